This design comes from an exercise in tuning for small area and a short achievable clock period on the open sky130 flow, not from production work.
At most, simulation tests tie the RTL to the original design; equivalence was not proved.
Order is by start time. A run may have started before the one above it ended, and the first run may already hold edits.
The series may have gaps, and a smaller design here may also do less where the tests do not look.
For runs 14 to 16, only the layout was checked, not whether the RTL still works.

[flow/design.v]
module Top(
	input clk,
	input reset,
	input signed [31:0] n,
	output reg signed [31:0] c
);
	reg signed [31:0] x;
	wire [31:0] absn;
	wire signed [31:0] n1;
	wire signed [31:0] n2;
	wire dir;
	wire signed [31:0] dirval;
	wire zerox;
	wire signed [31:0] zeroval;
	wire signed [31:0] moveval;
	wire signed [31:0] xnext;
	wire gth;
	wire ltz;
	wire crossed;
	wire signed [31:0] xmod;
	absval a0(n, absn);
	assign n1 = absn / 100;
	assign n2 = absn % 100;
	assign dir = ~n[31];
	assign dirval = dir ? 32'sd1 : -32'sd1;
	iszero z0(x, zerox);
	assign zeroval = dir ? n2 : (32'sd100 - n2);
	assign moveval = x + dirval * n2;
	mux2 m0(moveval, zeroval, zerox, xnext);
	gthundred g0(xnext, gth);
	ltzero l0(xnext, ltz);
	assign crossed = (~zerox) & (gth | ltz);
	assign xmod = (xnext % 100 + 100) % 100;
	always @(posedge clk) begin
		if (reset) begin
			x <= 32'sd50;
			c <= 32'sd0;
		end else begin
			x <= xmod;
			c <= c + n1 + crossed + (xmod == 0);
		end
	end
endmodule
module mux2(
	input [31:0] a,
	input [31:0] b,
	input sel,
	output [31:0] y
);
	assign y = sel ? b : a;
endmodule
module absval(
	input signed [31:0] a,
	output [31:0] y
);
	assign y = a[31] ? -a : a;
endmodule
module iszero(
	input signed [31:0] a,
	output z
);
	assign z = (a == 0);
endmodule
module gthundred(
	input signed [31:0] a,
	output y
);
	assign y = (a > 100);
endmodule
module ltzero(
	input signed [31:0] a,
	output y
);
	assign y = (a < 0);
endmodule
[flow/run.sh]
#!/bin/bash
# synth_recipe.tcl (not shown) runs the flow's synth.tcl, then flattens the netlist and writes it again
# the make line also repeats each setting of config.mk as NAME=value (left out here)
make -C /OpenROAD-flow-scripts/flow DESIGN_CONFIG=/design/flow/config.mk WORK_HOME=/design/flow/orfs CLKGATE_MAP_FILE= SYNTH_SCRIPT=/design/flow/synth_recipe.tcl finish
[flow/config.mk]
export PLATFORM = sky130hd
export DESIGN_NAME = Top
export DESIGN_NICKNAME = Top
export VERILOG_FILES = /design/flow/design.v
export SDC_FILE = /design/flow/constraint.sdc
export NUM_CORES = 4
export LEC_CHECK = 0
export CAP_MARGIN = 20
export CORE_MARGIN = 2
export CORE_UTILIZATION = 40
export SLEW_MARGIN = 20
[flow/constraint.sdc]
create_clock -name core_clock -period 76.0 [get_ports {clk}]
set_input_delay 15.2000 -clock core_clock [delete_from_list [all_inputs] [get_ports {clk}]]
set_output_delay 15.2000 -clock core_clock [all_outputs]
set_load 0.01 [all_outputs]
==> summary.txt, run 1 <==
The number of DRC markers in iteration 0 came out at 2,107. The number of antenna violations at the first check in global routing came out at 1. In this design, the critical path's most frequently occurring cell is sky130_fd_sc_hd__a21oi_1. The count of flip-flops with a built-in enable after synthesis came out at 0. The share of the core filled with cells in the final layout came out at 0.4310. The reported max-cap violation count came out at 0. The number of CTS-inserted buffers came out at 9. The area taken by multi-input logic gates came out at 0.03031 mm2. The path class of the tightest hold or removal check is reg -> reg.

The fraction of layout cells with a size suffix above 1 is 0.2000. The sequential element share of the synthesized area came out at 0.03739. The die footprint is 0.08802 mm2.

The signed area change from the synthesized netlist to the final layout is 6.942%. The final critical-path required period is 72,360 ps. The mean number of vias per cell is 6.019.

Yosys mapped the design onto 210 distinct sky130hd cell types. The number of placed instances, taps included, is 5,156. The clock transition at the registers of the reported paths came out at 60 ps. The CTS sink count came out at 64.

For this run, design rule violations remaining after detail routing come to 0. The deepest level of the CTS H-tree came out at 3. The synthesized instance count came out at 4,058.

Pin placement for this block handled 66 I/O pins. The number of buffers on the longest clock path is 2. The area inside the core boundary came out at 0.08501 mm2.

The fraction of registers with async set/reset is 0. The via count of the first global-routing pass came out at 29,793. The critical path data required time is 76,240 ps. The number of placement rows is 107. The via count is 31,435. For this run, the number of standard cells in the final layout without fillers is 5,223. The fill cell total of the finished layout came out at 8,488. The first detailed-routing pass took 7 iterations. The count of hold buffers inserted by post-cts repair came out at 0. TritonCTS built the clock tree. The cell at the slowest stage of the critical path is sky130_fd_sc_hd__fa_2. In the finished design, the share of the clock period the worst path needs comes to 0.9521. The number of diodes added for antenna fixing is 0. After legalization and detailed placement, the total HPWL measured 79,980 um. The post-route clock skew came out at 15.90 ps. The post-synthesis instance area is 0.03427 mm2. In the synthesized netlist the dominant register cell turns out to be sky130_fd_sc_hd__dfxtp_1. The average routed wire per standard cell is 18.93 um. The delay contributed by the slowest stage of the critical path came out at 690 ps. The area of all placed cells without fillers came out at 0.03664 mm2. The synthesized area divided by synthesized cell count came out at 8.444 um2. The number of antenna-violating nets in the routed design is 0. STA classifies the critical path endpoint as a flip-flop. For the worst setup path, the data arrival time is 72,600 ps. The clock latency on the worst-skew pair is 390 ps. The first-pass GRT wire length is 158,500 um. Before CTS, the worst setup slack after placement is 95.85 ps.

For the pin with the worst max-slew slack, the measured transition is 1077 ps. The post-route worst setup slack is 3641 ps. The largest driver fanout on the critical path came out at 18. Counting flops and latches in the post-synthesis netlist gives 64. The number of slew-limit violations in the final report is 0. In this run the clock root is driven by a sky130_fd_sc_hd__clkbuf_16. The vertical die dimension is 296.7 um. The count of endpoints failing hold in the final timing report is 0. In the final layout, flip-flops and latches occupy 0.001281 mm2. Derived from the worst setup path, the maximum achievable clock frequency is 13.82 MHz. The number of buffers added on ports came out at 65. Setup violations remaining at the end of the flow were counted as 0. The total length of routed wires came out at 98,850 um. The weighted congestion at the end of routability-driven global placement is 0.9198. The total routing usage reported by global routing is 0.2193. The total cell area at the placement stage came out at 0.03515 mm2.

The class of the most critical setup path is in -> reg. The maximum number of pins on one net before global-route repair came out at 57. The flow ran to the end and the layout has no timing, DRC or antenna violations.

The relative slew slack is 0.2632. The x dimension of the die came out at 296.7 um. For this run the aggregate overflow at the end of global routing stands at 0.

The total nets after synthesis came out at 4,557. The net count of the finished layout is 4,573. The count of yosys warnings during synthesis is 1. STA classifies the critical path startpoint as an input pin. For this configuration, the core starts out at a cell density of 0.4031.
-- synthesized netlist by cell type (all sizes together), types with 52 or more instances --
cell type,count,area share
o21ai,183,0.030
nand4,53,0.011
nor3,120,0.022
ha,215,0.079
nand2,278,0.033
a21o,52,0.013
nor4,59,0.015
clkbuf,63,0.018
o211ai,66,0.016
a21oi,235,0.040
fa,250,0.15
and2,59,0.012
nor2,296,0.034
xor2,80,0.023
inv,469,0.052
dfxtp,64,0.037
buf,99,0.028
a31oi,65,0.017
xnor2,224,0.064
nand3,95,0.015
a211oi,58,0.014
and3,53,0.011
-- cells in the final DEF (no fill, tap or decap), types with 24 or more instances in the layout --
master                            instances
sky130_fd_sc_hd__a211oi_1                42
sky130_fd_sc_hd__nor3_1                  95
sky130_fd_sc_hd__and3_1                  28
sky130_fd_sc_hd__o211ai_1                56
sky130_fd_sc_hd__a21o_1                  33
sky130_fd_sc_hd__nor2_1                 274
sky130_fd_sc_hd__inv_1                  457
sky130_fd_sc_hd__nand3_1                 89
sky130_fd_sc_hd__a311oi_1                24
sky130_fd_sc_hd__or3_1                   29
sky130_fd_sc_hd__xnor2_1                193
sky130_fd_sc_hd__buf_4                  103
sky130_fd_sc_hd__o31ai_1                 33
sky130_fd_sc_hd__nand2_1                259
sky130_fd_sc_hd__nor4_1                  40
sky130_fd_sc_hd__a31oi_1                 46
sky130_fd_sc_hd__clkdlybuf4s50_1         61
sky130_fd_sc_hd__dfxtp_1                 64
sky130_fd_sc_hd__ha_1                   214
sky130_fd_sc_hd__fa_1                   249
sky130_fd_sc_hd__xor2_1                  70
sky130_fd_sc_hd__o21ai_0                120
sky130_fd_sc_hd__nand4_1                 49
sky130_fd_sc_hd__o21ai_1                 37
sky130_fd_sc_hd__a21oi_1                197
sky130_fd_sc_hd__o2111ai_1               25
sky130_fd_sc_hd__a21oi_2                 25
sky130_fd_sc_hd__o21bai_1                45
sky130_fd_sc_hd__xnor2_2                 24
-- kinds of logic (layout without fill, tap and decap cells) --
kind of cell | count (synthesis) | count (layout) | share of synthesized area
multiplexers | 69 | 69 | 0.02410
XOR/XNOR | 307 | 307 | 0.08935
AO/OA/AOI/OAI | 1288 | 1290 | 0.3186
flip-flops | 64 | 64 | 0.03739
adder cells (fa/ha/maj) | 483 | 483 | 0.2301
AND/OR/NAND/NOR | 1207 | 1207 | 0.1997
buffers and inverters | 640 | 659 | 0.1008
-- critical path: cells and delay by family --
| family | cells | cell delay (ps) |
|---|---|---|
| xor gates and xnor gates | 9 | 1950 |
| and+or+nand+nor | 54 | 12610 |
| muxes | 6 | 1900 |
| AOI/OAI and AO/OA | 124 | 29230 |
| adders and majority gates | 18 | 6960 |
| buffers and inverters | 27 | 4560 |
-- metal layers --
layer / up-vias / wire length (um) / GRT usage
met4: 2 / 2926 / 0.06516
met3: 172 / 4833 / 0.02428
met5: - / 10 / 0
met2: 1009 / 47280 / 0.3684
li1: 15035 / - / -
met1: 15217 / 43800 / 0.2952
-- path summary, 6_finish.rpt --
| check | slack (ps) | to | depth (start not counted) | startpoint |
|---|---|---|---|---|
| max | 3640 | c[31] | 238 | n[1] |
| min | 530 | c[31] | 2 | c[31] |
| max reg2reg | 38140 | c[31] | 162 | x[10] |
| min reg2reg | 530 | c[31] | 2 | c[31] |
-- area by class of cell --
class	count	area share
timing repair buffer	171	0.04036
sequential	64	0.03496
clock buffer	9	0.006146
multi-input combinational	3356	0.8271
tap	1144	0.03906
inverter	472	0.04954
clock inverter	7	0.002834
-- metrics by stage --
step,hold slack (ps),TNS [ps]
finish,529.4,0
detailed placement,512.5,0
CTS,546.6,0
global route,602.7,-205.0
floorplan,544.4,0
global placement,532.5,0
-- sequential cells by signal, indices dropped and copies added (netlist names) --
signal  cells
c          32
x          32
-- what timing repair did --
action | 4_1_cts | 5_1_grt
gates resized for setup | 0 | 130
endpoints found under the setup margin | 0 | 28
setup buffers | 0 | 49
Power of run 1 is not shown: default switching activity piles up to over one toggle a cycle in this logic, so the estimate is an artifact.
==> run 2, diff against run 1 <==
==> flow/design.v (replaced) <==
module Top(
	input clk,
	input reset,
	input signed [31:0] n,
	output reg signed [31:0] c
);
	reg [6:0] x;
	wire s = n[31];
	wire [30:0] np = n[30:0] ^ {31{s}};    
	wire [4:0] rem [0:29];
	wire [28:0] q;
	assign rem[0] = 5'd0;
	genvar i;
	generate
		for (i = 0; i < 29; i = i + 1) begin : div
			wire [5:0] v = {rem[i], np[30-i]};
			wire ge = (v >= 6'd25);
			assign q[28-i] = ge;
			assign rem[i+1] = ge ? (v - 6'd25) : v[4:0];
		end
	endgenerate
	wire [6:0] r = {rem[29], np[1:0]};    
	wire xz = (x == 7'd0);
	wire [6:0] m = s ? (xz ? 7'd1 : 7'd101 - x) : x;
	wire [7:0] t = r + m;
	wire w = (t >= 8'd100);
	wire [6:0] rr = w ? (t - 8'd100) : t[6:0];
	wire rz = (rr == 7'd0);
	wire quirk = xz & rz;
	wire [6:0] xn = (s & ~rz) ? (7'd100 - rr) : rr;
	always @(posedge clk) begin
		if (reset) begin
			x <= 7'd50;
			c <= 32'sd0;
		end else begin
			x <= xn;
			c <= c + q + w + quirk;
		end
	end
endmodule
--- a/flow/config.mk
+++ b/flow/config.mk
@@ -5,6 +5,7 @@
 export SDC_FILE = /design/flow/constraint.sdc
 export NUM_CORES = 4
 export LEC_CHECK = 0
+export ABC_AREA = 1
 export CAP_MARGIN = 20
 export CORE_MARGIN = 2
 export CORE_UTILIZATION = 40
==> run 2 against run 1 <==
Against the previous run:
- still clean on timing, DRC and antenna
- sequential share of layout area grew 4.7 points
- non-clock buffer count shrank 105
- count of clock-buffer cells in the layout shrank 4
- first-iteration DRC count shrank 90%
- core utilization grew 2.5 points
- synthesized area shrank 75%
- final area shrank 74%
- clock skew shrank 9.0 ps
==> summary.txt, run 2 <==
The number of flip-flops and latches in the synthesized netlist came out at 39. Before CTS, the worst setup slack after placement is 32,190 ps. The tree is rooted in a sky130_fd_sc_hd__clkbuf_16. The area inside the core boundary is 0.02082 mm2.

The number of ports placed on the die boundary came out at 66. The via count came out at 7,524. The number of slew-limit violations in the final report came out at 0. The final setup violation count came out at 0.

The fraction of registers with async set/reset came out at 0. For this configuration, the core starts out at a cell density of 0.4038. The worst register-to-register path ends at c[30].

The maximum frequency from static timing analysis is 22.99 MHz. The count of unique library cells instantiated by Yosys is 48. The die footprint came out at 0.02220 mm2.

The critical path data required time came out at 76,170 ps. The number of buffers added on ports is 65. The post-route clock skew came out at 6.927 ps. The largest total area in the synthesized netlist belongs to sky130_fd_sc_hd__ha_1. The number of nets in the layout came out at 1,437. The CTS sink count is 39. The number of placement rows is 53. The startpoint kind of the worst setup timing path is an input pin. For this block, the routed nets add up to 16,840 um of wire.

In this run the worst setup path begins at n[31]. The number of CTS-inserted buffers is 5. The average routed wire per standard cell came out at 10.60 um. For the final routed database, the setup TNS stands at 0 ps. The number of hold buffers added after CTS was 0. Counting every net in the synthesized netlist gives 1,372. The post-route worst setup slack is 32,500 ps.

The minimum hold slack is 476.5 ps. The floorplan step set the die width to 149.0 um. The most common cell after layout, fill and taps aside is sky130_fd_sc_hd__nand2_1. The fraction of layout cells with a size suffix above 1 is 0.2123. The register name with the most flops is c. The multi-input combinational cells in the finished layout cover a total of 0.006790 mm2.

In the final layout, the registers with the most flip-flops are c: 32 flops, x: 7 flops. The deepest level of the CTS H-tree came out at 2. The number of antenna-violating nets in the routed design came out at 0. The area fraction of the dominant cell type after synthesis is 0.1280. The data arrival time at the worst-slack endpoint came out at 43,660 ps. TritonCTS built the clock tree. At the end of routability-driven placement, the weighted congestion stood at 0.8238.

For this run, the slowest stage of the critical path takes 530 ps. The maximum number of pins on one net before global-route repair is 42. The post-synthesis instance area came out at 0.008408 mm2.

Across the run, the number of max-cap violations was 0. The number of antenna violations at the first check in global routing was 0. The count of yosys warnings during synthesis is 1. The via count of the first global-routing pass is 6,857. The sequential element share of the synthesized area is 0.09286. Global routing finished with a remaining overflow of 0. The slew at the pin closest to its max-slew limit is 786.5 ps.

The setup slack of the most critical reg-to-reg path came out at 67,600 ps. The total half-perimeter wirelength after legalization and detailed placement came out at 14,120 um. The number of search-and-repair iterations in the first detailed-routing pass came out at 5. In the global route stage, overall resource usage came out at 0.1532. In this run the vertical extent of the chip is 149.0 um. The number of setup buffers added after CTS is 0. The fill cell total of the finished layout came out at 2,140. The final critical-path share of the clock period came out at 0.5723.

The number of DRC markers in iteration 0 came out at 204. Clock latency on the worst-skew pair, taken at its later pin, is 280 ps. The cell repeated most along the worst path is sky130_fd_sc_hd__nand2_1. The number of buffers on the longest clock path is 2.

The most critical setup path has its endpoint at c[30]. The first global-routing pass estimated 29,270 um of wire. The area taken by flip-flops and latches came out at 780.7 um2.

Along the worst path, the maximum fanout reaches 41. Setup repair after global routing left no endpoint under its margin. By startpoint and endpoint, the worst setup path is classified as in -> reg. The worst register-to-register path begins at x[1]. The largest individual stage delay along the critical path comes from the cell sky130_fd_sc_hd__buf_4. The count of cells along the worst register-to-register path is 57. Sorting the synthesized cells by area gives the leading types as sky130_fd_sc_hd__ha_1 (13%), sky130_fd_sc_hd__nand2_1 (11%), sky130_fd_sc_hd__dfxtp_1 (9.3%). Clock-pin slew was measured on the worst setup and hold paths at 60 ps.

The relative slew slack is 0.4751. The dominant cell by count in the synthesized netlist is sky130_fd_sc_hd__nand2_1. The share of the core filled with cells in the final layout is 0.4565.

The element type at the critical path end is a flip-flop. The synthesized area divided by synthesized cell count is 6.732 um2. The synthesized instance count came out at 1,249.

The most used flip-flop cell after synthesis is sky130_fd_sc_hd__dfxtp_1. The flow ran to the end and the layout has no timing, DRC or antenna violations. The count of endpoints failing hold in the final timing report is 0.

The final critical-path required period is 43,500 ps. The flip-flop count of the largest register after layout is 32. The worst hold path belongs to the class reg -> reg. The mean number of vias per cell came out at 4.735. The number of cells upsized or downsized after cts is 0. The signed area change from the synthesized netlist to the final layout came out at 13.05%. The total DRC errors in the routed layout is 0. After synthesis, the most frequently instantiated cells are sky130_fd_sc_hd__nand2_1 (238), sky130_fd_sc_hd__inv_1 (191), sky130_fd_sc_hd__nand3_1 (132), sky130_fd_sc_hd__nand2_2 (93), sky130_fd_sc_hd__ha_1 (86).

The library cells used most frequently in the layout, excluding fill and tap cells, are sky130_fd_sc_hd__nand2_1 (238), sky130_fd_sc_hd__inv_1 (191), sky130_fd_sc_hd__nand3_1 (132), sky130_fd_sc_hd__nand2_2 (93), sky130_fd_sc_hd__ha_1 (86). The count of flip-flops with a built-in enable after synthesis came out at 0. The number of diodes added for antenna fixing came out at 0.
==> run 2: changes by cell type after synthesis, moves of 83 or more <==
cell | before | now
sky130_fd_sc_hd__ha_1 | 215 | 86
sky130_fd_sc_hd__fa_1 | 250 | 3
sky130_fd_sc_hd__inv_1 | 459 | 191
sky130_fd_sc_hd__o21ai_0 | 124 | 41
sky130_fd_sc_hd__a21oi_1 | 201 | 51
sky130_fd_sc_hd__xnor2_1 | 200 | 28
sky130_fd_sc_hd__nor3_1 | 99 | 13
sky130_fd_sc_hd__nor2_1 | 279 | 60
==> run 2: cells by family (layout without fill, tap and decap cells) <==
group                    after synthesis  after routing  synth area share
flip-flops                            39             39           0.09286
XOR/XNOR                              83             83            0.1141
AND/OR/NAND/NOR                      690            690            0.4647
adder cells (fa/ha/maj)               89             89            0.1351
buffers and inverters                213            278           0.09955
AO/OA/AOI/OAI                        135            135           0.09360
==> run 2: worst min-delay path by stage <==
stage / slack [ps] / endpoint / from / cells past startpoint
2_1_floorplan: 470 / c[31] / c[31] / 1
3_3_place_gp: 450 / c[31] / c[31] / 1
3_5_place_dp: 470 / c[31] / c[31] / 1
4_1_cts: 480 / c[31] / c[31] / 1
5_1_grt: 520 / c[31] / c[31] / 1
6_report: 480 / c[31] / c[31] / 1
==> run 2: through the flow <==
| step | area (um2) | instances |
|---|---|---|
| 6_report | 9505 | 1589 |
| 4_1_cts | 9505 | 1589 |
| 2_1_floorplan | 8408 | 1249 |
| 3_3_place_gp | 9343 | 1582 |
| 5_1_grt | 9505 | 1589 |
| 3_5_place_dp | 9343 | 1582 |
==> run 2: metal layers <==
| layer | track usage | wire [um] | part of all wire | up-vias |
|---|---|---|---|---|
| li1 | - | - | - | 4140 |
| met1 | 0.2042 | 8395 | 0.50 | 3299 |
| met2 | 0.2652 | 7798 | 0.46 | 79 |
| met3 | 0.02936 | 581 | 0.035 | 6 |
| met4 | 0.01667 | 65 | 0.0039 | 0 |
| met5 | 0 | 0 | 0 | - |
==> run 2: critical path, delay by kind of cell <==
family | cells | cell delay (ps)
AND/OR/NAND/NOR | 168 | 16060
buffers and inverters | 56 | 4560
adder cells (fa/ha/maj) | 27 | 4610
AO/OA/AOI/OAI | 17 | 2890
XOR/XNOR | 1 | 210
==> run 2: final cells by class <==
cell class                 count  area share
tap                          275     0.03620
clock buffer                   5     0.01316
clock inverter                 2    0.003949
multi-input combinational    997      0.7144
timing repair buffer          66     0.06871
inverter                     205     0.08148
sequential                    39     0.08214
Power of run 2 is left out for the same reason.
==> run 3, diff against run 2 <==
==> flow/design.v (replaced) <==
module Top(
	input clk,
	input reset,
	input signed [31:0] n,
	output reg signed [31:0] c
);
	reg [6:0] x;
	wire s = n[31];
	wire [30:0] np = n[30:0] ^ {31{s}};
	wire [4:0] rem [0:29];
	wire [28:0] q;
	assign rem[0] = 5'd0;
	genvar i;
	generate
		for (i = 0; i < 29; i = i + 1) begin : div
			wire [4:0] r = rem[i];
			wire b = np[30-i];
			wire o = r[1] | r[0] | b;
			wire ge = r[4] | (r[3] & r[2] & o);    
			assign q[28-i] = ge;
			assign rem[i+1] = {r[3] ^ (ge & r[2] & o), r[2] ^ (ge & o),
			                   r[1] ^ (ge & ~r[0] & ~b), r[0] ^ (ge & ~b), b ^ ge};
		end
	endgenerate
	wire [6:0] r = {rem[29], np[1:0]};    
	wire [7:0] sm = {1'b0, x} + {1'b0, r ^ {7{s}}};
	wire ge100 = (sm >= 8'd100);
	wire le128 = (sm <= 8'd128);
	wire [6:0] xn = s ? (sm[7] ? sm[6:0] : sm[6:0] - 7'd28)
	                  : (ge100 ? sm[6:0] - 7'd100 : sm[6:0]);
	wire xz = (x == 7'd0);
	wire k0 = xz ? (~s & (r == 7'd0)) : (s ? le128 : ge100);
	wire k1 = xz & s & (r == 7'd99);
	always @(posedge clk) begin
		if (reset) begin
			x <= 7'd50;
			c <= 32'sd0;
		end else begin
			x <= xn;
			c <= c + q[24:0] + {k1, k0};
		end
	end
endmodule
==> flow/flow/run.sh (new file) <==
#!/bin/bash
# Standard ORFS layout, except that synthesis maps the logic with an
# area-oriented ABC script and without Yosys's full-adder extraction.
set -euo pipefail
W=$(pwd)
rm -rf "$W/scripts_area"
cp -r "$FLOW_HOME/scripts" "$W/scripts_area"
cp "$W/flow/abc_area.script" "$W/scripts_area/abc_area.script"
SCRIPTS_DIR="$W/scripts_area" ADDER_MAP_FILE= bash standard.sh synth > "$W/synth.log" 2>&1
bash standard.sh > "$W/layout.log" 2>&1
==> flow/flow/abc_area.script (new file) <==
strash
dc2
dch -f
map -a
topo
dnsize
stime -c
==> flow/standard.sh (new file) <==
#!/bin/bash
# synth_recipe.tcl (not shown) runs the flow's synth.tcl, then flattens the netlist and writes it again
# the make line also repeats each setting of config.mk as NAME=value (left out here)
make -C /OpenROAD-flow-scripts/flow DESIGN_CONFIG=/design/flow/config.mk WORK_HOME=/design/flow/orfs CLKGATE_MAP_FILE= SYNTH_SCRIPT=/design/flow/synth_recipe.tcl "${@:-finish}"
removed: flow/run.sh
==> run 3 against run 2 <==
Against the previous run:
- maximum frequency decreased by 4.6%
- synthesized area decreased by 39%
- sequential cell count unchanged
- largest cell class unchanged
- highest routed layer unchanged
==> summary.txt, run 3 <==
The run finished with no timing, DRC or antenna violations. The number of DRC markers in iteration 0 is 221. By area the synthesized netlist is led by sky130_fd_sc_hd__nor2_1 (20%), sky130_fd_sc_hd__dfxtp_1 (15%), sky130_fd_sc_hd__xor2_1 (12%). The multiplexer fraction of the synthesized cell area is 0.

The weighted congestion at the end of routability-driven global placement is 0.8058. Of the total synthesized cell area, the portion taken by XOR and XNOR cells is 0.1428. TritonCTS built the clock tree. The cell repeated most along the worst path is sky130_fd_sc_hd__nand2_1. Dividing the detail-routed wire length by the instance count gives 10.29 um. The signed area change from the synthesized netlist to the final layout came out at 20.51%. The floorplan step defined a core boundary enclosing 0.01262 mm2. The starting density of the core came out at 0.4084. Dividing the detail-routed via count by the number of cells gives 4.719.

The post-synthesis instance area came out at 0.005154 mm2. Of the post-synthesis cell area, the dominant cell type holds 0.2003. The fraction of layout cells with a size suffix above 1 is 0.02616.

The number of cells upsized or downsized after cts is 0. Counting every instance in the synthesized netlist gives 958. The total DRC errors in the routed layout is 0.

The minimum hold slack came out at 510.5 ps. The number of nets in the layout is 1,065. The total half-perimeter wirelength after legalization and detailed placement came out at 10,070 um. After synthesis, the share of flip-flops with an asynchronous set or reset is 0. The number of antenna violations at the first check in global routing came to 0. The pre-CTS setup slack came out at 30,200 ps. The final critical-path share of the clock period is 0.5998. The number of antenna-violating nets in the routed design came out at 0. The count of endpoints failing hold in the final timing report is 0.

The final setup violation count is 0. The sequential element share of the synthesized area is 0.1515. On the critical path, the stage with the largest delay is an instance of sky130_fd_sc_hd__buf_4. At the later pin of the worst-skew pair, clock insertion delay measures 280 ps.

The number of CTS-inserted buffers came out at 5. The post-route worst setup slack is 30,410 ps. The fill cell total of the finished layout is 1,438. The fraction of the mapped netlist area in adder cells came out at 0. The largest driver fanout on the critical path is 36. The worst register-to-register path ends at c[31]. For hold timing, the worst endpoint is c[29]. Clock tree synthesis selected as its root buffer the cell sky130_fd_sc_hd__clkbuf_16.

The number of buffers added on ports is 65. Yosys mapped the design onto 31 distinct sky130hd cell types. The count of hold buffers inserted by post-cts repair is 0. The vertical die dimension is 117.5 um. The number of flip-flops and latches in the synthesized netlist is 39.

The worst setup path is captured at a flip-flop. Of all cell types, the one taking the most synthesized area is sky130_fd_sc_hd__nor2_1. The sequential cells in the finished layout cover a total of 780.7 um2.

Setup repair after global routing left no endpoint under its margin. At the worst endpoint, the required time is 76,170 ps. The via count is 5,682. STA classifies the critical path startpoint as an input pin. The synthesized area divided by synthesized cell count came out at 5.380 um2. The most used flip-flop cell after synthesis is sky130_fd_sc_hd__dfxtp_1.

The largest single stage delay on the critical path is 470 ps. By instance count, the leading cell after synthesis is sky130_fd_sc_hd__nor2_1. The total negative slack came out at 0 ps. Sorting the synthesized cells by how often they occur yields sky130_fd_sc_hd__nor2_1 (275), sky130_fd_sc_hd__clkinv_1 (157), sky130_fd_sc_hd__nand2_1 (132), sky130_fd_sc_hd__xor2_1 (72), sky130_fd_sc_hd__o21ai_0 (71). The top cell types in the final layout, fill and taps aside, are sky130_fd_sc_hd__nor2_1 (275), sky130_fd_sc_hd__clkinv_1 (157), sky130_fd_sc_hd__nand2_1 (132), sky130_fd_sc_hd__xor2_1 (72), sky130_fd_sc_hd__o21ai_0 (71). Counting flops per register, the top entry is c. The post-route clock skew came out at 4.124 ps. The global-route congestion overflow total came out at 0. The number of placement rows came out at 41. The area fraction in compound gates after synthesis is 0.1750. The number of setup buffers added after CTS came out at 0. The die footprint is 0.01381 mm2.

The count of flip-flops with a built-in enable after synthesis came out at 0. The worst register-to-register path has a depth of 44. The number of slew-limit violations in the final report is 0.

The slew at the pin closest to its max-slew limit is 815.0 ps. The flip-flop count of the largest register after layout came out at 32. The x dimension of the die came out at 117.5 um. The first global-routing pass estimated 21,310 um of wire. The maximum frequency from static timing analysis is 21.94 MHz. The critical path in this run is classified as in -> reg. Of the total synthesized cell area, the portion taken by AND, OR, NAND and NOR gates is 0.4164. Before antenna repair, the detailed router went through 4 iterations. The largest registers in the layout are c: 32 flops, x: 7 flops. The worst hold path begins at c[29]. Synthesis produced a netlist with a net count of 992.

For this run, the total global-route usage over all layers was measured as 0.1758. Setup slack on the worst reg-to-reg path comes out at 69,380 ps. The number of diodes added for antenna fixing is 0. The CTS sink count came out at 39. The count of yosys warnings during synthesis came out at 1. In this run the worst hold path is classified as reg -> reg. Along the worst hold path, the cell count comes to 2.

The total length of routed wires is 12,390 um. The area taken by multi-input logic gates came out at 0.003784 mm2. The final critical-path required period is 45,590 ps.

The most common cell after layout, fill and taps aside is sky130_fd_sc_hd__nor2_1. The startpoint identified for the worst register-to-register timing path is x[1]. Measured against its own limit, the worst slew margin works out to 0.4549. The reported max-cap violation count is 0. After synthesis, the largest family of logic cells by area is simple AND/OR/NAND/NOR gates. The maximum number of pins on one net before global-route repair came out at 37. In this run the number of H-tree levels came out at 2.

STA puts the critical path data arrival time at 45,750 ps. The clock transition at the registers of the reported paths is 60 ps. The longest clock path from root to sink contains 2 buffers. The via count of the first global-routing pass came out at 4,960. The number of ports placed on the die boundary came out at 66. The share of the core filled with cells in the final layout is 0.4922.
run 3: changes by cell type after synthesis, sizes merged, moves of 8 or more:
cell and change:
inv -202, nand3 -99, nand3b -16, nor4 +13, xnor2 -32, and3 +8
ha -86, nand4 -8, nor2 +175, nand2 -258, xor2 +33, clkinv +154
run 3: cells by family after synthesis:
logic type,after synthesis
AO/OA/AOI/OAI,162
XOR/XNOR,84
buffers and inverters,157
flip-flops,39
AND/OR/NAND/NOR,516
run 3: critical path: cells and delay by family:
kind                   cells  cell delay (ps)
XOR/XNOR                  20             4150
buffers and inverters     48             5710
AND/OR/NAND/NOR          126            16920
AO/OA/AOI/OAI             23             3860
run 3: worst max-delay path by stage:
stage / from / to / cells past startpoint
floorplan: n[31] / c[31] / 214
global placement: n[31] / c[31] / 217
detailed placement: n[31] / c[31] / 217
CTS: n[31] / c[31] / 217
global route: n[31] / c[31] / 217
finish: n[31] / c[31] / 217
run 3: area by class of cell:
class,count,share of cell area
Inverter,157,0.09488
Tap cell,172,0.03465
Timing Repair Buffer,66,0.1052
Sequential cell,39,0.1257
Multi-Input combinational cell,762,0.6092
Clock inverter,2,0.009670
Clock buffer,6,0.02075
run 3: stage by stage:
step / instance area [um2] / instances
5_1_grt: 6211 / 1204
6_report: 6211 / 1204
2_1_floorplan: 5154 / 958
4_1_cts: 6211 / 1204
3_5_place_dp: 6022 / 1196
3_3_place_gp: 6022 / 1196
run 3: per-layer routing:
metal	vias up	routed length (um)	track usage
li1	3252	-	-
met1	2356	6888	0.2591
met2	67	5082	0.2825
met3	7	362	0.01986
met4	0	59	0.02259
met5	-	0	0
Power of run 3 is left out for the same reason.
==> run 4, diff against run 3 <==
==> flow/flow/run.sh (replaced) <==
#!/bin/bash
# Standard ORFS layout, except that synthesis maps the logic with an
# area-oriented ABC script and without Yosys's full-adder extraction, and
# the port buffers are the smallest buffer cell.
set -euo pipefail
W=$(pwd)
rm -rf "$W/scripts_area"
cp -r "$FLOW_HOME/scripts" "$W/scripts_area"
cp "$W/flow/abc_area.script" "$W/scripts_area/abc_area.script"
SCRIPTS_DIR="$W/scripts_area" ADDER_MAP_FILE= bash standard.sh synth > "$W/synth.log" 2>&1
export BUFFER_PORTS_ARGS="-buffer_cell sky130_fd_sc_hd__buf_1"
bash standard.sh > "$W/layout.log" 2>&1
--- a/flow/config.mk
+++ b/flow/config.mk
@@ -8,5 +8,6 @@
 export ABC_AREA = 1
 export CAP_MARGIN = 20
 export CORE_MARGIN = 2
-export CORE_UTILIZATION = 40
+export CORE_UTILIZATION = 70
+export CTS_BUF_LIST = sky130_fd_sc_hd__clkbuf_8
 export SLEW_MARGIN = 20
==> run 4 against run 3 <==
Against the previous run:
- clock skew hardly changed
- die area is 42% lower
- sequential share of layout area is 1.3 points higher
- via count is 3.4% higher
- register-to-register slack worse by 130 ps
- final cell count is 6.1% lower
==> summary.txt, run 4 <==
The register name with the most flops is c. After clock tree synthesis, the clock-pin slew on the worst setup and hold paths is 70 ps. The routed wire length on met3 came out at 448 um. The total negative slack came out at 0 ps.

The number of antenna violations at the first check in global routing came out at 0. The clock latency on the worst-skew pair came out at 290 ps. In this run the top signal layer used is met4. The number of flip-flops and latches in the synthesized netlist came out at 39. The path class of the lowest-slack min-delay path is reg -> reg. Clock tree synthesis found a total of 39 sinks.

Setup repair after global routing left no endpoint under its margin. The via count of the first global-routing pass was 5,225. The number of setup buffers added after CTS came out at 0. The die footprint came out at 0.008065 mm2.

The fill cell total of the finished layout came out at 652. The first detailed-routing pass ran for 6 iterations. The number of buffers on the longest clock path is 2.

The number of DRC markers in iteration 0 came out at 211. The floorplan has 31 rows. For the worst setup path, the data required time is 76,170 ps. The weighted congestion at the end of routability-driven global placement is 0.8699. The count of unique library cells instantiated by Yosys came out at 31. The cell accounting for the most synthesized area is sky130_fd_sc_hd__nor2_1. The most numerous cell type found on the critical path is sky130_fd_sc_hd__nand2_1.

Along the worst hold path, the cell count comes to 1. The signed area change from the synthesized netlist to the final layout came out at 8.861%. Entering global routing, the biggest net connects 37 pins. Once detail routing completed, the nets flagged for antenna violations numbered 0. The number of placed instances with taps included came out at 1,124. The number of slew-limit violations in the final report is 0. The fraction of registers with async set/reset came out at 0. The clock tree root buffer cell is sky130_fd_sc_hd__clkbuf_8. The global-route congestion overflow total came out at 0. The number of diodes added for antenna fixing came out at 0.

The number of ports placed on the die boundary came out at 66. The number of buffers added on ports came out at 65. The total routed wire length on the met1 layer is 5817 um. In the synthesized netlist, the cells that appear most often are sky130_fd_sc_hd__nor2_1 (275), sky130_fd_sc_hd__clkinv_1 (157), sky130_fd_sc_hd__nand2_1 (132), sky130_fd_sc_hd__xor2_1 (72), sky130_fd_sc_hd__o21ai_0 (71). For this run, the number of Yosys warnings is 1. The element type at the critical path end is a flip-flop. The count of flip-flops with a built-in enable after synthesis is 0. The total DRC errors in the routed layout is 0. After detailed routing, the average wire length per cell comes to 10.30 um. The delay contributed by the slowest stage of the critical path is 480 ps. In this run the register-to-register setup slack is 69,250 ps. The worst setup path is of the in -> reg kind. Setup violations remaining at the end of the flow were counted as 0. The final critical-path share of the clock period came out at 0.5993. The multi-input combinational cells in the finished layout cover a total of 0.003784 mm2. In the final layout, the share of cells above drive strength 1 is 0.02522. The x dimension of the die came out at 89.81 um. The data arrival time at the worst-slack endpoint came out at 45,720 ps. After floorplanning, the core was sized to cover 0.007176 mm2. In the post-synthesis netlist, the biggest area contributors are sky130_fd_sc_hd__nor2_1 (20%), sky130_fd_sc_hd__dfxtp_1 (15%), sky130_fd_sc_hd__xor2_1 (12%).

The count of cells along the worst register-to-register path is 43. The total routing usage reported by global routing came out at 0.2899. The sequential element share of the synthesized area came out at 0.1515.

Leaving out fill and tap cells, the most frequent cell in the layout is sky130_fd_sc_hd__nor2_1. In the final design database the tool counted 1,066 nets. Using the TritonRoute via totals, the vias-per-cell ratio works out to 5.200. The synthesized area divided by synthesized cell count came out at 5.380 um2. The worst pin sits at a relative slew slack of 0.5902. The tool flagged a number of max-cap violations equal to 0. Among all stages on the critical path, the largest delay is contributed by sky130_fd_sc_hd__or3b_2.

The routed length on met2 came out at 5268 um. In the post-synthesis netlist, the cell with the most instances is sky130_fd_sc_hd__nor2_1. Once layout is complete, the cells apart from fillers number 1,130.

The register with the most flip-flops in the layout has 32 of them. The number of cells upsized or downsized after cts came out at 0. Leaving out fill and tap cells, the most frequent cells in the layout are sky130_fd_sc_hd__nor2_1 (275), sky130_fd_sc_hd__clkinv_1 (157), sky130_fd_sc_hd__nand2_1 (132), sky130_fd_sc_hd__xor2_1 (72), sky130_fd_sc_hd__o21ai_0 (71). The final layout contains routed wiring with a total length of 11,640 um. The largest registers in the layout are c: 32 flops, x: 7 flops. The count of hold buffers inserted by post-cts repair is 0. The total half-perimeter wirelength after legalization and detailed placement came out at 9327 um. TritonCTS built the clock tree. The slew at the pin closest to its max-slew limit came out at 610.9 ps.

The largest driver fanout on the critical path came out at 36. For this configuration, the core starts out at a cell density of 0.7182. The worst setup path is launched from an input pin. The flow ran to the end and the layout has no timing, DRC or antenna violations. The number of CTS-inserted buffers is 5. The post-synthesis instance area came out at 0.005154 mm2. The synthesized instance count is 958.

Synthesis produced a netlist with a net count of 992. The clock arrives with 4.463 ps of skew. The area taken by flip-flops and latches came out at 780.7 um2. The final critical-path required period is 45,550 ps. Derived from the worst setup path, the maximum achievable clock frequency is 21.95 MHz.

Of the post-synthesis cell area, the dominant cell type holds 0.2003. The count of endpoints failing hold in the final timing report was 0. The deepest level of the CTS H-tree came out at 2.

The first-pass GRT wire length came out at 20,780 um. The routed layout has 5,876 vias. Among all flip-flop cells after synthesis, the most frequent one is sky130_fd_sc_hd__dfxtp_1.

From bottom edge to top edge, the die measures 89.81 um.
run 4: cell counts after synthesis:
Identical to the previous run, type by type.
run 4: path summary, 6_finish.rpt:
| kind | to | start |
|---|---|---|
| hold reg to reg | c[31] | c[31] |
| hold / removal | c[31] | c[31] |
| setup reg to reg | c[31] | x[1] |
| setup / recovery | c[31] | n[31] |
run 4: cell families (layout without fill, tap and decap cells):
group | after synthesis | after routing | share of synthesized area
buffers and inverters | 157 | 230 | 0.1143
XOR/XNOR | 84 | 84 | 0.1428
flip-flops | 39 | 39 | 0.1515
AO/OA/AOI/OAI | 162 | 162 | 0.1750
AND/OR/NAND/NOR | 516 | 516 | 0.4164
run 4: critical path: cells and delay by family:
kind	cells	cell delay [ps]
simple gates	125	16600
xor+xnor	21	4200
buf+inv	48	5690
compound gates	23	3940
run 4: final cells by class:
type	count	area share
timing repair buffer	67	0.04639
multi-input combinational	762	0.6744
tap	99	0.02208
clock inverter	1	0.0006690
sequential	39	0.1392
inverter	157	0.1050
clock buffer	5	0.01227
run 4: metal layers:
metal,GRT usage,vias up
li1,-,3243
met1,0.3867,2512
met2,0.5057,111
met3,0.03604,10
met4,0.06026,0
met5,0,-
run 4: metrics by stage:
| step | setup slack [ps] | hold slack, ps | util | area (um2) |
|---|---|---|---|---|
| CTS | 30760 | 458.7 | 0.7819 | 5610 |
| global placement | 31440 | 441.1 | 0.7718 | 5538 |
| floorplan | 35430 | 472.5 | - | 5154 |
| detailed placement | 30630 | 444.8 | 0.7718 | 5538 |
| finish | 30450 | 461.9 | 0.7819 | 5610 |
| global route | 25650 | 497.4 | 0.7819 | 5610 |
Power of run 4 is left out for the same reason.
==> run 5, diff against run 4 <==
--- a/flow/flow/run.sh
+++ b/flow/flow/run.sh
@@ -9,4 +9,4 @@
 cp "$W/flow/abc_area.script" "$W/scripts_area/abc_area.script"
 SCRIPTS_DIR="$W/scripts_area" ADDER_MAP_FILE= bash standard.sh synth > "$W/synth.log" 2>&1
 export BUFFER_PORTS_ARGS="-buffer_cell sky130_fd_sc_hd__buf_1"
-bash standard.sh > "$W/layout.log" 2>&1
+SETUP_SLACK_MARGIN=34 bash standard.sh > "$W/layout.log" 2>&1
--- a/flow/config.mk
+++ b/flow/config.mk
@@ -8,6 +8,6 @@
 export ABC_AREA = 1
 export CAP_MARGIN = 20
 export CORE_MARGIN = 2
-export CORE_UTILIZATION = 70
+export CORE_UTILIZATION = 40
 export CTS_BUF_LIST = sky130_fd_sc_hd__clkbuf_8
 export SLEW_MARGIN = 20
==> run 5 against run 4 <==
Against the previous run:
- critical endpoint unchanged
- die area increased by 71%
- first-iteration DRC count increased by 22%
- wire length increased by 23%
- sequential share of layout area decreased by 2.9 points
==> summary.txt, run 5 <==
The run finished with no timing, DRC or antenna violations. For this configuration, the core starts out at a cell density of 0.4084. The maximum number of pins on one net before global-route repair is 23. The largest driver fanout on the critical path is 5. During I/O placement, the number of pins put on the boundary was 66. The deepest level of the CTS H-tree came out at 2. The number of CTS-inserted buffers came out at 5. The average instance in the mapped netlist occupies 5.380 um2.

The first-pass GRT wire length is 22,320 um. Compared with the post-synthesis result, the final layout area differs by 37.97%. The maximum frequency from static timing analysis came out at 24.94 MHz. The data arrival time at the worst-slack endpoint is 40,300 ps. Across every metal layer, demand over resource in global routing totals 0.1856.

The die footprint came out at 0.01381 mm2. The worst setup path is launched from an input pin. The fraction of layout cells with a size suffix above 1 came out at 0.2592. The count of endpoints failing hold in the final timing report came to 0. The count of flip-flops with a built-in enable after synthesis is 0.

The post-synthesis instance area came out at 0.005154 mm2. The register name with the most flops is c. In the final timing run, aggregate negative setup slack is 0 ps. The number of antenna-violating nets in the routed design came out at 0. For this run, the slowest stage of the critical path takes 390 ps. The total half-perimeter wirelength after legalization and detailed placement is 9853 um. The vertical die dimension came out at 117.5 um. The global-route congestion overflow total is 0.

Setup repair after global routing left no endpoint under its margin. The element type at the critical path end is a flip-flop. At the pin with the least slew margin, the transition time is 616.9 ps.

The weighted congestion at the end of routability-driven global placement is 0.8241. In the final routed layout, each cell accounts on average for 11.13 um. The total cell area at the placement stage is 0.005629 mm2. The number of diodes added for antenna fixing came out at 0. For this block, the routed nets add up to 14,280 um of wire.

The number of DRC markers in iteration 0 is 257. In the post-synthesis netlist, the biggest area contributors are sky130_fd_sc_hd__nor2_1 (20%), sky130_fd_sc_hd__dfxtp_1 (15%), sky130_fd_sc_hd__xor2_1 (12%). Among all cell types in the netlist, the one instantiated most often is sky130_fd_sc_hd__nor2_1.

TritonCTS built the clock tree. Of the synthesized area, sequential elements account for 0.1515. The CTS sink count came out at 39. Across the run, the number of max-cap violations was 0. The synthesized instance count came out at 958. The most common cell after layout, fill and taps aside is sky130_fd_sc_hd__nor2_1. Among all flip-flop cells after synthesis, the most frequent one is sky130_fd_sc_hd__dfxtp_1. The path class of the lowest-slack min-delay path is reg -> reg.

Sorting the synthesized cells by how often they occur yields sky130_fd_sc_hd__nor2_1 (275), sky130_fd_sc_hd__clkinv_1 (157), sky130_fd_sc_hd__nand2_1 (132), sky130_fd_sc_hd__xor2_1 (72), sky130_fd_sc_hd__o21ai_0 (71). The final setup violation count is 0. The relative slew slack is 0.5862. The clock tree root buffer cell is sky130_fd_sc_hd__clkbuf_8. After detailed routing, the number of remaining DRC violations is 0.

The number of nets in the layout is 1,144. The area inside the core boundary is 0.01262 mm2. The number of buffers on the longest clock path is 2. The number of slew-limit violations in the final report came out at 0. The final critical-path required period is 40,100 ps. The critical path data required time is 76,190 ps. The pre-CTS setup slack came out at 30,450 ps. The clock latency on the worst-skew pair came out at 300 ps.

The post-route clock skew came out at 5.533 ps. The number of flip-flops and latches in the synthesized netlist is 39. In the final layout, the registers with the most flip-flops are c: 32 flops, x: 7 flops. In this design, the largest share of critical-path delay is due to simple AND/OR/NAND/NOR gates. The die is 117.5 um wide. The number of buffers added on ports is 65. The slowest stage of the critical path belongs to the cell sky130_fd_sc_hd__or3b_4. The final cell count without fillers is 1,283. The number of buffers and inverters on the critical path is 50.

Counting flops with an async set or reset pin after synthesis yields a share of 0. The finished cells cover 0.007111 mm2. The via count of the first global-routing pass is 5,248. The final critical-path share of the clock period came out at 0.5277.

The count of yosys warnings during synthesis is 1. For this run, the detailed router's first-pass iteration total came to 4. The class of the most critical setup path is in -> reg. The number of antenna violations at the first check in global routing is 0. The area fraction of the dominant cell type after synthesis came out at 0.2003. Leaving out fill and tap cells, the most frequent cells in the layout are sky130_fd_sc_hd__nor2_1 (224), sky130_fd_sc_hd__clkinv_1 (114), sky130_fd_sc_hd__nand2_1 (105), sky130_fd_sc_hd__buf_4 (78). The post-route worst setup slack is 35,900 ps. Summing over every cut layer, the via total after detailed routing is 6,229.

The number of placement rows came out at 41. The count of unique library cells instantiated by Yosys came out at 31. The mean number of vias per cell came out at 4.855.

After detailed placement, the design holds a cell count of 1,197. The register with the most flip-flops in the layout has 32 of them. After clock tree synthesis, the clock-pin slew on the worst setup and hold paths is 90 ps. The total nets after synthesis came out at 992. The synthesized design spends more area on one cell type than any other, namely sky130_fd_sc_hd__nor2_1.
[run 5: cell counts after synthesis]
No cell type changed its count.
[run 5: through the flow]
stage	hold WS, ps	utilization
6_report	468.9	0.5635
3_3_place_gp	434.5	0.4461
5_1_grt	525.5	0.5635
4_1_cts	474.7	0.4923
3_5_place_dp	459.3	0.4461
2_1_floorplan	472.5	-
[run 5: worst paths after layout]
kind              startpoint     to  slack [ps]  cells past startpoint
setup reg to reg        x[1]  c[31]       70380                     44
hold / removal         c[31]  c[31]         470                      1
setup / recovery       n[31]  c[31]       35900                    214
hold reg to reg        c[31]  c[31]         470                      1
[run 5: cells by family (layout without fill, tap and decap cells)]
group	count (synthesis)	count (layout)	share of synthesized area
and+or+nand+nor	516	516	0.4164
DFF	39	39	0.1515
buffers and inverters	157	310	0.1143
xor gates and xnor gates	84	84	0.1428
AOI/OAI and AO/OA	162	162	0.1750
[run 5: layout make-up]
cell class	count	area, um2
Clock buffer	5	68.82
Clock inverter	3	20.02
Fill cell	1309	5509
Inverter	157	604.3
Multi-Input combinational cell	762	4538
Sequential cell	39	780.7
Tap cell	172	215.2
Timing Repair Buffer	145	883.3
[run 5: per-layer routing]
metal	global-route usage	share of wire	wire [um]	vias up
li1	-	-	-	3385
met1	0.2551	0.49	6948	2736
met2	0.3118	0.47	6675	88
met3	0.02374	0.030	429	20
met4	0.03916	0.016	223	0
met5	0	0	0	-
[run 5: what timing repair did]
action,4_1_cts,5_1_grt
setup buffers,29,48
gates resized for setup,76,158
hold buffers,0,0
pin swaps,11,63
gates cloned,1,0
setup endpoints to repair,31,37
[run 5: worst register-to-register path: cells and delay by family, from the launching register on]
family	cells	cell delay [ps]
xor gates and xnor gates	2	340
and+or+nand+nor	22	2510
AOI/OAI and AO/OA	13	1780
buffers and inverters	7	540
DFF	1	330
Power of run 5 is left out for the same reason.
==> run 6, diff against run 5 <==
--- a/flow/flow/run.sh
+++ b/flow/flow/run.sh
@@ -9,4 +9,4 @@
 cp "$W/flow/abc_area.script" "$W/scripts_area/abc_area.script"
 SCRIPTS_DIR="$W/scripts_area" ADDER_MAP_FILE= bash standard.sh synth > "$W/synth.log" 2>&1
 export BUFFER_PORTS_ARGS="-buffer_cell sky130_fd_sc_hd__buf_1"
-SETUP_SLACK_MARGIN=34 bash standard.sh > "$W/layout.log" 2>&1
+bash standard.sh > "$W/layout.log" 2>&1
==> run 6 against run 5 <==
Against the previous run:
- maximum frequency is 11% lower
- largest cell class unchanged
- wire length is 16% lower
- still clean
- setup slack worse by 5200 ps
==> summary.txt, run 6 <==
66 I/O pins were placed. On the critical path, the stage with the largest delay is an instance of sky130_fd_sc_hd__buf_4. The global-route congestion overflow total is 0.

For the worst-skew pair, the clock arrives at the later sink with an insertion delay of 300 ps. For this run, the number of Yosys warnings is 1. The post-route clock skew came out at 6.014 ps. The count of nets left with antenna violations once routing finished came out at 0. The cell repeated most along the worst path is sky130_fd_sc_hd__nand2_1. At the pin with the least slew margin, the transition time is 607.2 ps. Of the post-synthesis cell area, the part taken by muxes is 0. The class of the most critical setup path is in -> reg.

The maximum frequency from static timing analysis is 22.07 MHz. TritonCTS built the clock tree. The final critical-path required period is 45,310 ps. The number of buffers on the longest clock path came out at 2. The number of nets in the layout is 1,066.

The fraction of registers with async set/reset is 0. The worst hold path belongs to the class reg -> reg. The count of hold buffers inserted by post-cts repair came out at 0. The via count came out at 5,686. The commonest cells after synthesis are sky130_fd_sc_hd__nor2_1 (275), sky130_fd_sc_hd__clkinv_1 (157), sky130_fd_sc_hd__nand2_1 (132), sky130_fd_sc_hd__xor2_1 (72), sky130_fd_sc_hd__o21ai_0 (71). In this run the critical register-to-register path is launched from x[1]. The startpoint kind of the worst setup timing path is an input pin.

The deepest level of the CTS H-tree came out at 2. The tool flagged a number of max-cap violations equal to 0. The total half-perimeter wirelength after legalization and detailed placement came out at 9853 um. The number of buffers added on ports is 65.

In the final layout, the share of cells above drive strength 1 is 0.02807. The die covers 0.01381 mm2. The number of CTS-inserted buffers came out at 5. The signed area change from the synthesized netlist to the final layout is 10.95%. In the final routed layout, each cell accounts on average for 9.999 um.

The clock transition at the registers of the reported paths is 90 ps. The number of antenna violations at the first check in global routing came to 0. The x dimension of the die is 117.5 um. Of the total synthesized cell area, the portion taken by XOR and XNOR cells is 0.1428.

The post-synthesis instance area came out at 0.005154 mm2. The count of endpoints failing hold in the final timing report is 0. The data arrival time at the worst-slack endpoint is 45,500 ps.

For this run, the leading register cell type out of synthesis is sky130_fd_sc_hd__dfxtp_1. More flip-flops sit in one register than any other, and that register is c. The vertical die dimension came out at 117.5 um. The minimum hold slack came out at 474.1 ps. The number of DRC markers in iteration 0 is 225.

The total negative slack came out at 0 ps. The cell count after synthesis came out at 958. The first detailed-routing pass took 4 iterations. Yosys mapped a number of flops with a built-in enable equal to 0. The most critical setup path has its startpoint at n[31]. The area fraction in compound gates after synthesis is 0.1750. The element type at the critical path end is a flip-flop. The total cell area at the placement stage is 0.005629 mm2. The delay contributed by the slowest stage of the critical path came out at 470 ps. Of the available clock period, the critical path in the final layout requires 0.5961. The relative slew slack is 0.5916. Summing all flip-flop and latch instances after layout gives 780.7 um2. The weighted congestion at the end of routability-driven global placement came out at 0.8241. The flip-flop count of the largest register after layout came out at 32. After filler insertion, the fill cell instance count of the layout stands at 1,481. Entering global routing, the biggest net connects 37 pins. After detailed routing, the number of remaining DRC violations is 0. Leaving out fill and tap cells, the most frequent cell in the layout is sky130_fd_sc_hd__nor2_1. Of the total synthesized cell area, the portion taken by full adders, half adders and majority gates is 0. The via count of the first global-routing pass was 4,924.

The cell sitting at the root of the clock tree is a sky130_fd_sc_hd__clkbuf_8. Setup violations remaining at the end of the flow were counted as 0. In the post-synthesis netlist, the biggest area contributors are sky130_fd_sc_hd__nor2_1 (20%), sky130_fd_sc_hd__dfxtp_1 (15%), sky130_fd_sc_hd__xor2_1 (12%). Row generation in the floorplan step produced 41 rows. The dominant combinational cell family by area after synthesis is simple AND/OR/NAND/NOR gates. The cell accounting for the most synthesized area is sky130_fd_sc_hd__nor2_1. The area inside the core boundary came out at 0.01262 mm2.

The total nets after synthesis is 992. The number of slew-limit violations in the final report is 0. The number of flip-flops and latches in the synthesized netlist is 39. The largest registers in the layout are c: 32 flops, x: 7 flops. Setup repair after global routing left no endpoint under its margin.

The mean number of vias per cell is 4.719. The flow ran to the end and the layout has no timing, DRC or antenna violations. The number of setup buffers added after CTS is 0. The starting density of the core came out at 0.4084. The fraction of the mapped netlist area in simple logic gates came out at 0.4164.

The number of diodes added for antenna fixing came out at 0. Along the worst path, the maximum fanout reaches 36. The share of the Yosys chip area taken by registers is 0.1515.

The number of cells upsized or downsized after cts is 0. The first global-routing pass estimated 21,060 um of wire. The total routing usage reported by global routing is 0.1738. The worst hold path begins at c[31]. Yosys instantiated no cell more often than sky130_fd_sc_hd__nor2_1.

The count of unique library cells instantiated by Yosys is 31. The area of all placed cells without fillers came out at 0.005718 mm2. Leaving out fill and tap cells, the most frequent cells in the layout are sky130_fd_sc_hd__nor2_1 (275), sky130_fd_sc_hd__clkinv_1 (157), sky130_fd_sc_hd__nand2_1 (132), sky130_fd_sc_hd__xor2_1 (72), sky130_fd_sc_hd__o21ai_0 (71).

The synthesized area divided by synthesized cell count came out at 5.380 um2. The area fraction of the dominant cell type after synthesis came out at 0.2003. For this block, the routed nets add up to 12,050 um of wire. The CTS sink count came out at 39. For the worst setup path, the data required time is 76,200 ps. Summing all multi-input logic gate instances after layout gives 0.003784 mm2.

The share of the core filled with cells in the final layout is 0.4531.
## run 6: stage by stage
step | setup WS (ps) | instances
after floorplan | 35430 | 958
after global placement | 30930 | 1197
after detailed placement | 30450 | 1197
after CTS | 30680 | 1205
after global routing | 25440 | 1205
final | 30690 | 1205
## run 6: path summary, 6_finish.rpt
path	to	slack [ps]	cells after the start
min	c[31]	470	1
max reg2reg	c[31]	69310	44
min reg2reg	c[31]	470	1
max	c[31]	30690	217
## run 6: metal layers
metal  share of wire  up-vias  track usage
met2            0.41       59       0.2833
li1                -     3251            -
met1            0.55     2372       0.2506
met4          0.0038        0      0.02410
met5               0        -            0
met3           0.027        4      0.02277
## run 6: critical path, delay by kind of cell
family,cells,cell delay (ps)
AO/OA/AOI/OAI,23,3940
AND/OR/NAND/NOR,126,16770
buffers and inverters,48,5540
XOR/XNOR,20,3960
## run 6: cell families (layout without fill, tap and decap cells)
kind of cell,Yosys count,count (layout)
DFF,39,39
xor gates and xnor gates,84,84
and+or+nand+nor,516,516
buffers and inverters,157,232
AOI/OAI and AO/OA,162,162
## run 6: final cells by class
cell class              instances  share of cell area
multi-input cells             762              0.6617
flip-flops and latches         39              0.1365
inverters                     157              0.1031
repair buffers                 67             0.04551
well taps                     172             0.03764
clock buffers                   5             0.01204
clock inverters                 3            0.003501
Power of run 6 is left out for the same reason.
==> run 7, diff against run 6 <==
==> flow/design.v (replaced) <==
module Top(
	input clk,
	input reset,
	input signed [31:0] n,
	output reg signed [31:0] c
);
	reg [6:0] x;
	wire s = n[31];
	wire [4:0] rem [0:29];
	wire [28:0] q;
	assign rem[0] = {s, s, 3'b000};    
	genvar i;
	generate
		for (i = 0; i < 29; i = i + 1) begin : div
			wire [4:0] r = rem[i];
			wire b = n[30-i];
			wire o = r[1] | r[0] | b;
			wire ge = r[4] | (r[3] & r[2] & o);    
			assign q[28-i] = ge;
			assign rem[i+1] = {r[3] ^ (ge & r[2] & o), r[2] ^ (ge & o),
			                   r[1] ^ (ge & ~r[0] & ~b), r[0] ^ (ge & ~b), b ^ ge};
		end
	endgenerate
	wire [6:0] rr = {rem[29], n[1:0]};    
	wire [7:0] sm = {1'b0, x} + {1'b0, rr};
	wire ge100 = (sm >= 8'd100);
	wire le100 = (sm <= 8'd100);
	wire [6:0] xn = ge100 ? sm[6:0] - 7'd100 : sm[6:0];
	wire xz = (x == 7'd0);
	wire rz = (rr == 7'd0);
	wire k0 = s ? (~xz & le100) : (ge100 | (xz & rz));
	wire k1 = s & xz & rz;
	always @(posedge clk) begin
		if (reset) begin
			x <= 7'd50;
			c <= 32'sd0;
		end else begin
			x <= xn;
			c <= c + (q[24:0] ^ {25{s}}) + {k1, k0};
		end
	end
endmodule
==> flow/flow/abc_area.script (replaced) <==
strash
dc2
dch -f
amap -x
topo
stime -c
==> run 7 against run 6 <==
Against the previous run:
- highest routed layer unchanged
- wire length shrank 14%
- via count shrank 9.4%
- sequential cell count is the same
- global-route usage grew 0.63 points
- count of clock-buffer cells in the layout grew 1
- core utilization grew 0.56 points
- clock skew shrank 0.82 ps
- still clean
- die area shrank 13%
- final cell count shrank 14%
==> summary.txt, run 7 <==
The flow ran to the end and the layout has no timing, DRC or antenna violations. In this run the remaining antenna-violating nets after routing total 0. The maximum number of pins on one net before global-route repair is 46. The tree is rooted in a sky130_fd_sc_hd__clkbuf_8. Pin placement for this block handled 66 I/O pins. The synthesized netlist occupies a cell area of 0.004451 mm2. The count of yosys warnings during synthesis is 1. The area inside the core boundary is 0.01084 mm2. The dominant cell by count in the synthesized netlist is sky130_fd_sc_hd__nor2_1. The detailed router finished its first iteration with 244 violations. The die footprint came out at 0.01199 mm2. The post-route clock skew came out at 5.190 ps.

The register with the most flip-flops in the final layout is c. The count of flip-flops with a built-in enable after synthesis came out at 0. After synthesis, the share of flip-flops with an asynchronous set or reset is 0.

Summed over all layers, the routed wires come to 10,370 um. Of the synthesized area, sequential elements account for 0.1754. Summed over all layers, the global routing overflow is 0. Registers take 780.7 um2.

The vertical die dimension is 109.5 um. The clock latency on the worst-skew pair came out at 290 ps. The number of flip-flops and latches in the synthesized netlist came out at 39. The final critical-path share of the clock period came out at 0.6285. Leaving out fill and tap cells, the most frequent cell in the layout is sky130_fd_sc_hd__nor2_1. STA classifies the critical path startpoint as an input pin. The count of hold buffers inserted by post-cts repair came out at 0. The first-pass GRT wire length came out at 18,310 um. The number of slew-limit violations in the final report was 0.

Ranked by total cell area, the synthesized netlist is headed by sky130_fd_sc_hd__dfxtp_1 (18%), sky130_fd_sc_hd__nor2_1 (17%), sky130_fd_sc_hd__a21oi_1 (13%). The fill cell total of the finished layout came out at 1,229. The count of cells along the worst hold path is 1.

The setup slack of the most critical reg-to-reg path came out at 68,410 ps. In this run the core area contains 38 standard-cell rows. The average routed wire per standard cell came out at 10.05 um. The total routing usage reported by global routing came out at 0.1801. The number of nets in the layout came out at 926. The cell that appears most often on the critical path is sky130_fd_sc_hd__nor2_1. Setup repair after global routing left no endpoint under its margin. The number of antenna violations at the first check in global routing is 0. The via count of the first global-routing pass came out at 4,376. The total half-perimeter wirelength after legalization and detailed placement came out at 8560 um.

The worst path in the final design needs a cycle of 47,770 ps, including I/O delays and setup. The total negative slack is 0 ps. The repair_antennas step left the layout with diodes totalling 0.

After clock tree synthesis, the clock-pin slew on the worst setup and hold paths is 70 ps. The synthesized area divided by synthesized cell count is 5.441 um2. The signed area change from the synthesized netlist to the final layout came out at 11.72%. The final setup violation count is 0. The number of clock buffers added by TritonCTS is 5.

The total nets after synthesis is 852. The CTS sink count came out at 39. The top cell types in the final layout, fill and taps aside, are sky130_fd_sc_hd__nor2_1 (196), sky130_fd_sc_hd__nand2_1 (136), sky130_fd_sc_hd__a21oi_1 (114), sky130_fd_sc_hd__o21ai_0 (87), sky130_fd_sc_hd__clkinv_1 (70). For the worst setup path, the data required time is 76,210 ps.

The area fraction of the dominant cell type after synthesis came out at 0.1754. The largest driver fanout on the critical path came out at 12. In this design, the stage delay of the slowest critical-path cell is 550 ps. TritonCTS built the clock tree.

The worst setup path is captured at a flip-flop. The count of endpoints failing hold in the final timing report was 0. Counting along the longest clock path gives a buffer depth of 2. The count of unique library cells instantiated by Yosys is 33. The synthesized instance count is 818. At the pin with the least slew margin, the transition time is 599.4 ps. The pre-antenna-repair detailed-routing pass consisted of 4 iterations. The flip-flop count of the largest register after layout is 32. The setup path with the least slack is of type in -> reg. The maximum frequency from static timing analysis came out at 20.93 MHz. The mean number of vias per cell is 4.992. The count of cells along the worst register-to-register path came out at 42. In the final layout, the share of cells above drive strength 1 is 0.01009.

The min-delay analysis places its worst path in the category reg -> reg. After clock tree synthesis, the setup repair step added 0 buffers. The number of buffers added on ports came out at 65. The cell accounting for the most synthesized area is sky130_fd_sc_hd__dfxtp_1.

The relative slew slack is 0.5953. The total DRC errors in the routed layout is 0. For the worst setup path, the data arrival time is 47,980 ps. The routed layout has 5,152 vias. The number of gates resized after CTS was 0. The x dimension of the die is 109.5 um. The largest registers in the layout are c: 32 flops, x: 7 flops. The reported max-cap violation count is 0. The most used flip-flop cell after synthesis is sky130_fd_sc_hd__dfxtp_1. The H-tree was split into 2 levels. In the final layout, the multi-input gates occupy 0.003407 mm2. The starting density of the core is 0.4105. By count the netlist is led by sky130_fd_sc_hd__nor2_1 (196), sky130_fd_sc_hd__nand2_1 (136), sky130_fd_sc_hd__a21oi_1 (114), sky130_fd_sc_hd__o21ai_0 (87), sky130_fd_sc_hd__clkinv_1 (70). The weighted congestion at the end of routability-driven global placement came out at 0.8258. The cell at the slowest stage of the critical path is sky130_fd_sc_hd__o311ai_0.
run 7: cell count changes in the layout (fill, tap and decap cells not counted), sizes merged, moves of 14 or more:
cell	previous run	this run
nand3	46	5
clkinv	158	71
nor3	18	48
nor2	275	196
nor3b	0	15
xor2	72	0
nor4	15	1
o21ai	71	87
a21oi	56	114
run 7: final cells by class:
cell class              count  share of cell area
multi-input cells         709              0.6852
repair buffers             67             0.05209
clock buffers               6             0.01661
flip-flops and latches     39              0.1570
inverters                  70             0.05284
clock inverters             1            0.001007
well taps                 140             0.03523
run 7: critical path: cells and delay by family:
family | cells | cell delay, ps
compound gates | 43 | 8860
buf+inv | 17 | 2480
simple gates | 129 | 21390
run 7: through the flow:
stage                     setup slack, ps    util  hold WS (ps)  instance area (um2)  instances
final                               28230  0.4587         462.1                 4972       1032
after global routing                22450  0.4587         512.2                 4972       1032
after CTS                           28350  0.4587         465.8                 4972       1032
after detailed placement            28220  0.4506         453.2                 4885       1025
after global placement              28530  0.4506         452.9                 4885       1025
after floorplan                     32520       -         488.1                 4451        818
run 7: per-layer routing:
layer,routed length [um],GRT usage,vias to the layer above
met3,290,0.01838,6
met1,5777,0.2641,2087
met2,4231,0.2866,48
met4,72,0.03345,0
li1,-,-,3011
met5,0,0,-
run 7: kinds of logic after synthesis:
| logic type | count (synthesis) | synth area share |
|---|---|---|
| AO/OA/AOI/OAI | 269 | 0.3435 |
| buffers and inverters | 70 | 0.05904 |
| flip-flops | 39 | 0.1754 |
| AND/OR/NAND/NOR | 440 | 0.4220 |
run 7: worst paths after layout:
check	from	end
worst max-delay path	n[31]	c[31]
worst min-delay path	c[31]	c[31]
worst max register to register	x[1]	c[31]
worst min register to register	c[31]	c[31]
Power of run 7 is left out for the same reason.
==> run 8, diff against run 7 <==
--- a/flow/design.v
+++ b/flow/design.v
@@ -6,12 +6,12 @@
 );
 	reg [6:0] x;
 	wire s = n[31];
-	wire [4:0] rem [0:29];
-	wire [28:0] q;
-	assign rem[0] = {s, s, 3'b000};    
+	wire [4:0] rem [4:29];
+	wire [24:0] q;
+	assign rem[4] = {1'b0, n[30:27]} + {1'b0, s, 2'b00, s};    
 	genvar i;
 	generate
-		for (i = 0; i < 29; i = i + 1) begin : div
+		for (i = 4; i < 29; i = i + 1) begin : div
 			wire [4:0] r = rem[i];
 			wire b = n[30-i];
 			wire o = r[1] | r[0] | b;
==> run 8 against run 7 <==
Against the previous run:
- still clean
- wire length fell by 3.7%
- final cell count did not move
- global-route usage fell by 0.45 points
- register-to-register slack improved by 860 ps
- maximum frequency rose by 2.2%
- via count fell by 0.93%
- core utilization fell by 0.27 points
- count of clock-buffer cells in the layout fell by 1
==> summary.txt, run 8 <==
The run finished with no timing, DRC or antenna violations. In the layout the commonest cells are sky130_fd_sc_hd__nor2_1 (194), sky130_fd_sc_hd__nand2_1 (141), sky130_fd_sc_hd__a21oi_1 (117), sky130_fd_sc_hd__o21ai_0 (87), sky130_fd_sc_hd__clkinv_1 (76). In the post-synthesis netlist, the biggest area contributors are sky130_fd_sc_hd__dfxtp_1 (18%), sky130_fd_sc_hd__nor2_1 (16%), sky130_fd_sc_hd__a21oi_1 (13%).

The final critical-path required period came out at 46,730 ps. The largest individual stage delay along the critical path comes from the cell sky130_fd_sc_hd__buf_1. The worst setup path is captured at a flip-flop. The signed area change from the synthesized netlist to the final layout is 11.42%. The finished layout holds 1,032 standard cells, fillers aside.

The area inside the core boundary came out at 0.01084 mm2. TritonCTS built the clock tree. The final setup violation count is 0. The flip-flop count of the largest register after layout came out at 32. The x dimension of the die is 109.3 um. The post-synthesis instance area came out at 0.004437 mm2. The post-route clock skew is 3.846 ps. Among all flip-flop cells after synthesis, the most frequent one is sky130_fd_sc_hd__dfxtp_1. The synthesized instance count came out at 819. The total negative slack is 0 ps. The number of placed instances with taps included came out at 1,026.

The sequential element share of the synthesized area is 0.1760. The worst hold path belongs to the class reg -> reg. The number of clock buffers added by TritonCTS is 5. The count of unique library cells instantiated by Yosys is 35. The setup path with the least slack is of type in -> reg. After routing the design area is 0.004943 mm2. The count of cells along the worst hold path came out at 2. The library cell used most frequently in the layout, excluding fill and tap cells, is sky130_fd_sc_hd__nor2_1. The via count is 5,104. The via count of the first global-routing pass is 4,374.

The data arrival time at the worst-slack endpoint is 46,930 ps. In the final layout, the registers with the most flip-flops are c: 32 flops, x: 7 flops. The count of yosys warnings during synthesis came out at 1. Using the TritonRoute via totals, the vias-per-cell ratio works out to 4.946. The first global-routing pass estimated 17,970 um of wire. The register name with the most flops is c.

The floorplan step defined a die boundary enclosing 0.01195 mm2. A synthesized cell averages 5.417 um2. The cell accounting for the most synthesized area is sky130_fd_sc_hd__dfxtp_1. The count of flip-flops with a built-in enable after synthesis is 0.

The dominant cell by count in the synthesized netlist is sky130_fd_sc_hd__nor2_1. The global-route congestion overflow total came out at 0. The total buffers and inverters traversed by the critical path came out at 10. The share of the core filled with cells in the final layout came out at 0.4560. The number of placement rows came out at 38. The commonest cells after synthesis are sky130_fd_sc_hd__nor2_1 (194), sky130_fd_sc_hd__nand2_1 (141), sky130_fd_sc_hd__a21oi_1 (117), sky130_fd_sc_hd__o21ai_0 (87), sky130_fd_sc_hd__clkinv_1 (76). The maximum frequency from static timing analysis is 21.40 MHz. The slew at the pin closest to its max-slew limit is 701.5 ps. The startpoint kind of the worst setup timing path is an input pin. The number of slew-limit violations in the final report is 0. The final critical-path share of the clock period came out at 0.6149.

The reported max-cap violation count is 0. The number of DRC markers in iteration 0 came out at 293. The vertical die dimension came out at 109.3 um. In this design, the critical path's most frequently occurring cell is sky130_fd_sc_hd__nor2_1.

The total DRC errors in the routed layout came out at 0. The number of diodes added for antenna fixing came out at 0. The number of ports placed on the die boundary came out at 66. The category of cells accounting for the largest share of critical-path delay is simple AND/OR/NAND/NOR gates. The number of antenna-violating nets in the routed design is 0. The weighted congestion at the end of routability-driven global placement came out at 0.8383.

The number of cells upsized or downsized after cts came out at 0. The net count of the finished layout is 927. Headroom to the max-slew limit came out at 0.5324. The CTS sink count is 39. The deepest level of the CTS H-tree is 2. The critical path data required time came out at 76,200 ps.

The number of antenna violations at the first check in global routing came out at 0. The fraction of layout cells with a size suffix above 1 is 0.007848. The total nets after synthesis is 853. The starting density of the core came out at 0.4093. The number of flip-flops and latches in the synthesized netlist is 39. The total half-perimeter wirelength after legalization and detailed placement is 8227 um.

The critical path crosses 188 cells after its start point. The count of endpoints failing hold in the final timing report came out at 0. The average routed wire per standard cell came out at 9.672 um.

Of all flip-flops after synthesis, the portion carrying an async set or reset was 0. Setup repair after global routing left no endpoint under its margin. The area fraction of the dominant cell type after synthesis came out at 0.1760. For this block, the routed nets add up to 9982 um of wire. Measured in cells, the most critical reg-to-reg path has a length of 44.

The count of hold buffers inserted by post-cts repair is 0. Of all nets on the critical path, the largest fanout is 13. The number of search-and-repair iterations in the first detailed-routing pass came out at 4.

The longest clock path from root to sink contains 2 buffers. The number of setup buffers added after CTS came out at 0. The clock latency on the worst-skew pair came out at 280 ps.

The maximum number of pins on one net before global-route repair is 47. Across every metal layer, demand over resource in global routing totals 0.1756. The cell sitting at the root of the clock tree is a sky130_fd_sc_hd__clkbuf_8. The total cell area at the placement stage is 0.004871 mm2.

The count of buffers added on input and output ports is 65. The clock transition at the registers of the reported paths came out at 70 ps. The delay contributed by the slowest stage of the critical path came out at 520 ps.
==> run 8: changes by cell type after synthesis, sizes merged, moves of 3 or more <==
cell    previous run  this run
a21oi            114       117
a31oi              9         4
clkinv            70        76
nand2            136       141
nor2b              5         2
nor3              48        51
nor3b             15        10
o21a              14        11
o221ai             2         6
==> run 8: per-stage QoR <==
step / setup WS (ps) / hold WS [ps]
after floorplan: 33190 / 473.8
after global placement: 29410 / 448.5
after detailed placement: 29130 / 447.5
after CTS: 29250 / 462.4
after global routing: 23380 / 477.8
final: 29270 / 456.2
==> run 8: logic make-up after synthesis <==
group,count (synthesis),share of synthesized area
buffers and inverters,76,0.06430
AO/OA/AOI/OAI,270,0.3480
AND/OR/NAND/NOR,434,0.4117
flip-flops,39,0.1760
==> run 8: routing by layer <==
layer / share of wire / up-vias / track usage
li1: - / 3026 / -
met1: 0.53 / 2017 / 0.2487
met2: 0.43 / 59 / 0.2906
met3: 0.034 / 2 / 0.02667
met4: 0.0019 / 0 / 0.01899
met5: 0 / - / 0
==> run 8: area by class of cell <==
class	instances	area (um2)
Timing Repair Buffer	67	259.0
Fill cell	1248	5897
Sequential cell	39	780.7
Clock inverter	1	3.754
Inverter	76	285.3
Multi-Input combinational cell	704	3371
Clock buffer	5	68.82
Tap cell	140	175.2
==> run 8: final timing paths <==
path          from     to  slack, ps
max          n[31]  c[30]      29270
min          c[31]  c[31]        460
max reg2reg   x[1]  c[30]      69270
min reg2reg  c[31]  c[31]        460
==> run 8: worst min-delay path: stages (launching register included) <==
cell and delay (ps):
sky130_fd_sc_hd__dfxtp_1 320, sky130_fd_sc_hd__clkinv_1 50, sky130_fd_sc_hd__a21oi_1 50
Power of run 8 is left out for the same reason.
==> run 9, diff against run 8 <==
--- a/flow/config.mk
+++ b/flow/config.mk
@@ -10,4 +10,5 @@
 export CORE_MARGIN = 2
 export CORE_UTILIZATION = 40
 export CTS_BUF_LIST = sky130_fd_sc_hd__clkbuf_8
+export PLACE_DENSITY = 0.9
 export SLEW_MARGIN = 20
==> run 9 against run 8 <==
Against the previous run:
- still clean on timing, DRC and antenna
- critical path depth stayed put
- final area grew 0.91%
- non-clock buffer count did not move
- setup slack got worse by 610 ps
- sequential cell count unchanged
- clock skew increased by 4.7 ps
- synthesized cell count stayed put
- wire length rose by 8.1%
- via count rose by 6.0%
- die area unchanged
- first-iteration DRC count fell by 29%
- critical endpoint unchanged
- largest cell class unchanged
==> summary.txt, run 9 <==
The worst setup path is of the in -> reg kind. Grouping stages by cell kind, the critical path spends the most delay in simple AND/OR/NAND/NOR gates. The area inside the core boundary came out at 0.01084 mm2. The count of endpoints failing hold in the final timing report came to 0. For this run, the number of Yosys warnings is 1.

The total DRC errors in the routed layout came out at 0. The number of antenna-violating nets in the routed design came out at 0. The number of placement rows is 38. Clock latency on the worst-skew pair, taken at its later pin, is 290 ps.

After clock tree synthesis, the clock-pin slew on the worst setup and hold paths is 70 ps. For the worst setup path, the data required time is 76,200 ps. The detailed router finished its first iteration with 209 violations. The die footprint is 0.01195 mm2. In the global route stage, overall resource usage came out at 0.1821.

Setup repair after global routing left no endpoint under its margin. The global-route congestion overflow total is 0. In the final layout, the registers with the most flip-flops are c: 32 flops, x: 7 flops. The flip-flop count of the largest register after layout is 32. The most numerous cell type found on the critical path is sky130_fd_sc_hd__nor2_1.

The total buffers and inverters traversed by the critical path is 10. In the finished design, the share of the clock period the worst path needs comes to 0.6229. The synthesized instance count came out at 819. The register name with the most flops is c. The worst path needs 47,340 ps of the cycle, external delays included. By area the synthesized netlist is led by sky130_fd_sc_hd__dfxtp_1 (18%), sky130_fd_sc_hd__nor2_1 (16%), sky130_fd_sc_hd__a21oi_1 (13%). For this design the top-level I/O count stands at 66.

The count of hold buffers inserted by post-cts repair came out at 0. The CTS sink count is 39. The number of cells upsized or downsized after cts came out at 0. In this run the cell area of the synthesized design comes to 0.004437 mm2. By instance count, the leading cell after synthesis is sky130_fd_sc_hd__nor2_1. The synthesized area divided by synthesized cell count is 5.417 um2. Leaving out fill and tap cells, the most frequent cells in the layout are sky130_fd_sc_hd__nor2_1 (194), sky130_fd_sc_hd__nand2_1 (141), sky130_fd_sc_hd__a21oi_1 (117), sky130_fd_sc_hd__o21ai_0 (87), sky130_fd_sc_hd__clkinv_1 (76). The total half-perimeter wirelength after legalization and detailed placement is 8849 um.

The deepest level of the CTS H-tree came out at 2. The post-route clock skew is 8.541 ps. The number of nets in the layout is 927. The cell accounting for the most synthesized area is sky130_fd_sc_hd__dfxtp_1. The clock tree root buffer cell is sky130_fd_sc_hd__clkbuf_8.

The reported max-cap violation count came out at 0. Leaving out fill and tap cells, the most frequent cell in the layout is sky130_fd_sc_hd__nor2_1. The count of unique library cells instantiated by Yosys came out at 35. The delay contributed by the slowest stage of the critical path is 520 ps. In this run the horizontal extent of the chip is 109.3 um. The startpoint of the lowest-slack register-to-register path is x[1]. The fill cell total of the finished layout came out at 1,152. The timing startpoint of the critical path is n[31]. After synthesis, the most frequently instantiated cells are sky130_fd_sc_hd__nor2_1 (194), sky130_fd_sc_hd__nand2_1 (141), sky130_fd_sc_hd__a21oi_1 (117), sky130_fd_sc_hd__o21ai_0 (87), sky130_fd_sc_hd__clkinv_1 (76). The startpoint identified for the worst hold timing path is c[31]. The worst setup path is launched from an input pin. The maximum number of pins on one net before global-route repair is 46.

The CTS tree is built. The slew at the pin closest to its max-slew limit came out at 710.0 ps. For this run, asynchronously set or reset flops after synthesis account for 0. The count of flip-flops with a built-in enable after synthesis came out at 0. The largest driver fanout on the critical path came out at 13. The element type at the critical path end is a flip-flop.

The maximum frequency from static timing analysis is 21.12 MHz. The first detailed-routing pass took 4 iterations. The total nets after synthesis came out at 853. The vertical die dimension came out at 109.3 um.

Of the cells placed in the final design, the portion with a size suffix greater than 1 is 0.01119. The first-pass GRT wire length is 18,440 um. The total length of routed wires is 10,790 um. The number of flip-flops and latches in the synthesized netlist is 39. The starting density of the core is 0.4093. The number of buffers added on ports is 65. The final setup violation count came out at 0. At the worst endpoint, the arrival time is 47,540 ps. The routed layout has 5,409 vias. The number of diodes added for antenna fixing came out at 0. The cell at the slowest stage of the critical path is sky130_fd_sc_hd__buf_1. Among all flip-flop cells after synthesis, the most frequent one is sky130_fd_sc_hd__dfxtp_1. The min-delay analysis places its worst path in the category reg -> reg.

The relative slew slack is 0.5267. Using the TritonRoute via totals, the vias-per-cell ratio works out to 5.231. The weighted congestion at the end of routability-driven global placement came out at 0.9166. The signed area change from the synthesized netlist to the final layout came out at 12.44%.

The sequential element share of the synthesized area came out at 0.1760. The number of antenna violations at the first check in global routing came out at 0. The number of slew-limit violations in the final report is 0. The number of setup buffers added after CTS is 0. The via count of the first global-routing pass is 4,658. The number of buffers on the longest clock path is 2. The number of CTS-inserted buffers came out at 5. For the final routed database, the setup TNS stands at 0 ps. The flow ran to the end and the layout has no timing, DRC or antenna violations. Dividing the detail-routed wire length by the instance count gives 10.43 um.

The share of synthesized area in the top cell type comes to 0.1760.
## run 9: cell counts after synthesis
No cell type changed its count.
## run 9: per-stage QoR
step / util / std cells / setup slack [ps] / area [um2] / hold WS, ps
after floorplan: - / 819 / 33190 / 4437 / 473.8
after global routing: 0.4602 / 1034 / 23640 / 4989 / 470.1
final: 0.4602 / 1034 / 28660 / 4989 / 451.4
after global placement: 0.4493 / 1026 / 30300 / 4871 / 445.5
after CTS: 0.4602 / 1034 / 28970 / 4989 / 454.8
after detailed placement: 0.4493 / 1026 / 28810 / 4871 / 441.8
## run 9: cells by family (layout without fill, tap and decap cells)
group,Yosys count,count (layout),synth area share
AOI/OAI and AO/OA,270,270,0.3480
DFF,39,39,0.1760
and+or+nand+nor,434,434,0.4117
buffers and inverters,76,151,0.06430
## run 9: layout make-up
cell class / count / area, um2 / area share
Tap cell: 140 / 175.2 / 0.03511
Inverter: 76 / 285.3 / 0.05719
Timing Repair Buffer: 67 / 259.0 / 0.05192
Multi-Input combinational cell: 704 / 3371 / 0.6757
Clock buffer: 6 / 82.58 / 0.01655
Sequential cell: 39 / 780.7 / 0.1565
Clock inverter: 2 / 35.03 / 0.007023
## run 9: routing by layer
layer  vias up  routed length (um)  share of wire  track usage
li1       3019                   -              -            -
met1      2323                5220           0.48       0.2333
met2        63                5063           0.47       0.3267
met3         4                 445          0.041      0.02845
met4         0                  59         0.0055      0.02893
met5         -                   0              0            0
## run 9: path summary, 6_finish.rpt
kind	depth (start not counted)	slack [ps]	endpoint
max	188	28660	c[30]
min reg2reg	2	450	c[31]
max reg2reg	44	69110	c[30]
min	2	450	c[31]
## run 9: worst min-delay path, stage by stage, from the launching register on
cell and delay, ps:
sky130_fd_sc_hd__dfxtp_1 310, sky130_fd_sc_hd__clkinv_1 50, sky130_fd_sc_hd__a21oi_1 50
Power of run 9 is left out for the same reason.
==> run 10, diff against run 9 <==
--- a/flow/config.mk
+++ b/flow/config.mk
@@ -8,7 +8,7 @@
 export ABC_AREA = 1
 export CAP_MARGIN = 20
 export CORE_MARGIN = 2
-export CORE_UTILIZATION = 40
+export CORE_UTILIZATION = 60
 export CTS_BUF_LIST = sky130_fd_sc_hd__clkbuf_8
-export PLACE_DENSITY = 0.9
+export PLACE_DENSITY = 0.85
 export SLEW_MARGIN = 20
==> run 10 against run 9 <==
Against the previous run:
- hold slack gained 4.2 ps
- core utilization up 22 points
- still clean
- wire length shrank 0.35%
==> summary.txt, run 10 <==
In the final layout, the share of cells above drive strength 1 is 0.008949. The class of the most critical setup path is in -> reg. The number of cells upsized or downsized after cts is 0. Yosys instantiated no cell more often than sky130_fd_sc_hd__nor2_1. The synthesized instance count came out at 819. The total length of routed wires is 10,750 um. The vertical die dimension came out at 89.99 um. On the final layout, the worst clock skew is 14.30 ps. The number of ports placed on the die boundary came out at 66. The number of antenna violations at the first check in global routing is 0. The number of search-and-repair iterations in the first detailed-routing pass is 6.

The number of slew-limit violations in the final report was 0. The weighted congestion at the end of routability-driven global placement came out at 0.8644. The slowest stage of the critical path belongs to the cell sky130_fd_sc_hd__buf_1. The worst setup path is launched from an input pin.

The number of buffers added on ports came out at 65. The library cells used most frequently in the layout, excluding fill and tap cells, are sky130_fd_sc_hd__nor2_1 (194), sky130_fd_sc_hd__nand2_1 (141), sky130_fd_sc_hd__a21oi_1 (117), sky130_fd_sc_hd__o21ai_0 (87), sky130_fd_sc_hd__clkinv_1 (76). Dividing the final minimum period by the clock period gives 0.6291. Yosys mapped the design onto 35 distinct sky130hd cell types. A synthesized cell averages 5.417 um2. The cell sitting at the root of the clock tree is a sky130_fd_sc_hd__clkbuf_8. The area fraction in compound gates after synthesis is 0.3480. The post-synthesis instance area is 0.004437 mm2. The starting density of the core is 0.6150.

The final critical-path required period is 47,810 ps. The number of antenna-violating nets in the routed design is 0. The area share of xor/xnor cells in the synthesized design is 0. The fraction of registers with async set/reset came out at 0. The total negative slack came out at 0 ps. The maximum number of pins on one net before global-route repair is 46. The most used flip-flop cell after synthesis is sky130_fd_sc_hd__dfxtp_1. The number of nets in the layout came out at 927. The final setup violation count came out at 0.

The fill cell total of the finished layout is 698. The count of yosys warnings during synthesis is 1. The number of buffers on the longest clock path is 2. The dominant combinational cell family by area after synthesis is simple AND/OR/NAND/NOR gates.

The path class of the tightest hold or removal check is reg -> reg. The number of diodes added for antenna fixing came out at 0. Relative to the synthesized area, the layout overhead comes to 10.46%. TritonCTS built the clock tree. The data arrival time at the worst-slack endpoint came out at 48,010 ps. The die covers 0.008098 mm2.

The area fraction of the dominant cell type after synthesis came out at 0.1760. Summed over all layers, the global routing overflow is 0. The via count is 5,558. The number of nets in the synthesized netlist is 853. The count of flip-flops with a built-in enable after synthesis is 0. The largest registers in the layout are c: 32 flops, x: 7 flops.

The clock transition at the registers of the reported paths came out at 80 ps. STA classifies the critical path endpoint as a flip-flop. The area inside the core boundary is 0.007214 mm2. The library cell used most frequently in the layout, excluding fill and tap cells, is sky130_fd_sc_hd__nor2_1. The critical path data required time came out at 76,200 ps. The share of the Yosys chip area taken by registers is 0.1760.

After synthesis, the share of cell area in mux cells is 0. Detailed placement ended at an HPWL of 8719 um. The x dimension of the die is 89.99 um. By count the netlist is led by sky130_fd_sc_hd__nor2_1 (194), sky130_fd_sc_hd__nand2_1 (141), sky130_fd_sc_hd__a21oi_1 (117), sky130_fd_sc_hd__o21ai_0 (87), sky130_fd_sc_hd__clkinv_1 (76). After floorplanning, the core was divided into 31 placement rows. Setup repair after global routing left no endpoint under its margin. Measured against its own limit, the worst slew margin works out to 0.5332. sky130_fd_sc_hd__dfxtp_1 takes more of the synthesized area than any other cell.

c holds more flip-flops than any other register. For this run, the slowest stage of the critical path takes 520 ps. The setup check on the worst reg-to-reg path leaves a slack of 69,060 ps. The critical path contains buffers and inverters numbering 10 combined. In the post-synthesis netlist, the biggest area contributors are sky130_fd_sc_hd__dfxtp_1 (18%), sky130_fd_sc_hd__nor2_1 (16%), sky130_fd_sc_hd__a21oi_1 (13%). The CTS sink count is 39. The count of endpoints failing hold in the final timing report was 0. The total DRC errors in the routed layout is 0. The fraction of the mapped netlist area in adder cells is 0.

Using the TritonRoute via totals, the vias-per-cell ratio works out to 5.597. The largest driver fanout on the critical path is 13. The flow ran to the end and the layout has no timing, DRC or antenna violations. The number of setup buffers added after CTS is 0. The post-route worst setup slack is 28,190 ps. The average routed wire per standard cell is 10.83 um. The cell that appears most often on the critical path is sky130_fd_sc_hd__nor2_1. Prior to clock tree synthesis, the placed netlist has a worst setup slack of 28,550 ps. At the later pin of the worst-skew pair, clock insertion delay measures 290 ps. The total routing usage reported by global routing is 0.2601. The number of DRC markers in iteration 0 is 284. The register with the most flip-flops in the layout has 32 of them.

The reported max-cap violation count is 0. The first global-routing pass estimated 18,860 um of wire. For the pin with the worst max-slew slack, the measured transition is 700.2 ps. The via count of the first global-routing pass was 4,875. The number of CTS-inserted buffers came out at 5. The deepest level of the CTS H-tree is 2. The maximum frequency from static timing analysis is 20.92 MHz. The share of the core filled with cells in the final layout came out at 0.6793. The category of cells accounting for the largest share of critical-path delay is simple AND/OR/NAND/NOR gates. The number of flip-flops and latches in the synthesized netlist came out at 39. Of the total synthesized cell area, the portion taken by AND, OR, NAND and NOR gates is 0.4117. The count of hold buffers inserted by post-cts repair is 0.
[run 10: area by class of cell]
| class | count | area [um2] | area share |
|---|---|---|---|
| clock buffer | 5 | 68.82 | 0.01404 |
| clock inverter | 3 | 12.51 | 0.002553 |
| inverter | 76 | 285.3 | 0.05821 |
| multi-input combinational | 704 | 3371 | 0.6878 |
| sequential | 39 | 780.7 | 0.1593 |
| tap | 99 | 123.9 | 0.02527 |
| timing repair buffer | 67 | 259.0 | 0.05285 |
[run 10: stage by stage]
| stage | instances | cell area (um2) | hold WS, ps |
|---|---|---|---|
| after floorplan | 819 | 4437 | 473.8 |
| after global placement | 985 | 4820 | 442.9 |
| after detailed placement | 985 | 4820 | 445.6 |
| after CTS | 993 | 4901 | 455.9 |
| after global routing | 993 | 4901 | 472.4 |
| final | 993 | 4901 | 455.7 |
[run 10: per-layer routing]
| layer | vias to the layer above | share of wire | track usage |
|---|---|---|---|
| li1 | 2999 | - | - |
| met1 | 2435 | 0.47 | 0.3229 |
| met2 | 108 | 0.49 | 0.4811 |
| met3 | 16 | 0.033 | 0.03101 |
| met4 | 0 | 0.0092 | 0.05897 |
| met5 | - | 0 | 0 |
[run 10: logic make-up (layout without fill, tap and decap cells)]
family / count (synthesis) / count (layout)
compound gates: 270 / 270
buf+inv: 76 / 151
simple gates: 434 / 434
flops: 39 / 39
[run 10: tightest hold or removal path, delay by kind of cell (launching register included)]
family	cells	cell delay, ps
compound gates	1	50
buf+inv	1	50
flops	1	320
[run 10: worst paths after layout]
check / from / endpoint / cells past startpoint
worst max-delay path: n[31] / c[30] / 189
worst min-delay path: c[31] / c[31] / 2
worst max register to register: x[1] / c[30] / 44
worst min register to register: c[31] / c[31] / 2
Power of run 10 is left out for the same reason.
==> run 11, diff against run 10 <==
--- a/flow/flow/run.sh
+++ b/flow/flow/run.sh
@@ -9,4 +9,4 @@
 cp "$W/flow/abc_area.script" "$W/scripts_area/abc_area.script"
 SCRIPTS_DIR="$W/scripts_area" ADDER_MAP_FILE= bash standard.sh synth > "$W/synth.log" 2>&1
 export BUFFER_PORTS_ARGS="-buffer_cell sky130_fd_sc_hd__buf_1"
-bash standard.sh > "$W/layout.log" 2>&1
+SETUP_SLACK_MARGIN=30 bash standard.sh > "$W/layout.log" 2>&1
--- a/flow/config.mk
+++ b/flow/config.mk
@@ -8,7 +8,6 @@
 export ABC_AREA = 1
 export CAP_MARGIN = 20
 export CORE_MARGIN = 2
-export CORE_UTILIZATION = 60
+export CORE_UTILIZATION = 40
 export CTS_BUF_LIST = sky130_fd_sc_hd__clkbuf_8
-export PLACE_DENSITY = 0.85
 export SLEW_MARGIN = 20
==> run 11 against run 10 <==
Against the previous run:
- first-iteration DRC count fell by 39%
- sequential share of layout area shrank 1.7 points
- register-to-register slack better by 580 ps
- synthesized cell count is the same
- largest cell class unchanged
==> summary.txt, run 11 <==
The via count of the first global-routing pass is 4,379. Once layout is complete, the utilization of the core stands at 0.5062. The number of antenna-violating nets in the routed design is 0. By count the netlist is led by sky130_fd_sc_hd__nor2_1 (194), sky130_fd_sc_hd__nand2_1 (141), sky130_fd_sc_hd__a21oi_1 (117), sky130_fd_sc_hd__o21ai_0 (87), sky130_fd_sc_hd__clkinv_1 (76).

The fraction of the mapped netlist area in adder cells came out at 0. STA classifies the critical path endpoint as a flip-flop. The area fraction of the dominant cell type after synthesis came out at 0.1760.

The x dimension of the die is 109.3 um. The reported max-cap violation count came out at 0. The final setup violation count came out at 0. The vertical die dimension came out at 109.3 um. The number of search-and-repair iterations in the first detailed-routing pass is 5. The number of antenna violations at the first check in global routing was 0.

The count of hold buffers inserted by post-cts repair came out at 0. The area inside the core boundary is 0.01084 mm2. The number of slew-limit violations in the final report came out at 0. Data on the critical path arrives at its endpoint at 42,890 ps.

The cell accounting for the most synthesized area is sky130_fd_sc_hd__dfxtp_1. The fraction of the mapped netlist area in simple logic gates came out at 0.4117. The total length of routed wires came out at 11,010 um. After synthesis, the cell types taking the most area are sky130_fd_sc_hd__dfxtp_1 (18%), sky130_fd_sc_hd__nor2_1 (16%), sky130_fd_sc_hd__a21oi_1 (13%). The fraction of registers with async set/reset is 0. The maximum number of pins on one net before global-route repair came out at 47. The starting density of the core came out at 0.4093. The total nets after synthesis is 853. The clock latency on the worst-skew pair came out at 280 ps. The tightest min-delay check is of the reg -> reg type. The area of all placed cells without fillers is 0.005488 mm2. The startpoint kind of the worst setup timing path is an input pin. CTS placed an instance of sky130_fd_sc_hd__clkbuf_8 at the clock tree root. The number of flip-flops and latches in the synthesized netlist came out at 39. The CTS sink count came out at 39. Across all hold checks on the routed design, the worst slack comes to 457.0 ps. The floorplan has 38 rows. In this run, synthesis inferred 0 flip-flops with an integrated enable.

The final critical-path share of the clock period came out at 0.5618. The mean number of vias per cell is 5.084. The cell at the slowest stage of the critical path is sky130_fd_sc_hd__a311oi_2. In the final layout, the registers with the most flip-flops are c: 32 flops, x: 7 flops. The first-pass GRT wire length is 18,000 um.

The number of CTS-inserted buffers is 5. The synthesized area divided by synthesized cell count is 5.417 um2. The flow ran to the end and the layout has no timing, DRC or antenna violations.

The dominant cell by count in the synthesized netlist is sky130_fd_sc_hd__nor2_1. The die covers 0.01195 mm2. The most used flip-flop cell after synthesis is sky130_fd_sc_hd__dfxtp_1. For this run, the number of Yosys warnings is 1. The dominant combinational cell family by area after synthesis is simple AND/OR/NAND/NOR gates. The top cell types in the final layout, fill and taps aside, are sky130_fd_sc_hd__nor2_1 (160), sky130_fd_sc_hd__nand2_1 (141), sky130_fd_sc_hd__a21oi_1 (101), sky130_fd_sc_hd__o21ai_0 (78), sky130_fd_sc_hd__clkinv_1 (70). The CTS tree is built. The post-route clock skew is 3.233 ps. The number of diodes added for antenna fixing is 0. The class of the most critical setup path is in -> reg. In the final layout, the share of cells above drive strength 1 is 0.1402. The critical path data required time came out at 76,190 ps. The number of DRC markers in iteration 0 is 173. The flip-flop count of the largest register after layout is 32. The number of buffers added on ports came out at 65.

The clock transition at the registers of the reported paths came out at 70 ps. The total half-perimeter wirelength after legalization and detailed placement is 8227 um. For this run, the post-layout net count is 934. The number of ports placed on the die boundary came out at 66. The total cell area at the placement stage is 0.004871 mm2. The cell that appears most often on the critical path is sky130_fd_sc_hd__nor2_1. After detailed routing, the average wire length per cell comes to 10.60 um.

The total DRC errors in the routed layout is 0. The relative slew slack is 0.5188. The largest driver fanout on the critical path is 13.

The count of endpoints failing hold in the final timing report came out at 0. The weighted congestion at the end of routability-driven global placement came out at 0.8383. The register name with the most flops is c. Setup repair after global routing left no endpoint under its margin. The synthesized instance count is 819. The mapped netlist covers 0.004437 mm2.

The signed area change from the synthesized netlist to the final layout is 23.69%. The total routing usage reported by global routing is 0.1758. The multiplexer fraction of the synthesized cell area is 0. Based on the critical path, the design can be clocked at up to 23.42 MHz. The H-tree was split into 2 levels. The via count came out at 5,282.

After global routing the overflow that remains totals 0. For the pin with the worst max-slew slack, the measured transition is 712.7 ps. The total negative slack is 0 ps.

The library cell used most frequently in the layout, excluding fill and tap cells, is sky130_fd_sc_hd__nor2_1. The count of unique library cells instantiated by Yosys came out at 35. The area share of xor/xnor cells in the synthesized design came out at 0. The final critical-path required period is 42,690 ps.

The number of buffers on the longest clock path is 2. The delay contributed by the slowest stage of the critical path is 450 ps. The area fraction in compound gates after synthesis came to 0.3480. The share of the Yosys chip area taken by registers is 0.1760.
[run 11: area by class of cell]
type,count,area (um2)
Clock inverter,1,3.754
Sequential cell,39,780.7
Clock buffer,5,68.82
Inverter,76,285.3
Multi-Input combinational cell,704,3859
Fill cell,1180,5353
Timing Repair Buffer,74,315.3
Tap cell,140,175.2
[run 11: final timing paths]
path	from	end	slack, ps	cells after the start
worst max-delay path	n[31]	c[25]	33310	182
worst min-delay path	c[31]	c[31]	460	2
worst max register to register	x[1]	c[25]	69640	34
worst min register to register	c[31]	c[31]	460	2
[run 11: worst max-delay path: cells and delay by family]
kind            cells  cell delay (ps)
simple gates      126            18180
buf+inv            12             1520
compound gates     44             7990
[run 11: what timing repair did]
action,CTS,global route
endpoints found under the setup margin,10,37
setup buffers,0,7
pin swaps,0,9
gates resized for setup,6,135
[run 11: cell families after synthesis]
logic type,Yosys count
AOI/OAI and AO/OA,270
and+or+nand+nor,434
buffers and inverters,76
DFF,39
[run 11: metrics by stage]
| stage | instances | setup WS [ps] |
|---|---|---|
| 2_1_floorplan | 819 | 33190 |
| 3_3_place_gp | 1026 | 29410 |
| 3_5_place_dp | 1026 | 29130 |
| 4_1_cts | 1032 | 30030 |
| 5_1_grt | 1039 | 29580 |
| 6_report | 1039 | 33310 |
[run 11: metal layers]
layer  vias up  track usage  share of wire
met5         -            0              0
met4         0      0.01899         0.0025
met3         2      0.02667          0.034
met2        54       0.2910           0.47
met1      2187       0.2491           0.50
li1       3039            -              -
Power of run 11 is left out for the same reason.
==> run 12, diff against run 11 <==
--- a/flow/flow/run.sh
+++ b/flow/flow/run.sh
@@ -9,4 +9,4 @@
 cp "$W/flow/abc_area.script" "$W/scripts_area/abc_area.script"
 SCRIPTS_DIR="$W/scripts_area" ADDER_MAP_FILE= bash standard.sh synth > "$W/synth.log" 2>&1
 export BUFFER_PORTS_ARGS="-buffer_cell sky130_fd_sc_hd__buf_1"
-SETUP_SLACK_MARGIN=30 bash standard.sh > "$W/layout.log" 2>&1
+SETUP_SLACK_MARGIN=29 bash standard.sh > "$W/layout.log" 2>&1
==> run 12 against run 11 <==
Against the previous run:
- first-iteration DRC count rose by 21%
- die area did not move
- wire length fell by 1.7%
- hold slack barely moved
- final area fell by 2.1%
==> summary.txt, run 12 <==
The number of DRC markers in iteration 0 is 210. On the final layout, the worst clock skew is 3.303 ps. Setup repair after global routing left no endpoint under its margin.

The most common cell in the synthesized netlist is sky130_fd_sc_hd__nor2_1. At the pin with the least slew margin, the transition time is 712.7 ps. Summed over all instances, the cell type with the most area after synthesis is sky130_fd_sc_hd__dfxtp_1.

The fill cell total of the finished layout is 1,201. Input and output buffers added on the ports amount to 65. The signed area change from the synthesized netlist to the final layout is 21.15%. The clock latency on the worst-skew pair is 280 ps. The congestion estimate from routability-driven global placement came to 0.8383.

The min-delay analysis places its worst path in the category reg -> reg. The synthesized area divided by synthesized cell count came out at 5.417 um2. The startpoint of the lowest-slack register-to-register path is x[1]. The largest individual stage delay along the critical path comes from the cell sky130_fd_sc_hd__a311oi_2. The critical path starts at n[31]. On the worst path, the slowest cell contributes a delay of 450 ps. The via count of the first global-routing pass is 4,374. The number of antenna violations at the first check in global routing was 0.

The floorplan step defined a die boundary enclosing 0.01195 mm2. The x dimension of the die came out at 109.3 um. Across all register-to-register paths, the minimum setup slack is 69,550 ps.

The commonest cells after synthesis are sky130_fd_sc_hd__nor2_1 (194), sky130_fd_sc_hd__nand2_1 (141), sky130_fd_sc_hd__a21oi_1 (117), sky130_fd_sc_hd__o21ai_0 (87), sky130_fd_sc_hd__clkinv_1 (76). The count of endpoints failing hold in the final timing report is 0. Entering global routing, the biggest net connects 47 pins. The number of search-and-repair iterations in the first detailed-routing pass is 4.

The fraction of registers with async set/reset came out at 0. The post-synthesis instance area is 0.004437 mm2. In this run the worst path has a maximum fanout of 13.

The routed layout has 5,229 vias. The share of synthesized area in the top cell type comes to 0.1760. The CTS sink count came out at 39. The clock passes through at most 2 buffers. The sequential element share of the synthesized area came out at 0.1760.

The largest registers in the layout are c: 32 flops, x: 7 flops. The number of ports placed on the die boundary is 66. The critical path data required time is 76,190 ps. The total nets after synthesis is 853. The flip-flop count of the largest register after layout is 32. The relative slew slack came out at 0.5188.

The area inside the core boundary is 0.01084 mm2. The library cells used most frequently in the layout, excluding fill and tap cells, are sky130_fd_sc_hd__nor2_1 (167), sky130_fd_sc_hd__nand2_1 (141), sky130_fd_sc_hd__a21oi_1 (108), sky130_fd_sc_hd__o21ai_0 (80), sky130_fd_sc_hd__clkinv_1 (73). The number of slew-limit violations in the final report came to 0. The count of yosys warnings during synthesis is 1. The cell sitting at the root of the clock tree is a sky130_fd_sc_hd__clkbuf_8. The cell that appears most often on the critical path is sky130_fd_sc_hd__nor2_1. The average routed wire per standard cell is 10.43 um. In this run the vertical extent of the chip is 109.3 um. After layout, the minimum clock period comes to 43,370 ps. In the synthesized netlist, the number of instances is 819. STA classifies the critical path startpoint as an input pin. After routing, the total negative slack on setup checks comes to 0 ps. The worst register-to-register path ends at c[25].

The number of CTS-inserted buffers came out at 5. Summed over all layers, the global routing overflow is 0. The fraction of layout cells with a size suffix above 1 came out at 0.1126. In this run the core area contains 38 standard-cell rows. The wire-length estimate of the detail-placed layout is 8227 um. For this run, design rule violations remaining after detail routing come to 0. The reported max-cap violation count came out at 0. The register with the most flip-flops in the final layout is c.

The worst setup path is of the in -> reg kind. The number of nets in the layout came out at 932. The total routing usage reported by global routing came out at 0.1756. The clock transition at the registers of the reported paths came out at 70 ps. The deepest level of the CTS H-tree came out at 2. In the synthesized netlist the dominant register cell turns out to be sky130_fd_sc_hd__dfxtp_1. The count of hold buffers inserted by post-cts repair came out at 0.

The mean number of vias per cell came out at 5.042. For this configuration, the core starts out at a cell density of 0.4093. The most common cell after layout, fill and taps aside is sky130_fd_sc_hd__nor2_1. The element type at the critical path end is a flip-flop. Counting flops and latches in the post-synthesis netlist gives 39. The total length of routed wires came out at 10,820 um. The run finished with no timing, DRC or antenna violations. The count of flip-flops with a built-in enable after synthesis came out at 0.

The data arrival time at the worst-slack endpoint is 43,560 ps. The CTS tree is built. The final setup violation count came out at 0. The number of diodes added for antenna fixing came out at 0. The first-pass GRT wire length came out at 17,970 um. The count of cells along the worst hold path came out at 2.

For this run, the top clock speed supported by timing is 23.06 MHz. After synthesis, the cell types taking the most area are sky130_fd_sc_hd__dfxtp_1 (18%), sky130_fd_sc_hd__nor2_1 (16%), sky130_fd_sc_hd__a21oi_1 (13%). Dividing the final minimum period by the clock period gives 0.5707. The path with the worst hold slack has its endpoint at c[31].

After synthesis, the netlist uses 35 different library cells. The launch instance of the worst min-delay path is c[31]. The number of antenna-violating nets in the routed design is 0. The count of cells along the worst register-to-register path came out at 36.
## run 12: how the worst max path moves through the flow
| stage | end | slack, ps | depth (start not counted) |
|---|---|---|---|
| after floorplan | c[30] | 33190 | 184 |
| after global placement | c[30] | 29410 | 189 |
| after detailed placement | c[30] | 29130 | 188 |
| after CTS | c[30] | 29250 | 189 |
| after global routing | c[25] | 28740 | 185 |
| final | c[25] | 32630 | 179 |
## run 12: critical path, delay by kind of cell
family,cells,cell delay (ps)
AOI/OAI and AO/OA,46,8380
and+or+nand+nor,121,18190
buffers and inverters,12,1700
## run 12: final cells by class
cell class / instances / area [um2] / share of cell area
clock buffers: 5 / 68.82 / 0.01280
clock inverters: 1 / 3.754 / 0.0006983
flip-flops and latches: 39 / 780.7 / 0.1453
inverters: 76 / 285.3 / 0.05307
well taps: 140 / 175.2 / 0.03259
multi-input cells: 704 / 3761 / 0.6997
repair buffers: 72 / 300.3 / 0.05587
## run 12: cell families (layout without fill, tap and decap cells)
family,Yosys count,after routing,synth area share
AND/OR/NAND/NOR,434,434,0.4117
AO/OA/AOI/OAI,270,270,0.3480
buffers and inverters,76,154,0.06430
flip-flops,39,39,0.1760
## run 12: repair_timing
action | CTS | global route
setup buffers | 0 | 5
setup endpoints to repair | 0 | 37
resized for setup | 0 | 109
## run 12: metrics by stage
step	utilization	hold WS, ps	cell area (um2)	setup slack [ps]	instances
floorplan	-	473.8	4437	33190	819
global placement	0.4493	448.5	4871	29410	1026
detailed placement	0.4493	447.5	4871	29130	1026
CTS	0.4560	462.4	4943	29250	1032
global route	0.4958	477.8	5375	28740	1037
finish	0.4958	456.8	5375	32630	1037
## run 12: per-layer routing
metal	track usage	wire length, um	vias to the layer above	share of wire
met1	0.2487	5446	2152	0.50
met2	0.2906	5054	44	0.47
met3	0.02667	320	0	0.030
met5	0	0	-	0
li1	-	-	3033	-
met4	0.01899	0	0	0
Power of run 12 is left out for the same reason.
==> run 13, diff against run 12 <==
--- a/flow/design.v
+++ b/flow/design.v
@@ -30,13 +30,33 @@
 	wire rz = (rr == 7'd0);
 	wire k0 = s ? (~xz & le100) : (ge100 | (xz & rz));
 	wire k1 = s & xz & rz;
+	wire [24:0] b = q[24:0] ^ {25{s}};
+	wire [25:0] ic;
+	wire [24:0] bk;
+	assign ic[0] = 1'b0;
+	assign ic[1] = k1;
+	assign bk[0] = b[0];
+	wire [32:0] cy;
+	wire [31:0] sum;
+	assign cy[0] = k0;
+	generate
+		for (i = 1; i < 25; i = i + 1) begin : inc
+			assign bk[i] = b[i] ^ ic[i];
+			assign ic[i+1] = b[i] & ic[i];
+		end
+		for (i = 0; i < 32; i = i + 1) begin : add
+			wire bb = (i < 25) ? bk[i] : (i == 25) ? ic[25] : 1'b0;
+			assign sum[i] = c[i] ^ bb ^ cy[i];
+			assign cy[i+1] = (c[i] & bb) | (cy[i] & (c[i] ^ bb));
+		end
+	endgenerate
 	always @(posedge clk) begin
 		if (reset) begin
 			x <= 7'd50;
 			c <= 32'sd0;
 		end else begin
 			x <= xn;
-			c <= c + (q[24:0] ^ {25{s}}) + {k1, k0};
+			c <= sum;
 		end
 	end
 endmodule
--- a/flow/flow/run.sh
+++ b/flow/flow/run.sh
@@ -9,4 +9,4 @@
 cp "$W/flow/abc_area.script" "$W/scripts_area/abc_area.script"
 SCRIPTS_DIR="$W/scripts_area" ADDER_MAP_FILE= bash standard.sh synth > "$W/synth.log" 2>&1
 export BUFFER_PORTS_ARGS="-buffer_cell sky130_fd_sc_hd__buf_1"
-SETUP_SLACK_MARGIN=29 bash standard.sh > "$W/layout.log" 2>&1
+bash standard.sh > "$W/layout.log" 2>&1
==> run 13 against run 12 <==
Against the previous run:
- setup slack worse by 6500 ps
- via count down 8.0%
- highest routed layer is now met4
- global-route usage down 0.14 points
- register-to-register slack worse by 3200 ps
- die area down 8.8%
- wire length down 12%
- still clean
- non-clock buffer count down 6
- sequential cell count unchanged
- synthesized cell count down 11%
- largest cell class unchanged
==> summary.txt, run 13 <==
The total half-perimeter wirelength after legalization and detailed placement is 7677 um. The total negative slack is 0 ps. The class of the most critical setup path is in -> reg. The H-tree was split into 2 levels. On the critical path, the stage with the largest delay is an instance of sky130_fd_sc_hd__a221oi_1.

The synthesized area divided by synthesized cell count is 5.521 um2. The filler cells instantiated in the layout total 1,078. The count of yosys warnings during synthesis is 1. Data arrives at the worst endpoint at 50,040 ps. The setup slack of the most critical reg-to-reg path is 66,370 ps. The flip-flop count of the largest register after layout came out at 32.

The number of diodes added for antenna fixing is 0. The signed area change from the synthesized netlist to the final layout came out at 13.32%. The launch instance of the worst min-delay path is c[31]. Wires add up to 9484 um.

The area fraction of the dominant cell type after synthesis is 0.1937. The path class of the lowest-slack min-delay path is reg -> reg. In this run the tool buffered the top-level ports with 65 buffer cells.

In the global route stage, overall resource usage came out at 0.1742. The relative slew slack is 0.4416. The starting density of the core is 0.4123. The largest driver fanout on the critical path is 7. The number of nets in the layout came out at 837. The clock transition at the registers of the reported paths is 80 ps.

The startpoint of the lowest-slack register-to-register path is x[1]. The critical path data required time is 76,190 ps. After synthesis the cells add up to 0.004030 mm2. The post-route clock skew came out at 3.665 ps. Derived from the worst setup path, the maximum achievable clock frequency is 20.06 MHz. The post-route worst setup slack is 26,150 ps.

Summed over all instances, the cell type with the most area after synthesis is sky130_fd_sc_hd__dfxtp_1. The weighted congestion at the end of routability-driven global placement came out at 0.8322. The number of flip-flops and latches in the synthesized netlist is 39.

In the final layout, the registers with the most flip-flops are c: 32 flops, x: 7 flops. From left edge to right edge, the die measures 104.4 um. In the post-synthesis netlist, the biggest area contributors are sky130_fd_sc_hd__dfxtp_1 (19%), sky130_fd_sc_hd__nor2_1 (16%), sky130_fd_sc_hd__a21oi_1 (15%). The fraction of layout cells with a size suffix above 1 is 0.01244. The count of unique library cells instantiated by Yosys is 25. The most common cell after layout, fill and taps aside is sky130_fd_sc_hd__nor2_1.

The flow ran to the end and the layout has no timing, DRC or antenna violations. Synthesis produced a netlist with a net count of 764. The average routed wire per standard cell is 10.12 um.

The die footprint came out at 0.01089 mm2. The first global-routing pass estimated 16,860 um of wire. The detail route stage leaves a number of antenna-violating nets equal to 0. The startpoint kind of the worst setup timing path is an input pin. The count of cells along the worst hold path is 1. After detailed routing, the number of remaining DRC violations is 0.

The number of setup buffers added after CTS came out at 0. At the pin with the least slew margin, the transition time is 837.6 ps. The element type at the critical path end is a flip-flop. The dominant cell by count in the synthesized netlist is sky130_fd_sc_hd__nor2_1. The number of antenna violations at the first check in global routing came out at 0.

Counting every instance in the synthesized netlist gives 730. By count the netlist is led by sky130_fd_sc_hd__nor2_1 (174), sky130_fd_sc_hd__a21oi_1 (124), sky130_fd_sc_hd__nand2_1 (122), sky130_fd_sc_hd__o21ai_0 (81), sky130_fd_sc_hd__nor3_1 (52). For this run, the slowest stage of the critical path takes 610 ps.

The count of cells along the worst register-to-register path is 69. At the placement stage, the worst setup path has a slack of 26,240 ps. The count of flip-flops with a built-in enable after synthesis is 0.

The library cells used most frequently in the layout, excluding fill and tap cells, are sky130_fd_sc_hd__nor2_1 (174), sky130_fd_sc_hd__a21oi_1 (124), sky130_fd_sc_hd__nand2_1 (122), sky130_fd_sc_hd__o21ai_0 (81), sky130_fd_sc_hd__buf_1 (64). The final critical-path required period is 49,850 ps. The vertical die dimension came out at 104.4 um. The via count of the first global-routing pass came out at 4,079. The clock passes through at most 2 buffers. The number of DRC markers in iteration 0 came out at 236.

Pin placement for this block handled 66 I/O pins. The number of slew-limit violations in the final report is 0. The area inside the core boundary is 0.009774 mm2. The CTS sink count came out at 39. The mean number of vias per cell came out at 5.132.

For this design, the CTS-stage hold fixing added 0 buffers. The count of endpoints failing hold in the final timing report is 0. The endpoint of the worst-slack reg-to-reg timing path is c[31]. Counting the buffers created by CTS gives 5. TritonCTS built the clock tree. The global-route congestion overflow total came out at 0. The number of search-and-repair iterations in the first detailed-routing pass came out at 4. The sequential element share of the synthesized area is 0.1937. The clock latency on the worst-skew pair came out at 280 ps.

Setup violations remaining at the end of the flow were counted as 0. In the finished design, the share of the clock period the worst path needs comes to 0.6559. The path with the worst hold slack has its endpoint at c[31]. Post-CTS repair changed the size of 0 cells. The via count is 4,809. The maximum number of pins on one net before global-route repair came out at 49. The cell repeated most along the worst path is sky130_fd_sc_hd__nor2_1. c holds more flip-flops than any other register.

Setup repair after global routing left no endpoint under its margin. The reported max-cap violation count is 0. The number of placement rows is 36.

After synthesis, the share of flip-flops with an asynchronous set or reset is 0. The cell sitting at the root of the clock tree is a sky130_fd_sc_hd__clkbuf_8. For this run, the leading register cell type out of synthesis is sky130_fd_sc_hd__dfxtp_1.
[run 13: worst max-delay path, delay by kind of cell]
kind                   cells  cell delay [ps]
AOI/OAI and AO/OA         56            10520
and+or+nand+nor          143            22910
buffers and inverters      8             1320
[run 13: kinds of logic after synthesis]
| group | after synthesis | synth area share |
|---|---|---|
| DFF | 39 | 0.1937 |
| and+or+nand+nor | 390 | 0.4083 |
| AOI/OAI and AO/OA | 261 | 0.3608 |
| buffers and inverters | 40 | 0.03725 |
[run 13: how the worst max path moves through the flow]
stage                      from  endpoint  slack [ps]
after floorplan           n[31]     c[31]       30900
after global placement    n[31]     c[31]       27200
after detailed placement  n[31]     c[31]       26240
after CTS                 n[31]     c[31]       26410
after global routing      n[31]     c[31]       20470
final                     n[31]     c[31]       26150
[run 13: layout make-up]
| cell class | count | area (um2) | share of cell area |
|---|---|---|---|
| clock inverters | 2 | 35.03 | 0.007671 |
| multi-input cells | 651 | 3099 | 0.6786 |
| repair buffers | 66 | 252.7 | 0.05534 |
| flip-flops and latches | 39 | 780.7 | 0.1710 |
| well taps | 133 | 166.4 | 0.03644 |
| clock buffers | 6 | 82.58 | 0.01808 |
| inverters | 40 | 150.1 | 0.03288 |
[run 13: routing by layer]
metal / vias up / track usage / wire length (um)
li1: 2725 / - / -
met4: 0 / 0.02027 / 50
met1: 2012 / 0.2266 / 4990
met3: 4 / 0.02632 / 293
met2: 68 / 0.3114 / 4150
met5: - / 0 / 0
[run 13: per-stage QoR]
stage / std cells / util / area [um2] / hold slack (ps)
6_report: 937 / 0.4672 / 4567 / 468.2
5_1_grt: 937 / 0.4672 / 4567 / 498.5
4_1_cts: 937 / 0.4672 / 4567 / 473.6
3_5_place_dp: 929 / 0.4552 / 4449 / 456.1
3_3_place_gp: 929 / 0.4552 / 4449 / 456.2
2_1_floorplan: 730 / - / 4030 / 501.8
Power of run 13 is left out for the same reason.
==> run 14, diff against run 13 <==
--- a/flow/design.v
+++ b/flow/design.v
@@ -36,20 +36,38 @@
 	assign ic[0] = 1'b0;
 	assign ic[1] = k1;
 	assign bk[0] = b[0];
-	wire [32:0] cy;
-	wire [31:0] sum;
-	assign cy[0] = k0;
 	generate
 		for (i = 1; i < 25; i = i + 1) begin : inc
 			assign bk[i] = b[i] ^ ic[i];
 			assign ic[i+1] = b[i] & ic[i];
 		end
+	endgenerate
+	wire [31:0] bv = {6'd0, ic[25], bk};
+	wire [31:0] pp = c ^ bv;
+	wire [31:0] gg = c & bv;
+	wire [32:0] lc, lp, cy;
+	wire bcin [6:31];
+	wire [31:0] sum;
+	assign cy[0] = k0;
+	generate
 		for (i = 0; i < 32; i = i + 1) begin : add
-			wire bb = (i < 25) ? bk[i] : (i == 25) ? ic[25] : 1'b0;
-			assign sum[i] = c[i] ^ bb ^ cy[i];
-			assign cy[i+1] = (c[i] & bb) | (cy[i] & (c[i] ^ bb));
+			localparam START = (i == 6) || (i == 13) || (i == 20) || (i == 26);
+			if (i < 6) begin : rip
+				assign cy[i+1] = gg[i] | (pp[i] & cy[i]);
+			end else begin : blk
+				wire lci = START ? 1'b0 : lc[i];
+				wire lpi = START ? 1'b1 : lp[i];
+				wire cin = START ? cy[i] : bcin[i-1];
+				assign bcin[i] = cin;
+				assign lc[i+1] = gg[i] | (pp[i] & lci);
+				assign lp[i+1] = pp[i] & lpi;
+				assign cy[i+1] = lc[i+1] | (lp[i+1] & cin);
+			end
+			assign sum[i] = pp[i] ^ cy[i];
 		end
 	endgenerate
+	assign lc[6:0] = 7'd0;
+	assign lp[6:0] = 7'd0;
 	always @(posedge clk) begin
 		if (reset) begin
 			x <= 7'd50;
==> run 14 against run 13 <==
Against the previous run:
- still clean on timing, DRC and antenna
- final area rose by 1.6%
- final cell count up 1.9%
- synthesized area rose by 1.4%
- wire length decreased by 1.2%
- maximum frequency up 0.99%
- global-route usage fell by 0.38 points
- synthesized cell count grew 2.5%
- register-to-register slack better by 290 ps
- die area up 1.3%
- sequential cell count is the same
- via count increased by 0.19%
==> summary.txt, run 14 <==
The signed area change from the synthesized netlist to the final layout is 13.59%. The post-synthesis instance area is 0.004086 mm2. The number of slew-limit violations in the final report is 0.

The number of placement rows came out at 36. The first routing iteration left 197 violations. The number of ports placed on the die boundary is 66. The weighted congestion at the end of routability-driven global placement came out at 0.8417.

The number of cells upsized or downsized after cts came out at 0. By startpoint and endpoint, the worst setup path is classified as in -> reg. After detailed routing, the number of remaining DRC violations is 0. The number of setup buffers added after CTS is 0.

Once detail routing completed, the nets flagged for antenna violations numbered 0. TritonCTS built the clock tree. Routed signal wires occupy layers up through met4. The number of buffers added on ports is 65. For this design, the CTS-stage hold fixing added 0 buffers. The largest driver fanout on the critical path came out at 17.

The most common cell after layout, fill and taps aside is sky130_fd_sc_hd__nor2_1. Detailed routing inserted a total of 4,818 vias. The total negative slack is 0 ps. Of the available clock period, the critical path in the final layout requires 0.6495. The number of flip-flops and latches in the synthesized netlist is 39.

The area taken by flip-flops and latches came out at 780.7 um2. The synthesized instance count is 748. The worst path in the final design needs a cycle of 49,360 ps, including I/O delays and setup. STA classifies the critical path endpoint as a flip-flop. The fill cell total of the finished layout came out at 1,086.

The maximum number of pins on one net before global-route repair is 41. In the final layout, the registers with the most flip-flops are c: 32 flops, x: 7 flops. The worst pin sits at a relative slew slack of 0.4795. In the final layout, the share of cells above drive strength 1 is 0.01338. The die footprint came out at 0.01104 mm2.

In the final routed layout, each cell accounts on average for 9.814 um. On the critical path, the stage with the largest delay is an instance of sky130_fd_sc_hd__a211oi_1. The tightest hold path in the finished design has a slack of 464.4 ps. The sequential element share of the synthesized area is 0.1911.

The number of search-and-repair iterations in the first detailed-routing pass is 5. The total routed wire length on the met1 layer came out at 4813 um. The dominant cell by count in the synthesized netlist is sky130_fd_sc_hd__nor2_1.

The net count of the finished layout is 855. The slew at the pin closest to its max-slew limit came out at 780.8 ps. The starting density of the core is 0.4143. The clock latency on the worst-skew pair came out at 290 ps. For this run, the number of Yosys warnings is 1. The routed wire length on met3 came out at 399 um. The area fraction of the dominant cell type after synthesis came out at 0.1911. The number of diodes added for antenna fixing came out at 0. The most used flip-flop cell after synthesis is sky130_fd_sc_hd__dfxtp_1.

The number of antenna violations at the first check in global routing came out at 0. The flow ran to the end and the layout has no timing, DRC or antenna violations. The via count of the first global-routing pass was 4,140. The clock tree synthesis step divided the H-tree into 2 levels. The commonest cells after synthesis are sky130_fd_sc_hd__nor2_1 (194), sky130_fd_sc_hd__a21oi_1 (130), sky130_fd_sc_hd__nand2_1 (112), sky130_fd_sc_hd__o21ai_0 (76), sky130_fd_sc_hd__nor3_1 (52). Data arrives at the worst endpoint at 49,550 ps.

The count of endpoints failing hold in the final timing report came out at 0. The multi-input combinational cells in the finished layout cover a total of 0.003122 mm2. Global routing finished with a remaining overflow of 0. The total routing usage reported by global routing came out at 0.1703. The delay contributed by the slowest stage of the critical path came out at 510 ps.

After synthesis, the netlist uses 25 different library cells. The synthesized area divided by synthesized cell count came out at 5.463 um2. Setup repair after global routing left no endpoint under its margin. The count of flip-flops with a built-in enable after synthesis came out at 0.

Setup violations remaining at the end of the flow were counted as 0. The clock transition at the registers of the reported paths came out at 80 ps. The area inside the core boundary came out at 0.009864 mm2.

The die is 105.1 um tall. The first-pass GRT wire length is 16,570 um. The fraction of registers with async set/reset is 0. The x dimension of the die is 105.1 um. c holds more flip-flops than any other register. In the detailed route, the total length drawn on met2 is 4122 um. The maximum frequency from static timing analysis came out at 20.26 MHz. The cell sitting at the root of the clock tree is a sky130_fd_sc_hd__clkbuf_8. The total length of routed wires is 9372 um.

The CTS sink count came out at 39. The cell accounting for the most synthesized area is sky130_fd_sc_hd__dfxtp_1. The reported max-cap violation count came out at 0. The number of buffers on the longest clock path is 2. In the layout the commonest cells are sky130_fd_sc_hd__nor2_1 (194), sky130_fd_sc_hd__a21oi_1 (130), sky130_fd_sc_hd__nand2_1 (112), sky130_fd_sc_hd__o21ai_0 (76), sky130_fd_sc_hd__buf_1 (64).

In this run, CTS created clock tree buffers numbering 5. The worst hold path belongs to the class reg -> reg. The register with the most flip-flops in the layout has 32 of them. Among the stages of the critical path, the cell type that occurs most often is sky130_fd_sc_hd__nor2_1.

In the routed layout, each cell is associated on average with a via count of 5.045. The total nets after synthesis is 782. On the final layout, the worst clock skew is 7.101 ps. By area the synthesized netlist is led by sky130_fd_sc_hd__dfxtp_1 (19%), sky130_fd_sc_hd__nor2_1 (18%), sky130_fd_sc_hd__a21oi_1 (16%). STA classifies the critical path startpoint as an input pin. The total half-perimeter wirelength after legalization and detailed placement came out at 7595 um.

The critical path data required time is 76,180 ps.
[run 14: final timing paths]
path                            startpoint     to  slack (ps)  cells after the start
worst max-delay path                 n[31]  c[31]       26640                    212
worst min-delay path                 c[31]  c[31]         460                      1
worst max register to register        x[1]  c[31]       66660                     69
worst min register to register       c[31]  c[31]         460                      1
[run 14: stage by stage]
| step | util | instances | setup WS, ps | area (um2) |
|---|---|---|---|---|
| 6_report | 0.4706 | 955 | 26640 | 4642 |
| 4_1_cts | 0.4706 | 955 | 26650 | 4642 |
| 5_1_grt | 0.4706 | 955 | 20640 | 4642 |
| 2_1_floorplan | - | 748 | 31650 | 4086 |
| 3_3_place_gp | 0.4567 | 947 | 27280 | 4506 |
| 3_5_place_dp | 0.4567 | 947 | 26510 | 4506 |
[run 14: kinds of logic (layout without fill, tap and decap cells)]
| group | count (synthesis) | count (layout) | synth area share |
|---|---|---|---|
| flip-flops | 39 | 39 | 0.1911 |
| AO/OA/AOI/OAI | 260 | 260 | 0.3515 |
| AND/OR/NAND/NOR | 401 | 401 | 0.4124 |
| buffers and inverters | 48 | 122 | 0.04501 |
[run 14: cell type report]
cell class,instances,area share
Multi-Input combinational cell,661,0.6725
Clock inverter,3,0.01456
Clock buffer,5,0.01482
Timing Repair Buffer,67,0.05606
Tap cell,133,0.03585
Sequential cell,39,0.1682
Inverter,47,0.03801
[run 14: worst max-delay path, delay by kind of cell]
family,cells,cell delay [ps]
simple gates,146,22470
buf+inv,13,1740
compound gates,53,10130
[run 14: layer usage]
metal | GRT usage | vias up
met5 | 0 | -
met4 | 0.02571 | 0
met3 | 0.03119 | 4
met2 | 0.2922 | 69
met1 | 0.2263 | 1972
li1 | - | 2773
Power of run 14 is left out for the same reason.
==> run 15, diff against run 14 <==
--- a/flow/design.v
+++ b/flow/design.v
@@ -31,15 +31,36 @@
 	wire k0 = s ? (~xz & le100) : (ge100 | (xz & rz));
 	wire k1 = s & xz & rz;
 	wire [24:0] b = q[24:0] ^ {25{s}};
+	wire [29:0] n4 = n[31:2];
 	wire [25:0] ic;
 	wire [24:0] bk;
+	wire [25:0] z;    
+	wire [25:5] u;    
+	assign z[0] = 1'b1;
+	assign u[5] = 1'b1;
 	assign ic[0] = 1'b0;
 	assign ic[1] = k1;
 	assign bk[0] = b[0];
 	generate
+		for (i = 0; i < 25; i = i + 1) begin : zp
+			assign z[i+1] = z[i] & ~n4[i];
+			if (i >= 5) begin : up
+				assign u[i+1] = u[i] & ~n4[i];
+			end
+		end
 		for (i = 1; i < 25; i = i + 1) begin : inc
 			assign bk[i] = b[i] ^ ic[i];
-			assign ic[i+1] = b[i] & ic[i];
+		end
+		for (i = 2; i < 26; i = i + 1) begin : cj
+			wire w;
+			if (i <= 3) begin : lo
+				assign w = n4[0] & (n4[i-1:1] == 0);
+			end else if (i == 4) begin : m4
+				assign w = (n4[3:0] == 4'd9);
+			end else begin : hi
+				assign w = (n4[4:0] == 5'd25) & u[i];
+			end
+			assign ic[i] = k1 & (z[i] | w);
 		end
 	endgenerate
 	wire [31:0] bv = {6'd0, ic[25], bk};
==> flow/flow/abc_area.script (replaced) <==
strash
dc2
amap -x
topo
stime -c
==> run 15 against run 14 <==
Against the previous run:
- synthesized cell count rose by 2.3%
- critical path depth rose by 14
- die area rose by 1.8%
- maximum frequency rose by 0.58%
- via count rose by 3.8%
- global-route usage rose by 1.7 points
- synthesized area rose by 1.9%
- sequential share of layout area fell by 0.17 points
- core utilization fell by 1.2 points
- clock skew rose by 2.9 ps
- non-clock buffer count fell by 2
- still clean on timing, DRC and antenna
- setup slack improved by 290 ps
==> summary.txt, run 15 <==
Clock tree synthesis found a total of 39 sinks. The signed area change from the synthesized netlist to the final layout is 12.59%. The delay contributed by the slowest stage of the critical path is 570 ps.

For this run, the detailed router's first-pass iteration total came to 5. The synthesized design contains 0 enable-type register cells. The worst setup path is captured at a flip-flop. The total length of routed wires is 10,320 um. The area taken by multi-input logic gates came out at 0.003166 mm2. The maximum frequency from static timing analysis came out at 20.38 MHz. The worst setup path is launched from an input pin. The reported max-cap violation count is 0. On the critical path, the stage with the largest delay is an instance of sky130_fd_sc_hd__a211oi_1. In the final layout, flip-flops and latches occupy 780.7 um2. The area fraction of the dominant cell type after synthesis is 0.1875. The worst hold path belongs to the class reg -> reg.

Across the routed clock network, the largest skew measured is 10.04 ps. The count of endpoints failing hold in the final timing report was 0. The class of the most critical setup path is in -> reg. The clock tree root buffer cell is sky130_fd_sc_hd__clkbuf_8.

The number of antenna diodes in the final layout is 0. After synthesis, the cell types taking the most area are sky130_fd_sc_hd__dfxtp_1 (19%), sky130_fd_sc_hd__nand2_1 (16%), sky130_fd_sc_hd__o21ai_0 (15%). The met2 routing resource usage after global routing came out at 0.3341.

In this run, synthesis produced a sequential element count of 39. The die covers 0.01124 mm2. Post-CTS repair changed the size of 0 cells. In this run the most used layer during global routing was met2. The total nets after synthesis is 799. The number of ports placed on the die boundary is 66. The critical path data required time came out at 76,230 ps. The deepest level of the CTS H-tree came out at 2. For this run, the post-layout net count is 870.

The total routing usage reported by global routing is 0.1876. The clock transition at the registers of the reported paths is 70 ps. In the layout the commonest cells are sky130_fd_sc_hd__nand2_1 (177), sky130_fd_sc_hd__nor2_1 (139), sky130_fd_sc_hd__o21ai_0 (121), sky130_fd_sc_hd__a21oi_1 (93), sky130_fd_sc_hd__buf_1 (65). Setup repair after global routing left no endpoint under its margin. Global routing finished with a remaining overflow of 0. In this run, CTS created clock tree buffers numbering 5.

The number of placement rows came out at 37. The synthesized design spends more area on one cell type than any other, namely sky130_fd_sc_hd__dfxtp_1. The area inside the core boundary is 0.01023 mm2. The maximum number of pins on one net before global-route repair came out at 29. The via count of the first global-routing pass is 4,377. The via count came out at 4,999.

More flip-flops sit in one register than any other, and that register is c. The vertical die dimension is 106.0 um. The flow ran to the end and the layout has no timing, DRC or antenna violations. The count of nets left with antenna violations once routing finished came out at 0. Once detailed placement completed, the half-perimeter wirelength came to 8393 um.

The met3 global-route usage is 0.02085. Yosys instantiated no cell more often than sky130_fd_sc_hd__nand2_1. After clock tree synthesis, the flow added hold-fix buffers numbering 0.

The relative slew slack came out at 0.4397. The flip-flop count of the largest register after layout is 32. The first routing iteration left 177 violations.

Counting along the longest clock path gives a buffer depth of 2. The slew at the pin closest to its max-slew limit came out at 835.3 ps. After routing, the total negative slack on setup checks comes to 0 ps.

For this run, the number of Yosys warnings is 1. Along the worst path, the maximum fanout reaches 11. The average routed wire per standard cell came out at 10.60 um.

The starting density of the core is 0.4070. The number of slew-limit violations in the final report came to 0. The synthesized netlist occupies a cell area of 0.004164 mm2. A synthesized cell averages 5.443 um2. In this run the horizontal extent of the chip is 106.0 um. For this run, design rule violations remaining after detail routing come to 0. The first-pass GRT wire length is 17,990 um.

By instance count, the cell type seen most on the critical path is sky130_fd_sc_hd__nand2_1. The most common cell after layout, fill and taps aside is sky130_fd_sc_hd__nand2_1. In the routed layout, each cell is associated on average with a via count of 5.138. The number of antenna violations at the first check in global routing is 0. Among all flip-flop cells after synthesis, the most frequent one is sky130_fd_sc_hd__dfxtp_1. The data arrival time at the worst-slack endpoint came out at 49,310 ps.

After filler insertion, the fill cell instance count of the layout stands at 1,141. The largest registers in the layout are c: 32 flops, x: 7 flops. The clock latency on the worst-skew pair is 300 ps. The met1 capacity usage during global routing is 0.2368. TritonCTS built the clock tree.

The fraction of registers with async set/reset came out at 0. The final critical-path required period is 49,080 ps. Dividing the final minimum period by the clock period gives 0.6458. The count of buffers added on input and output ports is 65. The final setup violation count came out at 0. The weighted congestion at the end of routability-driven global placement is 0.8177. The commonest cells after synthesis are sky130_fd_sc_hd__nand2_1 (177), sky130_fd_sc_hd__nor2_1 (139), sky130_fd_sc_hd__o21ai_0 (121), sky130_fd_sc_hd__a21oi_1 (93), sky130_fd_sc_hd__clkinv_1 (56).

Counting distinct cell types in the post-synthesis netlist gives 25. The fraction of layout cells with a size suffix above 1 is 0.009558. Buffers added to address setup during post-CTS repair amount to 0. The cell count after synthesis came out at 765.

For this run, the register share of the synthesized area comes to 0.1875.
run 15: changes by cell type after synthesis, moves of 9 or more:
cell                       change
sky130_fd_sc_hd__nor3_1       -14
sky130_fd_sc_hd__nor3b_1      +17
sky130_fd_sc_hd__nand2_1      +65
sky130_fd_sc_hd__o21ai_0      +45
sky130_fd_sc_hd__nor2b_1      +14
sky130_fd_sc_hd__a21oi_1      -37
sky130_fd_sc_hd__nor2_1       -55
sky130_fd_sc_hd__o21a_1       +18
sky130_fd_sc_hd__or2_0        -13
sky130_fd_sc_hd__clkinv_1      +9
sky130_fd_sc_hd__a211oi_1     -25
run 15: worst paths after layout:
path                             from  endpoint  slack (ps)  cells after the start
worst min-delay path            c[31]     c[31]         460                      1
worst min register to register  c[31]     c[31]         460                      1
worst max-delay path            n[31]     c[31]       26920                    226
worst max register to register   x[1]     c[31]       68030                     75
run 15: final cells by class:
cell class              count  share of cell area
clock inverters             2            0.007473
inverters                  56             0.04484
clock buffers               6             0.01761
well taps                 136             0.03630
flip-flops and latches     39              0.1665
repair buffers             65             0.05204
multi-input cells         669              0.6752
run 15: critical path: cells and delay by family:
kind,cells,cell delay (ps)
AOI/OAI and AO/OA,38,7980
and+or+nand+nor,164,22910
buffers and inverters,24,3180
run 15: cell families after synthesis:
family          after synthesis  share of synthesized area
buf+inv                      57                    0.05228
compound gates              263                     0.3453
flops                        39                     0.1875
simple gates                406                     0.4150
run 15: through the flow:
| step | worst slack (ps) | utilization | hold WS (ps) | cells | cell area, um2 |
|---|---|---|---|---|---|
| after floorplan | 32980 | - | 472.5 | 765 | 4164 |
| after global placement | 28170 | 0.4467 | 436.8 | 965 | 4571 |
| after detailed placement | 27110 | 0.4467 | 452.8 | 965 | 4571 |
| after CTS | 27230 | 0.4582 | 466.2 | 973 | 4688 |
| after global routing | 21000 | 0.4582 | 481.4 | 973 | 4688 |
| final | 26920 | 0.4582 | 455.5 | 973 | 4688 |
run 15: routing by layer:
layer / part of all wire / vias to the layer above / wire length (um)
met4: 0.011 / 0 / 115
met2: 0.46 / 68 / 4782
li1: - / 2793 / -
met1: 0.50 / 2130 / 5136
met5: 0 / - / 0
met3: 0.027 / 8 / 282
Power of run 15 is left out for the same reason.
==> run 16, diff against run 15 <==
==> flow/flow/abc_area.script (replaced) <==
strash
dc2
dch -f
amap -x
topo
stime -c
==> run 16 against run 15 <==
Against the previous run:
- still clean on timing, DRC and antenna
- count of clock-buffer cells in the layout is 1 lower
- first-iteration DRC count is 9.0% higher
- critical path depth is 6 lower
- final area is 3.1% lower
- via count is 2.4% lower
- largest cell class unchanged
==> summary.txt, run 16 <==
The element type at the critical path end is a flip-flop. The number of search-and-repair iterations in the first detailed-routing pass came out at 5. Clock skew on the completed layout was measured at 5.971 ps.

Ranked by instance count, the synthesized netlist is headed by sky130_fd_sc_hd__nor2_1 (162), sky130_fd_sc_hd__nand2_1 (115), sky130_fd_sc_hd__a21oi_1 (103), sky130_fd_sc_hd__o21ai_0 (101), sky130_fd_sc_hd__clkinv_1 (56). The post-synthesis instance area is 0.004048 mm2. The count of hold buffers inserted by post-cts repair is 0. The pre-CTS setup slack is 24,760 ps.

The deepest level of the CTS H-tree is 2. The run finished with no timing, DRC or antenna violations. In this run the worst path has a maximum fanout of 12.

The number of placement rows is 36. Synthesis handed over a netlist of 733 instances. The number of slew-limit violations in the final report came out at 0. In the post-synthesis netlist, the cell with the most instances is sky130_fd_sc_hd__nor2_1. The number of setup buffers added after CTS is 0.

The number of buffers added on ports is 65. The fraction of layout cells with a size suffix above 1 is 0.01117. The count of flip-flops with a built-in enable after synthesis came out at 0. The most used flip-flop cell after synthesis is sky130_fd_sc_hd__dfxtp_1.

The number of buffers on the longest clock path is 2. The final cell count without fillers is 939. The largest total area in the synthesized netlist belongs to sky130_fd_sc_hd__dfxtp_1. By instance count, the cell type seen most on the critical path is sky130_fd_sc_hd__nor2_1. The register with the most flip-flops in the layout has 32 of them. The final setup violation count came out at 0. Of the post-synthesis cell area, the dominant cell type holds 0.1929. In the final timing run, aggregate negative setup slack is 0 ps.

In the routed layout, each cell is associated on average with a via count of 5.196. For this block, the initial DRC count from the detailed router was 193. The reported max-cap violation count is 0. CTS saw 39 sinks. Across all layers, the routed design uses 4,879 vias. Global routing finished with a remaining overflow of 0.

The share of the core filled with cells in the final layout came out at 0.4628. The clock tree root buffer cell is sky130_fd_sc_hd__clkbuf_8. The area inside the core boundary came out at 0.009819 mm2. Leaving out fill and tap cells, the most frequent cell in the layout is sky130_fd_sc_hd__nor2_1.

The slew at the pin closest to its max-slew limit came out at 1074 ps. In the layout the commonest cells are sky130_fd_sc_hd__nor2_1 (162), sky130_fd_sc_hd__nand2_1 (115), sky130_fd_sc_hd__a21oi_1 (103), sky130_fd_sc_hd__o21ai_0 (101), sky130_fd_sc_hd__buf_1 (64). Routability-driven placement finished with a final weighted congestion of 0.8866. The path class of the tightest hold or removal check is reg -> reg.

The data arrival time at the worst-slack endpoint is 51,500 ps. The sequential element share of the synthesized area came out at 0.1929. The number of antenna-violating nets in the routed design came out at 0. The largest individual stage delay along the critical path comes from the cell sky130_fd_sc_hd__o311ai_0.

The fraction of registers with async set/reset came out at 0. The via count of the first global-routing pass is 4,168. Setup repair after global routing left no endpoint under its margin. The final critical-path share of the clock period came out at 0.6750. The number of flip-flops and latches in the synthesized netlist is 39. More flip-flops sit in one register than any other, and that register is c.

The total nets after synthesis came out at 767. The clock latency on the worst-skew pair came out at 300 ps. For the worst setup path, the data required time is 76,190 ps. The count of unique library cells instantiated by Yosys is 28. The clock transition at the registers of the reported paths is 80 ps. The vertical die dimension came out at 104.6 um. The startpoint kind of the worst setup timing path is an input pin. The total routing usage reported by global routing came out at 0.1821. The starting density of the core is 0.4122. The number of placed instances with taps included is 931. Buffers inserted during clock tree synthesis total 5. Setup slack closes at 24,700 ps. The number of antenna violations at the first check in global routing is 0. The first-pass GRT wire length is 17,330 um.

In this run the horizontal extent of the chip is 104.6 um. 0 antenna diodes ended up in the layout. Subtracting the final worst setup slack from the clock period gives 51,300 ps. The die footprint is 0.01094 mm2.

The synthesized area divided by synthesized cell count came out at 5.522 um2. The largest registers in the layout are c: 32 flops, x: 7 flops. The maximum frequency from static timing analysis is 19.49 MHz. In this run the tightest slew margin relative to its limit is 0.2749. The total DRC errors in the routed layout came out at 0.

The critical path is of the in -> reg type. TritonCTS built the clock tree. The count of yosys warnings during synthesis came out at 1. The delay contributed by the slowest stage of the critical path came out at 890 ps. The count of endpoints failing hold in the final timing report is 0.

In this run the count of I/O pins placed on the die edge is 66. The maximum number of pins on one net before global-route repair is 38. After the last flow step, the layout net total stands at 839. The signed area change from the synthesized netlist to the final layout is 12.27%. The number of cells upsized or downsized after cts came out at 0.

The routed design has 10,020 um of wire. By area the synthesized netlist is led by sky130_fd_sc_hd__dfxtp_1 (19%), sky130_fd_sc_hd__nor2_1 (15%), sky130_fd_sc_hd__a21oi_1 (13%). The total half-perimeter wirelength after legalization and detailed placement came out at 8124 um.

After detailed routing, the average wire length per cell comes to 10.67 um.
[run 16: cell types whose count changed after synthesis, sizes merged, moves of 10 or more]
| cell | delta |
|---|---|
| nand2 | -62 |
| nor3b | -12 |
| a211oi | +21 |
| a21oi | +10 |
| nor3 | +13 |
| nor2 | +23 |
| o21ai | -20 |
| o21a | -25 |
[run 16: worst max-delay path: cells and delay by family]
family	cells	cell delay (ps)
AO/OA/AOI/OAI	62	12670
buffers and inverters	16	2620
AND/OR/NAND/NOR	142	20970
[run 16: area by class of cell]
cell class                      count  area (um2)
Fill cell                        1111        5275
Timing Repair Buffer               66       252.7
Sequential cell                    39       780.7
Clock buffer                        5       68.82
Clock inverter                      3       16.27
Inverter                           56       210.2
Multi-Input combinational cell    637        3049
Tap cell                          133       166.4
[run 16: worst paths after layout]
check | start | end | slack [ps] | cells past startpoint
setup / recovery | n[31] | c[31] | 24700 | 220
setup reg to reg | x[1] | c[31] | 65740 | 67
hold reg to reg | c[31] | c[31] | 460 | 1
hold / removal | c[31] | c[31] | 460 | 1
[run 16: stage by stage]
stage	cell area, um2	hold slack [ps]
2_1_floorplan	4048	472.5
3_3_place_gp	4459	437.9
3_5_place_dp	4459	455.6
4_1_cts	4544	467.7
5_1_grt	4544	505.6
6_report	4544	457.5
[run 16: cell families after synthesis]
kind of cell           Yosys count  share of synthesized area
DFF                             39                     0.1929
and+or+nand+nor                380                     0.4037
AOI/OAI and AO/OA              257                     0.3496
buffers and inverters           57                    0.05379
[run 16: metal layers]
layer	routed length (um)	track usage	share of wire
met5	0	0	0
met4	70	0.03429	0.0070
met3	426	0.03244	0.043
met2	4466	0.3119	0.45
met1	5056	0.2413	0.50
Power of run 16 is left out for the same reason.
==> run 17, diff against run 16 <==
==> flow/design.v (replaced) <==
module Top(
	input clk,
	input reset,
	input signed [31:0] n,
	output reg signed [31:0] c
);
	reg [6:0] x;
	wire s = n[31];
	wire [4:0] rem [4:29];
	wire [24:0] q;
	assign rem[4] = {1'b0, n[30:27]} + {1'b0, s, 2'b00, s};    
	genvar i;
	generate
		for (i = 4; i < 29; i = i + 1) begin : div
			wire [4:0] r = rem[i];
			wire b = n[30-i];
			wire o = r[1] | r[0] | b;
			wire ge = r[4] | (r[3] & r[2] & o);    
			assign q[28-i] = ge;
			assign rem[i+1] = {r[3] ^ (ge & r[2] & o), r[2] ^ (ge & o),
			                   r[1] ^ (ge & ~r[0] & ~b), r[0] ^ (ge & ~b), b ^ ge};
		end
	endgenerate
	wire [6:0] rr = {rem[29], n[1:0]};    
	wire [7:0] sm = {1'b0, x} + {1'b0, rr};
	wire ge100 = (sm >= 8'd100);
	wire le100 = (sm <= 8'd100);
	wire [6:0] xn = ge100 ? sm[6:0] - 7'd100 : sm[6:0];
	wire xz = (x == 7'd0);
	wire rz = (rr == 7'd0);
	wire k0 = s ? (~xz & le100) : (ge100 | (xz & rz));
	wire k1 = s & xz & rz;
	wire [24:0] b = q[24:0] ^ {25{s}};
	wire [25:0] ic;
	wire [24:0] bk;
	assign ic[0] = 1'b0;
	assign ic[1] = k1;
	assign bk[0] = b[0];
	wire [32:0] cy;
	wire [31:0] sum;
	assign cy[0] = k0;
	generate
		for (i = 1; i < 25; i = i + 1) begin : inc
			assign bk[i] = b[i] ^ ic[i];
			assign ic[i+1] = b[i] & ic[i];
		end
		for (i = 0; i < 32; i = i + 1) begin : add
			wire bb = (i < 25) ? bk[i] : (i == 25) ? ic[25] : 1'b0;
			assign sum[i] = c[i] ^ bb ^ cy[i];
			assign cy[i+1] = (c[i] & bb) | (cy[i] & (c[i] ^ bb));
		end
	endgenerate
	always @(posedge clk) begin
		if (reset) begin
			x <= 7'd50;
			c <= 32'sd0;
		end else begin
			x <= xn;
			c <= sum;
		end
	end
endmodule
--- a/flow/config.mk
+++ b/flow/config.mk
@@ -9,5 +9,7 @@
 export CAP_MARGIN = 20
 export CORE_MARGIN = 2
 export CORE_UTILIZATION = 40
-export CTS_BUF_LIST = sky130_fd_sc_hd__clkbuf_8
+export CTS_BUF_LIST = sky130_fd_sc_hd__clkbuf_4
+export CTS_CLUSTER_DIAMETER = 30
+export CTS_CLUSTER_SIZE = 6
 export SLEW_MARGIN = 20
==> run 17 against run 16 <==
Against the previous run:
- synthesized cell count is 0.41% lower
- clock skew hardly changed
- register-to-register slack better by 630 ps
- count of clock-buffer cells in the layout stayed put
- critical endpoint unchanged
- critical path type unchanged
- highest routed layer unchanged
- setup slack better by 1600 ps
- non-clock buffer count stayed put
- synthesized area is 0.43% lower
- maximum frequency is 3.1% higher
- first-iteration DRC count is 8.8% higher
==> summary.txt, run 17 <==
The register name with the most flops is c. The x dimension of the die came out at 104.4 um. The top cell types in the final layout, fill and taps aside, are sky130_fd_sc_hd__nor2_1 (174), sky130_fd_sc_hd__a21oi_1 (124), sky130_fd_sc_hd__nand2_1 (122), sky130_fd_sc_hd__o21ai_0 (81), sky130_fd_sc_hd__buf_1 (64). The number of ports placed on the die boundary is 66. The post-route clock skew is 5.779 ps. Clock-pin slew was measured on the worst setup and hold paths at 120 ps.

The clock tree root buffer cell is sky130_fd_sc_hd__clkbuf_4. The clock reaches the later pin of the worst-skew pair after 350 ps. The number of cells upsized or downsized after cts is 0. The number of flip-flops and latches in the synthesized netlist is 39.

The cell at the slowest stage of the critical path is sky130_fd_sc_hd__a221oi_1. The average routed wire per standard cell is 10.13 um. The vertical die dimension is 104.4 um. The weighted congestion at the end of routability-driven global placement came out at 0.8322. For the worst flop-to-flop path, the logic depth is 69. The deepest level of the CTS H-tree is 2. The count of endpoints failing hold in the final timing report is 0. Counting the fill cells in the layout gives 1,080. The mean number of vias per cell is 5.139. The first-pass GRT wire length came out at 16,810 um.

The number of CTS-inserted buffers came out at 5. The routed design has 9492 um of wire. Among all flip-flop cells after synthesis, the most frequent one is sky130_fd_sc_hd__dfxtp_1.

The number of search-and-repair iterations in the first detailed-routing pass is 4. The count of yosys warnings during synthesis is 1. The cell accounting for the most synthesized area is sky130_fd_sc_hd__dfxtp_1. After synthesis, the cell types taking the most area are sky130_fd_sc_hd__dfxtp_1 (19%), sky130_fd_sc_hd__nor2_1 (16%), sky130_fd_sc_hd__a21oi_1 (15%). Of the synthesized area, sequential elements account for 0.1937. The mapped netlist covers 0.004030 mm2. The maximum number of pins on one net before global-route repair is 49.

Of the post-synthesis cell area, the dominant cell type holds 0.1937. The area inside the core boundary is 0.009774 mm2. Setup repair after global routing left no endpoint under its margin. The element type at the critical path end is a flip-flop. Static timing analysis puts the maximum clock frequency at 20.10 MHz. The count of flip-flops with a built-in enable after synthesis came out at 0. The class of the most critical setup path is in -> reg.

The count of unique library cells instantiated by Yosys came out at 25. The via count is 4,815. In the final layout, the registers with the most flip-flops are c: 32 flops, x: 7 flops. Among all cell types in the netlist, the one instantiated most often is sky130_fd_sc_hd__nor2_1. The reported max-cap violation count came out at 0.

The number of diodes added for antenna fixing came out at 0. The worst pin sits at a relative slew slack of 0.4386. Buffers inserted to repair hold after CTS numbered 0.

At the worst endpoint, the arrival time is 50,010 ps. The fraction of registers with async set/reset came out at 0. For this design, the sink count on the clock tree is 39. The global-route congestion overflow total came out at 0. The final critical-path share of the clock period came out at 0.6546. The slew at the pin closest to its max-slew limit is 842.1 ps. The starting density of the core came out at 0.4123. TritonCTS built the clock tree. The total negative slack is 0 ps. The cell that appears most often on the critical path is sky130_fd_sc_hd__nor2_1. The number of buffers added on ports came out at 65. A synthesized cell averages 5.521 um2. The die footprint came out at 0.01089 mm2. After the last flow step, the layout net total stands at 837. The number of setup buffers added after CTS is 0. After synthesis, the most frequently instantiated cells are sky130_fd_sc_hd__nor2_1 (174), sky130_fd_sc_hd__a21oi_1 (124), sky130_fd_sc_hd__nand2_1 (122), sky130_fd_sc_hd__o21ai_0 (81), sky130_fd_sc_hd__nor3_1 (52). The HPWL after detailed placement is 7677 um. The total DRC errors in the routed layout came out at 0.

The total nets after synthesis is 764. Synthesis produced 730 cells. The final critical-path required period is 49,750 ps. In this run the core area contains 36 standard-cell rows.

The clock passes through at most 2 buffers. STA puts the critical path data required time at 76,260 ps. The final setup violation count came out at 0. The count of cells along the worst hold path came out at 1.

The library cell used most frequently in the layout, excluding fill and tap cells, is sky130_fd_sc_hd__nor2_1. The path class of the lowest-slack min-delay path is reg -> reg. In this run the remaining antenna-violating nets after routing total 0. The via count of the first global-routing pass is 4,077. The number of slew-limit violations in the final report is 0. The run finished with no timing, DRC or antenna violations.

The number of DRC markers in iteration 0 came out at 210. The register with the most flip-flops in the layout has 32 of them. Along the worst path, the maximum fanout reaches 7. The signed area change from the synthesized netlist to the final layout is 12.29%. The fraction of layout cells with a size suffix above 1 came out at 0.01119. STA classifies the critical path startpoint as an input pin. The delay contributed by the slowest stage of the critical path is 610 ps. Across every metal layer, demand over resource in global routing totals 0.1745. The number of antenna violations at the first check in global routing is 0.
## run 17: cell count changes in the layout (fill, tap and decap cells not counted), sizes merged, moves of 11 or more
cell	before	now
a21oi	103	124
clkinv	57	42
nor2	162	174
nor2b	20	5
o21ai	101	81
or2	6	17
## run 17: area by class of cell
type	instances	area [um2]	share of cell area
sequential	39	780.7	0.1725
multi-input combinational	651	3099	0.6848
clock inverter	3	38.79	0.008571
clock buffer	5	37.54	0.008294
tap	133	166.4	0.03677
inverter	40	150.1	0.03318
timing repair buffer	66	252.7	0.05585
## run 17: logic make-up after synthesis
group                  synth area share
DFF                              0.1937
and+or+nand+nor                  0.4083
buffers and inverters           0.03725
AOI/OAI and AO/OA                0.3608
## run 17: final timing paths
check,from,to,slack (ps)
worst min register to register,c[31],c[31],470
worst max register to register,x[1],c[31],66370
worst min-delay path,c[31],c[31],470
worst max-delay path,n[31],c[31],26250
## run 17: worst max-delay path: cells and delay by family
kind            cells  cell delay (ps)
compound gates     56            10490
simple gates      143            22890
buf+inv             8             1310
## run 17: metrics by stage
step	worst slack (ps)	hold WS [ps]	std cells	utilization	cell area [um2]
global placement	27200	456.2	929	0.4552	4449
detailed placement	26240	456.1	929	0.4552	4449
finish	26250	474.6	937	0.4630	4526
CTS	26490	479.9	937	0.4630	4526
global route	20560	504.8	937	0.4630	4526
floorplan	30900	501.8	730	-	4030
## run 17: layer usage
layer	wire length, um	GRT usage	vias up
met2	4161	0.3105	69
met5	0	0	-
met4	67	0.03185	0
li1	-	-	2723
met1	4964	0.2250	2016
met3	299	0.02444	7
Power of run 17 is left out for the same reason.
==> run 18, diff against run 17 <==
--- a/flow/config.mk
+++ b/flow/config.mk
@@ -9,7 +9,5 @@
 export CAP_MARGIN = 20
 export CORE_MARGIN = 2
 export CORE_UTILIZATION = 40
-export CTS_BUF_LIST = sky130_fd_sc_hd__clkbuf_4
-export CTS_CLUSTER_DIAMETER = 30
-export CTS_CLUSTER_SIZE = 6
+export CTS_BUF_LIST = sky130_fd_sc_hd__clkbuf_4 sky130_fd_sc_hd__clkbuf_8
 export SLEW_MARGIN = 20
==> run 18 against run 17 <==
Against the previous run:
- clock skew is 2.1 ps lower
- final area rose by 0.91%
- count of clock-buffer cells in the layout up 1
- hold slack got worse by 6.4 ps
- core utilization rose by 0.42 points
- setup slack lost 100 ps
- maximum frequency is 0.20% lower
- critical endpoint unchanged
- global-route usage is essentially flat
- final cell count is the same
- synthesized cell count did not move
==> summary.txt, run 18 <==
The setup slack of the most critical reg-to-reg path came out at 66,370 ps. The largest driver fanout on the critical path is 7. The flow ran to the end and the layout has no timing, DRC or antenna violations. In the synthesized netlist, the cells that appear most often are sky130_fd_sc_hd__nor2_1 (174), sky130_fd_sc_hd__a21oi_1 (124), sky130_fd_sc_hd__nand2_1 (122), sky130_fd_sc_hd__o21ai_0 (81), sky130_fd_sc_hd__nor3_1 (52). The endpoint of the worst-slack reg-to-reg timing path is c[31]. The path class of the lowest-slack min-delay path is reg -> reg. The most common cell in the synthesized netlist is sky130_fd_sc_hd__nor2_1. The vertical die dimension came out at 104.4 um. The worst setup path is launched from an input pin. The data arrival time at the worst-slack endpoint is 50,040 ps. The count of flip-flops with a built-in enable after synthesis is 0. Setup violations remaining at the end of the flow were counted as 0.

The number of setup buffers added after CTS is 0. Headroom to the max-slew limit came out at 0.4416. The count of nets left with antenna violations once routing finished came out at 0. The clock tree root buffer cell is sky130_fd_sc_hd__clkbuf_8. Tracing the worst setup path back leads to its startpoint at n[31].

After detailed routing, the total wire length is 9484 um. The number of buffers on the longest clock path came out at 2. The maximum number of pins on one net before global-route repair came out at 49. The most used flip-flop cell after synthesis is sky130_fd_sc_hd__dfxtp_1. The count of unique library cells instantiated by Yosys is 25. The total DRC errors in the routed layout is 0.

The via count of the first global-routing pass is 4,079. The floorplan step defined a die boundary enclosing 0.01089 mm2. The number of ports placed on the die boundary came out at 66. sky130_fd_sc_hd__dfxtp_1 takes more of the synthesized area than any other cell.

After global routing, the most crowded layer is met2. The reported max-cap violation count is 0. The count of endpoints failing hold in the final timing report came to 0. In this design, the stage delay of the slowest critical-path cell is 610 ps. Dividing the detail-routed wire length by the instance count gives 10.12 um. The largest registers in the layout are c: 32 flops, x: 7 flops. At the end of the flow, the number of nets in the layout was 837.

The maximum frequency from static timing analysis came out at 20.06 MHz. The sequential element share of the synthesized area is 0.1937. 0 antenna diodes ended up in the layout. Following the worst setup path forward leads to its endpoint at c[31]. The signed area change from the synthesized netlist to the final layout is 13.32%. The total area inside the core boundary comes to 0.009774 mm2. Of the cells placed in the final design, the portion with a size suffix greater than 1 is 0.01244. The number of antenna violations at the first check in global routing is 0. The worst hold path begins at c[31]. The post-route clock skew is 3.665 ps.

The total routing usage reported by global routing came out at 0.1742. The library cell used most frequently in the layout, excluding fill and tap cells, is sky130_fd_sc_hd__nor2_1. The total negative slack came out at 0 ps. The mean number of vias per cell came out at 5.132.

The met1 capacity usage during global routing is 0.2266. The first routing iteration left 236 violations. The total overflow left after global routing is 0.

The first detailed-routing pass took 4 iterations. For met2 alone, demand over resource in global routing was 0.3114. The clock tree synthesis step divided the H-tree into 2 levels. The clock latency on the worst-skew pair came out at 280 ps. Dividing the final minimum period by the clock period gives 0.6559. The register name with the most flops is c. The critical path in this run is classified as in -> reg. The total nets after synthesis came out at 764.

The number of CTS-inserted buffers is 5. The count of hold buffers inserted by post-cts repair came out at 0. The number of buffers added on ports is 65. The count of cells along the worst register-to-register path came out at 69. The starting density of the core came out at 0.4123.

The library cells used most frequently in the layout, excluding fill and tap cells, are sky130_fd_sc_hd__nor2_1 (174), sky130_fd_sc_hd__a21oi_1 (124), sky130_fd_sc_hd__nand2_1 (122), sky130_fd_sc_hd__o21ai_0 (81), sky130_fd_sc_hd__buf_1 (64). The slew at the pin closest to its max-slew limit came out at 837.6 ps. The area fraction of the dominant cell type after synthesis is 0.1937. The worst path in the final design needs a cycle of 49,850 ps, including I/O delays and setup. After synthesis, the mean cell area works out to 5.521 um2. The number of placement rows came out at 36. The number of flip-flops and latches in the synthesized netlist came out at 39. The count of yosys warnings during synthesis is 1. Final hold analysis gives a worst-case slack of 468.2 ps. Clock tree synthesis found a total of 39 sinks. The post-synthesis instance area came out at 0.004030 mm2. The met3 global-route usage came out at 0.02632. Along the worst hold path, the cell count comes to 1. Of all flip-flops after synthesis, the portion carrying an async set or reset was 0.

The via count came out at 4,809. The critical path data required time is 76,190 ps. Counting stages on the worst path, the most repeated cell is sky130_fd_sc_hd__nor2_1. TritonCTS built the clock tree. After clock tree synthesis, the repair step resized 0 gates. The wire-length estimate of the detail-placed layout is 7677 um.

The flip-flop count of the largest register after layout is 32. In this run the critical register-to-register path is launched from x[1]. The die is 104.4 um wide. The cell at the slowest stage of the critical path is sky130_fd_sc_hd__a221oi_1. Counting every instance in the synthesized netlist gives 730. The weighted congestion at the end of routability-driven global placement is 0.8322. The first-pass GRT wire length came out at 16,860 um. Setup repair after global routing left no endpoint under its margin. STA classifies the critical path endpoint as a flip-flop.

The number of slew-limit violations in the final report came out at 0. The clock transition at the registers of the reported paths is 80 ps. Ranked by total cell area, the synthesized netlist is headed by sky130_fd_sc_hd__dfxtp_1 (19%), sky130_fd_sc_hd__nor2_1 (16%), sky130_fd_sc_hd__a21oi_1 (15%).
[run 18: changes by cell type in the layout (fill, tap and decap cells not counted), sizes merged]
cell and delta:
clkbuf +1, clkinv -1
[run 18: per-stage QoR]
stage / cell area, um2 / std cells / utilization / setup WS, ps
global route: 4567 / 937 / 0.4672 / 20470
floorplan: 4030 / 730 / - / 30900
finish: 4567 / 937 / 0.4672 / 26150
global placement: 4449 / 929 / 0.4552 / 27200
CTS: 4567 / 937 / 0.4672 / 26410
detailed placement: 4449 / 929 / 0.4552 / 26240
[run 18: kinds of logic (layout without fill, tap and decap cells)]
kind of cell | after synthesis | count (layout) | synth area share
buf+inv | 40 | 114 | 0.03725
simple gates | 390 | 390 | 0.4083
compound gates | 261 | 261 | 0.3608
flops | 39 | 39 | 0.1937
[run 18: area by class of cell]
type                            count  area, um2
Clock inverter                      2      35.03
Fill cell                        1078       5207
Sequential cell                    39      780.7
Multi-Input combinational cell    651       3099
Clock buffer                        6      82.58
Timing Repair Buffer               66      252.7
Inverter                           40      150.1
Tap cell                          133      166.4
[run 18: critical path: cells and delay by family]
| kind | cells | cell delay [ps] |
|---|---|---|
| AO/OA/AOI/OAI | 56 | 10520 |
| buffers and inverters | 8 | 1320 |
| AND/OR/NAND/NOR | 143 | 22910 |
[run 18: routing by layer]
metal	wire [um]	up-vias
met2	4150	68
met4	50	0
met1	4990	2012
li1	-	2725
met5	0	-
met3	293	4
[run 18: worst min path at each step]
stage	endpoint	slack [ps]
floorplan	c[31]	500
global placement	c[31]	460
detailed placement	c[31]	460
CTS	c[31]	470
global route	c[31]	500
finish	c[31]	470
Power of run 18 is left out for the same reason.
==> run 19, diff against run 18 <==
--- a/flow/config.mk
+++ b/flow/config.mk
@@ -9,5 +9,7 @@
 export CAP_MARGIN = 20
 export CORE_MARGIN = 2
 export CORE_UTILIZATION = 40
-export CTS_BUF_LIST = sky130_fd_sc_hd__clkbuf_4 sky130_fd_sc_hd__clkbuf_8
+export CTS_BUF_LIST = sky130_fd_sc_hd__clkbuf_2 sky130_fd_sc_hd__clkbuf_4
+export CTS_CLUSTER_DIAMETER = 25
+export CTS_CLUSTER_SIZE = 5
 export SLEW_MARGIN = 20
==> run 19 against run 18 <==
Against the previous run:
- synthesized cell count unchanged
- setup slack better by 100 ps
- first-iteration DRC count down 11%
- maximum frequency up 0.20%
- register-to-register slack about the same
- non-clock buffer count unchanged
- sequential share of layout area up 0.16 points
- synthesized area unchanged
- die area unchanged
- global-route usage about the same
- final area down 0.90%
- sequential cell count unchanged
- critical path type unchanged
- largest cell class unchanged
- highest routed layer unchanged
==> summary.txt, run 19 <==
The worst setup path is captured at a flip-flop. The worst hold path belongs to the class reg -> reg. The final critical-path share of the clock period is 0.6546. The total negative slack is 0 ps. The fill cell total of the finished layout came out at 1,080. The library cells used most frequently in the layout, excluding fill and tap cells, are sky130_fd_sc_hd__nor2_1 (174), sky130_fd_sc_hd__a21oi_1 (124), sky130_fd_sc_hd__nand2_1 (122), sky130_fd_sc_hd__o21ai_0 (81), sky130_fd_sc_hd__buf_1 (64). Along the worst hold path, the cell count comes to 1. The slowest stage of the critical path is the sky130_fd_sc_hd__a221oi_1 cell. For this run, the number of Yosys warnings is 1. The post-route clock skew came out at 5.779 ps. The post-synthesis instance area came out at 0.004030 mm2. For the worst setup path, the data required time is 76,260 ps. The fraction of registers with async set/reset is 0. After clock tree synthesis, the setup repair step added 0 buffers. The area fraction of the dominant cell type after synthesis is 0.1937. The largest registers in the layout are c: 32 flops, x: 7 flops. The total DRC errors in the routed layout is 0.

After detailed placement, the total cell area comes to 0.004449 mm2. After synthesis, the most frequently instantiated cells are sky130_fd_sc_hd__nor2_1 (174), sky130_fd_sc_hd__a21oi_1 (124), sky130_fd_sc_hd__nand2_1 (122), sky130_fd_sc_hd__o21ai_0 (81), sky130_fd_sc_hd__nor3_1 (52). The relative slew slack came out at 0.4386.

The number of ports placed on the die boundary came out at 66. The average routed wire per standard cell came out at 10.13 um. The via count of the first global-routing pass came out at 4,077. The maximum number of pins on one net before global-route repair came out at 49.

The number of antenna violations at the first check in global routing came to 0. The total nets after synthesis is 764. The register with the most flip-flops in the layout has 32 of them. The final critical-path required period came out at 49,750 ps. The area of all placed cells without fillers is 0.004526 mm2. The number of search-and-repair iterations in the first detailed-routing pass came out at 4. For this run, the register share of the synthesized area comes to 0.1937.

The CTS tree is built. A synthesized cell averages 5.521 um2. Derived from the worst setup path, the maximum achievable clock frequency is 20.10 MHz.

The worst setup path is of the in -> reg kind. The CTS sink count came out at 39. The reported max-cap violation count is 0.

The final setup violation count came out at 0. Of all nets on the critical path, the largest fanout is 7. During placement, the flow inserted port buffers numbering 65. The number of placement rows is 36. The clock latency on the worst-skew pair is 350 ps. The area inside the core boundary came out at 0.009774 mm2. The most common cell in the synthesized netlist is sky130_fd_sc_hd__nor2_1. STA puts the critical path data arrival time at 50,010 ps.

Counting distinct cell types in the post-synthesis netlist gives 25. The die is 104.4 um tall. The longest clock path from root to sink contains 2 buffers.

CTS placed an instance of sky130_fd_sc_hd__clkbuf_4 at the clock tree root. The fraction of layout cells with a size suffix above 1 is 0.01119. The number of CTS-inserted buffers came out at 5. The total number of cells along the worst setup path came out at 207. The weighted congestion at the end of routability-driven global placement is 0.8322.

The die footprint is 0.01089 mm2. The count of flip-flops with a built-in enable after synthesis is 0. After synthesis, the cell types taking the most area are sky130_fd_sc_hd__dfxtp_1 (19%), sky130_fd_sc_hd__nor2_1 (16%), sky130_fd_sc_hd__a21oi_1 (15%). The number of DRC markers in iteration 0 came out at 210. Of all cell types, the one taking the most synthesized area is sky130_fd_sc_hd__dfxtp_1. Registers take 780.7 um2. The number of flip-flops and latches in the synthesized netlist came out at 39. The flow ran to the end and the layout has no timing, DRC or antenna violations. The most used flip-flop cell after synthesis is sky130_fd_sc_hd__dfxtp_1. The count of hold buffers inserted by post-cts repair came out at 0. The number of slew-limit violations in the final report is 0. The startpoint kind of the worst setup timing path is an input pin. The cell repeated most along the worst path is sky130_fd_sc_hd__nor2_1. For this run, the post-layout net count is 837.

The first-pass GRT wire length came out at 16,810 um. The synthesized instance count came out at 730. The most common cell after layout, fill and taps aside is sky130_fd_sc_hd__nor2_1. The number of cells on the worst reg-to-reg path is 69. The x dimension of the die is 104.4 um. The number of diodes added for antenna fixing came out at 0.

The delay contributed by the slowest stage of the critical path came out at 610 ps. The initial utilization of the core area, before any placement, comes to 0.4123. Together, buffers and inverters on the worst path number 8. Wires add up to 9492 um. The via count is 4,815. The deepest level of the CTS H-tree is 2. The multi-input combinational cells in the finished layout cover a total of 0.003099 mm2. The clock transition at the registers of the reported paths came out at 120 ps. The count of endpoints failing hold in the final timing report came out at 0. Setup repair after global routing left no endpoint under its margin. Ranked by flip-flop count, first place goes to c.

The number of antenna-violating nets in the routed design is 0. Compared with the post-synthesis result, the final layout area differs by 12.29%. The cell family contributing the most delay on the critical path is simple AND/OR/NAND/NOR gates. The total routing usage reported by global routing is 0.1745. In the routed layout, each cell is associated on average with a via count of 5.139. The global-route congestion overflow total came out at 0.

Once the clock tree was built, the resizer swapped 0 gates to a different size. The slew at the pin closest to its max-slew limit is 842.1 ps. After legalization and detailed placement, the total HPWL measured 7677 um.
## run 19: cell counts after synthesis
No cell type changed its count.
## run 19: metal layers
| metal | up-vias | share of wire | global-route usage | routed length (um) |
|---|---|---|---|---|
| met2 | 69 | 0.44 | 0.3105 | 4161 |
| li1 | 2723 | - | - | - |
| met1 | 2016 | 0.52 | 0.2250 | 4964 |
| met3 | 7 | 0.032 | 0.02444 | 299 |
| met4 | 0 | 0.0071 | 0.03185 | 67 |
| met5 | - | 0 | 0 | 0 |
## run 19: final cells by class
| class | count | area share |
|---|---|---|
| Clock buffer | 5 | 0.008294 |
| Timing Repair Buffer | 66 | 0.05585 |
| Clock inverter | 3 | 0.008571 |
| Sequential cell | 39 | 0.1725 |
| Tap cell | 133 | 0.03677 |
| Multi-Input combinational cell | 651 | 0.6848 |
| Inverter | 40 | 0.03318 |
## run 19: worst paths after layout
check                to  slack (ps)   from
hold reg to reg   c[31]         470  c[31]
hold / removal    c[31]         470  c[31]
setup reg to reg  c[31]       66370   x[1]
setup / recovery  c[31]       26250  n[31]
## run 19: worst register-to-register path, delay by kind of cell, from the launching register on
kind	cells	cell delay, ps
buffers and inverters	1	90
AOI/OAI and AO/OA	32	5340
and+or+nand+nor	36	3700
DFF	1	390
## run 19: metrics by stage
stage	instances	setup slack (ps)	utilization	hold WS (ps)
6_report	937	26250	0.4630	474.6
5_1_grt	937	20560	0.4630	504.8
4_1_cts	937	26490	0.4630	479.9
3_5_place_dp	929	26240	0.4552	456.1
3_3_place_gp	929	27200	0.4552	456.2
2_1_floorplan	730	30900	-	501.8
## run 19: kinds of logic (layout without fill, tap and decap cells)
logic type	count (synthesis)	in the layout	synth area share
simple gates	390	390	0.4083
flops	39	39	0.1937
buf+inv	40	114	0.03725
compound gates	261	261	0.3608
Power of run 19 is left out for the same reason.
==> run 20, diff against run 19 <==
--- a/flow/config.mk
+++ b/flow/config.mk
@@ -9,7 +9,7 @@
 export CAP_MARGIN = 20
 export CORE_MARGIN = 2
 export CORE_UTILIZATION = 40
-export CTS_BUF_LIST = sky130_fd_sc_hd__clkbuf_2 sky130_fd_sc_hd__clkbuf_4
-export CTS_CLUSTER_DIAMETER = 25
-export CTS_CLUSTER_SIZE = 5
+export CTS_BUF_LIST = sky130_fd_sc_hd__clkbuf_4
+export CTS_CLUSTER_DIAMETER = 20
+export CTS_CLUSTER_SIZE = 4
 export SLEW_MARGIN = 20
==> run 20 against run 19 <==
Against the previous run:
- wire length unchanged
- largest cell class unchanged
- clock skew unchanged
- via count unchanged
- global-route usage unchanged
- sequential cell count unchanged
- maximum frequency unchanged
- setup slack unchanged
- non-clock buffer count unchanged
- synthesized cell count unchanged
==> summary.txt, run 20 <==
Detailed routing inserted a total of 4,815 vias. The destination of the worst hold path is c[31]. The via count of the first global-routing pass came to 4,077. The min-delay analysis places its worst path in the category reg -> reg. The number of slew-limit violations in the final report came out at 0. Setup repair after global routing left no endpoint under its margin. The mean number of vias per cell is 5.139. The weighted congestion at the end of routability-driven global placement is 0.8322. For this run, the top clock speed supported by timing is 20.10 MHz. For this run, the number of Yosys warnings is 1. The number of placement rows came out at 36. The clock transition at the registers of the reported paths is 120 ps. The die footprint is 0.01089 mm2. The total half-perimeter wirelength after legalization and detailed placement came out at 7677 um.

The run finished with no timing, DRC or antenna violations. The clock latency on the worst-skew pair is 350 ps. The multiplexer fraction of the synthesized cell area is 0.

The final critical-path share of the clock period is 0.6546. Leaving out fill and tap cells, the most frequent cell in the layout is sky130_fd_sc_hd__nor2_1. The area fraction in compound gates after synthesis is 0.3608. The number of CTS-inserted buffers came out at 5. The CTS sink count came out at 39. Of the total synthesized cell area, the portion taken by AND, OR, NAND and NOR gates is 0.4083. The number of DRC markers in iteration 0 is 210. The average routed wire per standard cell came out at 10.13 um.

The largest total area in the synthesized netlist belongs to sky130_fd_sc_hd__dfxtp_1. The fill cell total of the finished layout is 1,080. The cell at the slowest stage of the critical path is sky130_fd_sc_hd__a221oi_1. In the post-synthesis netlist, the cell with the most instances is sky130_fd_sc_hd__nor2_1. The area inside the core boundary is 0.009774 mm2.

The number of ports placed on the die boundary came out at 66. The total DRC errors in the routed layout is 0. The number of antenna-violating nets in the routed design is 0.

The post-route clock skew is 5.779 ps. The cell repeated most along the worst path is sky130_fd_sc_hd__nor2_1. The number of antenna violations at the first check in global routing came out at 0. STA classifies the critical path endpoint as a flip-flop. The x dimension of the die came out at 104.4 um.

The flip-flop count of the largest register after layout came out at 32. The fraction of layout cells with a size suffix above 1 is 0.01119. For this run, the leading register cell type out of synthesis is sky130_fd_sc_hd__dfxtp_1. The slew at the pin closest to its max-slew limit came out at 842.1 ps. Ranked by flip-flop count, first place goes to c.

By area the synthesized netlist is led by sky130_fd_sc_hd__dfxtp_1 (19%), sky130_fd_sc_hd__nor2_1 (16%), sky130_fd_sc_hd__a21oi_1 (15%). Measured on the finished design, the core utilization comes to 0.4630. The number of cells upsized or downsized after cts came out at 0.

The worst register-to-register path has a setup slack of 66,370 ps. The count of cells along the worst register-to-register path came out at 69. The first-pass GRT wire length is 16,810 um. Leaving out fill and tap cells, the most frequent cells in the layout are sky130_fd_sc_hd__nor2_1 (174), sky130_fd_sc_hd__a21oi_1 (124), sky130_fd_sc_hd__nand2_1 (122), sky130_fd_sc_hd__o21ai_0 (81), sky130_fd_sc_hd__buf_1 (64). The synthesized area divided by synthesized cell count is 5.521 um2. The relative slew slack is 0.4386. The number of diodes added for antenna fixing came out at 0. The number of nets in the layout is 837. The count of hold buffers inserted by post-cts repair came out at 0. The total routing usage reported by global routing is 0.1745. The area taken by flip-flops and latches came out at 780.7 um2. The cell sitting at the root of the clock tree is a sky130_fd_sc_hd__clkbuf_4.

The fraction of the mapped netlist area in adder cells is 0. The count of endpoints failing hold in the final timing report is 0. The number of setup buffers added after CTS is 0. The area share of xor/xnor cells in the synthesized design is 0. Synthesis inferred 39 register bits. The vertical die dimension came out at 104.4 um. The total length of routed wires is 9492 um. The number of search-and-repair iterations in the first detailed-routing pass is 4. The area fraction of the dominant cell type after synthesis came out at 0.1937.

STA classifies the critical path startpoint as an input pin. The signed area change from the synthesized netlist to the final layout came out at 12.29%. The number of buffers on the longest clock path came out at 2. Data on the critical path is required at its endpoint by 76,260 ps. The delay contributed by the slowest stage of the critical path came out at 610 ps.

The commonest cells after synthesis are sky130_fd_sc_hd__nor2_1 (174), sky130_fd_sc_hd__a21oi_1 (124), sky130_fd_sc_hd__nand2_1 (122), sky130_fd_sc_hd__o21ai_0 (81), sky130_fd_sc_hd__nor3_1 (52). The deepest level of the CTS H-tree is 2. The setup path with the least slack is of type in -> reg. Counting flops with a built-in enable in the synthesized netlist gives 0. The starting density of the core is 0.4123.

The startpoint identified for the worst hold timing path is c[31]. The area of all placed cells without fillers is 0.004526 mm2. The sequential element share of the synthesized area is 0.1937. The count of buffers added on input and output ports is 65.

TritonCTS built the clock tree. The area taken by multi-input logic gates came out at 0.003099 mm2. The largest driver fanout on the critical path came out at 7. The count of cells along the worst hold path came out at 1.

The endpoint of the worst-slack reg-to-reg timing path is c[31]. The startpoint of the lowest-slack register-to-register path is x[1]. The total nets after synthesis is 764. Data arrives at the worst endpoint at 50,010 ps.

The total cell area at the placement stage came out at 0.004449 mm2. After synthesis, the largest family of logic cells by area is simple AND/OR/NAND/NOR gates. The maximum number of pins on one net before global-route repair came out at 49. The final critical-path required period is 49,750 ps.

The reported max-cap violation count is 0. Counting flops with an async set or reset pin after synthesis yields a share of 0. The total negative slack came out at 0 ps. The post-synthesis instance area is 0.004030 mm2. The final setup violation count came out at 0. The count of unique library cells instantiated by Yosys came out at 25. The synthesized instance count came out at 730.

The global-route congestion overflow total came out at 0. The largest registers in the layout are c: 32 flops, x: 7 flops.
run 20: cell counts in the layout (fill, tap and decap cells not counted):
No cell type changed its count.
run 20: worst max-delay path, delay by kind of cell:
family	cells	cell delay (ps)
and+or+nand+nor	143	22890
AOI/OAI and AO/OA	56	10490
buffers and inverters	8	1310
run 20: how the worst max path moves through the flow:
stage          slack [ps]    end  start  cells past startpoint
2_1_floorplan       30900  c[31]  n[31]                    205
3_3_place_gp        27200  c[31]  n[31]                    208
3_5_place_dp        26240  c[31]  n[31]                    207
4_1_cts             26490  c[31]  n[31]                    207
5_1_grt             20560  c[31]  n[31]                    206
6_report            26250  c[31]  n[31]                    207
run 20: kinds of logic (layout without fill, tap and decap cells):
family                 Yosys count  count (layout)
flip-flops                      39              39
AO/OA/AOI/OAI                  261             261
buffers and inverters           40             114
AND/OR/NAND/NOR                390             390
run 20: stage by stage:
step                instances  hold WS, ps  worst slack [ps]
floorplan                 730        501.8             30900
global placement          929        456.2             27200
detailed placement        929        456.1             26240
CTS                       937        479.9             26490
global route              937        504.8             20560
finish                    937        474.6             26250
run 20: cell type report:
type                    count  area share
clock buffers               5    0.008294
inverters                  40     0.03318
clock inverters             3    0.008571
multi-input cells         651      0.6848
repair buffers             66     0.05585
well taps                 133     0.03677
flip-flops and latches     39      0.1725
run 20: routing by layer:
| layer | part of all wire | GRT usage | up-vias |
|---|---|---|---|
| met4 | 0.0071 | 0.03185 | 0 |
| li1 | - | - | 2723 |
| met2 | 0.44 | 0.3105 | 69 |
| met1 | 0.52 | 0.2250 | 2016 |
| met3 | 0.032 | 0.02444 | 7 |
| met5 | 0 | 0 | - |
Power of run 20 is left out for the same reason.
==> run 21, diff against run 20 <==
--- a/flow/flow/run.sh
+++ b/flow/flow/run.sh
@@ -9,4 +9,4 @@
 cp "$W/flow/abc_area.script" "$W/scripts_area/abc_area.script"
 SCRIPTS_DIR="$W/scripts_area" ADDER_MAP_FILE= bash standard.sh synth > "$W/synth.log" 2>&1
 export BUFFER_PORTS_ARGS="-buffer_cell sky130_fd_sc_hd__buf_1"
-bash standard.sh > "$W/layout.log" 2>&1
+SETUP_SLACK_MARGIN=27 SETUP_MOVE_SEQUENCE=sizeup bash standard.sh > "$W/layout.log" 2>&1
--- a/flow/config.mk
+++ b/flow/config.mk
@@ -9,7 +9,5 @@
 export CAP_MARGIN = 20
 export CORE_MARGIN = 2
 export CORE_UTILIZATION = 40
-export CTS_BUF_LIST = sky130_fd_sc_hd__clkbuf_4
-export CTS_CLUSTER_DIAMETER = 20
-export CTS_CLUSTER_SIZE = 4
+export CTS_BUF_LIST = sky130_fd_sc_hd__clkbuf_8
 export SLEW_MARGIN = 20
==> run 21 against run 20 <==
Against the previous run:
- die area did not move
- critical path depth rose by 3
- via count rose by 3.2%
- first-iteration DRC count rose by 4.8%
- largest cell class unchanged
- sequential cell count did not move
- global-route usage barely moved
- highest routed layer unchanged
- still clean
- critical endpoint unchanged
- count of clock-buffer cells in the layout rose by 1
- final cell count did not move
==> summary.txt, run 21 <==
The area inside the core boundary is 0.009774 mm2. Counting instances in the post-synthesis netlist gives the leading cell types as sky130_fd_sc_hd__nor2_1 (174), sky130_fd_sc_hd__a21oi_1 (124), sky130_fd_sc_hd__nand2_1 (122), sky130_fd_sc_hd__o21ai_0 (81), sky130_fd_sc_hd__nor3_1 (52). The largest driver fanout on the critical path came out at 7. The element type at the critical path end is a flip-flop. The fraction of registers with async set/reset is 0. The clock transition at the registers of the reported paths is 80 ps. The clock latency on the worst-skew pair came out at 280 ps.

For this run, the leading register cell type out of synthesis is sky130_fd_sc_hd__dfxtp_1. The cell repeated most along the worst path is sky130_fd_sc_hd__nor2_1. The signed area change from the synthesized netlist to the final layout came out at 28.50%. The number of DRC markers in iteration 0 is 220. Leaving out fill and tap cells, the most frequent cells in the layout are sky130_fd_sc_hd__nor2_1 (138), sky130_fd_sc_hd__nand2_1 (118), sky130_fd_sc_hd__a21oi_1 (95), sky130_fd_sc_hd__o21ai_0 (74), sky130_fd_sc_hd__buf_1 (63).

The maximum frequency from static timing analysis is 21.83 MHz. In this run the worst hold path is classified as reg -> reg. The sequential element share of the synthesized area is 0.1937. For this design, the slowest cell found on the critical path is sky130_fd_sc_hd__a221oi_4. The die is 104.4 um tall.

The relative slew slack came out at 0.4551. The final critical-path required period came out at 45,800 ps. The maximum number of pins on one net before global-route repair is 49. The reported max-cap violation count came out at 0. The final setup violation count is 0. The post-synthesis instance area is 0.004030 mm2. The critical path in this run is classified as in -> reg.

The H-tree was split into 2 levels. The number of CTS-inserted buffers is 5. For this run, the slowest stage of the critical path takes 360 ps. The total negative slack is 0 ps. The first-pass GRT wire length is 16,930 um.

The area share of xor/xnor cells in the synthesized design came out at 0. For this run, the number of Yosys warnings is 1. The register with the most flip-flops in the layout has 32 of them. On the critical path the largest part of the delay comes from simple AND/OR/NAND/NOR gates.

The flow ran to the end and the layout has no timing, DRC or antenna violations. The count of flip-flops with a built-in enable after synthesis is 0. The floorplan has 36 rows. At the end of routability-driven placement, the weighted congestion stood at 0.8322. The starting density of the core came out at 0.4123. The count of endpoints failing hold in the final timing report came out at 0. The area of all placed cells without fillers is 0.005179 mm2. The via count came out at 4,968. In this run the cell area measured after placement is 0.004449 mm2. By area the synthesized netlist is led by sky130_fd_sc_hd__dfxtp_1 (19%), sky130_fd_sc_hd__nor2_1 (16%), sky130_fd_sc_hd__a21oi_1 (15%).

The final critical-path share of the clock period is 0.6026. The count of unique library cells instantiated by Yosys is 25. The pre-CTS setup slack came out at 26,240 ps. For this run, the total global-route usage over all layers was measured as 0.1750. Counting tap cells, the placed design contains a total of 929 instances.

The synthesized area divided by synthesized cell count is 5.521 um2. TritonCTS built the clock tree. The cell count after synthesis came out at 730. The post-route worst setup slack came out at 30,200 ps. The total nets after synthesis is 764.

The number of buffers and inverters on the critical path is 8. The slew at the pin closest to its max-slew limit is 817.3 ps. After detailed routing, the total wire length is 10,620 um. The area fraction of the dominant cell type after synthesis is 0.1937.

Summed over all instances, the cell type with the most area after synthesis is sky130_fd_sc_hd__dfxtp_1. sky130_fd_sc_hd__nor2_1 is the most common cell in the netlist. For the worst setup path, the data required time is 76,190 ps. The number of search-and-repair iterations in the first detailed-routing pass came out at 5. The area fraction in compound gates after synthesis came to 0.3608. The number of flip-flops and latches in the synthesized netlist came out at 39. The number of antenna-violating nets in the routed design is 0. The CTS sink count is 39. The number of buffers on the longest clock path is 2. The final cell count without fillers came out at 937. Once the clock tree was built, the setup fixing pass inserted 0 buffers. Of the post-synthesis cell area, the part taken by muxes is 0.

The repair_antennas step left the layout with diodes totalling 0. The number of buffers added on ports is 65. The via count of the first global-routing pass came to 4,101.

The average routed wire per standard cell came out at 11.33 um. Ranked by flip-flop count, first place goes to c. The total half-perimeter wirelength after legalization and detailed placement came out at 7677 um. The worst setup path is launched from an input pin. In the final layout, the registers with the most flip-flops are c: 32 flops, x: 7 flops. After the last flow step, the layout net total stands at 837. Pin placement for this block handled 66 I/O pins. The number of antenna violations at the first check in global routing is 0. The total DRC errors in the routed layout came out at 0. The die footprint came out at 0.01089 mm2. The library cell used most frequently in the layout, excluding fill and tap cells, is sky130_fd_sc_hd__nor2_1. The total overflow left after global routing is 0. The dominant combinational cell family by area after synthesis is simple AND/OR/NAND/NOR gates. The post-route clock skew came out at 4.090 ps. Setup repair after global routing left no endpoint under its margin. In the final layout, the share of cells above drive strength 1 is 0.1704. Data arrives at the worst endpoint at 45,990 ps. The mean number of vias per cell is 5.302. The number of slew-limit violations in the final report came out at 0. The x dimension of the die is 104.4 um.

The tree is rooted in a sky130_fd_sc_hd__clkbuf_8. Of the total synthesized cell area, the portion taken by AND, OR, NAND and NOR gates is 0.4083. Of the total synthesized cell area, the portion taken by full adders, half adders and majority gates is 0.
run 21: cell families after synthesis:
group | Yosys count
compound gates | 261
buf+inv | 40
flops | 39
simple gates | 390
run 21: cell type report:
cell class	count	area, um2
fill	1039	4596
clock inverter	2	35.03
tap	133	166.4
sequential	39	780.7
clock buffer	6	82.58
timing repair buffer	66	254.0
inverter	40	150.1
multi-input combinational	651	3710
run 21: worst register-to-register path, delay by kind of cell, from the launching register on:
family	cells	cell delay (ps)
compound gates	33	5070
simple gates	35	3560
flops	1	370
buf+inv	1	90
run 21: layer usage:
layer	global-route usage	up-vias	part of all wire
li1	-	2740	-
met1	0.2258	2162	0.48
met5	0	-	0
met3	0.02757	6	0.030
met2	0.3114	60	0.48
met4	0.02606	0	0.0057
run 21: path summary, 6_finish.rpt:
check              from    end  slack [ps]  cells after the start
hold / removal    c[31]  c[31]         470                      1
setup reg to reg   x[1]  c[31]       66780                     69
hold reg to reg   c[31]  c[31]         470                      1
setup / recovery  n[31]  c[31]       30200                    210
run 21: repair_timing:
action / in CTS / in global routing
hold buffers: 0 / 0
setup endpoints to repair: 7 / 24
pin swaps: 0 / 0
gates resized for setup: 7 / 158
run 21: through the flow:
stage / hold slack (ps) / utilization
final: 468.1 / 0.5298
after global routing: 498.5 / 0.5298
after CTS: 473.6 / 0.4694
after detailed placement: 456.1 / 0.4552
after global placement: 456.2 / 0.4552
after floorplan: 501.8 / -
Power of run 21 is left out for the same reason.
==> run 22, diff against run 21 <==
--- a/flow/flow/run.sh
+++ b/flow/flow/run.sh
@@ -9,4 +9,4 @@
 cp "$W/flow/abc_area.script" "$W/scripts_area/abc_area.script"
 SCRIPTS_DIR="$W/scripts_area" ADDER_MAP_FILE= bash standard.sh synth > "$W/synth.log" 2>&1
 export BUFFER_PORTS_ARGS="-buffer_cell sky130_fd_sc_hd__buf_1"
-SETUP_SLACK_MARGIN=27 SETUP_MOVE_SEQUENCE=sizeup bash standard.sh > "$W/layout.log" 2>&1
+SETUP_SLACK_MARGIN=29 SETUP_MOVE_SEQUENCE=sizeup bash standard.sh > "$W/layout.log" 2>&1
==> run 22 against run 21 <==
Against the previous run:
- global-route usage up 0.35 points
- clock skew down 0.72 ps
- maximum frequency up 3.1%
- synthesized cell count unchanged
- critical path depth up 7
- sequential share of layout area down 1.1 points
- final cell count unchanged
- highest routed layer unchanged
==> summary.txt, run 22 <==
The flow ran to the end and the layout has no timing, DRC or antenna violations. Ranked by flip-flop count, first place goes to c. The number of search-and-repair iterations in the first detailed-routing pass is 4. The routed length on met2 came out at 5582 um. The CTS sink count came out at 39. The total length of routed wires came out at 11,280 um.

The maximum number of pins on one net before global-route repair came out at 49. The clock transition at the registers of the reported paths is 80 ps. The vertical die dimension is 104.4 um. The area fraction in compound gates after synthesis is 0.3608.

Leaving out fill and tap cells, the most frequent cell in the layout is sky130_fd_sc_hd__nor2_1. Pin placement for this block handled 66 I/O pins. The post-synthesis instance area is 0.004030 mm2.

The cell at the slowest stage of the critical path is sky130_fd_sc_hd__a221oi_4. The number of DRC markers in iteration 0 came out at 186. The count of flip-flops with a built-in enable after synthesis came out at 0. On the critical path the largest part of the delay comes from simple AND/OR/NAND/NOR gates. The total routing usage reported by global routing is 0.1785. The worst setup path is of the in -> reg kind.

The via count of the first global-routing pass is 4,173. The via count is 5,058. The count of hold buffers inserted by post-cts repair came out at 0. After detailed routing, no signal wire sits above met4. After detailed routing, the average wire length per cell comes to 12.03 um. The delay contributed by the slowest stage of the critical path came out at 360 ps.

The fraction of registers with async set/reset is 0. The biggest area contributor in the post-synthesis netlist is sky130_fd_sc_hd__dfxtp_1. The synthesized area divided by synthesized cell count is 5.521 um2.

The weighted congestion at the end of routability-driven global placement is 0.8322. The first-pass GRT wire length came out at 17,240 um. The multiplexer fraction of the synthesized cell area is 0. The sequential element share of the synthesized area is 0.1937. The final setup violation count came out at 0. The flip-flop count of the largest register after layout came out at 32. The number of setup buffers added after CTS is 0.

The mean number of vias per cell came out at 5.398. The relative slew slack came out at 0.4373. The path class of the lowest-slack min-delay path is reg -> reg. The global-route congestion overflow total came out at 0. The fraction of the mapped netlist area in adder cells is 0. The slew at the pin closest to its max-slew limit came out at 844.0 ps. Leaving out fill and tap cells, the most frequent cells in the layout are sky130_fd_sc_hd__nor2_1 (115), sky130_fd_sc_hd__nand2_1 (109), sky130_fd_sc_hd__a21oi_1 (77), sky130_fd_sc_hd__o21ai_0 (66), sky130_fd_sc_hd__buf_1 (63).

For the worst setup path, the data required time is 76,190 ps. The number of buffers on the longest clock path is 2. The dominant cell by count in the synthesized netlist is sky130_fd_sc_hd__nor2_1. The filler cells instantiated in the layout total 983. For this run, the number of Yosys warnings is 1. The x dimension of the die came out at 104.4 um.

The number of antenna-violating nets in the routed design came out at 0. The routed wire length on met3 is 346 um. The area share of xor/xnor cells in the synthesized design came out at 0.

Setup repair after global routing left no endpoint under its margin. The number of diodes added for antenna fixing came out at 0. After floorplanning, the core was divided into 36 placement rows. The number of CTS-inserted buffers came out at 5.

TritonCTS built the clock tree. Of the total synthesized cell area, the portion taken by AND, OR, NAND and NOR gates is 0.4083. Static timing analysis puts the maximum clock frequency at 22.50 MHz. The die footprint came out at 0.01089 mm2. The largest driver fanout on the critical path came out at 7. The area inside the core boundary is 0.009774 mm2.

The count of buffers added on input and output ports is 65. The clock tree root buffer cell is sky130_fd_sc_hd__clkbuf_8. The number of nets in the layout came out at 837. Of the post-synthesis cell area, the dominant cell type holds 0.1937. The total nets after synthesis came out at 764. The total routed wire length on the met1 layer is 5296 um. The total half-perimeter wirelength after legalization and detailed placement is 7677 um. The total buffers and inverters traversed by the critical path came out at 7. The cell repeated most along the worst path is sky130_fd_sc_hd__nor2_2. After synthesis, the largest family of logic cells by area is simple AND/OR/NAND/NOR gates.

The startpoint kind of the worst setup timing path is an input pin. The count of endpoints failing hold in the final timing report is 0. The final critical-path share of the clock period came out at 0.5847. STA classifies the critical path endpoint as a flip-flop. The total negative slack is 0 ps. The data arrival time at the worst-slack endpoint came out at 44,630 ps. In the final layout, the registers with the most flip-flops are c: 32 flops, x: 7 flops. The count of unique library cells instantiated by Yosys is 25. The deepest level of the CTS H-tree is 2. The total DRC errors in the routed layout is 0. The number of flip-flops and latches in the synthesized netlist came out at 39. The number of slew-limit violations in the final report is 0. For this run, the leading register cell type out of synthesis is sky130_fd_sc_hd__dfxtp_1.

After synthesis, the most frequently instantiated cells are sky130_fd_sc_hd__nor2_1 (174), sky130_fd_sc_hd__a21oi_1 (124), sky130_fd_sc_hd__nand2_1 (122), sky130_fd_sc_hd__o21ai_0 (81), sky130_fd_sc_hd__nor3_1 (52). By area the synthesized netlist is led by sky130_fd_sc_hd__dfxtp_1 (19%), sky130_fd_sc_hd__nor2_1 (16%), sky130_fd_sc_hd__a21oi_1 (15%). The starting density of the core is 0.4123. The synthesized instance count came out at 730.

The post-route clock skew came out at 3.369 ps. The number of antenna violations at the first check in global routing came to 0. The clock latency on the worst-skew pair came out at 280 ps. The fraction of layout cells with a size suffix above 1 is 0.2649.

The reported max-cap violation count is 0. The final critical-path required period came out at 44,440 ps. The signed area change from the synthesized netlist to the final layout came out at 38.68%.
-- run 22: final timing paths --
path                            startpoint    end  slack (ps)  depth (start not counted)
worst min register to register       c[31]  c[31]         470                          1
worst min-delay path                 c[31]  c[31]         470                          1
worst max register to register        x[1]  c[31]       67360                         71
worst max-delay path                 n[31]  c[31]       31560                        217
-- run 22: cell families after synthesis --
| group | Yosys count |
|---|---|
| buf+inv | 40 |
| flops | 39 |
| compound gates | 261 |
| simple gates | 390 |
-- run 22: final cells by class --
cell class,count,area (um2),area share
sequential,39,780.7,0.1397
timing repair buffer,66,256.5,0.04589
inverter,40,150.1,0.02686
tap,133,166.4,0.02977
multi-input combinational,651,4118,0.7367
clock inverter,2,35.03,0.006268
clock buffer,6,82.58,0.01478
-- run 22: what timing repair did --
item                                    in CTS  in global routing
resized for setup                           54                231
gates cloned                                 0                  0
endpoints found under the setup margin      15                 22
-- run 22: stage by stage --
| step | cell area, um2 | util | cells | worst slack (ps) | hold slack (ps) |
|---|---|---|---|---|---|
| global placement | 4449 | 0.4552 | 929 | 27200 | 456.2 |
| finish | 5589 | 0.5718 | 937 | 31560 | 468.2 |
| CTS | 4770 | 0.4880 | 937 | 29020 | 473.6 |
| detailed placement | 4449 | 0.4552 | 929 | 26240 | 456.1 |
| global route | 5589 | 0.5718 | 937 | 28360 | 498.5 |
| floorplan | 4030 | - | 730 | 30900 | 501.8 |
-- run 22: worst reg2reg max path: cells and delay by family, from the launching register on --
family / cells / cell delay [ps]
compound gates: 34 / 2640
buf+inv: 1 / 90
flops: 1 / 370
simple gates: 36 / 5440
-- run 22: routing by layer --
metal  vias to the layer above  global-route usage
met5                         -                   0
met4                         0             0.02799
met3                         4             0.02820
met2                        78              0.3179
met1                      2253              0.2296
li1                       2723                   -
Power of run 22 is left out for the same reason.

what the ideal ports hide:
How much do the figures lean on ideal ports? The routed layouts below were timed once more, with nothing changed but the port constraints. Step 1 (the two cells are an assumption about what drives the block):
set clk [get_ports {clk}]
set_driving_cell -lib_cell sky130_fd_sc_hd__clkbuf_16 $clk
set_driving_cell -lib_cell sky130_fd_sc_hd__buf_2 [delete_from_list [all_inputs] $clk]
Step 2 also shifts input and output timing later by t, the mid clock arrival at the registers, as if the neighbouring blocks saw the same clock. a / b / c = no drivers / after step 1 / after step 2; a / b = the first two.
run	shift t [ns]	slack for setup (ns)	worst slew at a driven data input, ns
run 1	0.433	3.641 / 3.673 / 3.240	0.05
run 2	0.315	32.505 / 32.523 / 32.209	0.03
run 3	0.314	30.414 / 30.430 / 30.116	0.03
run 4	0.314	30.452 / 30.460 / 30.146	0.03
run 5	0.328	35.897 / 35.909 / 35.581	0.03
run 6	0.328	30.694 / 30.704 / 30.376	0.03
run 7	0.317	28.233 / 28.241 / 27.925	0.03
run 8	0.307	29.270 / 29.276 / 28.969	0.03
run 9	0.310	28.660 / 28.665 / 28.355	0.04
run 10	0.306	28.188 / 28.187 / 27.881	0.03
run 11	0.306	33.305 / 33.312 / 33.006	0.04
run 12	0.303	32.630 / 32.635 / 32.331	0.04
run 13	0.308	26.148 / 26.155 / 25.847	0.03
run 14	0.315	26.635 / 26.644 / 26.330	0.03
run 15	0.330	26.921 / 26.929 / 26.599	0.03
run 16	0.330	24.696 / 24.702 / 24.372	0.03
run 17	0.371	26.250 / 26.255 / 25.884	0.03
run 18	0.308	26.148 / 26.155 / 25.847	0.03
run 19	0.371	26.250 / 26.255 / 25.884	0.03
run 20	0.371	26.250 / 26.255 / 25.884	0.03
run 21	0.309	30.200 / 30.209 / 29.900	0.03
run 22	0.309	31.564 / 31.569 / 31.260	0.03
After both steps setup and hold are still met in every run listed. For run 1, which loses most, drivers alone change the setup slack by +0.032 ns; drivers and shift together by -0.401 ns.
